What follows belongs to an exercise in optimizing a design on an open flow for small area; a production flow would make more cautious choices. Function was checked by simulation only, so behaviour that the tests miss may differ from the original. Order is by start time. A run may have started before the one above it ended, and the first run may already hold edits. Some runs may be left out. An edit can pass the tests and still lose a function that they never use. No activity file was given, so power comes from the tool's default toggle rates.

<file path="flow/run.sh">
#!/bin/bash
# synth_recipe.tcl (not shown) runs the flow's synth.tcl, then flattens the netlist and writes it again
# the make line also repeats each setting of config.mk as NAME=value (left out here)
make -C /OpenROAD-flow-scripts/flow DESIGN_CONFIG=/design/flow/config.mk WORK_HOME=/design/flow/orfs CLKGATE_MAP_FILE= SYNTH_SCRIPT=/design/flow/synth_recipe.tcl finish
</file>
<file path="flow/config.mk">
export PLATFORM = sky130hd
export DESIGN_NAME = pulse_gen
export DESIGN_NICKNAME = pulse_gen
export VERILOG_FILES = /design/flow/design.v
export SDC_FILE = /design/flow/constraint.sdc
export NUM_CORES = 4
export LEC_CHECK = 0
export CAP_MARGIN = 20
export CORE_MARGIN = 2
export CORE_UTILIZATION = 30
export SLEW_MARGIN = 20
</file>
<file path="flow/constraint.sdc">
create_clock -name core_clock -period 10.0 [get_ports {clk}]
set_input_delay 2.0000 -clock core_clock [delete_from_list [all_inputs] [get_ports {clk}]]
set_output_delay 2.0000 -clock core_clock [all_outputs]
set_load 0.01 [all_outputs]
</file>
<file path="flow/design.v">
module pulse_gen
(
	input wire clk, rst, 
	input wire instr_fifo_empty,
	input wire [31:0] instr_fifo_data,
	output reg instr_fifo_read,
	input wire pulse_fifo_empty,
	input wire [31:0] pulse_fifo_data,
	output reg pulse_fifo_read,
    (* X_INTERFACE_PARAMETER = "FREQ_HZ 250000000"*) output wire [255:0] m_axis_tdata,
    (* X_INTERFACE_PARAMETER = "FREQ_HZ 250000000"*) output wire m_axis_tvalid,
    (* X_INTERFACE_PARAMETER = "FREQ_HZ 250000000"*) input wire m_axis_tready,
	(* X_INTERFACE_PARAMETER = "FREQ_HZ 250000000"*) output reg [255:0] m0_axis_tdata,
    (* X_INTERFACE_PARAMETER = "FREQ_HZ 250000000"*) output wire m0_axis_tvalid,
    (* X_INTERFACE_PARAMETER = "FREQ_HZ 250000000"*) input wire m0_axis_tready,
	output wire [7:0] state_out,
	output wire busy
);
assign m0_axis_tvalid = 1;
reg is_phase_meas_mode; 
reg [15:0] amplitude;
reg [15:0] coarse_delay;
reg [7:0] fine_delay;
reg rst_clock;
reg [45:0] main_clock; 
reg [23:0] clock_period;
reg [15:0] pulses_to_send; 
reg [7:0] dead_pulses, dead_pulses_reg; 
reg [15:0] pulse_len_reg; 
reg [255:0] m_axis_tdata_int;
reg [15:0] pulse_samples_left; 
assign m_axis_tvalid = 1;
wire [255:0] default_pulse = {amplitude,amplitude,amplitude,amplitude,amplitude,amplitude,amplitude,amplitude,amplitude,amplitude,amplitude,amplitude,amplitude,amplitude,amplitude,amplitude};
wire clock_tick = main_clock == 0;
wire clock_pre_tick = main_clock >= (clock_period - 1); 
wire [7:0] FIFO_COMMAND = instr_fifo_data[31:24];
wire [15:0] FIFO_COARSE = instr_fifo_data[23:8];
wire [7:0] FIFO_FINE = instr_fifo_data[7:0];
reg [7:0] pulse_end_return_vector; 
localparam [7:0] command_reset_clock = 0, 
				 command_send_pulse = 1,
				 command_set_period = 2,
				 command_set_phase_meas_mode = 3,
				 command_reset_phase_meas_mode = 4,
				 command_toggle_phase_meas_mode = 5,
				 command_sync_and_stream = 6,
				 command_clear_queue = 7, 
				 command_set_amplitude = 8,
				 command_set_pulse_len = 9;
reg [7:0] state;
assign state_out = state;
localparam [7:0] state_idle  = 0,
				 state_rst_read = 1,
				 state_read = 2,
				 state_wait_tick = 3, 
				 state_wait_pulse = 4,
				 state_toggle_end = 5,
				 state_ss_1 = 6,
				 state_ss_2 = 7,
				 state_ss_3 = 8,
				 state_ss_4 = 9,
				 state_ss_5 = 10,
				 state_ss_6 = 11,
				 state_ss_wait = 12,
				 state_wait_clear = 13,
				 state_ss_sync_send = 14,
				 state_toggle_send = 15;
assign m_axis_tdata = is_phase_meas_mode ? (clock_tick ? get_default_pulse(pulse_len_reg, amplitude) : 0) : m_axis_tdata_int;
assign busy = (state != state_idle) || is_phase_meas_mode;
function [255:0] get_default_pulse;
input [15:0] pulse_len;  
input [15:0] amp; 
integer i;
begin
	if(pulse_len < 16) begin 
		for(i = 0; i < 16; i = i + 1) begin
			if(i < pulse_len) begin
				get_default_pulse[((15-i)<<4)+:16] = amp;
			end
			else begin
				get_default_pulse[((15-i)<<4)+:16] = 16'h0;
			end
		end
	end
	else begin 
		get_default_pulse = {amp,amp,amp,amp,amp,amp,amp,amp,amp,amp,amp,amp,amp,amp,amp,amp};
	end
end
endfunction
task reset_regs();
begin
    coarse_delay <= 0;
    fine_delay <= 0;
    rst_clock <= 0;
    clock_period <= 10; 
    state <= state_idle;
    instr_fifo_read <= 0;
    m_axis_tdata_int <= 0;
	is_phase_meas_mode <= 0;
	pulses_to_send <= 0;
	dead_pulses <= 0;
	amplitude <= 16'h7FFF;
	pulse_len_reg <= 18; 
	pulse_end_return_vector <= state_idle;
	pulse_samples_left <= 0;
	pulse_fifo_read <= 0;
	m0_axis_tdata <= 0;
	dead_pulses_reg <= 0;
end
endtask
always @ (posedge clk or negedge rst) begin
	if(!rst) begin
        reset_regs();
	end
	else begin
		case(state)
			state_idle: begin
				instr_fifo_read <= 0;
				m_axis_tdata_int <= 0;
				rst_clock <= 0;
				if(!instr_fifo_empty) begin
					instr_fifo_read <= 1;
					state <= state_rst_read;
				end
			end
			state_rst_read: begin
				instr_fifo_read <= 0;
				state <= state_read;
			end
			state_read: begin
				case(FIFO_COMMAND)
					command_reset_clock: begin
						rst_clock <= 1;
						m_axis_tdata_int <= get_default_pulse(pulse_len_reg, amplitude);
						state <= state_idle;
					end
					command_send_pulse: begin
						  coarse_delay <= FIFO_COARSE;
						  fine_delay <= FIFO_FINE;
						  state <= state_wait_tick;
					end
					command_set_period: begin
						clock_period <= instr_fifo_data[23:0];
						state <= state_idle;
					end
					command_set_phase_meas_mode: begin
						is_phase_meas_mode <= 1;
						state <= state_idle;
					end
					command_reset_phase_meas_mode: begin
						is_phase_meas_mode <= 0;
						state <= state_idle;
					end
					command_toggle_phase_meas_mode: begin
						pulses_to_send <= instr_fifo_data[15:0];
						is_phase_meas_mode <= 0;
						state <= state_toggle_end;
					end
					command_sync_and_stream: begin
						pulses_to_send <= instr_fifo_data[15:0];
						dead_pulses <= instr_fifo_data[23:16];
						dead_pulses_reg <= instr_fifo_data[23:16];
						state <= state_ss_1;
					end
					command_clear_queue: begin
						if(pulse_fifo_empty) begin
							state <= state_idle;
						end
						else begin
							state <= state_wait_clear;
							pulse_fifo_read <= 1; 
						end
					end
					command_set_amplitude: begin
						amplitude = instr_fifo_data[15:0];
						state <= state_idle;
					end
					command_set_pulse_len: begin
						pulse_len_reg <= instr_fifo_data[15:0];
						state <= state_idle;
					end
					default begin
						  state <= state_idle;
					end
				endcase
			end
			state_wait_clear: begin
				if(pulse_fifo_empty) begin 
					state <= state_idle; 
					pulse_fifo_read <= 0; 
				end
			end
			state_toggle_end: begin
				m_axis_tdata_int <= 0; 
				if(pulses_to_send == 0) begin
					state <= state_idle; 
				end
				else if(clock_pre_tick) begin 
					pulses_to_send = pulses_to_send - 1; 
					pulse_samples_left <= pulse_len_reg < 16 ? 0 : pulse_len_reg - 16; 
					m_axis_tdata_int <= get_default_pulse(pulse_len_reg, amplitude);
					state <= state_toggle_send;
				end
			end
			state_toggle_send: begin
				if(pulse_samples_left < 16) begin
					m_axis_tdata_int <= get_default_pulse(pulse_samples_left, amplitude);
					state <= state_toggle_end;
				end
				else begin
					pulse_samples_left <= pulse_samples_left - 16;
					m_axis_tdata_int <= default_pulse;
				end
			end
			state_ss_1: begin 
				if(pulses_to_send == 0) begin
					m_axis_tdata_int <= 0; 
					if(!pulse_fifo_empty) begin 
						state <= state_ss_wait;
					end
					else begin
						state <= state_idle; 
					end
				end
				else if(clock_pre_tick) begin 
					pulses_to_send = pulses_to_send - 1; 
					pulse_samples_left <= pulse_len_reg < 16 ? 0 : pulse_len_reg - 16; 
					m_axis_tdata_int <= get_default_pulse(pulse_len_reg, amplitude);
					state <= state_ss_sync_send;
				end
			end
			state_ss_sync_send: begin
				if(pulse_samples_left < 16) begin
					m_axis_tdata_int <= get_default_pulse(pulse_samples_left, amplitude);
					state <= state_ss_1;
				end
				else begin
					pulse_samples_left <= pulse_samples_left - 16;
					m_axis_tdata_int <= default_pulse;
				end
			end
			state_ss_wait: begin 
				m0_axis_tdata <= 0;
				if(dead_pulses == 0) begin
					state <= state_ss_2;
					pulse_fifo_read <= 1;
				end
				else if(clock_tick) begin
					dead_pulses <= dead_pulses - 1;
					if(dead_pulses == (dead_pulses_reg >> 1)) begin
						m0_axis_tdata <= get_default_pulse(pulse_len_reg, amplitude);
					end
				end
			end
			state_ss_2: begin
				m_axis_tdata_int <= 0; 
				pulse_fifo_read <= 0;
				state <= state_ss_3;
			end
			state_ss_3: begin 
				coarse_delay <= pulse_fifo_data[23:8];
				fine_delay <= pulse_fifo_data[7:0] & 8'h0F; 
				state <= state_ss_4;
			end
			state_ss_4: begin 
				if(clock_pre_tick) begin
					if(coarse_delay == 0) begin
						start_encoded_pulse();
					end
					else begin
						state <= state_ss_5;
						coarse_delay <= coarse_delay - 1; 
					end
			     end
			end
			state_ss_5: begin
				if(coarse_delay == 0) begin
			        start_encoded_pulse();
			     end
	             else begin 
	                 coarse_delay <= coarse_delay - 1;
	             end
			end
			state_ss_6: begin
				if(pulse_samples_left < 16) begin
					m_axis_tdata_int <= get_default_pulse(pulse_samples_left, amplitude);
					if(!pulse_fifo_empty) begin
						pulse_fifo_read <= 1;
						state <= state_ss_2;
					end
					else begin
						state <= state_idle;
					end
				end
				else begin 
					pulse_samples_left <= pulse_samples_left - 16;
					m_axis_tdata_int <= default_pulse;
				end
			end
			state_wait_tick: begin
			     if(clock_pre_tick) begin
					if(coarse_delay == 0) begin
						m_axis_tdata_int <= (default_pulse >> (fine_delay << 4));
						state <= state_idle;
					end
					else begin
						state <= state_wait_pulse;
						coarse_delay <= coarse_delay - 1;
					end
			     end
			end 
			state_wait_pulse: begin
			     if(coarse_delay == 0) begin
			         m_axis_tdata_int <= (default_pulse >> (fine_delay << 4));
			         state <= state_idle;
			     end
	             else begin 
	                 coarse_delay <= coarse_delay - 1;
	             end
			end
			default begin
			     reset_regs();
			end
		endcase 
	end
end
always @ (posedge clk or negedge rst) begin
	if(!rst) begin
		main_clock <= 0;
	end
	else begin
		if(rst_clock) begin
			main_clock <= 0;
		end
		else begin
		    if(main_clock >= (clock_period - 1)) begin
			     main_clock <= 0; 
			end
			else begin
			     main_clock <= main_clock + 1;
			end
		end
	end
end
task start_encoded_pulse();
begin
m_axis_tdata_int <= (get_default_pulse(pulse_len_reg, amplitude) >> (fine_delay << 4));
if(pulse_len_reg > 15) begin 
	pulse_samples_left = pulse_len_reg - 16 + fine_delay;
end
else begin
	if(fine_delay + pulse_len_reg > 16) begin
		pulse_samples_left <= fine_delay + pulse_len_reg - 16;
	end
	else begin
		pulse_samples_left <= 0;
	end
end
state <= state_ss_6;
end
endtask
endmodule
</file>
==> qor.csv, run 1 <==
metric,value,unit
run_status,no timing/DRC/antenna violations,
leakage,18.5,nW
cts_sinks,693,
core_area,118000,sq um
grt-busiest-layer,met2,
grt_pass1_wl,221000,um
min_period,7.50,ns
grtUsageTotal,24.2,%
post_cts_buffers,0,
gp_congestion,0.955,
layout.nets,4171,
clockPowerShare,32.7,%
tightest_slew,1.30,ns
grt_pass1_vias,31288,
wirelength,152000,um
cp.arrival,5.50,ns
yosysMostFrequentCell,dfrtp_1,
synth.area.top_cells,"dfrtp_1 (47%), a22o_1 (5.3%), o22ai_1 (4.8%), a32o_1 (4.0%), inv_1 (3.3%)",
clk_latency,0.68,ns
relSlewSlack,13.5,%
async_flop_share,100,%
reg2reg_from,clock_period[2],
reg2regPathDepth,16,
netlist.area_leader.share,47.4,%
r2r_end,m_axis_tdata_int[104],
cp_top_family,simple AND/OR/NAND/NOR gates,
whs_path_depth,2,
syn_avg_cell_area,9.83,sq um
viasPerCell,5.84,
grtUsageMet1,33.0,%
slowest_stage,nand2b_1,
cp.required,8.00,ns
critPathMaxStageDelay,0.91,ns
final_cell_area,45500,sq um
ioPinCount,595,
cts_root_buf,clkbuf_16,
postSynthCellCount,3623,
yosys.area.top_type,dfrtp_1,
maxCapViolations,0,
dp_hpwl,102000,um
place_inst,5482,
antenna_found_initial,4,
cts-htree-levels,3,
postCtsResizedCells,0,
power.density,210,nW/um^2
fin_cells,5636,
die_area,121000,sq um
wire_per_inst,27.0,um
whs,0.482,ns
report.final.slew_viol_count,0,
finalCritPeriodShare,75.0,%
ant_nets,0,
largestRegisters,"m0_axis_tdata x256, m_axis_tdata_int x256, main_clock x46",
p_comb_share,34.7,%
grt.overflow.total,0,
remaining_drc_errors,0,
p_seq_share,32.6,%
drt-initial-drc-count,3518,
worst-path-buf-inv,2,
chipHeight,349,um
rsz0062_at_grt,no,
ys.flop_type,dfrtp_1,
cts_tree,yes,
ir_drop,0.000259,V
port_buffers,574,
fmax,133,MHz
yosysUniqueCellTypes,100,
fin_tns_setup,0,ns
die_w,349,um
start_kind,register,
cts_buffers,82,
p_int,5.60,mW
first_pass_iters,17,
hp-start,m0_axis_tdata[79],
crit_path_cell_trace,"inv_1, ha_1, or3b_2, nor3_2, nand2_1, o21ai_1, nand2b_1, o22ai_1, clkdlybuf4s50_1",
post-route-util,38.6,%
switching_power,3.97,mW
placed_area,42700,sq um
hold_end,m0_axis_tdata[79],
min_path_type,reg2reg,
syn-cell-area,35600,sq um
clk_pin_slew,0.06,ns
start_util,30.2,%
setup_viol,0,
synth-edff-count,0,
hold_buffers,0,
skew,0.0388,ns
ys_seq_area_share,48.8,%
ys_warn_count,1,
synth.top_cells.by_count,"dfrtp_1 (674), inv_1 (314), o22ai_1 (271), clkbuf_1 (252), nand2_1 (229)",
drive_gt1_share,8.54,%
fin_ws,2.50,ns
worst_setup_path_end_kind,output port,
critPathMaxFanout,15,
synth_seq_cells,693,
gr-usage-met3,5.19,%
crit_type,reg2out,
hold_viol,0,
rows,126,
cts_max_path_buffers,3,
place_ws,3.22,ns
vias,32901,
grt_max_degree,236,
p_total,9.57,mW
grt.met2_usage,36.2,%
r2r_slack,3.12,ns
area_growth,27.8,%
netSwitchingFraction,41.5,%
nFillCells,11683,
power groups by stage:
stage                     Clock (mW)  Sequential (mW)  Combinational (mW)
final                           3.13             3.12                3.32
after global routing            3.30             3.14                3.54
after detailed placement           0             3.16                3.22
after floorplan                    0             3.09                2.23
after CTS                       3.19             3.12                3.23
after global placement             0             3.16                3.20
layout make-up:
class | instances | area, sq um | share of cell area (%)
Tap cell | 1536 | 1920 | 4.22
Antenna cell | 2 | 5.00 | 0.0110
Clock inverter | 23 | 375 | 0.825
Sequential cell | 693 | 17400 | 38.2
Timing Repair Buffer | 650 | 6400 | 14.1
Inverter | 315 | 1180 | 2.60
Multi-Input combinational cell | 2289 | 15800 | 34.8
Clock buffer | 128 | 2430 | 5.33
cell usage in the layout, fill, tap and decap left out, drive strengths merged, types with 16 or more instances in the layout:
| cell | Yosys | layout |
|---|---|---|
| nor4 | 46 | 46 |
| a22oi | 54 | 54 |
| a22o | 216 | 216 |
| nor2 | 183 | 183 |
| o22ai | 271 | 271 |
| o21ai | 206 | 206 |
| a21oi | 127 | 127 |
| or3 | 19 | 19 |
| mux2 | 66 | 66 |
| buf | 78 | 77 |
| nand3 | 66 | 66 |
| nor3 | 67 | 67 |
| xor2 | 56 | 56 |
| ha | 69 | 69 |
| o2bb2ai | 81 | 81 |
| o31ai | 23 | 23 |
| nand2 | 230 | 230 |
| dfrtp | 674 | 674 |
| clkdlybuf4s50 | 0 | 573 |
| inv | 314 | 317 |
| a32o | 143 | 143 |
| nand4 | 49 | 49 |
| nand2b | 16 | 16 |
| clkbuf | 252 | 128 |
| xnor2 | 42 | 42 |
| dfstp | 19 | 19 |
worst reg2reg max path, delay by kind of cell, from the launching register on:
kind / cells / cell delay [ns]
and+or+nand+nor: 8 / 3.84
buffers and inverters: 3 / 1.20
AOI/OAI and AO/OA: 4 / 0.91
adders and majority gates: 1 / 0.49
DFF: 1 / 0.42
routing by layer:
| metal | routed length (um) | up-vias | share of wire, % |
|---|---|---|---|
| met3 | 12800 | 372 | 8.4 |
| met4 | 8430 | 2 | 5.5 |
| met2 | 66600 | 1675 | 44 |
| met1 | 64100 | 16594 | 42 |
| met5 | 15 | - | 0.0099 |
| li1 | - | 14258 | - |
cell families after synthesis:
family,share of synthesized area [%]
XOR/XNOR,2.41
buffers and inverters,7.10
adder cells (fa/ha/maj),2.48
multiplexers,2.23
AO/OA/AOI/OAI,26.6
other,0.0211
flip-flops,48.8
AND/OR/NAND/NOR,10.4
worst max path at each step:
stage | slack, ns | from | to | cells after the start
after global routing | 2.42 | pulse_len_reg[5] | m_axis_tdata[54] | 9
after floorplan | 5.17 | pulse_len_reg[4] | m_axis_tdata[182] | 10
final | 2.50 | pulse_len_reg[4] | m_axis_tdata[54] | 9
after CTS | 2.69 | pulse_len_reg[4] | m_axis_tdata[54] | 9
after detailed placement | 3.22 | clock_period[2] | m_axis_tdata_int[104] | 16
after global placement | 3.33 | clock_period[2] | m_axis_tdata_int[250] | 16
==> run 2, diff against run 1 <==
==> flow/design.v (replaced) <==
module pulse_gen
(
	input wire clk, rst,
	input wire instr_fifo_empty,
	input wire [31:0] instr_fifo_data,
	output wire instr_fifo_read,
	input wire pulse_fifo_empty,
	input wire [31:0] pulse_fifo_data,
	output wire pulse_fifo_read,
	output wire [255:0] m_axis_tdata,
	output wire m_axis_tvalid,
	input wire m_axis_tready,
	output wire [255:0] m0_axis_tdata,
	output wire m0_axis_tvalid,
	input wire m0_axis_tready,
	output wire [7:0] state_out,
	output wire busy
);
localparam [3:0] S_IDLE = 0, S_RST_READ = 1, S_READ = 2, S_WAIT_TICK = 3,
                 S_WAIT_PULSE = 4, S_TOGGLE_END = 5, S_SS_1 = 6, S_SS_2 = 7,
                 S_SS_3 = 8, S_SS_4 = 9, S_SS_5 = 10, S_SS_6 = 11,
                 S_SS_WAIT = 12, S_WAIT_CLEAR = 13, S_SS_SYNC_SEND = 14,
                 S_TOGGLE_SEND = 15;
reg [3:0] state;
reg is_phase_meas_mode;
reg [15:0] amplitude;
reg [15:0] pulse_len_reg;
reg [23:0] clock_period;
reg [45:0] main_clock;
reg rst_clock;
reg [15:0] cnt;           
reg [3:0] fine_delay;
reg [7:0] dead_pulses, dead_pulses_reg;
reg [16:0] samples;       
reg [15:0] mask;          
reg m0_on;
assign m_axis_tvalid = 1'b1;
assign m0_axis_tvalid = 1'b1;
assign state_out = {4'b0, state};
assign busy = (state != S_IDLE) || is_phase_meas_mode;
assign instr_fifo_read = (state == S_RST_READ);
assign pulse_fifo_read = (state == S_SS_2) || (state == S_WAIT_CLEAR);
wire clock_tick = main_clock == 0;
wire clock_pre_tick = main_clock >= ({22'b0, clock_period} - 46'd1);
function [15:0] len_mask;
input [15:0] n;
begin
	len_mask = (n[15:4] != 0) ? 16'hFFFF : ~(16'hFFFF >> n[3:0]);
end
endfunction
wire [15:0] pulse_mask = len_mask(pulse_len_reg);
wire [15:0] out_mask = is_phase_meas_mode ? (clock_tick ? pulse_mask : 16'h0) : mask;
wire [15:0] m0_mask = m0_on ? pulse_mask : 16'h0;
genvar g;
generate
	for (g = 0; g < 16; g = g + 1) begin : lanes
		assign m_axis_tdata[g*16 +: 16] = out_mask[g] ? amplitude : 16'h0;
		assign m0_axis_tdata[g*16 +: 16] = m0_mask[g] ? amplitude : 16'h0;
	end
endgenerate
wire [7:0] cmd = instr_fifo_data[31:24];
wire cnt_zero = (cnt == 0);
wire [15:0] cnt_dec = cnt - 16'd1;
wire samples_last = (samples[16:5] == 0);
wire [15:0] samples_tail = samples[4] ? ~(16'hFFFF >> samples[3:0]) : 16'h0;
always @(posedge clk or negedge rst) begin
	if (!rst) begin
		state <= S_IDLE;
		is_phase_meas_mode <= 0;
		amplitude <= 16'h7FFF;
		pulse_len_reg <= 18;
		clock_period <= 10;
		rst_clock <= 0;
		cnt <= 0;
		fine_delay <= 0;
		dead_pulses <= 0;
		dead_pulses_reg <= 0;
		samples <= 0;
		mask <= 0;
		m0_on <= 0;
	end
	else begin
		rst_clock <= 0;
		m0_on <= 0;
		case (state)
			S_IDLE: begin
				mask <= 0;
				if (!instr_fifo_empty) state <= S_RST_READ;
			end
			S_RST_READ: state <= S_READ;
			S_READ: begin
				state <= S_IDLE;
				case (cmd)
					8'd0: begin
						rst_clock <= 1;
						mask <= pulse_mask;
					end
					8'd1: begin
						cnt <= instr_fifo_data[23:8];
						fine_delay <= instr_fifo_data[3:0];
						state <= S_WAIT_TICK;
					end
					8'd2: clock_period <= instr_fifo_data[23:0];
					8'd3: is_phase_meas_mode <= 1;
					8'd4: is_phase_meas_mode <= 0;
					8'd5: begin
						cnt <= instr_fifo_data[15:0];
						is_phase_meas_mode <= 0;
						state <= S_TOGGLE_END;
					end
					8'd6: begin
						cnt <= instr_fifo_data[15:0];
						dead_pulses <= instr_fifo_data[23:16];
						dead_pulses_reg <= instr_fifo_data[23:16];
						state <= S_SS_1;
					end
					8'd7: if (!pulse_fifo_empty) state <= S_WAIT_CLEAR;
					8'd8: amplitude <= instr_fifo_data[15:0];
					8'd9: pulse_len_reg <= instr_fifo_data[15:0];
					default: ;
				endcase
			end
			S_WAIT_CLEAR: if (pulse_fifo_empty) state <= S_IDLE;
			S_TOGGLE_END, S_SS_1: begin
				if (cnt_zero) begin
					mask <= 0;
					if (state == S_TOGGLE_END || pulse_fifo_empty) state <= S_IDLE;
					else state <= S_SS_WAIT;
				end
				else if (clock_pre_tick) begin
					cnt <= cnt_dec;
					samples <= {1'b0, pulse_len_reg};
					mask <= pulse_mask;
					state <= (state == S_TOGGLE_END) ? S_TOGGLE_SEND : S_SS_SYNC_SEND;
				end
				else if (state == S_TOGGLE_END) mask <= 0;
			end
			S_TOGGLE_SEND, S_SS_SYNC_SEND, S_SS_6: begin
				if (samples_last) begin
					mask <= samples_tail;
					if (state == S_TOGGLE_SEND) state <= S_TOGGLE_END;
					else if (state == S_SS_SYNC_SEND) state <= S_SS_1;
					else if (!pulse_fifo_empty) state <= S_SS_2;
					else state <= S_IDLE;
				end
				else begin
					samples <= samples - 17'd16;
					mask <= 16'hFFFF;
				end
			end
			S_SS_WAIT: begin
				if (dead_pulses == 0) state <= S_SS_2;
				else if (clock_tick) begin
					dead_pulses <= dead_pulses - 1;
					if (dead_pulses == (dead_pulses_reg >> 1)) m0_on <= 1;
				end
			end
			S_SS_2: begin
				mask <= 0;
				state <= S_SS_3;
			end
			S_SS_3: begin
				cnt <= pulse_fifo_data[23:8];
				fine_delay <= pulse_fifo_data[3:0];
				state <= S_SS_4;
			end
			S_SS_4, S_SS_5, S_WAIT_TICK, S_WAIT_PULSE: begin
				if (clock_pre_tick || state == S_SS_5 || state == S_WAIT_PULSE) begin
					if (cnt_zero) begin
						if (state == S_SS_4 || state == S_SS_5) begin
							mask <= pulse_mask >> fine_delay;
							samples <= {1'b0, pulse_len_reg} + fine_delay;
							state <= S_SS_6;
						end
						else begin
							mask <= 16'hFFFF >> fine_delay;
							state <= S_IDLE;
						end
					end
					else begin
						cnt <= cnt_dec;
						if (state == S_SS_4) state <= S_SS_5;
						else if (state == S_WAIT_TICK) state <= S_WAIT_PULSE;
					end
				end
			end
		endcase
	end
end
always @(posedge clk or negedge rst) begin
	if (!rst) main_clock <= 0;
	else if (rst_clock || clock_pre_tick) main_clock <= 0;
	else main_clock <= main_clock + 1;
end
endmodule
==> run 2 against run 1 <==
Still clean; setup slack improved by 0.73 ns; combinational power decreased by 52%; sequential share of layout area decreased by 19 points; maximum frequency increased by 11%; final cell count decreased by 43%; register-to-register slack improved by 0.91 ns; critical path depth unchanged; utilization increased by 4.7 points; routed wire length decreased by 52%; clock-buffer cell count decreased by 109.
==> qor.csv, run 2 <==
metric,value,unit,change
hold_viol,0,,unchanged
vias,17223,,-48%
hold_end,mask[3],,
setup_viol,0,,unchanged
antenna_found_initial,2,,-2
worst_setup_path_end_kind,output port,,
fin_tns_setup,0,ns,unchanged
synth.area.top_cells,"dfrtp_1 (25%), and2_1 (7.9%), and3_1 (5.9%), nor2_1 (5.3%), nor2b_1 (5.0%)",,
final_cell_area,22700,sq um,-50%
cp.required,8.00,ns,about the same
cts-htree-levels,4,,+1
drt-initial-drc-count,1354,,-62%
largestRegisters,"main_clock x46, clock_period x24, samples x17",,
grt_pass1_wl,104000,um,-53%
wl_met3,5200,um,-59%
leakage,9.80,nW,-47%
ioPinCount,595,,unchanged
ant_nets,0,,unchanged
dp_hpwl,53500,um,-48%
syn-cell-area,15900,sq um,-55%
hp-start,mask[3],,
grt_pass1_vias,15378,,-51%
port_buffers,574,,unchanged
gp_congestion,0.961,,+0.65%
cp.arrival,4.77,ns,-0.73 ns
wl_met2,34800,um,-48%
wire_per_inst,22.9,um,-15%
finalCritPeriodShare,67.7,%,-7.3 points
relSlewSlack,24.2,%,+11 points
cts_sinks,177,,-74%
grtUsageTotal,25.4,%,+1.2 points
highest_layer,met4,,
tightest_slew,1.14,ns,-0.160 ns
place_ws,3.67,ns,+0.444 ns
report.final.slew_viol_count,0,,unchanged
die_w,234,um,-33%
placed_area,22100,sq um,-48%
run_status,no timing/DRC/antenna violations,,
grt_max_degree,101,,-57%
yosysMostFrequentCell,nor2_1,,
crit_type,reg2out,,
critPathMaxFanout,27,,+12
fin_ws,3.23,ns,+0.730 ns
rsz0062_at_grt,no,,
cts_tree,yes,,
yosys.area.top_type,dfrtp_1,,
whs_path_depth,2,,unchanged
clk_latency,0.45,ns,-0.23 ns
cts_buffers,17,,-79%
whs,0.494,ns,+0.0129 ns
yosysUniqueCellTypes,90,,-10%
syn_avg_cell_area,7.76,sq um,-21%
ys.flop_type,dfrtp_1,,
netlist.area_leader.share,24.9,%,-23 points
reg2reg_from,clock_period[0],,
wl_met1,30600,um,-52%
synth.top_cells.by_count,"nor2_1 (225), and2_1 (200), dfrtp_1 (158), and3_1 (149), clkbuf_1 (142)",,
cts_max_path_buffers,2,,-1
core_area,52400,sq um,-56%
min_path_type,reg2reg,,
ys_seq_area_share,28.0,%,-21 points
reg2regPathDepth,16,,unchanged
clk_pin_slew,0.07,ns,about the same
drive_gt1_share,8.04,%,-0.51 points
power.density,147,nW/um^2,-30%
ys_warn_count,1,,unchanged
postSynthCellCount,2050,,-43%
async_flop_share,100,%,unchanged
post_cts_buffers,0,,unchanged
r2r_end,mask[15],,
grt.overflow.total,0,,unchanged
layout.nets,2629,,-37%
maxCapViolations,0,,unchanged
hold_buffers,0,,unchanged
r2r_slack,4.03,ns,+0.91 ns
synth_seq_cells,177,,-74%
synth-edff-count,0,,unchanged
largest_register_ffs,46,,
final_cell_mix,"clkdlybuf4s50_1 (573), nor2_1 (225), and2_1 (200)",,
rows,84,,-33%
postCtsResizedCells,0,,unchanged
fmax,148,MHz,+11%
skew,0.0169,ns,-0.0219 ns
chipHeight,234,um,-33%
viasPerCell,5.37,,-7.9%
final_common_cell,clkdlybuf4s50_1,,
start_kind,register,,
start_util,30.3,%,+0.13 points
cts_root_buf,clkbuf_16,,
die_area,54900,sq um,-55%
first_pass_iters,5,,-12
min_period,6.77,ns,-0.730 ns
regMostFlops,main_clock,,
ir_drop,0.000131,V,-49%
remaining_drc_errors,0,,unchanged
wirelength,73500,um,-52%
area_growth,42.8,%,
-- run 2: cell types whose count changed in the layout (fill, tap and decap cells not counted), moves of 95 or more --
cell,previous run,this run
nor2b_1,9,126
o22ai_1,271,9
dfrtp_1,672,156
a32o_1,143,1
and3_1,9,149
nand2_1,229,134
and2_1,11,200
a22o_1,216,12
inv_1,314,44
-- run 2: worst max-delay path by stage --
stage | from | end | cells past startpoint
final | pulse_len_reg[10] | m_axis_tdata[74] | 9
after global routing | pulse_len_reg[10] | m_axis_tdata[65] | 9
after CTS | pulse_len_reg[10] | m_axis_tdata[74] | 9
after detailed placement | pulse_len_reg[10] | m_axis_tdata[74] | 9
after global placement | pulse_len_reg[10] | m_axis_tdata[67] | 9
after floorplan | pulse_len_reg[6] | m_axis_tdata[213] | 9
-- run 2: kinds of logic (layout without fill, tap and decap cells) --
logic type / count (synthesis) / in the layout / synth area share, %
flops: 177 / 177 / 28.0
other cells: 2 / 9 / 0.0472
compound gates: 357 / 357 / 14.5
buf+inv: 216 / 676 / 5.50
mux: 91 / 91 / 6.24
fa+ha+maj: 60 / 60 / 4.73
xor+xnor: 81 / 81 / 4.46
simple gates: 1066 / 1066 / 36.5
-- run 2: per-layer routing --
metal,vias to the layer above,track usage (%)
met5,-,0
met4,0,11.1
met3,101,3.42
met2,765,41.6
met1,8323,33.4
li1,8034,-
-- run 2: metrics by stage --
step                      util, %  instances  power [mW]
final                        43.3       3205        3.35
after global routing         43.3       3202        3.61
after CTS                    43.3       3202        3.34
after detailed placement     42.1       3170        2.63
after global placement       42.1       3170        2.59
after floorplan                 -       2054        2.15
-- run 2: worst max-delay path, cell delays in order (launching register included) --
cell and delay, ns:
dfrtp_1 0.45, or4_4 0.60, or3_1 0.36, buf_4 0.25
nor2_2 0.83, nor2_1 0.15, and3_1 0.25, a21oi_2 0.76
nor2b_1 0.11, clkdlybuf4s50_1 0.52
-- run 2: power by group --
group,switching (mW),internal [mW]
Combinational,0.968,0.617
Clock,0.319,0.376
Sequential,0.214,0.858
Total,1.50,1.85
-- run 2: cell type report --
type                    instances  area, sq um
diodes                          3         7.51
repair buffers                598         5930
clock inverters                13          118
flip-flops and latches        177         4460
fillers                      5110        29700
clock buffers                  19          475
inverters                      46          173
well taps                     688          861
multi-input cells            1661        10700
==> run 3, diff against run 2 <==
==> flow/design.v (replaced) <==
module pulse_gen
(
	input wire clk, rst,
	input wire instr_fifo_empty,
	input wire [31:0] instr_fifo_data,
	output wire instr_fifo_read,
	input wire pulse_fifo_empty,
	input wire [31:0] pulse_fifo_data,
	output wire pulse_fifo_read,
	output wire [255:0] m_axis_tdata,
	output wire m_axis_tvalid,
	input wire m_axis_tready,
	output wire [255:0] m0_axis_tdata,
	output wire m0_axis_tvalid,
	input wire m0_axis_tready,
	output wire [7:0] state_out,
	output wire busy
);
localparam [3:0] S_IDLE = 0, S_RST_READ = 1, S_READ = 2, S_WAIT_TICK = 3,
                 S_WAIT_PULSE = 4, S_TOGGLE_END = 5, S_SS_1 = 6, S_SS_2 = 7,
                 S_SS_3 = 8, S_SS_4 = 9, S_SS_5 = 10, S_SS_6 = 11,
                 S_SS_WAIT = 12, S_WAIT_CLEAR = 13, S_SS_SYNC_SEND = 14,
                 S_TOGGLE_SEND = 15;
reg [3:0] state;
reg is_phase_meas_mode;
reg [15:0] amplitude_n;    
reg [15:0] pulse_len_reg;
reg [23:0] clock_period;
reg [45:0] main_clock;
reg rst_clock;
reg [15:0] cnt;           
reg [3:0] fine_delay;     
reg [7:0] dead_pulses;
reg [6:0] dead_half;      
reg [11:0] words;         
reg [15:0] mask;          
reg m0_on;
assign m_axis_tvalid = 1'b1;
assign m0_axis_tvalid = 1'b1;
assign state_out = {4'b0, state};
assign busy = (state != S_IDLE) || is_phase_meas_mode;
assign instr_fifo_read = (state == S_RST_READ);
assign pulse_fifo_read = (state == S_SS_2) || (state == S_WAIT_CLEAR);
wire clock_tick = main_clock == 0;
wire clock_pre_tick = main_clock >= ({22'b0, clock_period} - 46'd1);
function [15:0] therm;
input [3:0] n;
begin
	therm = ~(16'hFFFF >> n);
end
endfunction
wire len_long = (pulse_len_reg[15:4] != 0);
wire [15:0] pulse_mask = len_long ? 16'hFFFF : therm(pulse_len_reg[3:0]);
wire [15:0] out_mask = is_phase_meas_mode ? (clock_tick ? pulse_mask : 16'h0) : mask;
wire [15:0] m0_mask = m0_on ? pulse_mask : 16'h0;
genvar g;
generate
	for (g = 0; g < 16; g = g + 1) begin : lanes
		assign m_axis_tdata[g*16 +: 16] = ~(amplitude_n | {16{~out_mask[g]}});
		assign m0_axis_tdata[g*16 +: 16] = ~(amplitude_n | {16{~m0_mask[g]}});
	end
endgenerate
wire [4:0] end_lane = pulse_len_reg[3:0] + fine_delay;
wire [15:0] end_mask = therm(end_lane[3:0]);
wire [15:0] late_mask = ~therm(fine_delay);
wire [15:0] start_mask = late_mask & ((len_long || end_lane[4]) ? 16'hFFFF : end_mask);
wire words_last = (words[11:1] == 0) && !(words[0] && end_lane[4]);
wire [15:0] tail_mask = (words[0] ^ end_lane[4]) ? end_mask : 16'h0;
wire [7:0] cmd = instr_fifo_data[31:24];
wire cnt_zero = (cnt == 0);
always @(posedge clk) begin
	case (state)
		S_RST_READ: fine_delay <= 0;
		S_READ: if (cmd == 8'd1) fine_delay <= instr_fifo_data[3:0];
		S_SS_3: fine_delay <= pulse_fifo_data[3:0];
		default: ;
	endcase
	case (state)
		S_READ: begin
			if (cmd == 8'd1) cnt <= instr_fifo_data[23:8];
			else if (cmd == 8'd5 || cmd == 8'd6) cnt <= instr_fifo_data[15:0];
		end
		S_SS_3: cnt <= pulse_fifo_data[23:8];
		S_TOGGLE_END, S_SS_1, S_WAIT_TICK, S_SS_4:
			if (!cnt_zero && clock_pre_tick) cnt <= cnt - 16'd1;
		S_WAIT_PULSE, S_SS_5:
			if (!cnt_zero) cnt <= cnt - 16'd1;
		default: ;
	endcase
	if (state == S_READ && cmd == 8'd6) begin
		dead_pulses <= instr_fifo_data[23:16];
		dead_half <= instr_fifo_data[23:17];
	end
	else if (state == S_SS_WAIT && dead_pulses != 0 && clock_tick)
		dead_pulses <= dead_pulses - 8'd1;
	case (state)
		S_TOGGLE_END, S_SS_1, S_SS_4, S_SS_5: words <= pulse_len_reg[15:4];
		S_TOGGLE_SEND, S_SS_SYNC_SEND, S_SS_6: if (!words_last) words <= words - 12'd1;
		default: ;
	endcase
end
always @(posedge clk or negedge rst) begin
	if (!rst) begin
		state <= S_IDLE;
		is_phase_meas_mode <= 0;
		amplitude_n <= 16'h8000;
		pulse_len_reg <= 18;
		clock_period <= 10;
		rst_clock <= 0;
		mask <= 0;
		m0_on <= 0;
	end
	else begin
		rst_clock <= (state == S_READ) && (cmd == 8'd0);
		m0_on <= (state == S_SS_WAIT) && (dead_pulses != 0) && clock_tick &&
		         (dead_pulses == {1'b0, dead_half});
		case (state)
			S_IDLE: begin
				mask <= 0;
				if (!instr_fifo_empty) state <= S_RST_READ;
			end
			S_RST_READ: state <= S_READ;
			S_READ: begin
				state <= S_IDLE;
				case (cmd)
					8'd0: mask <= start_mask;
					8'd1: state <= S_WAIT_TICK;
					8'd2: clock_period <= instr_fifo_data[23:0];
					8'd3: is_phase_meas_mode <= 1;
					8'd4: is_phase_meas_mode <= 0;
					8'd5: begin
						is_phase_meas_mode <= 0;
						state <= S_TOGGLE_END;
					end
					8'd6: state <= S_SS_1;
					8'd7: if (!pulse_fifo_empty) state <= S_WAIT_CLEAR;
					8'd8: amplitude_n <= ~instr_fifo_data[15:0];
					8'd9: pulse_len_reg <= instr_fifo_data[15:0];
					default: ;
				endcase
			end
			S_WAIT_CLEAR: if (pulse_fifo_empty) state <= S_IDLE;
			S_TOGGLE_END, S_SS_1: begin
				if (cnt_zero) begin
					mask <= 0;
					if (state == S_TOGGLE_END || pulse_fifo_empty) state <= S_IDLE;
					else state <= S_SS_WAIT;
				end
				else if (clock_pre_tick) begin
					mask <= start_mask;
					state <= (state == S_TOGGLE_END) ? S_TOGGLE_SEND : S_SS_SYNC_SEND;
				end
				else if (state == S_TOGGLE_END) mask <= 0;
			end
			S_TOGGLE_SEND, S_SS_SYNC_SEND, S_SS_6: begin
				if (words_last) begin
					mask <= tail_mask;
					if (state == S_TOGGLE_SEND) state <= S_TOGGLE_END;
					else if (state == S_SS_SYNC_SEND) state <= S_SS_1;
					else if (!pulse_fifo_empty) state <= S_SS_2;
					else state <= S_IDLE;
				end
				else mask <= 16'hFFFF;
			end
			S_SS_WAIT: if (dead_pulses == 0) state <= S_SS_2;
			S_SS_2: begin
				mask <= 0;
				state <= S_SS_3;
			end
			S_SS_3: state <= S_SS_4;
			S_SS_4, S_SS_5: begin
				if (clock_pre_tick || state == S_SS_5) begin
					if (cnt_zero) begin
						mask <= start_mask;
						state <= S_SS_6;
					end
					else state <= S_SS_5;
				end
			end
			S_WAIT_TICK, S_WAIT_PULSE: begin
				if (clock_pre_tick || state == S_WAIT_PULSE) begin
					if (cnt_zero) begin
						mask <= late_mask;
						state <= S_IDLE;
					end
					else state <= S_WAIT_PULSE;
				end
			end
		endcase
	end
end
always @(posedge clk or negedge rst) begin
	if (!rst) main_clock <= 0;
	else if (rst_clock || clock_pre_tick) main_clock <= 0;
	else main_clock <= main_clock + 46'd1;
end
endmodule
==> flow/flow/run.sh (new file) <==
#!/bin/bash
# Standard layout, with the smallest buffer on every port and no CTS dummy loads.
set -euo pipefail
export BUFFER_PORTS_ARGS="-buffer_cell sky130_fd_sc_hd__buf_1"
export CTS_ARGS="-sink_clustering_enable -repair_clock_nets -dont_use_dummy_load"
bash standard.sh > standard.log 2>&1
==> flow/standard.sh (new file) <==
#!/bin/bash
# synth_recipe.tcl (not shown) runs the flow's synth.tcl, then flattens the netlist and writes it again
# the make line also repeats each setting of config.mk as NAME=value (left out here)
make -C /OpenROAD-flow-scripts/flow DESIGN_CONFIG=/design/flow/config.mk WORK_HOME=/design/flow/orfs CLKGATE_MAP_FILE= SYNTH_SCRIPT=/design/flow/synth_recipe.tcl "${@:-finish}"
removed: flow/run.sh
==> run 3 against run 2 <==
Global-route usage decreased by 1.4 points; highest routed layer is now met5; still clean on timing, DRC and antenna; setup slack improved by 0.70 ns; clock-buffer cell count decreased by 2; sequential power increased by 4%.
==> qor.csv, run 3 <==
metric,value,unit,change
final_cell_mix,"nor2_1 (587), buf_1 (573), nand2_1 (131)",,
postSynthCellCount,1817,,-11%
skew,0.0191,ns,+0.00218 ns
drive_gt1_share,6.42,%,-1.6 points
min_path_type,reg2reg,,
whs_path_depth,2,,unchanged
synth.area.top_cells,"dfrtp_1 (22%), nor2_1 (16%), edfxtp_1 (11%), ha_1 (5.4%), xnor2_1 (3.8%)",,
final_common_cell,nor2_1,,
dp_hpwl,42900,um,-20%
switching_power,1.27,mW,-15%
remaining_drc_errors,0,,unchanged
clk_pin_slew,0.07,ns,about the same
drt-initial-drc-count,1689,,+25%
fin_ws,3.92,ns,+0.698 ns
clk_latency,0.44,ns,about the same
yosysMostFrequentCell,nor2_1,,
clockPowerShare,18.3,%,-2.4 points
cp.required,8.00,ns,about the same
p_comb_share,44.3,%,-3.0 points
p_int,1.69,mW,-8.6%
async_flop_share,72.7,%,-27 points
chipHeight,216,um,-8.0%
start_kind,register,,
ys.flop_type,dfrtp_1,,
die_w,216,um,-8.0%
rows,77,,-8.3%
port_buffers,574,,unchanged
r2r_slack,4.04,ns,about the same
critPathMaxFanout,19,,-30%
min_period,6.08,ns,-0.698 ns
rsz0062_at_grt,no,,
netlist.area_leader.share,22.4,%,-2.5 points
ioPinCount,595,,unchanged
hp-start,mask[6],,
largestRegisters,"main_clock x46, clock_period x24",,
place_ws,4.11,ns,+0.445 ns
yosysUniqueCellTypes,67,,-26%
cts_tree,yes,,
crit_type,reg2out,,
wire_per_inst,20.6,um,-10%
yosys.area.top_type,dfrtp_1,,
leakage,7.70,nW,-21%
run_status,no timing/DRC/antenna violations,,
place_inst,2865,,-9.6%
grt_pass1_wl,85400,um,-18%
antenna_found_initial,2,,unchanged
gp_congestion,0.915,,-4.9%
worst_setup_path_end_kind,output port,,
core_area,44200,sq um,-16%
grt_max_degree,73,,-28%
layout.nets,2422,,-7.9%
p_seq_share,37.4,%,+5.4 points
reg2reg_from,clock_period[7],,
largest_register_ffs,46,,unchanged
relSlewSlack,24.7,%,+0.51 points
syn-cell-area,13400,sq um,-16%
cts_buffers,17,,unchanged
grtUsageTotal,24.1,%,-1.4 points
grt.overflow.total,0,,unchanged
fin_cells,2884,,-10%
cp.arrival,4.08,ns,-0.69 ns
maxCapViolations,0,,unchanged
die_area,46400,sq um,-15%
ir_drop,0.000120,V,-8.7%
cts-htree-levels,4,,unchanged
finalCritPeriodShare,60.8,%,-7.0 points
synth-edff-count,47,,+47
cts_max_path_buffers,2,,unchanged
power.density,179,nW/um^2,+21%
grt_pass1_vias,13565,,-12%
r2r_end,mask[10],,
hold_viol,0,,unchanged
start_util,30.4,%,about the same
hold_buffers,0,,unchanged
first_pass_iters,6,,+1
setup_viol,0,,unchanged
vias,15510,,-9.9%
area_growth,23.6,%,
fin_tns_setup,0,ns,unchanged
wirelength,59400,um,-19%
cts_sinks,172,,-2.8%
regMostFlops,main_clock,,
viasPerCell,5.38,,about the same
postCtsResizedCells,0,,unchanged
synth.top_cells.by_count,"nor2_1 (588), nand2_1 (132), clkbuf_1 (128), dfrtp_1 (120), o21ai_0 (85)",,
synth_seq_cells,172,,-2.8%
ys_warn_count,1,,unchanged
hold_end,mask[6],,
ys_seq_area_share,33.9,%,+5.9 points
reg2regPathDepth,16,,unchanged
post_cts_buffers,0,,unchanged
cts_root_buf,clkbuf_16,,
netSwitchingFraction,42.9,%,-1.9 points
report.final.slew_viol_count,0,,unchanged
tightest_slew,1.13,ns,-0.0110 ns
fmax,165,MHz,+11%
ant_nets,0,,unchanged
syn_avg_cell_area,7.39,sq um,-4.8%
==> run 3: cell types whose count changed after synthesis, sizes merged, moves of 18 or more <==
cell / before / now
and3: 149 / 19
inv: 44 / 21
xnor2: 40 / 58
nor2b: 126 / 22
edfxtp: 0 / 47
a21oi: 97 / 73
nor2: 231 / 588
nor3: 45 / 77
mux2: 66 / 40
dfrtp: 158 / 120
o21ai: 129 / 88
and2: 200 / 3
==> run 3: metrics by stage <==
step	instance area [sq um]	total power, mW	hold slack [ns]	util (%)
after global placement	16100	2.37	0.457	36.4
after floorplan	13400	2.00	0.442	-
after global routing	16600	3.16	0.496	37.5
after CTS	16600	2.95	0.476	37.4
final	16600	2.96	0.472	37.5
after detailed placement	16100	2.41	0.463	36.5
==> run 3: cells by family after synthesis <==
family	after synthesis	synth area share, %
multiplexers	66	5.30
other	2	0.0560
XOR/XNOR	105	6.85
AND/OR/NAND/NOR	972	31.4
adder cells (fa/ha/maj)	59	5.56
AO/OA/AOI/OAI	260	11.7
flip-flops	172	33.9
buffers and inverters	181	5.29
==> run 3: cell type report <==
type	count	area (sq um)
sequential	172	4560
tap	592	741
timing repair buffer	611	2460
antenna	1	2.50
fill	4661	27600
multi-input combinational	1468	8310
inverter	23	86.3
clock buffer	17	425
==> run 3: per-layer routing <==
| metal | track usage (%) | part of all wire (%) | up-vias |
|---|---|---|---|
| li1 | - | - | 7093 |
| met1 | 31.4 | 42 | 7374 |
| met2 | 40.2 | 47 | 911 |
| met3 | 5.03 | 8.6 | 130 |
| met4 | 6.90 | 2.6 | 2 |
| met5 | 0.625 | 0.017 | - |
==> run 3: how the worst max path moves through the flow <==
stage	from	end	slack [ns]	cells past startpoint
floorplan	clock_period[7]	cnt[0]	4.52	14
CTS	pulse_len_reg[11]	m_axis_tdata[126]	4.02	9
global placement	clock_period[7]	mask[15]	4.30	16
finish	pulse_len_reg[11]	m_axis_tdata[184]	3.92	8
global route	pulse_len_reg[11]	m_axis_tdata[188]	3.57	8
detailed placement	clock_period[7]	mask[10]	4.11	16
==> run 3: critical path, stage by stage, from the launching register on <==
cell and delay (ns):
dfrtp_1 0.40, nor4_1 0.44, nand3_1 0.64, a21oi_1 0.31
buf_4 0.29, nand3_1 0.27, a31oi_2 0.99, nor2_1 0.11
buf_1 0.17
==> run 3: power groups by stage <==
| stage | Sequential, mW | Clock [mW] | Combinational [mW] |
|---|---|---|---|
| after detailed placement | 1.11 | 0 | 1.29 |
| after global routing | 1.13 | 0.580 | 1.46 |
| after global placement | 1.10 | 0 | 1.26 |
| after CTS | 1.10 | 0.554 | 1.30 |
| final | 1.11 | 0.543 | 1.31 |
| after floorplan | 1.02 | 0 | 0.986 |
==> run 4, diff against run 3 <==
==> flow/design.v (replaced) <==
module pulse_gen
(
	input wire clk, rst,
	input wire instr_fifo_empty,
	input wire [31:0] instr_fifo_data,
	output wire instr_fifo_read,
	input wire pulse_fifo_empty,
	input wire [31:0] pulse_fifo_data,
	output wire pulse_fifo_read,
	output wire [255:0] m_axis_tdata,
	output wire m_axis_tvalid,
	input wire m_axis_tready,
	output wire [255:0] m0_axis_tdata,
	output wire m0_axis_tvalid,
	input wire m0_axis_tready,
	output wire [7:0] state_out,
	output wire busy
);
localparam [3:0] S_IDLE = 0, S_RST_READ = 1, S_READ = 2, S_WAIT_TICK = 3,
                 S_WAIT_PULSE = 4, S_TOGGLE_END = 5, S_SS_1 = 6, S_SS_2 = 7,
                 S_SS_3 = 8, S_SS_4 = 9, S_SS_5 = 10, S_SS_6 = 11,
                 S_SS_WAIT = 12, S_WAIT_CLEAR = 13, S_SS_SYNC_SEND = 14,
                 S_TOGGLE_SEND = 15;
reg [3:0] state;
reg is_phase_meas_mode;
reg [15:0] amplitude_n;   
reg [15:0] pulse_len_reg;
reg [23:0] clock_period;
reg [45:0] main_clock;
reg clock_tick;           
reg rst_clock;
reg [15:0] cnt_n;         
reg [3:0] fine_delay;     
reg [7:0] dead_n;         
reg [6:0] dead_half;      
reg [11:0] words_n;       
reg word_on;              
reg word_late;            
reg word_end;             
reg m0_on;
assign m_axis_tvalid = 1'b1;
assign m0_axis_tvalid = 1'b1;
assign state_out = {4'b0, state};
assign busy = (state != S_IDLE) || is_phase_meas_mode;
assign instr_fifo_read = (state == S_RST_READ);
assign pulse_fifo_read = (state == S_SS_2) || (state == S_WAIT_CLEAR);
genvar i;
wire [46:0] mc_c;
assign mc_c[0] = 1'b1;
generate
	for (i = 0; i < 46; i = i + 1) begin : mc_chain
		assign mc_c[i+1] = mc_c[i] & main_clock[i];
	end
endgenerate
wire [45:0] mc_inc = main_clock ^ mc_c[45:0];
wire period_zero = (clock_period == 0);
wire clock_pre_tick = period_zero ? mc_c[46] :
	(mc_c[24] || (main_clock[45:24] != 0) || (mc_inc[23:0] >= clock_period));
wire clock_clear = rst_clock || clock_pre_tick;
function [15:0] therm;
input [3:0] n;
begin
	therm = ~(16'hFFFF >> n);
end
endfunction
wire len_long = (pulse_len_reg[15:4] != 0);
wire [15:0] pulse_mask = len_long ? 16'hFFFF : therm(pulse_len_reg[3:0]);
wire [4:0] end_lane = pulse_len_reg[3:0] + fine_delay;
wire [15:0] end_mask = therm(end_lane[3:0]);
wire [15:0] late_mask = ~therm(fine_delay);
wire words_last = (&words_n[11:1]) && !(!words_n[0] && end_lane[4]);
wire tail_on = !words_n[0] ^ end_lane[4];
wire [15:0] mask = {16{word_on}} & (word_late ? late_mask : 16'hFFFF) &
	(word_end ? (end_mask | {16{word_late && (len_long || end_lane[4])}}) : 16'hFFFF);
wire [15:0] out_mask = is_phase_meas_mode ? (clock_tick ? pulse_mask : 16'h0) : mask;
wire [15:0] m0_mask = m0_on ? pulse_mask : 16'h0;
generate
	for (i = 0; i < 16; i = i + 1) begin : lanes
		assign m_axis_tdata[i*16 +: 16] = ~(amplitude_n | {16{~out_mask[i]}});
		assign m0_axis_tdata[i*16 +: 16] = ~(amplitude_n | {16{~m0_mask[i]}});
	end
endgenerate
wire [16:0] cnt_c;
wire [12:0] words_c;
wire [8:0] dead_c;
assign cnt_c[0] = 1'b1;
assign words_c[0] = 1'b1;
assign dead_c[0] = 1'b1;
generate
	for (i = 0; i < 16; i = i + 1) begin : cnt_chain
		assign cnt_c[i+1] = cnt_c[i] & cnt_n[i];
	end
	for (i = 0; i < 12; i = i + 1) begin : words_chain
		assign words_c[i+1] = words_c[i] & words_n[i];
	end
	for (i = 0; i < 8; i = i + 1) begin : dead_chain
		assign dead_c[i+1] = dead_c[i] & dead_n[i];
	end
endgenerate
wire cnt_zero = cnt_c[16];
wire dead_zero = dead_c[8];
wire [7:0] cmd = instr_fifo_data[31:24];
task set_word(input on, input late, input ends);
begin
	word_on <= on;
	word_late <= late;
	word_end <= ends;
end
endtask
always @(posedge clk) begin
	case (state)
		S_RST_READ: fine_delay <= 0;
		S_READ: if (cmd == 8'd1) fine_delay <= instr_fifo_data[3:0];
		S_SS_3: fine_delay <= pulse_fifo_data[3:0];
		default: ;
	endcase
	case (state)
		S_READ: begin
			if (cmd == 8'd1) cnt_n <= ~instr_fifo_data[23:8];
			else if (cmd == 8'd5 || cmd == 8'd6) cnt_n <= ~instr_fifo_data[15:0];
		end
		S_SS_3: cnt_n <= ~pulse_fifo_data[23:8];
		S_TOGGLE_END, S_SS_1, S_WAIT_TICK, S_SS_4:
			if (!cnt_zero && clock_pre_tick) cnt_n <= cnt_n ^ cnt_c[15:0];
		S_WAIT_PULSE, S_SS_5:
			if (!cnt_zero) cnt_n <= cnt_n ^ cnt_c[15:0];
		default: ;
	endcase
	if (state == S_READ && cmd == 8'd6) begin
		dead_n <= ~instr_fifo_data[23:16];
		dead_half <= instr_fifo_data[23:17];
	end
	else if (state == S_SS_WAIT && !dead_zero && clock_tick)
		dead_n <= dead_n ^ dead_c[7:0];
	case (state)
		S_TOGGLE_END, S_SS_1: if (clock_pre_tick) words_n <= ~pulse_len_reg[15:4];
		S_SS_4, S_SS_5: words_n <= ~pulse_len_reg[15:4];
		S_TOGGLE_SEND, S_SS_SYNC_SEND, S_SS_6: if (!words_last) words_n <= words_n ^ words_c[11:0];
		default: ;
	endcase
end
always @(posedge clk or negedge rst) begin
	if (!rst) begin
		state <= S_IDLE;
		is_phase_meas_mode <= 0;
		amplitude_n <= 16'h8000;
		pulse_len_reg <= 18;
		clock_period <= 10;
		rst_clock <= 0;
		word_on <= 0;
		word_late <= 0;
		word_end <= 0;
		m0_on <= 0;
	end
	else begin
		rst_clock <= (state == S_READ) && (cmd == 8'd0);
		m0_on <= (state == S_SS_WAIT) && !dead_zero && clock_tick &&
		         (dead_n == ~{1'b0, dead_half});
		case (state)
			S_IDLE: begin
				set_word(0, 0, 0);
				if (!instr_fifo_empty) state <= S_RST_READ;
			end
			S_RST_READ: state <= S_READ;
			S_READ: begin
				state <= S_IDLE;
				case (cmd)
					8'd0: set_word(1, 1, 1);
					8'd1: state <= S_WAIT_TICK;
					8'd2: clock_period <= instr_fifo_data[23:0];
					8'd3: is_phase_meas_mode <= 1;
					8'd4: is_phase_meas_mode <= 0;
					8'd5: begin
						is_phase_meas_mode <= 0;
						state <= S_TOGGLE_END;
					end
					8'd6: state <= S_SS_1;
					8'd7: if (!pulse_fifo_empty) state <= S_WAIT_CLEAR;
					8'd8: amplitude_n <= ~instr_fifo_data[15:0];
					8'd9: pulse_len_reg <= instr_fifo_data[15:0];
					default: ;
				endcase
			end
			S_WAIT_CLEAR: if (pulse_fifo_empty) state <= S_IDLE;
			S_TOGGLE_END, S_SS_1: begin
				if (cnt_zero) begin
					set_word(0, 0, 0);
					if (state == S_TOGGLE_END || pulse_fifo_empty) state <= S_IDLE;
					else state <= S_SS_WAIT;
				end
				else if (clock_pre_tick) begin
					set_word(1, 1, 1);
					state <= (state == S_TOGGLE_END) ? S_TOGGLE_SEND : S_SS_SYNC_SEND;
				end
				else if (state == S_TOGGLE_END) set_word(0, 0, 0);
			end
			S_TOGGLE_SEND, S_SS_SYNC_SEND, S_SS_6: begin
				if (words_last) begin
					set_word(tail_on, 0, 1);
					if (state == S_TOGGLE_SEND) state <= S_TOGGLE_END;
					else if (state == S_SS_SYNC_SEND) state <= S_SS_1;
					else if (!pulse_fifo_empty) state <= S_SS_2;
					else state <= S_IDLE;
				end
				else set_word(1, 0, 0);
			end
			S_SS_WAIT: if (dead_zero) state <= S_SS_2;
			S_SS_2: begin
				set_word(0, 0, 0);
				state <= S_SS_3;
			end
			S_SS_3: state <= S_SS_4;
			S_SS_4, S_SS_5: begin
				if (clock_pre_tick || state == S_SS_5) begin
					if (cnt_zero) begin
						set_word(1, 1, 1);
						state <= S_SS_6;
					end
					else state <= S_SS_5;
				end
			end
			S_WAIT_TICK, S_WAIT_PULSE: begin
				if (clock_pre_tick || state == S_WAIT_PULSE) begin
					if (cnt_zero) begin
						set_word(1, 1, 0);
						state <= S_IDLE;
					end
					else state <= S_WAIT_PULSE;
				end
			end
		endcase
	end
end
always @(posedge clk or negedge rst) begin
	if (!rst) begin
		main_clock <= 0;
		clock_tick <= 1;
	end
	else begin
		main_clock <= clock_clear ? 46'd0 : mc_inc;
		clock_tick <= clock_clear;
	end
end
endmodule
==> run 4 against run 3 <==
Clock power shrank 3%; routed wire length shrank 13%; sequential share of layout area increased by 1.4 points; critical path depth grew 42; final cell count decreased by 12%; first-iteration DRC count is 13% lower; cell area decreased by 11%; setup slack worse by 3.5 ns; combinational power is 39% lower; critical path type is now reg2reg; highest routed layer unchanged.
==> qor.csv, run 4 <==
metric,value,unit,change
postSynthCellCount,1540,,-15%
synth.top_cells.by_count,"nor2_1 (518), dfrtp_1 (107), ha_1 (106), nand2_1 (106), clkbuf_1 (92)",,
core_area,38800,sq um,-12%
r2r_end,words_n[6],,
port_buffers,574,,unchanged
dp_hpwl,38300,um,-11%
cts-htree-levels,4,,unchanged
synth.area.top_cells,"dfrtp_1 (23%), nor2_1 (16%), edfxtp_1 (12%), ha_1 (11%), nand2_1 (3.4%)",,
worst_setup_path_end_kind,register,,
seqCellArea,4260,sq um,-6.6%
chipHeight,203,um,-5.9%
hold_buffers,0,,unchanged
yosysUniqueCellTypes,66,,-1.5%
start_util,30.5,%,+0.19 points
clk_latency,0.44,ns,about the same
ir_drop,0.000107,V,-11%
hp-start,clock_period[3],,
largestRegisters,"main_clock x46, clock_period x24",,
final_common_cell,buf_1,,
reg2reg_from,main_clock[0],,
rows,72,,-6.5%
grt_pass1_vias,11924,,-12%
min_period,9.53,ns,+3.45 ns
cts_max_path_buffers,2,,unchanged
final_cell_area,14700,sq um,-11%
ioPinCount,595,,unchanged
fin_cells,2528,,-12%
cp.arrival,9.69,ns,+5.61 ns
start_kind,register,,
slowest_stage,dfrtp_1,,
ys.flop_type,dfrtp_1,,
grt.overflow.total,0,,unchanged
critPathMaxStageDelay,0.39,ns,-0.60 ns
diodes,0,,-1
worst-path-buf-inv,1,,-1
clk_pin_slew,0.06,ns,about the same
ant_nets,0,,unchanged
finalCritPeriodShare,95.3,%,+35 points
netlist.area_leader.share,22.6,%,+0.21 points
relSlewSlack,25.8,%,+1.1 points
viasPerCell,5.18,,-3.6%
leakage,7.35,nW,-4.6%
remaining_drc_errors,0,,unchanged
switching_power,0.866,mW,-32%
whs_path_depth,2,,unchanged
placed_area,14200,sq um,-12%
power.density,154,nW/um^2,-14%
fmax,105,MHz,-36%
yosys.area.top_type,dfrtp_1,,
drive_gt1_share,5.92,%,-0.50 points
cts_tree,yes,,
grt_pass1_wl,72900,um,-15%
setup_viol,0,,unchanged
critPathMaxFanout,12,,-7
wire_per_inst,20.5,um,-0.59%
run_status,no timing/DRC/antenna violations,,
grtUsageTotal,23.6,%,-0.43 points
area_growth,24.4,%,
yosysMostFrequentCell,nor2_1,,
tightest_slew,1.11,ns,-0.0135 ns
report.final.slew_viol_count,0,,unchanged
min_path_type,reg2reg,,
cp_top_family,adder cells,,
startpoint,main_clock[0],,
grt_max_degree,75,,+2.7%
largest_register_ffs,46,,unchanged
vias,13103,,-16%
syn-cell-area,11900,sq um,-12%
ys_warn_count,1,,unchanged
r2r_slack,0.47,ns,-3.57 ns
cts_buffers,17,,unchanged
gp_congestion,0.930,,+1.7%
crit_type,reg2reg,,
first_pass_iters,5,,-1
ys_seq_area_share,35.8,%,+1.9 points
synth-edff-count,47,,unchanged
skew,0.0382,ns,+0.0191 ns
crit_cells,50,,+42
p_seq_share,41.4,%,+4.0 points
wirelength,51800,um,-13%
layout.nets,2189,,-9.6%
drt-initial-drc-count,1466,,-13%
reg2regPathDepth,50,,+34
crit_path_end,words_n[6],,
maxCapViolations,0,,unchanged
syn_avg_cell_area,7.70,sq um,+4.2%
path_common_cell,ha_1,,
regMostFlops,main_clock,,
cts_root_buf,clkbuf_16,,
final_cell_mix,"buf_1 (573), nor2_1 (517), nand2_1 (106)",,
antenna_found_initial,0,,-2
die_w,203,um,-5.9%
multi_input_area,6890,sq um,-17%
p_comb_share,35.3,%,-9.0 points
p_int,1.40,mW,-17%
cp.required,10.16,ns,+2.16 ns
async_flop_share,70.6,%,-2.0 points
clockPowerShare,23.3,%,+5.0 points
nFillCells,4064,,-13%
cts_sinks,160,,-7.0%
netSwitchingFraction,38.2,%,-4.7 points
synth_seq_cells,160,,-7.0%
die_area,41100,sq um,-11%
place_inst,2507,,-12%
hold_viol,0,,unchanged
[run 4: cell types whose count changed after synthesis, sizes merged, moves of 21 or more]
cell / delta
and2: +45
buf: +33
clkbuf: -36
ha: +48
mux2: -22
nand2: -27
nand3: -21
nor2: -68
nor4: -21
xnor2: -56
xor2: -35
[run 4: routing by layer]
layer | routed length [um] | share of wire (%) | track usage, %
met1 | 21100 | 41 | 29.1
met2 | 24600 | 48 | 40.0
met3 | 4300 | 8.3 | 5.76
met4 | 1660 | 3.2 | 8.63
met5 | 48 | 0.093 | 0.952
[run 4: worst register-to-register path: cells and delay by family (launching register included)]
family | cells | cell delay, ns
fa+ha+maj | 45 | 8.07
flops | 1 | 0.39
compound gates | 3 | 0.38
simple gates | 1 | 0.24
buf+inv | 1 | 0.23
[run 4: how the worst min path moves through the flow]
stage,endpoint,slack [ns]
3_3_place_gp,main_clock[0],0.46
6_report,clock_period[3],0.54
3_5_place_dp,main_clock[0],0.47
5_1_grt,clock_period[3],0.56
4_1_cts,main_clock[0],0.48
2_1_floorplan,main_clock[0],0.43
[run 4: cell families after synthesis]
family | synth area share, %
XOR/XNOR | 1.03
AND/OR/NAND/NOR | 30.0
other | 0.0633
adder cells (fa/ha/maj) | 11.4
flip-flops | 35.8
buffers and inverters | 6.88
multiplexers | 3.14
AO/OA/AOI/OAI | 11.7
[run 4: area by class of cell]
type	instances	share of cell area, %
tap	518	4.39
clock buffer	17	2.88
multi-input combinational	1193	46.7
timing repair buffer	604	16.3
inverter	36	0.916
sequential	160	28.9
[run 4: through the flow]
step | worst slack, ns | hold WS, ns | util (%) | total power [mW] | setup TNS (ns)
finish | 0.470 | 0.538 | 38.0 | 2.27 | 0
global route | -0.000929 | 0.561 | 38.0 | 2.41 | -0.000929
CTS | 0.218 | 0.477 | 37.8 | 2.25 | 0
detailed placement | 0.271 | 0.465 | 36.7 | 1.73 | 0
global placement | 0.354 | 0.461 | 36.6 | 1.71 | 0
floorplan | 0.733 | 0.433 | - | 1.49 | 0
[run 4: power by group through the flow]
stage          Combinational, mW  Sequential, mW  Clock (mW)
2_1_floorplan              0.630           0.863           0
3_3_place_gp               0.771           0.942           0
3_5_place_dp               0.783           0.946           0
4_1_cts                    0.784           0.934       0.534
5_1_grt                    0.896           0.949       0.562
6_report                   0.800           0.938       0.527
[run 4: what timing repair did]
action	in CTS	in global routing
resized for setup	0	10
endpoints found under the setup margin	0	80
setup buffers	0	1
==> run 5, diff against run 4 <==
==> flow/flow/run.sh (replaced) <==
#!/bin/bash
# Standard layout, with the smallest buffer on every port, a clock tree of
# mid-sized buffers and no CTS dummy loads.
set -euo pipefail
export BUFFER_PORTS_ARGS="-buffer_cell sky130_fd_sc_hd__buf_1"
export CTS_ARGS="-sink_clustering_enable -repair_clock_nets -dont_use_dummy_load -buf_list sky130_fd_sc_hd__clkbuf_8 -root_buf sky130_fd_sc_hd__clkbuf_8 -sink_clustering_size 24 -sink_clustering_max_diameter 60"
bash standard.sh > standard.log 2>&1
==> run 5 against run 4 <==
Setup slack improved by 0.0054 ns; die area unchanged; power decreased by 7.5%; register-to-register slack about the same.
==> qor.csv, run 5 <==
metric,value,unit,change
run_status,no timing/DRC/antenna violations,,
synth-edff-count,47,,unchanged
final_common_cell,buf_1,,
hp-start,clock_period[3],,
rsz0062_at_grt,no,,
placed_area,14200,sq um,unchanged
r2r_slack,0.48,ns,about the same
cts_tree,yes,,
cp.required,10.12,ns,-0.04 ns
yosysUniqueCellTypes,66,,unchanged
area_growth,22.7,%,
ioPinCount,595,,unchanged
synth.top_cells.by_count,"nor2_1 (518), dfrtp_1 (107), ha_1 (106), nand2_1 (106), clkbuf_1 (92)",,
maxCapViolations,0,,unchanged
port_buffers,574,,unchanged
leakage,7.26,nW,-1.2%
skew,0.0496,ns,+0.0113 ns
report.final.slew_viol_count,0,,unchanged
cts_root_buf,clkbuf_8,,
ys_warn_count,1,,unchanged
grt_pass1_vias,11925,,+0.0084%
grt.overflow.total,0,,unchanged
setup_viol,0,,unchanged
remaining_drc_errors,0,,unchanged
cts_max_path_buffers,2,,unchanged
ys_seq_area_share,35.8,%,unchanged
clk_latency,0.47,ns,+0.03 ns
synth_seq_cells,160,,unchanged
yosysMostFrequentCell,nor2_1,,
viasPerCell,5.21,,+0.44%
wirelength,51700,um,-0.22%
startpoint,main_clock[0],,
power.density,144,nW/um^2,-6.3%
synth.area.top_cells,"dfrtp_1 (23%), nor2_1 (16%), edfxtp_1 (12%), ha_1 (11%), nand2_1 (3.4%)",,
core_area,38800,sq um,unchanged
grt.met2_usage,40.1,%,+0.12 points
async_flop_share,70.6,%,unchanged
vias,13161,,+0.44%
diodes,0,,unchanged
whs,0.540,ns,+0.00204 ns
cp_top_family,adder cells,,
dp_hpwl,38300,um,unchanged
fin_tns_setup,0,ns,unchanged
die_area,41100,sq um,unchanged
fmax,105,MHz,about the same
ys.flop_type,dfrtp_1,,
first_pass_iters,6,,+1
drt-initial-drc-count,1402,,-4.4%
ir_drop,0.0000914,V,-14%
critPathMaxStageDelay,0.39,ns,about the same
fin_cells,2528,,unchanged
netlist.area_leader.share,22.6,%,unchanged
wire_per_inst,20.4,um,-0.22%
crit_type,reg2reg,,
cts_sinks,160,,unchanged
regMostFlops,main_clock,,
reg2reg_from,main_clock[0],,
clk_pin_slew,0.07,ns,about the same
slowest_stage,dfrtp_1,,
final_cell_mix,"buf_1 (573), nor2_1 (517), nand2_1 (106)",,
largest_register_ffs,46,,unchanged
drive_gt1_share,5.97,%,+0.050 points
start_kind,register,,
worst-path-buf-inv,0,,-1
die_w,203,um,unchanged
critPathMaxFanout,16,,+4
syn_avg_cell_area,7.70,sq um,unchanged
gr-usage-met3,5.31,%,-0.45 points
start_util,30.5,%,unchanged
rows,72,,unchanged
hold_viol,0,,unchanged
grt_pass1_wl,72900,um,-0.12%
tightest_slew,1.11,ns,-0.00388 ns
min_period,9.52,ns,-0.00538 ns
worst_setup_path_end_kind,register,,
largestRegisters,"main_clock x46, clock_period x24",,
grt-busiest-layer,met2,,
syn-cell-area,11900,sq um,unchanged
grtUsageMet1,29.1,%,about the same
final_cell_area,14600,sq um,-1.3%
min_path_type,reg2reg,,
path_common_cell,ha_1,,
grtUsageTotal,23.6,%,-0.043 points
place_inst,2507,,unchanged
antenna_found_initial,0,,unchanged
cts-htree-levels,4,,unchanged
gp_congestion,0.930,,unchanged
layout.nets,2189,,unchanged
cp.arrival,9.64,ns,-0.05 ns
finalCritPeriodShare,95.2,%,about the same
postSynthCellCount,1540,,unchanged
chipHeight,203,um,unchanged
grt_max_degree,75,,unchanged
ant_nets,0,,unchanged
relSlewSlack,26.1,%,+0.26 points
cts_buffers,17,,unchanged
yosys.area.top_type,dfrtp_1,,
==> run 5: kinds of logic (layout without fill, tap and decap cells) <==
kind of cell,count (synthesis),after routing,synth area share (%)
compound gates,205,205,11.7
xor+xnor,14,14,1.03
fa+ha+maj,107,107,11.4
buf+inv,191,657,6.88
flops,160,160,35.8
mux,35,35,3.14
other cells,2,6,0.0633
simple gates,826,826,30.0
==> run 5: final timing paths <==
check / to / cells after the start
setup / recovery: cnt_n[12] / 49
hold / removal: clock_period[3] / 2
setup reg to reg: cnt_n[12] / 49
hold reg to reg: clock_period[3] / 2
max in group asynchronous: amplitude_n[6] / 2
min in group asynchronous: amplitude_n[1] / 1
==> run 5: stage by stage <==
step | total power, mW | utilization, % | worst slack (ns)
floorplan | 1.49 | - | 0.733
global placement | 1.71 | 36.6 | 0.354
detailed placement | 1.73 | 36.7 | 0.271
CTS | 2.08 | 37.3 | 0.198
global route | 2.24 | 37.5 | 0.0175
finish | 2.10 | 37.5 | 0.476
==> run 5: area by class of cell <==
class / instances / area [sq um]
flip-flops and latches: 160 / 4260
clock buffers: 17 / 234
repair buffers: 604 / 2400
well taps: 518 / 648
inverters: 36 / 135
fillers: 4089 / 24300
multi-input cells: 1193 / 6880
==> run 5: repair_timing <==
| action | 4_1_cts | 5_1_grt |
|---|---|---|
| gates resized for setup | 0 | 10 |
| hold buffers | 0 | 0 |
| hold endpoints to repair | 0 | 0 |
| buffers inserted | 0 | 1 |
| endpoints found under the setup margin | 0 | 81 |
==> run 5: worst register-to-register path, delay by kind of cell (launching register included) <==
family                     cells  cell delay [ns]
and+or+nand+nor                2             0.45
AOI/OAI and AO/OA              2             0.32
DFF                            1             0.39
adders and majority gates     45             8.10
==> run 5: power breakdown <==
part           total [mW]  switching [mW]  internal (mW)
clock network       0.360           0.210          0.150
logic               0.796           0.504          0.292
registers           0.938           0.128          0.810
==> run 5: layer usage <==
metal / up-vias / share of wire (%)
met1: 6218 / 40
met2: 809 / 48
met5: - / 0.093
met3: 86 / 8.5
li1: 6046 / -
met4: 2 / 3.1
==> run 6, diff against run 5 <==
--- a/flow/design.v
+++ b/flow/design.v
@@ -26,9 +26,8 @@
 reg [15:0] amplitude_n;   
 reg [15:0] pulse_len_reg;
 reg [23:0] clock_period;
-reg [45:0] main_clock;
+reg [45:0] main_clock_p1;  
 reg clock_tick;           
-reg rst_clock;
 reg [15:0] cnt_n;         
 reg [3:0] fine_delay;     
 reg [7:0] dead_n;         
@@ -45,17 +44,24 @@
 assign instr_fifo_read = (state == S_RST_READ);
 assign pulse_fifo_read = (state == S_SS_2) || (state == S_WAIT_CLEAR);
 genvar i;
-wire [46:0] mc_c;
+wire [24:0] mc_c;
+wire [22:0] mc_hc;
 assign mc_c[0] = 1'b1;
+assign mc_hc[0] = &main_clock_p1[23:0];
 generate
-	for (i = 0; i < 46; i = i + 1) begin : mc_chain
-		assign mc_c[i+1] = mc_c[i] & main_clock[i];
+	for (i = 0; i < 24; i = i + 1) begin : mc_chain
+		assign mc_c[i+1] = mc_c[i] & main_clock_p1[i];
+	end
+	for (i = 0; i < 22; i = i + 1) begin : mc_hchain
+		assign mc_hc[i+1] = mc_hc[i] & main_clock_p1[24+i];
 	end
 endgenerate
-wire [45:0] mc_inc = main_clock ^ mc_c[45:0];
-wire period_zero = (clock_period == 0);
-wire clock_pre_tick = period_zero ? mc_c[46] :
-	(mc_c[24] || (main_clock[45:24] != 0) || (mc_inc[23:0] >= clock_period));
+wire [45:0] mc_inc = main_clock_p1 ^ {mc_hc[21:0], mc_c[23:0]};
+wire mc_high = (main_clock_p1[45:24] != 0);
+wire mc_ones = !mc_high && (main_clock_p1[23:0] == 0);
+wire clock_pre_tick = mc_ones ||
+	((clock_period != 0) && (mc_high || (main_clock_p1[23:0] >= clock_period)));
+wire rst_clock = (state == S_IDLE) && word_on && word_late && word_end;
 wire clock_clear = rst_clock || clock_pre_tick;
 function [15:0] therm;
 input [3:0] n;
@@ -80,12 +86,22 @@
 		assign m0_axis_tdata[i*16 +: 16] = ~(amplitude_n | {16{~m0_mask[i]}});
 	end
 endgenerate
+wire cnt_zero = &cnt_n;
+wire dead_zero = &dead_n;
+wire cnt_count = !cnt_zero && (((state == S_TOGGLE_END || state == S_SS_1 ||
+	state == S_WAIT_TICK || state == S_SS_4) && clock_pre_tick) ||
+	state == S_WAIT_PULSE || state == S_SS_5);
+wire dead_count = (state == S_SS_WAIT) && !dead_zero && clock_tick;
+wire words_count = (state == S_TOGGLE_SEND || state == S_SS_SYNC_SEND || state == S_SS_6) &&
+	!words_last;
+wire words_load = ((state == S_TOGGLE_END || state == S_SS_1) && clock_pre_tick) ||
+	state == S_SS_4 || state == S_SS_5;
 wire [16:0] cnt_c;
 wire [12:0] words_c;
 wire [8:0] dead_c;
-assign cnt_c[0] = 1'b1;
-assign words_c[0] = 1'b1;
-assign dead_c[0] = 1'b1;
+assign cnt_c[0] = cnt_count;
+assign words_c[0] = words_count;
+assign dead_c[0] = dead_count;
 generate
 	for (i = 0; i < 16; i = i + 1) begin : cnt_chain
 		assign cnt_c[i+1] = cnt_c[i] & cnt_n[i];
@@ -97,8 +113,6 @@
 		assign dead_c[i+1] = dead_c[i] & dead_n[i];
 	end
 endgenerate
-wire cnt_zero = cnt_c[16];
-wire dead_zero = dead_c[8];
 wire [7:0] cmd = instr_fifo_data[31:24];
 task set_word(input on, input late, input ends);
 begin
@@ -114,30 +128,17 @@
 		S_SS_3: fine_delay <= pulse_fifo_data[3:0];
 		default: ;
 	endcase
-	case (state)
-		S_READ: begin
-			if (cmd == 8'd1) cnt_n <= ~instr_fifo_data[23:8];
-			else if (cmd == 8'd5 || cmd == 8'd6) cnt_n <= ~instr_fifo_data[15:0];
-		end
-		S_SS_3: cnt_n <= ~pulse_fifo_data[23:8];
-		S_TOGGLE_END, S_SS_1, S_WAIT_TICK, S_SS_4:
-			if (!cnt_zero && clock_pre_tick) cnt_n <= cnt_n ^ cnt_c[15:0];
-		S_WAIT_PULSE, S_SS_5:
-			if (!cnt_zero) cnt_n <= cnt_n ^ cnt_c[15:0];
-		default: ;
-	endcase
+	if (state == S_READ && cmd == 8'd1) cnt_n <= ~instr_fifo_data[23:8];
+	else if (state == S_READ && (cmd == 8'd5 || cmd == 8'd6)) cnt_n <= ~instr_fifo_data[15:0];
+	else if (state == S_SS_3) cnt_n <= ~pulse_fifo_data[23:8];
+	else cnt_n <= cnt_n ^ cnt_c[15:0];
 	if (state == S_READ && cmd == 8'd6) begin
 		dead_n <= ~instr_fifo_data[23:16];
 		dead_half <= instr_fifo_data[23:17];
 	end
-	else if (state == S_SS_WAIT && !dead_zero && clock_tick)
-		dead_n <= dead_n ^ dead_c[7:0];
-	case (state)
-		S_TOGGLE_END, S_SS_1: if (clock_pre_tick) words_n <= ~pulse_len_reg[15:4];
-		S_SS_4, S_SS_5: words_n <= ~pulse_len_reg[15:4];
-		S_TOGGLE_SEND, S_SS_SYNC_SEND, S_SS_6: if (!words_last) words_n <= words_n ^ words_c[11:0];
-		default: ;
-	endcase
+	else dead_n <= dead_n ^ dead_c[7:0];
+	if (words_load) words_n <= ~pulse_len_reg[15:4];
+	else words_n <= words_n ^ words_c[11:0];
 end
 always @(posedge clk or negedge rst) begin
 	if (!rst) begin
@@ -146,14 +147,12 @@
 		amplitude_n <= 16'h8000;
 		pulse_len_reg <= 18;
 		clock_period <= 10;
-		rst_clock <= 0;
 		word_on <= 0;
 		word_late <= 0;
 		word_end <= 0;
 		m0_on <= 0;
 	end
 	else begin
-		rst_clock <= (state == S_READ) && (cmd == 8'd0);
 		m0_on <= (state == S_SS_WAIT) && !dead_zero && clock_tick &&
 		         (dead_n == ~{1'b0, dead_half});
 		case (state)
@@ -233,11 +232,11 @@
 end
 always @(posedge clk or negedge rst) begin
 	if (!rst) begin
-		main_clock <= 0;
+		main_clock_p1 <= 1;
 		clock_tick <= 1;
 	end
 	else begin
-		main_clock <= clock_clear ? 46'd0 : mc_inc;
+		main_clock_p1 <= clock_clear ? 46'd1 : mc_inc;
 		clock_tick <= clock_clear;
 	end
 end
==> flow/flow/run.sh (replaced) <==
#!/bin/bash
# The standard layout (standard.sh), with three changes that only size cells:
#  - synthesis maps logic with an area-oriented ABC script (flow/area_synth.tcl);
#  - every port still gets its own buffer, the smallest one (buf_1);
#  - CTS builds the clock tree from clkbuf_8 cells and adds no dummy loads.
set -euo pipefail
here=$(cd "$(dirname "$0")" && pwd)
export BUFFER_PORTS_ARGS="-buffer_cell sky130_fd_sc_hd__buf_1"
export CTS_ARGS="-sink_clustering_enable -repair_clock_nets -dont_use_dummy_load -buf_list sky130_fd_sc_hd__clkbuf_8 -root_buf sky130_fd_sc_hd__clkbuf_8 -sink_clustering_size 24 -sink_clustering_max_diameter 60"
bash standard.sh SYNTH_SCRIPT="$here/area_synth.tcl" finish > standard.log 2>&1
==> flow/flow/area.abc (new file) <==
strash; &get -n; &st; &dch; &nf -R 1000; &put; topo; dnsize -c
==> flow/flow/area_synth.tcl (new file) <==
# The standard synthesis, with ABC mapping the logic by an area-oriented
# script (flow/area.abc) in place of ORFS's speed script. Registers are
# untouched: ABC maps only the combinational logic between them.
set area_abc_script [file join [file dirname [file normalize [info script]]] area.abc]
proc abc {args} {
  set i [lsearch -exact $args -script]
  if {$i >= 0} {
    set args [lreplace $args $i [expr {$i + 1}] -script $::area_abc_script]
  }
  yosys abc {*}$args
}
source [file join [file dirname [file dirname [file normalize [info script]]]] synth_recipe.tcl]
==> run 6 against run 5 <==
Clock-buffer cell count unchanged; via count decreased by 3.2%; global-route usage rose by 0.41 points; maximum frequency up 44%; critical path depth decreased by 15; sequential power shrank 4.4%; area after synthesis is 11% lower; clock power fell by 2%; combinational power rose to 2.9 times the previous value; routed wire length decreased by 6.9%; largest power group is now combinational cells.
==> qor.csv, run 6 <==
metric,value,unit,change
vias,12736,,-3.2%
diodes,0,,unchanged
drive_gt1_share,3.62,%,-2.4 points
synth.area.top_cells,"dfrtp_1 (25%), nor2_1 (21%), ha_1 (13%), dfxtp_1 (6.8%), mux2_1 (4.4%)",,
fin_tns_setup,0,ns,unchanged
final_cell_area,13800,sq um,-5.2%
final_common_cell,nor2_1,,
core_area,34600,sq um,-11%
r2r_slack,3.38,ns,+2.90 ns
grt_pass1_wl,65500,um,-10%
report.final.slew_viol_count,0,,unchanged
area_growth,30.4,%,
tightest_slew,1.13,ns,+0.0171 ns
syn_avg_cell_area,7.68,sq um,-0.26%
fmax,151,MHz,+44%
startpoint,clock_period[1],,
start_util,30.6,%,about the same
die_w,192,um,-5.4%
syn-cell-area,10600,sq um,-11%
cts_sinks,159,,-0.63%
yosys.area.top_type,dfrtp_1,,
synth_seq_cells,159,,-0.63%
reg2reg_from,clock_period[1],,
grt_pass1_vias,10756,,-9.8%
wirelength,48100,um,-6.9%
cp_top_family,adder cells,,
crit_type,reg2reg,,
r2r_end,cnt_n[15],,
largestRegisters,"main_clock_p1 x46, clock_period x24",,
whs_path_depth,1,,-1
critPathMaxFanout,5,,-11
postSynthCellCount,1378,,-11%
netlist.area_leader.share,24.8,%,+2.2 points
cts_tree,yes,,
ys.flop_type,dfrtp_1,,
remaining_drc_errors,0,,unchanged
largest_register_ffs,46,,unchanged
ys_warn_count,1,,unchanged
synth.top_cells.by_count,"nor2_1 (592), ha_1 (106), dfrtp_1 (105), nand2_1 (78), a21oi_1 (65)",,
worst_setup_path_end_kind,register,,
relSlewSlack,24.9,%,-1.1 points
dp_hpwl,33700,um,-12%
ant_nets,0,,unchanged
power.density,257,nW/um^2,+78%
ir_drop,0.000245,V,+170%
hold_end,main_clock_p1[0],,
cts-htree-levels,4,,unchanged
cts_max_path_buffers,2,,unchanged
slowest_stage,dfstp_2,,
yosysUniqueCellTypes,52,,-21%
cp.required,10.35,ns,+0.23 ns
post_cts_buffers,0,,unchanged
first_pass_iters,6,,unchanged
hp-start,main_clock_p1[0],,
viasPerCell,5.21,,about the same
leakage,7.07,nW,-2.6%
antenna_found_initial,0,,unchanged
worst-path-buf-inv,1,,+1
reg2regPathDepth,34,,-31%
die_area,36800,sq um,-11%
skew,0.0295,ns,-0.0200 ns
cts_buffers,17,,unchanged
synth-edff-count,11,,-77%
rsz0062_at_grt,no,,
setup_viol,0,,unchanged
grtUsageTotal,24.0,%,+0.41 points
yosysMostFrequentCell,nor2_1,,
ys_seq_area_share,36.5,%,+0.68 points
gp_congestion,0.872,,-6.2%
maxCapViolations,0,,unchanged
wire_per_inst,19.7,um,-3.8%
ioPinCount,595,,unchanged
run_status,no timing/DRC/antenna violations,,
finalCritPeriodShare,66.2,%,-29 points
cts_root_buf,clkbuf_8,,
placed_area,13500,sq um,-5.2%
critPathMaxStageDelay,0.55,ns,+0.16 ns
async_flop_share,70.4,%,-0.18 points
regMostFlops,main_clock_p1,,
layout.nets,2169,,-0.91%
path_common_cell,ha_1,,
clk_pin_slew,0.09,ns,+0.02 ns
grt_max_degree,63,,-16%
postCtsResizedCells,0,,unchanged
rows,68,,-5.6%
cp.arrival,6.97,ns,-2.67 ns
min_period,6.62,ns,-2.90 ns
clk_latency,0.46,ns,about the same
chipHeight,192,um,-5.4%
final_cell_mix,"nor2_1 (591), buf_1 (573), ha_1 (106)",,
min_path_type,reg2reg,,
grt.overflow.total,0,,unchanged
hold_viol,0,,unchanged
port_buffers,574,,unchanged
start_kind,register,,
drt-initial-drc-count,1471,,+4.9%
hold_buffers,0,,unchanged
[run 6: cell count changes after synthesis, sizes merged, moves of 36 or more]
cell / previous run / this run
nor2: 520 / 592
buf: 63 / 6
edfxtp: 47 / 11
dfxtp: 0 / 36
nor3: 64 / 14
clkbuf: 92 / 0
inv: 36 / 0
[run 6: worst max path at each step]
| stage | to | slack (ns) | cells after the start |
|---|---|---|---|
| 5_1_grt | cnt_n[15] | 2.91 | 34 |
| 6_report | cnt_n[15] | 3.38 | 34 |
| 2_1_floorplan | cnt_n[15] | 4.20 | 34 |
| 4_1_cts | cnt_n[15] | 3.34 | 34 |
| 3_5_place_dp | cnt_n[15] | 3.41 | 34 |
| 3_3_place_gp | cnt_n[15] | 3.39 | 34 |
[run 6: logic make-up (layout without fill, tap and decap cells)]
| kind of cell | count (synthesis) | count (layout) | share of synthesized area, % |
|---|---|---|---|
| and+or+nand+nor | 830 | 830 | 33.0 |
| AOI/OAI and AO/OA | 187 | 187 | 10.8 |
| DFF | 159 | 159 | 36.5 |
| adders and majority gates | 107 | 107 | 12.7 |
| muxes | 42 | 42 | 4.46 |
| buffers and inverters | 41 | 649 | 1.67 |
| xor gates and xnor gates | 10 | 10 | 0.828 |
| other | 2 | 6 | 0.0710 |
[run 6: layout make-up]
| type | instances | area, sq um |
|---|---|---|
| clock buffer | 17 | 234 |
| fill | 3633 | 20800 |
| inverter | 35 | 131 |
| multi-input combinational | 1182 | 6620 |
| sequential | 159 | 3880 |
| tap | 455 | 569 |
| timing repair buffer | 597 | 2360 |
[run 6: stage by stage]
stage                     cells  power (mW)  worst slack, ns  hold slack [ns]  utilization, %
after floorplan            1382        2.20             4.20            0.433               -
after global placement     2424        3.13             3.39            0.440            38.9
after detailed placement   2426        3.15             3.41            0.449            39.0
after CTS                  2443        3.52             3.34            0.462            39.7
after global routing       2445        3.82             2.91            0.489            39.8
final                      2445        3.54             3.38            0.462            39.8
[run 6: routing by layer]
layer	vias to the layer above	part of all wire [%]	global-route usage, %
met4	0	2.6	7.25
met2	768	49	41.6
met1	5954	39	29.6
met3	92	9.6	5.34
li1	5922	-	-
met5	-	0	0
[run 6: power by group]
group	internal, mW	switching [mW]
clock network	0.150	0.204
registers	0.750	0.147
logic	0.753	1.54
==> run 7, diff against run 6 <==
--- a/flow/design.v
+++ b/flow/design.v
@@ -59,8 +59,25 @@
 wire [45:0] mc_inc = main_clock_p1 ^ {mc_hc[21:0], mc_c[23:0]};
 wire mc_high = (main_clock_p1[45:24] != 0);
 wire mc_ones = !mc_high && (main_clock_p1[23:0] == 0);
-wire clock_pre_tick = mc_ones ||
-	((clock_period != 0) && (mc_high || (main_clock_p1[23:0] >= clock_period)));
+wire [24:0] ge_lo;        
+wire [24:12] ge_hi0, ge_hi1;
+assign ge_lo[0] = 1'b1;
+assign ge_hi0[12] = 1'b0;
+assign ge_hi1[12] = 1'b1;
+generate
+	for (i = 0; i < 12; i = i + 1) begin : ge_chain
+		assign ge_lo[i+1] = (main_clock_p1[i] & ~clock_period[i]) |
+			((main_clock_p1[i] | ~clock_period[i]) & ge_lo[i]);
+	end
+	for (i = 12; i < 24; i = i + 1) begin : ge_sel
+		assign ge_hi0[i+1] = (main_clock_p1[i] & ~clock_period[i]) |
+			((main_clock_p1[i] | ~clock_period[i]) & ge_hi0[i]);
+		assign ge_hi1[i+1] = (main_clock_p1[i] & ~clock_period[i]) |
+			((main_clock_p1[i] | ~clock_period[i]) & ge_hi1[i]);
+	end
+endgenerate
+wire mc_ge = ge_lo[12] ? ge_hi1[24] : ge_hi0[24];
+wire clock_pre_tick = mc_ones || ((clock_period != 0) && (mc_high || mc_ge));
 wire rst_clock = (state == S_IDLE) && word_on && word_late && word_end;
 wire clock_clear = rst_clock || clock_pre_tick;
 function [15:0] therm;
==> flow/flow/area.abc (replaced) <==
strash; &get -n; &st; &dch; &nf -R 20; &put; topo; dnsize -c
==> run 7 against run 6 <==
First-iteration DRC count decreased by 18%; routed wire length down 0.78%; setup slack lost 0.89 ns; die area decreased by 2.0%; global-route usage grew 0.59 points; register-to-register slack got worse by 0.89 ns; maximum frequency fell by 12%; critical endpoint is now cnt_n[14]; highest routed layer unchanged.
==> qor.csv, run 7 <==
metric,value,unit,change
run_status,no timing/DRC/antenna violations,,
syn-cell-area,10400,sq um,-2.1%
startpoint,main_clock_p1[0],,
dp_hpwl,32700,um,-2.9%
synth.area.top_cells,"dfrtp_1 (25%), nor2_1 (21%), ha_1 (9.9%), dfxtp_1 (7.0%), mux2_1 (3.8%)",,
cts_sinks,159,,unchanged
diodes,0,,unchanged
die_w,190,um,-1.0%
hold_end,main_clock_p1[0],,
p_comb_share,60.0,%,-4.7 points
power.density,238,nW/um^2,-7.4%
vias,12668,,-0.53%
ir_drop,0.000122,V,-50%
grt_pass1_vias,10552,,-1.9%
clk_pin_slew,0.08,ns,about the same
wire_per_inst,19.6,um,-0.25%
r2r_end,cnt_n[14],,
whs_path_depth,1,,unchanged
postCtsResizedCells,0,,unchanged
leakage,6.88,nW,-2.6%
ys_warn_count,1,,unchanged
final_common_cell,nor2_1,,
synth-edff-count,11,,unchanged
netSwitchingFraction,51.8,%,-1.5 points
clockPowerShare,11.1,%,+1.1 points
cp.required,10.32,ns,-0.03 ns
grt_max_degree,63,,unchanged
rows,68,,unchanged
wirelength,47700,um,-0.78%
remaining_drc_errors,0,,unchanged
drt-initial-drc-count,1200,,-18%
critPathMaxStageDelay,0.55,ns,about the same
syn_avg_cell_area,7.59,sq um,-1.2%
min_path_type,reg2reg,,
crit_type,reg2reg,,
r2r_slack,2.49,ns,-0.89 ns
synth.top_cells.by_count,"nor2_1 (579), dfrtp_1 (105), nand2_1 (92), ha_1 (82), o21ai_0 (64)",,
yosysMostFrequentCell,nor2_1,,
drive_gt1_share,3.64,%,+0.024 points
largest_register_ffs,46,,unchanged
viasPerCell,5.21,,about the same
reg2reg_from,main_clock_p1[0],,
start_util,30.2,%,-0.34 points
cts_root_buf,clkbuf_8,,
cts-htree-levels,4,,unchanged
cp.arrival,7.83,ns,+0.86 ns
slowest_stage,dfstp_2,,
cts_buffers,17,,unchanged
async_flop_share,70.4,%,unchanged
skew,0.0473,ns,+0.0177 ns
ys.flop_type,dfrtp_1,,
post_cts_buffers,0,,unchanged
port_buffers,574,,unchanged
start_kind,register,,
fin_tns_setup,0,ns,unchanged
grtUsageTotal,24.6,%,+0.59 points
final_cell_area,13600,sq um,-1.7%
hold_viol,0,,unchanged
switching_power,1.67,mW,-12%
synth_seq_cells,159,,unchanged
gp_congestion,0.935,,+7.2%
cts_max_path_buffers,2,,unchanged
grt_pass1_wl,66500,um,+1.5%
first_pass_iters,6,,unchanged
relSlewSlack,26.5,%,+1.5 points
hp-start,main_clock_p1[0],,
netlist.area_leader.share,25.4,%,+0.52 points
place_inst,2415,,-0.45%
yosys.area.top_type,dfrtp_1,,
antenna_found_initial,0,,unchanged
worst_setup_path_end_kind,register,,
whs,0.462,ns,-0.000178 ns
rsz0062_at_grt,no,,
p_total,3.23,mW,-9.0%
chipHeight,190,um,-1.0%
cts_tree,yes,,
reg2regPathDepth,39,,+15%
postSynthCellCount,1366,,-0.87%
p_seq_share,28.9,%,+3.6 points
layout.nets,2132,,-1.7%
final_cell_mix,"nor2_1 (579), buf_1 (573), nand2_1 (92)",,
ant_nets,0,,unchanged
path_common_cell,ha_1,,
grt.overflow.total,0,,unchanged
placed_area,13300,sq um,-1.5%
report.final.slew_viol_count,0,,unchanged
maxCapViolations,0,,unchanged
tightest_slew,1.10,ns,-0.0267 ns
yosysUniqueCellTypes,54,,+3.8%
core_area,34300,sq um,-0.98%
fin_cells,2432,,-0.53%
nFillCells,3615,,-0.50%
setup_viol,0,,unchanged
die_area,36000,sq um,-2.0%
ioPinCount,595,,unchanged
hold_buffers,0,,unchanged
ys_seq_area_share,37.3,%,+0.77 points
fmax,133,MHz,-12%
critPathMaxFanout,5,,unchanged
largestRegisters,"main_clock_p1 x46, clock_period x24",,
clk_latency,0.47,ns,about the same
area_growth,30.9,%,
min_period,7.51,ns,+0.886 ns
finalCritPeriodShare,75.1,%,+8.9 points
p_int,1.55,mW,-6.0%
regMostFlops,main_clock_p1,,
run 7: cell types whose count changed in the layout (fill, tap and decap cells not counted), sizes merged, moves of 6 or more:
| cell | delta |
|---|---|
| nand2 | +14 |
| nor2 | -13 |
| ha | -24 |
| clkinv | -8 |
| o22ai | +7 |
| o21ai | +13 |
| a21oi | -7 |
| nand2b | +6 |
| mux2 | -6 |
run 7: how the worst max path moves through the flow:
stage / slack [ns] / endpoint
after CTS: 2.51 / cnt_n[14]
final: 2.49 / cnt_n[14]
after global placement: 2.59 / cnt_n[14]
after detailed placement: 2.57 / cnt_n[14]
after floorplan: 3.36 / cnt_n[14]
after global routing: 1.94 / cnt_n[15]
run 7: stage by stage:
step | util (%) | worst slack (ns)
global route | 39.6 | 1.94
CTS | 39.5 | 2.51
finish | 39.6 | 2.49
detailed placement | 38.8 | 2.57
floorplan | - | 3.36
global placement | 38.7 | 2.59
run 7: routing by layer:
layer	share of wire [%]	wire, um	global-route usage [%]
met1	42	20200	33.0
met2	48	22800	42.0
met3	8.7	4170	4.32
met4	1.2	564	4.03
met5	0	0	0
run 7: power by group through the flow:
stage                     Clock (mW)  Sequential, mW  Combinational, mW
after floorplan                    0           0.877               1.16
after global placement             0           0.939               1.89
after detailed placement           0           0.940               1.91
after CTS                      0.366           0.928               1.92
after global routing           0.393           0.949               2.13
final                          0.357           0.933               1.94
run 7: cells by family after synthesis:
group / synth area share (%)
flops: 37.3
xor+xnor: 0.676
compound gates: 12.2
fa+ha+maj: 10.4
simple gates: 34.1
mux: 3.90
other cells: 0.0725
buf+inv: 1.41
run 7: layout make-up:
class                      count  area [sq um]  area share (%)
clock buffer                  17           234            1.73
inverter                      27           101           0.747
multi-input combinational   1178          6430            47.4
sequential                   159          3880            28.6
tap                          455           569            4.20
timing repair buffer         596          2340            17.3
run 7: critical path: cells and delay by family, from the launching register on:
family | cells | cell delay [ns]
AO/OA/AOI/OAI | 19 | 3.22
adder cells (fa/ha/maj) | 18 | 3.43
buffers and inverters | 1 | 0.08
flip-flops | 1 | 0.55
AND/OR/NAND/NOR | 1 | 0.10
==> run 8, diff against run 7 <==
==> flow/config.mk (replaced) <==
export PLATFORM = sky130hd
export DESIGN_NAME = pulse_gen
export DESIGN_NICKNAME = pulse_gen
export VERILOG_FILES = /design/flow/design.v
export SDC_FILE = /design/flow/constraint.sdc
export NUM_CORES = 4
export LEC_CHECK = 0
export CAP_MARGIN = 0
export CORE_MARGIN = 2
export CORE_UTILIZATION = 45
export SLEW_MARGIN = 0
==> run 8 against run 7 <==
The run now fails in 3_2_place_iop; area after synthesis stayed put; synthesized cell count is the same.
==> qor.csv, run 8 <==
metric,value,unit,change
run_status,stopped before the end,,
flow.stopped_at,3_2_place_iop,,
firstError,[ERROR PPL-0024] Number of IO pins (595) exceeds maximum number of available positions (556). Increase the die perimeter from 623.02um to 809.20um.,,
synth.top_cells.by_count,"nor2_1 (579), dfrtp_1 (105), nand2_1 (92), ha_1 (82), o21ai_0 (64)",,
yosys.area.top_type,dfrtp_1,,
ys_warn_count,1,,unchanged
synth.area.top_cells,"dfrtp_1 (25%), nor2_1 (21%), ha_1 (9.9%), dfxtp_1 (7.0%), mux2_1 (3.8%)",,
yosysUniqueCellTypes,54,,unchanged
ys.flop_type,dfrtp_1,,
rows,55,,-19%
syn_avg_cell_area,7.59,sq um,unchanged
async_flop_share,70.4,%,unchanged
chipHeight,156,um,-18%
synth-edff-count,11,,unchanged
postSynthCellCount,1366,,unchanged
netlist.area_leader.share,25.4,%,unchanged
start_util,45.8,%,+16 points
ys_seq_area_share,37.3,%,unchanged
synth_seq_cells,159,,unchanged
die_w,156,um,-18%
syn-cell-area,10400,sq um,unchanged
yosysMostFrequentCell,nor2_1,,
## run 8: kinds of logic after synthesis
logic type               synth area share [%]
AO/OA/AOI/OAI                            12.2
XOR/XNOR                                0.676
adder cells (fa/ha/maj)                  10.4
buffers and inverters                    1.41
flip-flops                               37.3
multiplexers                             3.90
other                                  0.0725
AND/OR/NAND/NOR                          34.1
==> run 9, diff against run 8 <==
--- a/flow/config.mk
+++ b/flow/config.mk
@@ -7,5 +7,5 @@
 export LEC_CHECK = 0
 export CAP_MARGIN = 0
 export CORE_MARGIN = 2
-export CORE_UTILIZATION = 45
+export CORE_UTILIZATION = 30
 export SLEW_MARGIN = 0
==> run 9 against run 8 <==
Now clean on timing, DRC and antenna; area after synthesis is the same; synthesized cell count is the same.
==> qor.csv, run 9 <==
metric,value,unit,change
run_status,no timing/DRC/antenna violations,,
hold_buffers,0,,
syn-cell-area,10400,sq um,unchanged
core_area,34300,sq um,
cts_root_buf,clkbuf_8,,
synth.top_cells.by_count,"nor2_1 (579), dfrtp_1 (105), nand2_1 (92), ha_1 (82), o21ai_0 (64)",,
syn_avg_cell_area,7.59,sq um,unchanged
drt-initial-drc-count,1419,,
ys_warn_count,1,,unchanged
remaining_drc_errors,0,,
finalCritPeriodShare,75.6,%,
synth-edff-count,11,,unchanged
leakage,6.86,nW,
grt_pass1_wl,66500,um,
largest_register_ffs,46,,
grt_max_degree,63,,
clk_latency,0.47,ns,
rsz0062_at_grt,no,,
area_growth,30.4,%,
netlist.area_leader.share,25.4,%,unchanged
setup_viol,0,,
rows,68,,+24%
ant_nets,0,,
antenna_found_initial,1,,
tightest_slew,1.30,ns,
fmax,132,MHz,
ir_drop,0.000130,V,
vias,12684,,
worst_setup_path_end_kind,register,,
wire_per_inst,19.6,um,
hp-start,main_clock_p1[0],,
fin_tns_setup,0,ns,
yosys.area.top_type,dfrtp_1,,
crit_type,reg2reg,,
drive_gt1_share,3.34,%,
die_area,36000,sq um,
start_util,30.2,%,-16 points
path_common_cell,ha_1,,
synth.area.top_cells,"dfrtp_1 (25%), nor2_1 (21%), ha_1 (9.9%), dfxtp_1 (7.0%), mux2_1 (3.8%)",,
critPathMaxStageDelay,0.55,ns,
cts_buffers,17,,
cts_max_path_buffers,2,,
critPathMaxFanout,5,,
largestRegisters,"main_clock_p1 x46, clock_period x24",,
yosysUniqueCellTypes,54,,unchanged
wirelength,47800,um,
min_path_type,reg2reg,,
report.final.slew_viol_count,0,,
skew,0.0490,ns,
post_cts_buffers,0,,
cp.required,10.31,ns,
fin_cells,2433,,
gp_congestion,0.935,,
grt.overflow.total,0,,
postSynthCellCount,1366,,unchanged
cts-htree-levels,4,,
final_cell_mix,"nor2_1 (579), buf_1 (573), nand2_1 (92)",,
reg2reg_from,main_clock_p1[0],,
start_kind,register,,
clk_pin_slew,0.08,ns,
regMostFlops,main_clock_p1,,
ys.flop_type,dfrtp_1,,
first_pass_iters,6,,
cp.arrival,7.88,ns,
startpoint,main_clock_p1[0],,
postCtsResizedCells,0,,
place_inst,2413,,
die_w,190,um,+22%
relSlewSlack,12.8,%,
power.density,238,nW/um^2,
cts_sinks,159,,
port_buffers,574,,
maxCapViolations,0,,
grtUsageTotal,24.6,%,
slowest_stage,dfstp_2,,
grt_pass1_vias,10535,,
viasPerCell,5.21,,
ioPinCount,595,,
chipHeight,190,um,+22%
synth_seq_cells,159,,unchanged
layout.nets,2130,,
async_flop_share,70.4,%,unchanged
final_common_cell,nor2_1,,
dp_hpwl,32600,um,
hold_viol,0,,
ys_seq_area_share,37.3,%,unchanged
yosysMostFrequentCell,nor2_1,,
min_period,7.56,ns,
cts_tree,yes,,
[run 9: cell counts after synthesis]
Identical to the previous run, type by type.
[run 9: power by group]
| group | total, mW | switching [mW] | internal (mW) |
|---|---|---|---|
| clock network | 0.358 | 0.208 | 0.150 |
| registers | 0.935 | 0.173 | 0.762 |
| logic | 1.92 | 1.29 | 0.630 |
[run 9: final timing paths]
path                               endpoint  slack [ns]  cells after the start
setup reg to reg                  cnt_n[14]        2.44                     39
hold / removal             main_clock_p1[0]        0.47                      1
max in group asynchronous    amplitude_n[0]        7.01                      2
min in group asynchronous   amplitude_n[11]        1.60                      1
hold reg to reg            main_clock_p1[0]        0.47                      1
setup / recovery                  cnt_n[14]        2.44                     39
[run 9: critical path, delay by kind of cell, from the launching register on]
kind | cells | cell delay (ns)
flops | 1 | 0.55
buf+inv | 1 | 0.09
compound gates | 19 | 3.28
fa+ha+maj | 18 | 3.40
simple gates | 1 | 0.10
[run 9: logic make-up after synthesis]
family / count (synthesis) / share of synthesized area [%]
XOR/XNOR: 8 / 0.676
buffers and inverters: 33 / 1.41
multiplexers: 36 / 3.90
AND/OR/NAND/NOR: 836 / 34.1
other: 2 / 0.0725
flip-flops: 159 / 37.3
adder cells (fa/ha/maj): 86 / 10.4
AO/OA/AOI/OAI: 206 / 12.2
[run 9: metrics by stage]
step / hold WS [ns] / power (mW) / utilization [%] / instance area [sq um] / worst slack, ns
5_1_grt: 0.484 / 3.46 / 39.4 / 13500 / 2.00
3_5_place_dp: 0.454 / 2.84 / 38.7 / 13300 / 2.58
3_3_place_gp: 0.444 / 2.83 / 38.7 / 13300 / 2.59
6_report: 0.466 / 3.22 / 39.4 / 13500 / 2.44
4_1_cts: 0.473 / 3.21 / 39.4 / 13500 / 2.47
2_1_floorplan: 0.433 / 2.04 / - / 10400 / 3.36
[run 9: layout make-up]
class	instances	area [sq um]
antenna	3	7.51
clock buffer	17	234
fill	3578	20800
inverter	27	101
multi-input combinational	1178	6410
sequential	159	3880
tap	455	569
timing repair buffer	594	2310
[run 9: metal layers]
| metal | up-vias | track usage (%) | share of wire [%] | wire length (um) |
|---|---|---|---|---|
| li1 | 5895 | - | - | - |
| met5 | - | 0 | 0 | 0 |
| met1 | 5942 | 32.7 | 42 | 19900 |
| met4 | 0 | 4.35 | 1.2 | 550 |
| met2 | 794 | 41.6 | 48 | 22800 |
| met3 | 53 | 5.18 | 9.4 | 4490 |
==> run 10, diff against run 9 <==
--- a/flow/design.v
+++ b/flow/design.v
@@ -58,7 +58,6 @@
 endgenerate
 wire [45:0] mc_inc = main_clock_p1 ^ {mc_hc[21:0], mc_c[23:0]};
 wire mc_high = (main_clock_p1[45:24] != 0);
-wire mc_ones = !mc_high && (main_clock_p1[23:0] == 0);
 wire [24:0] ge_lo;        
 wire [24:12] ge_hi0, ge_hi1;
 assign ge_lo[0] = 1'b1;
@@ -77,6 +76,7 @@
 	end
 endgenerate
 wire mc_ge = ge_lo[12] ? ge_hi1[24] : ge_hi0[24];
+wire mc_ones = !mc_high && (main_clock_p1[23:0] == 0);
 wire clock_pre_tick = mc_ones || ((clock_period != 0) && (mc_high || mc_ge));
 wire rst_clock = (state == S_IDLE) && word_on && word_late && word_end;
 wire clock_clear = rst_clock || clock_pre_tick;
@@ -134,8 +134,6 @@
 task set_word(input on, input late, input ends);
 begin
 	word_on <= on;
-	word_late <= late;
-	word_end <= ends;
 end
 endtask
 always @(posedge clk) begin
@@ -154,6 +152,11 @@
 		dead_half <= instr_fifo_data[23:17];
 	end
 	else dead_n <= dead_n ^ dead_c[7:0];
+	if (!(state == S_SS_1 && !cnt_zero && !clock_pre_tick)) begin
+		word_late <= !(state == S_TOGGLE_SEND || state == S_SS_SYNC_SEND || state == S_SS_6);
+		word_end <= (state == S_TOGGLE_SEND || state == S_SS_SYNC_SEND || state == S_SS_6) ?
+			words_last : !(state == S_WAIT_TICK || state == S_WAIT_PULSE);
+	end
 	if (words_load) words_n <= ~pulse_len_reg[15:4];
 	else words_n <= words_n ^ words_c[11:0];
 end
@@ -165,8 +168,6 @@
 		pulse_len_reg <= 18;
 		clock_period <= 10;
 		word_on <= 0;
-		word_late <= 0;
-		word_end <= 0;
 		m0_on <= 0;
 	end
 	else begin
==> flow/flow/run.sh (replaced) <==
#!/bin/bash
# The standard layout (standard.sh), with four changes that only size cells:
#  - synthesis maps logic with an area-oriented ABC script (flow/area_synth.tcl);
#  - every port still gets its own buffer, the smallest one (buf_1);
#  - tie cells are not copied per port;
#  - CTS builds the clock tree from clkbuf_8 cells and adds no dummy loads.
set -euo pipefail
here=$(cd "$(dirname "$0")" && pwd)
export BUFFER_PORTS_ARGS="-buffer_cell sky130_fd_sc_hd__buf_1"
export SKIP_REPAIR_TIE_FANOUT=1
export CTS_ARGS="-sink_clustering_enable -repair_clock_nets -dont_use_dummy_load -buf_list sky130_fd_sc_hd__clkbuf_8 -root_buf sky130_fd_sc_hd__clkbuf_8 -sink_clustering_size 24 -sink_clustering_max_diameter 60"
bash standard.sh SYNTH_SCRIPT="$here/area_synth.tcl" finish > standard.log 2>&1
==> run 10 against run 9 <==
Sequential power is 4.4% lower; highest routed layer unchanged; still clean on timing, DRC and antenna; critical path type unchanged; worst hold slack better by 0.0059 ns; sequential share of layout area is 0.17 points higher; largest cell class unchanged; critical endpoint is now cnt_n[15].
==> qor.csv, run 10 <==
metric,value,unit,change
wirelength,48100,um,+0.70%
min_period,8.27,ns,+0.707 ns
cp.required,10.31,ns,about the same
nFillCells,3543,,-0.98%
whs_path_depth,1,,unchanged
core_area,33700,sq um,-1.7%
wire_per_inst,19.8,um,+0.87%
worst_setup_path_end_kind,register,,
cts_sinks,159,,unchanged
syn-cell-area,10300,sq um,-0.24%
final_common_cell,nor2_1,,
finalCritPeriodShare,82.7,%,+7.1 points
ioPinCount,595,,unchanged
grt.overflow.total,0,,unchanged
antenna_found_initial,0,,-1
startpoint,clock_period[1],,
seqCellArea,3890,sq um,+0.26%
die_w,190,um,-0.12%
ys_seq_area_share,37.5,%,+0.19 points
relSlewSlack,17.5,%,+4.7 points
remaining_drc_errors,0,,unchanged
run_status,no timing/DRC/antenna violations,,
ant_nets,0,,unchanged
final_cell_mix,"nor2_1 (590), buf_1 (573), nand2_1 (89)",,
netlist.area_leader.share,24.9,%,-0.42 points
min_path_type,reg2reg,,
yosys.area.top_type,dfrtp_1,,
grt_max_degree,68,,+7.9%
reg2regPathDepth,41,,+5.1%
reg2reg_from,clock_period[1],,
wl_met1,20700,um,+3.7%
yosysUniqueCellTypes,51,,-5.6%
async_flop_share,69.2,%,-1.3 points
p_total,3.04,mW,-5.4%
slowest_stage,a21boi_0,,
area_growth,30.3,%,about the same
grtUsageTotal,25.2,%,+0.61 points
start_kind,register,,
ys.flop_type,dfrtp_1,,
clk_latency,0.45,ns,-0.02 ns
maxCapViolations,0,,unchanged
crit_type,reg2reg,,
die_area,36000,sq um,-0.24%
cts_max_path_buffers,2,,unchanged
hold_end,words_n[8],,
cp.arrival,8.58,ns,+0.70 ns
vias,12582,,-0.80%
grt_pass1_vias,11110,,+5.5%
yosysMostFrequentCell,nor2_1,,
postSynthCellCount,1373,,+0.51%
leakage,6.73,nW,-2.0%
drive_gt1_share,3.43,%,+0.093 points
hp-start,pulse_len_reg[12],,
fmax,121,MHz,-8.6%
cts_buffers,17,,unchanged
cts_tree,yes,,
port_buffers,574,,unchanged
wl_met3,3590,um,-20%
drt-initial-drc-count,944,,-33%
synth-edff-count,13,,+2
rows,67,,-1.5%
multi_input_area,6360,sq um,-0.88%
critPathMaxFanout,5,,unchanged
post-route-util,40.0,%,+0.55 points
fin_ws,1.73,ns,-0.707 ns
largestRegisters,"main_clock_p1 x46, clock_period x24",,
cts_root_buf,clkbuf_8,,
synth_seq_cells,159,,unchanged
clk_pin_slew,0.08,ns,about the same
viasPerCell,5.18,,-0.64%
hold_buffers,0,,unchanged
whs,0.472,ns,+0.00589 ns
largest_register_ffs,46,,unchanged
critPathMaxStageDelay,0.66,ns,+0.11 ns
regMostFlops,main_clock_p1,,
gp_congestion,0.898,,-4.0%
post_cts_buffers,0,,unchanged
synth.area.top_cells,"dfrtp_1 (25%), nor2_1 (21%), ha_1 (9.9%), dfxtp_1 (7.0%), edfxtp_1 (3.8%)",,
tightest_slew,1.23,ns,-0.0653 ns
power.density,226,nW/um^2,-5.0%
r2r_end,cnt_n[15],,
place_ws,1.78,ns,-0.803 ns
ir_drop,0.000148,V,+13%
r2r_slack,1.73,ns,-0.71 ns
layout.nets,2135,,+0.23%
postCtsResizedCells,0,,unchanged
path_common_cell,ha_1,,
cts-htree-levels,4,,unchanged
highest_layer,met4,,
chipHeight,190,um,-0.12%
first_pass_iters,5,,-1
fin_tns_setup,0,ns,unchanged
rsz0062_at_grt,no,,
ys_warn_count,1,,unchanged
grt_pass1_wl,68300,um,+2.6%
setup_viol,0,,unchanged
syn_avg_cell_area,7.53,sq um,-0.75%
hold_viol,0,,unchanged
report.final.slew_viol_count,0,,unchanged
synth.top_cells.by_count,"nor2_1 (590), dfrtp_1 (103), nand2_1 (89), ha_1 (82), a21oi_1 (67)",,
start_util,30.7,%,+0.45 points
skew,0.0389,ns,-0.0102 ns
wl_met2,22500,um,-1.5%
dp_hpwl,32900,um,+0.94%
run 10: cell types whose count changed after synthesis, sizes merged, moves of 6 or more:
cell and change:
mux2 -7, and3 -6, nor2 +11, a21oi +9
run 10: critical path, delay by kind of cell (launching register included):
kind / cells / cell delay, ns
fa+ha+maj: 18 / 3.86
xor+xnor: 1 / 0.14
flops: 1 / 0.54
buf+inv: 2 / 0.39
simple gates: 2 / 0.20
compound gates: 18 / 3.03
run 10: per-layer routing:
layer	global-route usage, %	up-vias
li1	-	5895
met1	32.7	5915
met2	41.8	684
met3	4.81	88
met4	9.15	0
met5	0	-
run 10: cell families (layout without fill, tap and decap cells):
logic type / after synthesis / after routing / share of synthesized area (%)
AOI/OAI and AO/OA: 206 / 206 / 12.0
DFF: 159 / 159 / 37.5
buffers and inverters: 33 / 640 / 1.42
other: 2 / 3 / 0.0726
adders and majority gates: 86 / 86 / 10.4
xor gates and xnor gates: 10 / 10 / 0.847
and+or+nand+nor: 849 / 849 / 34.7
muxes: 28 / 28 / 3.05
run 10: final cells by class:
class / count / area share, %
Multi-Input combinational cell: 1181 / 47.2
Sequential cell: 159 / 28.9
Timing Repair Buffer: 596 / 17.2
Tap cell: 448 / 4.16
Clock buffer: 17 / 1.74
Inverter: 27 / 0.752
Antenna cell: 1 / 0.0186
run 10: where the power goes:
| group | switching (mW) | total, mW | leakage [nW] | internal [mW] |
|---|---|---|---|---|
| clock | 0.206 | 0.356 | 0.122 | 0.150 |
| combinational | 1.21 | 1.79 | 4.78 | 0.588 |
| sequential | 0.141 | 0.894 | 1.83 | 0.753 |
| total | 1.55 | 3.04 | 6.73 | 1.49 |
run 10: worst max-delay path by stage:
stage | cells past startpoint | endpoint
2_1_floorplan | 41 | cnt_n[15]
3_3_place_gp | 41 | cnt_n[15]
3_5_place_dp | 41 | cnt_n[15]
4_1_cts | 40 | cnt_n[14]
5_1_grt | 40 | cnt_n[14]
6_report | 41 | cnt_n[15]
run 10: stage by stage:
stage / instances / cell area [sq um]
2_1_floorplan: 1373 / 10300
3_3_place_gp: 2410 / 13200
3_5_place_dp: 2410 / 13200
4_1_cts: 2427 / 13500
5_1_grt: 2428 / 13500
6_report: 2429 / 13500
==> run 11, diff against run 10 <==
--- a/flow/config.mk
+++ b/flow/config.mk
@@ -8,4 +8,5 @@
 export CAP_MARGIN = 0
 export CORE_MARGIN = 2
 export CORE_UTILIZATION = 30
+export GPL_TIMING_DRIVEN = 0
 export SLEW_MARGIN = 0
==> run 11 against run 10 <==
Cell area increased by 1.8%; largest cell class unchanged; critical endpoint unchanged; setup slack got worse by 0.19 ns; clock-buffer cell count unchanged; sequential share of layout area decreased by 0.51 points; critical path depth unchanged; still clean on timing, DRC and antenna; largest power group unchanged; routed wire length increased by 1.3%.
==> qor.csv, run 11 <==
metric,value,unit,change
run_status,no timing/DRC/antenna violations,,
fmax,118,MHz,-2.3%
chipHeight,190,um,unchanged
power.density,224,nW/um^2,-0.92%
cts-htree-levels,4,,unchanged
maxCapViolations,0,,unchanged
min_path_type,reg2reg,,
rsz0062_at_grt,no,,
wirelength,48700,um,+1.3%
vias,12628,,+0.37%
largestRegisters,"main_clock_p1 x46, clock_period x24",,
whs_path_depth,1,,unchanged
clk_latency,0.46,ns,about the same
p_comb_share,59.4,%,+0.5 points
ir_drop,0.000153,V,+3.0%
drive_gt1_share,4.12,%,+0.69 points
cts_max_path_buffers,2,,unchanged
slowest_stage,a21boi_0,,
largest_register_ffs,46,,unchanged
yosys.area.top_type,dfrtp_1,,
cts_tree,yes,,
netlist.area_leader.share,24.9,%,unchanged
postSynthCellCount,1373,,unchanged
min_period,8.46,ns,+0.192 ns
syn_avg_cell_area,7.53,sq um,unchanged
layout.nets,2143,,+0.37%
ys_warn_count,1,,unchanged
ant_nets,0,,unchanged
p_total,3.07,mW,+0.85%
fin_cells,2436,,+0.29%
final_cell_mix,"nor2_1 (590), buf_1 (573), nand2_1 (89)",,
die_w,190,um,unchanged
synthSimpleGateAreaFrac,34.7,%,unchanged
grtUsageTotal,25.6,%,+0.34 points
postCtsResizedCells,0,,unchanged
ys.flop_type,dfrtp_1,,
ys_seq_area_share,37.5,%,unchanged
tightest_slew,1.43,ns,+0.198 ns
async_flop_share,69.2,%,unchanged
synthXorXnorAreaFrac,0.847,%,unchanged
critPathMaxFanout,5,,unchanged
syn-cell-area,10300,sq um,unchanged
cp.required,10.30,ns,about the same
p_seq_share,29.0,%,-0.4 points
clk_pin_slew,0.08,ns,about the same
first_pass_iters,6,,+1
grt_max_degree,40,,-41%
place_inst,2416,,+0.25%
dp_hpwl,35000,um,+6.4%
start_kind,register,,
reg2regPathDepth,41,,unchanged
area_growth,32.6,%,
grt_pass1_vias,11308,,+1.8%
cp.arrival,8.76,ns,+0.18 ns
cts_buffers,17,,unchanged
fin_ws,1.54,ns,-0.192 ns
cts_sinks,159,,unchanged
place_ws,1.58,ns,-0.196 ns
worst_setup_path_end_kind,register,,
setup_viol,0,,unchanged
switching_power,1.56,mW,+0.48%
nFillCells,3541,,-0.056%
grt.overflow.total,0,,unchanged
hold_buffers,0,,unchanged
viasPerCell,5.18,,about the same
core_area,33700,sq um,unchanged
fin_tns_setup,0,ns,unchanged
start_util,30.7,%,unchanged
yosysMostFrequentCell,nor2_1,,
synth_mux_area_share,3.05,%,unchanged
synth_top_family_by_area,simple AND/OR/NAND/NOR gates,,
netSwitchingFraction,50.8,%,-0.19 points
drt-initial-drc-count,1029,,+9.0%
path_common_cell,ha_1,,
synth.area.top_cells,"dfrtp_1 (25%), nor2_1 (21%), ha_1 (9.9%), dfxtp_1 (7.0%), edfxtp_1 (3.8%)",,
report.final.slew_viol_count,0,,unchanged
synth-edff-count,13,,unchanged
hold_viol,0,,unchanged
ioPinCount,595,,unchanged
diodes,0,,-1
gp_congestion,0.902,,+0.46%
synth_seq_cells,159,,unchanged
synth_compound_area_share,12.0,%,unchanged
remaining_drc_errors,0,,unchanged
crit_type,reg2reg,,
yosysUniqueCellTypes,51,,unchanged
antenna_found_initial,0,,unchanged
synthAdderAreaFrac,10.4,%,unchanged
leakage,6.83,nW,+1.5%
port_buffers,574,,unchanged
placed_area,13400,sq um,+1.6%
grt_pass1_wl,69000,um,+1.0%
synth.top_cells.by_count,"nor2_1 (590), dfrtp_1 (103), nand2_1 (89), ha_1 (82), a21oi_1 (67)",,
wire_per_inst,20.0,um,+1.0%
relSlewSlack,4.48,%,-13 points
post_cts_buffers,0,,unchanged
rows,67,,unchanged
critPathMaxStageDelay,0.76,ns,+0.10 ns
final_cell_area,13700,sq um,+1.8%
regMostFlops,main_clock_p1,,
p_int,1.51,mW,+1.2%
finalCritPeriodShare,84.6,%,+1.9 points
cts_root_buf,clkbuf_8,,
final_common_cell,nor2_1,,
die_area,36000,sq um,unchanged
clockPowerShare,11.6,%,about the same
skew,0.0419,ns,+0.00298 ns
## run 11: changes by cell type in the layout (fill, tap and decap cells not counted), sizes merged
cell and delta:
buf +9, diode -1, clkbuf -1
## run 11: logic make-up after synthesis
group,Yosys count
xor+xnor,10
compound gates,206
fa+ha+maj,86
mux,28
other cells,2
simple gates,849
flops,159
buf+inv,33
## run 11: per-stage QoR
stage / hold WS, ns / utilization (%)
finish: 0.466 / 40.7
global route: 0.493 / 40.7
CTS: 0.463 / 40.6
detailed placement: 0.455 / 39.9
global placement: 0.449 / 38.7
floorplan: 0.437 / -
## run 11: layout make-up
cell class / instances / area [sq um] / area share [%]
sequential: 159 / 3890 / 28.4
tap: 448 / 561 / 4.09
multi-input combinational: 1181 / 6390 / 46.6
timing repair buffer: 598 / 2490 / 18.1
buffer: 6 / 45.0 / 0.328
clock buffer: 17 / 234 / 1.71
inverter: 27 / 101 / 0.739
## run 11: per-layer routing
metal	wire length, um	vias to the layer above	GRT usage, %
met5	0	-	0
met1	20200	5895	32.1
li1	-	5899	-
met4	1660	0	9.00
met2	23000	735	43.3
met3	3950	99	5.57
## run 11: critical path, delay by kind of cell, from the launching register on
family | cells | cell delay, ns
adders and majority gates | 18 | 3.92
AOI/OAI and AO/OA | 18 | 3.03
DFF | 1 | 0.54
buffers and inverters | 2 | 0.44
and+or+nand+nor | 2 | 0.22
xor gates and xnor gates | 1 | 0.14
## run 11: worst paths after layout
| kind | slack [ns] | start | to |
|---|---|---|---|
| worst max-delay path | 1.54 | clock_period[1] | cnt_n[15] |
| worst min-delay path | 0.47 | pulse_len_reg[8] | words_n[4] |
| worst max register to register | 1.54 | clock_period[1] | cnt_n[15] |
| worst min register to register | 0.47 | pulse_len_reg[8] | words_n[4] |
| max in group asynchronous | 7.26 | rst | clock_tick |
| min in group asynchronous | 1.64 | rst | amplitude_n[7] |
## run 11: power groups by stage
stage	logic, mW	registers [mW]	clock network (mW)
final	1.82	0.889	0.356
after global routing	2.01	0.901	0.390
after CTS	1.82	0.884	0.363
after detailed placement	1.80	0.897	0
after global placement	1.76	0.898	0
after floorplan	1.09	0.853	0
==> run 12, diff against run 11 <==
==> flow/flow/area.abc (replaced) <==
strash; &get -n; &st; &dch; &nf -R 20 -p -F 8 -A 4 -C 32; &put; strash; &get -n; &st; &dch; &nf -R 20 -p -F 8 -A 4 -C 32; &put; topo; dnsize -c
--- a/flow/config.mk
+++ b/flow/config.mk
@@ -8,5 +8,4 @@
 export CAP_MARGIN = 0
 export CORE_MARGIN = 2
 export CORE_UTILIZATION = 30
-export GPL_TIMING_DRIVEN = 0
 export SLEW_MARGIN = 0
==> run 12 against run 11 <==
Still clean; critical path depth fell by 2; routed wire length is 3.3% lower; worst hold slack improved by 0.0051 ns; sequential share of layout area grew 0.65 points; setup slack gained 0.83 ns; clock skew fell by 0.010 ns; power is 0.14% lower; cell area shrank 2.2%; critical endpoint unchanged; largest cell class unchanged.
==> qor.csv, run 12 <==
metric,value,unit,change
run_status,no timing/DRC/antenna violations,,
post-route-util,40.0,%,-0.71 points
synth.area.top_cells,"dfrtp_1 (25%), nor2_1 (22%), ha_1 (10%), dfxtp_1 (7.0%), edfxtp_1 (3.8%)",,
setup_viol,0,,unchanged
grt_max_degree,77,,+93%
ant_nets,0,,unchanged
rows,67,,unchanged
vias,12630,,+0.016%
remaining_drc_errors,0,,unchanged
area_growth,31.0,%,
wire_per_inst,19.6,um,-1.9%
cp.arrival,7.96,ns,-0.80 ns
highest_layer,met5,,
final_cell_mix,"nor2_1 (594), buf_1 (573), dfrtp_1 (88)",,
yosysUniqueCellTypes,58,,+14%
drive_gt1_share,3.84,%,-0.28 points
maxCapViolations,0,,unchanged
wl_met3,4780,um,+21%
antenna_found_initial,1,,+1
final_common_cell,nor2_1,,
min_period,7.63,ns,-0.832 ns
wl_met1,19000,um,-5.9%
wirelength,47100,um,-3.3%
cts_sinks,159,,unchanged
clk_pin_slew,0.09,ns,about the same
largestRegisters,"main_clock_p1 x46, clock_period x24",,
post_cts_buffers,0,,unchanged
worst_setup_path_end_kind,register,,
slowest_stage,dfstp_2,,
leakage,6.90,nW,+1.0%
fmax,131,MHz,+11%
postSynthCellCount,1341,,-2.3%
dp_hpwl,32800,um,-6.2%
ioPinCount,595,,unchanged
syn_avg_cell_area,7.63,sq um,+1.3%
ys_seq_area_share,37.8,%,+0.38 points
synth_seq_cells,159,,unchanged
hold_buffers,0,,unchanged
relSlewSlack,24.9,%,+20 points
finalCritPeriodShare,76.3,%,-8.3 points
syn-cell-area,10200,sq um,-1.0%
yosysMostFrequentCell,nor2_1,,
first_pass_iters,6,,unchanged
min_path_type,reg2reg,,
ys_warn_count,1,,unchanged
regMostFlops,main_clock_p1,,
core_area,33500,sq um,-0.50%
cts_buffers,17,,unchanged
critPathMaxFanout,3,,-2
path_common_cell,ha_1,,
skew,0.0314,ns,-0.0105 ns
grt.overflow.total,0,,unchanged
crit_type,reg2reg,,
synth-edff-count,13,,unchanged
fin_tns_setup,0,ns,unchanged
port_buffers,574,,unchanged
viasPerCell,5.26,,+1.5%
postCtsResizedCells,0,,unchanged
largest_register_ffs,46,,unchanged
grt_pass1_wl,67400,um,-2.3%
grt_pass1_vias,11077,,-2.0%
chipHeight,189,um,-0.50%
cts_max_path_buffers,2,,unchanged
diodes,0,,unchanged
report.final.slew_viol_count,0,,unchanged
clk_latency,0.45,ns,about the same
start_util,30.5,%,-0.16 points
rsz0062_at_grt,no,,
drt-initial-drc-count,1489,,+45%
wl_met2,22300,um,-2.8%
die_w,189,um,-0.50%
ir_drop,0.000143,V,-6.0%
cts-htree-levels,4,,unchanged
yosys.area.top_type,dfrtp_1,,
grtUsageTotal,24.9,%,-0.68 points
cts_root_buf,clkbuf_8,,
power.density,229,nW/um^2,+2.1%
ys.flop_type,dfrtp_1,,
die_area,35600,sq um,-0.99%
start_kind,register,,
netlist.area_leader.share,25.2,%,+0.26 points
synth.top_cells.by_count,"nor2_1 (595), dfrtp_1 (103), ha_1 (82), nand2_1 (73), a21oi_1 (65)",,
hold_viol,0,,unchanged
async_flop_share,69.2,%,unchanged
tightest_slew,1.12,ns,-0.309 ns
cts_tree,yes,,
layout.nets,2108,,-1.6%
gp_congestion,0.905,,+0.41%
cp.required,10.33,ns,+0.03 ns
critPathMaxStageDelay,0.54,ns,-0.22 ns
-- run 12: cell count changes after synthesis, sizes merged, moves of 6 or more --
| cell | delta |
|---|---|
| and2 | -49 |
| and3 | +47 |
| nand2 | -16 |
| nor2b | -7 |
| nor4 | -6 |
| o21ai | -17 |
-- run 12: final timing paths --
path	start	end	slack [ns]	depth (start not counted)
setup / recovery	clock_period[1]	cnt_n[15]	2.37	39
hold / removal	pulse_len_reg[12]	words_n[8]	0.47	1
setup reg to reg	clock_period[1]	cnt_n[15]	2.37	39
hold reg to reg	pulse_len_reg[12]	words_n[8]	0.47	1
max in group asynchronous	rst	main_clock_p1[21]	7.07	2
min in group asynchronous	rst	amplitude_n[4]	1.55	1
-- run 12: per-layer routing --
metal  vias to the layer above  global-route usage [%]
met1                      5936                    31.8
li1                       5870                       -
met2                       751                    41.7
met4                         2                    5.77
met5                         -                    2.47
met3                        71                    6.54
-- run 12: stage by stage --
step	cell area, sq um	hold WS (ns)	instances	power (mW)	setup WS, ns
floorplan	10200	0.438	1341	1.95	2.37
global placement	13200	0.457	2383	2.68	2.38
detailed placement	13200	0.460	2383	2.69	2.39
CTS	13400	0.471	2400	3.05	2.39
global route	13400	0.480	2401	3.29	1.83
finish	13400	0.471	2401	3.07	2.37
-- run 12: worst max-delay path, delay by kind of cell, from the launching register on --
family | cells | cell delay [ns]
AO/OA/AOI/OAI | 18 | 3.42
adder cells (fa/ha/maj) | 18 | 3.28
flip-flops | 1 | 0.54
AND/OR/NAND/NOR | 2 | 0.18
XOR/XNOR | 1 | 0.14
-- run 12: cell type report --
class	instances	area, sq um
clock buffers	17	234
fillers	3556	20100
inverters	27	101
multi-input cells	1149	6250
flip-flops and latches	159	3890
well taps	448	561
repair buffers	601	2360
-- run 12: logic make-up (layout without fill, tap and decap cells) --
kind of cell,after synthesis,in the layout,synth area share [%]
mux,29,29,3.19
xor+xnor,9,9,0.770
flops,159,159,37.8
compound gates,205,205,12.7
simple gates,818,818,33.5
fa+ha+maj,86,86,10.5
other cells,2,2,0.0734
buf+inv,33,645,1.43
-- run 12: power breakdown --
group / internal, mW / switching (mW)
combinational: 0.595 / 1.21
clock: 0.150 / 0.205
sequential: 0.755 / 0.146
total: 1.50 / 1.56
==> run 13, diff against run 12 <==
--- a/flow/config.mk
+++ b/flow/config.mk
@@ -8,4 +8,5 @@
 export CAP_MARGIN = 0
 export CORE_MARGIN = 2
 export CORE_UTILIZATION = 30
+export PLACE_DENSITY = 0.8
 export SLEW_MARGIN = 0
==> run 13 against run 12 <==
Still clean on timing, DRC and antenna; sequential cell count unchanged; setup slack worse by 0.16 ns; combinational power about the same; maximum frequency down 2.1%; sequential power about the same; die area unchanged; synthesized cell count unchanged; cell area down 0.10%; non-clock buffer count down 1; largest cell class unchanged.
==> qor.csv, run 13 <==
metric,value,unit,change
cts_max_path_buffers,2,,unchanged
grt_max_degree,74,,-3.9%
hold_end,words_n[6],,
hold_viol,0,,unchanged
cts_tree,yes,,
fin_ws,2.21,ns,-0.161 ns
fin_cells,2400,,-0.042%
run_status,no timing/DRC/antenna violations,,
reg2regPathDepth,39,,unchanged
reg2reg_from,clock_period[1],,
fmax,128,MHz,-2.1%
hold_buffers,0,,unchanged
drive_gt1_share,3.69,%,-0.15 points
place_inst,2383,,unchanged
antenna_found_initial,0,,-1
final_cell_mix,"nor2_1 (594), buf_1 (573), dfrtp_1 (88)",,
whs,0.467,ns,-0.00458 ns
rsz0062_at_grt,no,,
start_kind,register,,
die_area,35600,sq um,unchanged
yosysMostFrequentCell,nor2_1,,
synth_seq_cells,159,,unchanged
worst_setup_path_end_kind,register,,
relSlewSlack,23.7,%,-1.2 points
leakage,6.89,nW,about the same
gp_congestion,0.921,,+1.7%
postSynthCellCount,1341,,unchanged
chipHeight,189,um,unchanged
largestRegisters,"main_clock_p1 x46, clock_period x24",,
final_cell_area,13400,sq um,-0.10%
whs_path_depth,1,,unchanged
setup_viol,0,,unchanged
placed_area,13200,sq um,about the same
diodes,0,,unchanged
skew,0.0240,ns,-0.00736 ns
async_flop_share,69.2,%,unchanged
die_w,189,um,unchanged
fin_tns_setup,0,ns,unchanged
synth.top_cells.by_count,"nor2_1 (595), dfrtp_1 (103), ha_1 (82), nand2_1 (73), a21oi_1 (65)",,
grt_pass1_vias,10968,,-0.98%
layout.nets,2107,,-0.047%
grtUsageTotal,24.0,%,-0.93 points
r2r_end,cnt_n[15],,
first_pass_iters,6,,unchanged
dp_hpwl,32100,um,-2.4%
finalCritPeriodShare,77.9,%,+1.6 points
wire_per_inst,19.2,um,-2.2%
yosys.area.top_type,dfrtp_1,,
critPathMaxFanout,3,,unchanged
grt_pass1_wl,65200,um,-3.3%
rows,67,,unchanged
power.density,228,nW/um^2,about the same
synth.area.top_cells,"dfrtp_1 (25%), nor2_1 (22%), ha_1 (10%), dfxtp_1 (7.0%), edfxtp_1 (3.8%)",,
ioPinCount,595,,unchanged
yosysUniqueCellTypes,58,,unchanged
tightest_slew,1.14,ns,+0.0178 ns
post-route-util,39.9,%,-0.041 points
r2r_slack,2.21,ns,-0.16 ns
ys_seq_area_share,37.8,%,unchanged
remaining_drc_errors,0,,unchanged
area_growth,30.9,%,
vias,12901,,+2.1%
cts_sinks,159,,unchanged
clk_latency,0.46,ns,about the same
core_area,33500,sq um,unchanged
maxCapViolations,0,,unchanged
cts-htree-levels,4,,unchanged
p_total,3.06,mW,-0.20%
ir_drop,0.000170,V,+19%
hp-start,pulse_len_reg[10],,
port_buffers,574,,unchanged
cts_root_buf,clkbuf_8,,
wirelength,46100,um,-2.2%
critPathMaxStageDelay,0.55,ns,about the same
cts_buffers,17,,unchanged
path_common_cell,ha_1,,
report.final.slew_viol_count,0,,unchanged
ys_warn_count,1,,unchanged
min_path_type,reg2reg,,
post_cts_buffers,0,,unchanged
synth-edff-count,13,,unchanged
postCtsResizedCells,0,,unchanged
min_period,7.79,ns,+0.161 ns
start_util,30.5,%,unchanged
syn-cell-area,10200,sq um,unchanged
regMostFlops,main_clock_p1,,
ys.flop_type,dfrtp_1,,
netlist.area_leader.share,25.2,%,unchanged
place_ws,2.30,ns,-0.0845 ns
clk_pin_slew,0.08,ns,about the same
crit_type,reg2reg,,
slowest_stage,dfstp_2,,
viasPerCell,5.38,,+2.2%
drt-initial-drc-count,1738,,+17%
final_common_cell,nor2_1,,
cp.arrival,8.13,ns,+0.17 ns
syn_avg_cell_area,7.63,sq um,unchanged
grt.overflow.total,0,,unchanged
cp.required,10.34,ns,about the same
largest_register_ffs,46,,unchanged
ant_nets,0,,unchanged
## run 13: final cells by class
type	count	area, sq um
Clock buffer	17	234
Inverter	27	101
Fill cell	3378	20100
Sequential cell	159	3890
Tap cell	448	561
Multi-Input combinational cell	1149	6250
Timing Repair Buffer	600	2350
## run 13: cells by family (layout without fill, tap and decap cells)
| family | Yosys count | in the layout | synth area share, % |
|---|---|---|---|
| AND/OR/NAND/NOR | 818 | 818 | 33.5 |
| XOR/XNOR | 9 | 9 | 0.770 |
| buffers and inverters | 33 | 644 | 1.43 |
| adder cells (fa/ha/maj) | 86 | 86 | 10.5 |
| other | 2 | 2 | 0.0734 |
| AO/OA/AOI/OAI | 205 | 205 | 12.7 |
| multiplexers | 29 | 29 | 3.19 |
| flip-flops | 159 | 159 | 37.8 |
## run 13: report_power, final
group          switching (mW)  internal, mW  total, mW  leakage [nW]
clock                   0.199         0.150      0.349         0.122
combinational            1.22         0.594       1.81          4.95
sequential              0.144         0.756      0.899          1.82
## run 13: metal layers
metal  GRT usage, %  part of all wire [%]
met5              0                     0
met4           12.2                   4.9
met3           7.19                    10
met2           37.2                    46
met1           30.1                    39
## run 13: worst max-delay path, delay by kind of cell, from the launching register on
| kind | cells | cell delay [ns] |
|---|---|---|
| AOI/OAI and AO/OA | 18 | 3.51 |
| adders and majority gates | 18 | 3.29 |
| DFF | 1 | 0.55 |
| and+or+nand+nor | 2 | 0.17 |
| xor gates and xnor gates | 1 | 0.14 |
## run 13: how the worst max path moves through the flow
stage | start | endpoint | cells after the start
after floorplan | clock_period[1] | cnt_n[15] | 39
after global placement | clock_period[1] | cnt_n[15] | 39
after detailed placement | clock_period[1] | cnt_n[15] | 39
after CTS | clock_period[1] | cnt_n[15] | 39
after global routing | clock_period[0] | cnt_n[15] | 40
final | clock_period[1] | cnt_n[15] | 39
==> run 14, diff against run 13 <==
==> flow/flow/area.abc (replaced) <==
strash; &get -n; &st; &dch -f; &nf -R 20 -p -F 8 -A 4 -C 32; &put; strash; &get -n; &st; &dch -f; &nf -R 20 -p -F 8 -A 4 -C 32; &put; topo; dnsize -c
==> run 14 against run 13 <==
Power shrank 3.3%; final cell count is essentially flat; register-to-register slack improved by 0.22 ns; first-iteration DRC count fell by 22%; sequential cell count did not move.
==> qor.csv, run 14 <==
metric,value,unit,change
critPathMaxFanout,3,,unchanged
ys.flop_type,dfrtp_1,,
remaining_drc_errors,0,,unchanged
post-route-util,39.8,%,-0.14 points
slowest_stage,dfrtp_1,,
min_path_type,reg2reg,,
synth_mux_area_share,3.17,%,-0.017 points
area_growth,30.7,%,
grt_pass1_vias,11445,,+4.3%
report.final.slew_viol_count,0,,unchanged
hold_viol,0,,unchanged
chipHeight,188,um,-0.12%
start_util,30.4,%,-0.075 points
rsz0062_at_grt,no,,
largest_register_ffs,46,,unchanged
synthXorXnorAreaFrac,0.772,%,+0.0019 points
viasPerCell,5.43,,+0.98%
hold_buffers,0,,unchanged
ir_drop,0.000158,V,-6.8%
grtUsageTotal,25.2,%,+1.2 points
clk_latency,0.47,ns,about the same
synth.area.top_cells,"dfrtp_1 (25%), nor2_1 (21%), ha_1 (10%), dfxtp_1 (7.1%), edfxtp_1 (3.8%)",,
syn-cell-area,10200,sq um,-0.24%
cts_buffers,17,,unchanged
first_pass_iters,6,,unchanged
synth-edff-count,13,,unchanged
final_cell_area,13300,sq um,-0.36%
grt.overflow.total,0,,unchanged
fin_tns_setup,0,ns,unchanged
drive_gt1_share,3.59,%,-0.099 points
run_status,no timing/DRC/antenna violations,,
largestRegisters,"main_clock_p1 x46, clock_period x24",,
vias,13022,,+0.94%
grt_max_degree,66,,-11%
fmax,132,MHz,+2.9%
nFillCells,3460,,+2.4%
skew,0.0377,ns,+0.0137 ns
worst_setup_path_end_kind,register,,
grt_pass1_wl,67800,um,+4.0%
rows,67,,unchanged
final_cell_mix,"nor2_1 (583), buf_1 (573), dfrtp_1 (88)",,
final_common_cell,nor2_1,,
dp_hpwl,33000,um,+2.9%
cts_root_buf,clkbuf_8,,
power.density,222,nW/um^2,-3.0%
ys_seq_area_share,37.9,%,+0.093 points
path_common_cell,ha_1,,
yosysMostFrequentCell,nor2_1,,
antenna_found_initial,3,,+3
syn_avg_cell_area,7.58,sq um,-0.62%
ant_nets,0,,unchanged
cts_tree,yes,,
async_flop_share,69.2,%,unchanged
relSlewSlack,11.6,%,-12 points
drt-initial-drc-count,1361,,-22%
core_area,33500,sq um,unchanged
cts-htree-levels,4,,unchanged
min_period,7.57,ns,-0.217 ns
whs,0.476,ns,+0.00954 ns
synthSimpleGateAreaFrac,33.4,%,-0.16 points
wirelength,48200,um,+4.5%
tightest_slew,1.32,ns,+0.180 ns
layout.nets,2105,,-0.095%
ioPinCount,595,,unchanged
cts_sinks,159,,unchanged
synth.top_cells.by_count,"nor2_1 (583), dfrtp_1 (103), nand2_1 (85), ha_1 (82), a21oi_1 (65)",,
netlist.area_leader.share,25.2,%,+0.062 points
synth_top_family_by_area,simple AND/OR/NAND/NOR gates,,
maxCapViolations,0,,unchanged
postCtsResizedCells,0,,unchanged
setup_viol,0,,unchanged
cp.required,10.32,ns,-0.02 ns
yosysUniqueCellTypes,52,,-10%
post_cts_buffers,0,,unchanged
synth_seq_cells,159,,unchanged
postSynthCellCount,1346,,+0.37%
wire_per_inst,20.1,um,+4.6%
regMostFlops,main_clock_p1,,
clk_pin_slew,0.08,ns,about the same
port_buffers,574,,unchanged
cp.arrival,7.89,ns,-0.24 ns
synth_compound_area_share,12.6,%,-0.055 points
finalCritPeriodShare,75.7,%,-2.2 points
crit_type,reg2reg,,
gp_congestion,0.910,,-1.2%
die_area,35500,sq um,-0.24%
start_kind,register,,
placed_area,13100,sq um,-0.38%
critPathMaxStageDelay,0.37,ns,-0.18 ns
yosys.area.top_type,dfrtp_1,,
ys_warn_count,1,,unchanged
cts_max_path_buffers,2,,unchanged
leakage,6.84,nW,-0.80%
die_w,188,um,-0.12%
synthAdderAreaFrac,10.5,%,+0.026 points
## run 14: cell count changes after synthesis, sizes merged, moves of 3 or more
cell	delta
o21ai	+14
a41oi	-3
nand2	+12
a211oi	-16
clkinv	+3
nor4	+4
o211ai	+15
a22oi	-3
nor3	+3
nor2	-12
## run 14: cells by family after synthesis
logic type / Yosys count
xor+xnor: 9
other cells: 2
simple gates: 816
compound gates: 209
mux: 29
flops: 159
fa+ha+maj: 86
buf+inv: 36
## run 14: layer usage
| metal | routed length [um] | track usage [%] | share of wire [%] | vias up |
|---|---|---|---|---|
| met4 | 2090 | 11.7 | 4.3 | 4 |
| met1 | 18400 | 30.6 | 38 | 6101 |
| met2 | 22100 | 41.0 | 46 | 912 |
| met3 | 5490 | 7.54 | 11 | 154 |
| met5 | 32 | 0 | 0.066 | - |
| li1 | - | - | - | 5851 |
## run 14: stage by stage
step	setup slack [ns]	instances	total power, mW
finish	2.43	2399	2.96
global route	1.81	2399	3.16
CTS	2.44	2398	2.94
detailed placement	2.51	2381	2.58
global placement	2.55	2381	2.56
floorplan	1.90	1346	1.87
## run 14: final timing paths
check	slack, ns	endpoint	cells after the start	start
worst max-delay path	2.43	cnt_n[14]	38	clock_period[0]
worst min-delay path	0.48	words_n[3]	1	pulse_len_reg[7]
worst max register to register	2.43	cnt_n[14]	38	clock_period[0]
worst min register to register	0.48	words_n[3]	1	pulse_len_reg[7]
max in group asynchronous	7.17	clock_period[1]	2	rst
min in group asynchronous	1.66	amplitude_n[10]	1	rst
## run 14: final cells by class
class,count,area (sq um),area share (%)
timing repair buffer,593,2300,17.2
antenna,1,2.50,0.0188
clock buffer,17,234,1.75
sequential,159,3890,29.2
multi-input combinational,1151,6240,46.8
tap,448,561,4.20
inverter,30,113,0.844
## run 14: report_power, final
part / switching, mW / internal, mW
Sequential: 0.133 / 0.752
Clock: 0.201 / 0.150
Combinational: 1.17 / 0.556
Total: 1.50 / 1.46
## run 14: worst max-delay path: cells and delay by family (launching register included)
kind                       cells  cell delay (ns)
adders and majority gates     18             3.38
AOI/OAI and AO/OA             15             3.09
and+or+nand+nor                4             0.52
DFF                            1             0.37
muxes                          1             0.09
==> run 15, diff against run 14 <==
==> flow/flow/run.sh (replaced) <==
#!/bin/bash
# The standard layout (standard.sh), with five changes that only size cells:
#  - synthesis maps logic with an area-oriented ABC script (flow/area_synth.tcl);
#  - every port still gets its own buffer, the smallest one (buf_1);
#  - tie cells are not copied per port;
#  - CTS builds the clock tree from clkbuf_8 cells and adds no dummy loads;
#  - before placement, gates driving 12 or more pins get the next drive
#    strength (flow/upsize.tcl), in place of buffers added by repair_design.
set -euo pipefail
here=$(cd "$(dirname "$0")" && pwd)
export BUFFER_PORTS_ARGS="-buffer_cell sky130_fd_sc_hd__buf_1"
export SKIP_REPAIR_TIE_FANOUT=1
export PRE_GLOBAL_PLACE_TCL="$here/upsize.tcl"
export CTS_ARGS="-sink_clustering_enable -repair_clock_nets -dont_use_dummy_load -buf_list sky130_fd_sc_hd__clkbuf_8 -root_buf sky130_fd_sc_hd__clkbuf_8 -sink_clustering_size 24 -sink_clustering_max_diameter 60"
bash standard.sh SYNTH_SCRIPT="$here/area_synth.tcl" finish > standard.log 2>&1
==> flow/flow/upsize.tcl (new file) <==
# Before placement: give each logic gate that drives many pins the next drive
# strength up, so that repair_design need not buffer its net.
proc upsize_high_fanout_drivers {min_fanout} {
  set db [ord::get_db]
  set block [ord::get_db_block]
  set n 0
  foreach net [$block getNets] {
    if {[$net getSigType] ne "SIGNAL"} continue
    set iterms [$net getITerms]
    if {[llength $iterms] - 1 < $min_fanout} continue
    foreach it $iterms {
      if {![$it isOutputSignal]} continue
      set inst [$it getInst]
      set m [[$inst getMaster] getName]
      if {[regexp {^sky130_fd_sc_hd__(df|edf|sdf|dl|buf|clk|conb|ha|fa)} $m]} continue
      if {![regexp {^(sky130_fd_sc_hd__\w+)_[01]$} $m -> base]} continue
      set new [$db findMaster ${base}_2]
      if {$new eq "NULL"} continue
      $inst swapMaster $new
      incr n
      puts "upsize: [$inst getName] $m -> ${base}_2 (fanout [expr {[llength $iterms] - 1}])"
    }
  }
  puts "upsized $n high-fanout drivers"
}
upsize_high_fanout_drivers [expr {[info exists ::env(UPSIZE_MIN_FANOUT)] ? $::env(UPSIZE_MIN_FANOUT) : 12}]
==> run 15 against run 14 <==
Critical path depth unchanged; area after synthesis unchanged; global-route usage increased by 0.32 points; clock-buffer cell count unchanged; combinational power about the same; sequential share of layout area decreased by 0.074 points; sequential power about the same.
==> qor.csv, run 15 <==
metric,value,unit,change
run_status,no timing/DRC/antenna violations,,
final_cell_mix,"nor2_1 (583), buf_1 (573), dfrtp_1 (88)",,
ys.flop_type,dfrtp_1,,
crit_type,reg2reg,,
netlist.area_leader.share,25.2,%,unchanged
critPathMaxStageDelay,0.54,ns,+0.17 ns
wire_per_inst,20.3,um,+1.1%
yosysUniqueCellTypes,52,,unchanged
tightest_slew,1.24,ns,-0.0859 ns
post_cts_buffers,0,,unchanged
grt_pass1_vias,11423,,-0.19%
start_kind,register,,
synth_mux_area_share,3.17,%,unchanged
cts_tree,yes,,
hp-start,pulse_len_reg[7],,
place_ws,2.33,ns,-0.179 ns
hold_buffers,0,,unchanged
layout.nets,2093,,-0.57%
synth_seq_cells,159,,unchanged
fin_ws,2.16,ns,-0.267 ns
nFillCells,3419,,-1.2%
syn_avg_cell_area,7.58,sq um,unchanged
antenna_found_initial,2,,-1
postSynthCellCount,1346,,unchanged
path_common_cell,ha_1,,
synthXorXnorAreaFrac,0.772,%,unchanged
synth_top_family_by_area,simple AND/OR/NAND/NOR gates,,
die_area,35500,sq um,unchanged
area_growth,31.0,%,
synth.top_cells.by_count,"nor2_1 (583), dfrtp_1 (103), nand2_1 (85), ha_1 (82), a21oi_1 (65)",,
finalCritPeriodShare,78.4,%,+2.7 points
slowest_stage,dfstp_2,,
synthAdderAreaFrac,10.5,%,unchanged
hold_viol,0,,unchanged
min_period,7.84,ns,+0.267 ns
cts_buffers,17,,unchanged
dp_hpwl,33100,um,+0.38%
drt-initial-drc-count,1266,,-7.0%
maxCapViolations,0,,unchanged
vias,12912,,-0.84%
critPathMaxFanout,3,,unchanged
first_pass_iters,9,,+3
synthSimpleGateAreaFrac,33.4,%,unchanged
gp_congestion,0.903,,-0.77%
rsz0062_at_grt,no,,
async_flop_share,69.2,%,unchanged
min_path_type,reg2reg,,
port_buffers,574,,unchanged
cts_sinks,159,,unchanged
grt_max_degree,67,,+1.5%
leakage,6.83,nW,-0.10%
drive_gt1_share,4.64,%,+1.1 points
relSlewSlack,17.4,%,+5.7 points
cts-htree-levels,4,,unchanged
clk_pin_slew,0.09,ns,about the same
cp.arrival,8.15,ns,+0.26 ns
die_w,188,um,unchanged
ir_drop,0.000164,V,+3.4%
cts_root_buf,clkbuf_8,,
ys_seq_area_share,37.9,%,unchanged
regMostFlops,main_clock_p1,,
rows,67,,unchanged
cp.required,10.31,ns,about the same
setup_viol,0,,unchanged
largest_register_ffs,46,,unchanged
grtUsageTotal,25.5,%,+0.32 points
largestRegisters,"main_clock_p1 x46, clock_period x24",,
core_area,33500,sq um,unchanged
reg2reg_from,clock_period[1],,
yosysMostFrequentCell,nor2_1,,
grt.overflow.total,0,,unchanged
cts_max_path_buffers,2,,unchanged
grt_pass1_wl,68500,um,+1.0%
syn-cell-area,10200,sq um,unchanged
power.density,222,nW/um^2,+0.21%
post-route-util,39.9,%,+0.10 points
viasPerCell,5.41,,-0.35%
chipHeight,188,um,unchanged
skew,0.0332,ns,-0.00452 ns
fin_tns_setup,0,ns,unchanged
start_util,30.4,%,unchanged
worst_setup_path_end_kind,register,,
final_common_cell,nor2_1,,
yosys.area.top_type,dfrtp_1,,
ant_nets,0,,unchanged
fmax,128,MHz,-3.4%
synth.area.top_cells,"dfrtp_1 (25%), nor2_1 (21%), ha_1 (10%), dfxtp_1 (7.1%), edfxtp_1 (3.8%)",,
ioPinCount,595,,unchanged
wirelength,48400,um,+0.56%
postCtsResizedCells,0,,unchanged
report.final.slew_viol_count,0,,unchanged
ys_warn_count,1,,unchanged
clk_latency,0.46,ns,about the same
synth-edff-count,13,,unchanged
remaining_drc_errors,0,,unchanged
synth_compound_area_share,12.6,%,unchanged
startpoint,clock_period[1],,
-- run 15: layout make-up --
type	count	area, sq um	area share (%)
inverters	30	113	0.842
clock buffers	17	234	1.75
well taps	448	561	4.19
repair buffers	581	2210	16.5
diodes	1	2.50	0.0187
flip-flops and latches	159	3890	29.1
multi-input cells	1151	6370	47.6
-- run 15: critical path: cells and delay by family (launching register included) --
family	cells	cell delay (ns)
AOI/OAI and AO/OA	16	3.40
adders and majority gates	18	3.29
DFF	1	0.54
and+or+nand+nor	3	0.34
xor gates and xnor gates	1	0.14
-- run 15: cell families after synthesis --
group                      after synthesis
buffers and inverters                   36
and+or+nand+nor                        816
adders and majority gates               86
other                                    2
DFF                                    159
AOI/OAI and AO/OA                      209
xor gates and xnor gates                 9
muxes                                   29
-- run 15: routing by layer --
layer,vias up,track usage (%),wire [um]
met3,141,7.79,5280
met4,2,10.3,1900
met2,893,42.6,22600
met1,6051,30.6,18700
li1,5825,-,-
met5,-,0,13
-- run 15: worst paths after layout --
path                                     endpoint  slack (ns)  cells past startpoint
worst max-delay path                    cnt_n[15]        2.16                     38
worst min-delay path                   words_n[3]        0.48                      1
worst max register to register          cnt_n[15]        2.16                     38
worst min register to register         words_n[3]        0.48                      1
max in group asynchronous          amplitude_n[2]        7.07                      2
min in group asynchronous       pulse_len_reg[13]        1.57                      1
-- run 15: where the power goes --
| group | leakage, nW | internal (mW) | total, mW | switching (mW) |
|---|---|---|---|---|
| clock | 0.122 | 0.150 | 0.354 | 0.204 |
| sequential | 1.81 | 0.752 | 0.886 | 0.134 |
| combinational | 4.90 | 0.553 | 1.73 | 1.18 |
-- run 15: metrics by stage --
step | hold slack (ns) | instances | total power [mW] | cell area, sq um
2_1_floorplan | 0.441 | 1346 | 1.87 | 10200
3_3_place_gp | 0.457 | 2369 | 2.56 | 13100
3_5_place_dp | 0.464 | 2369 | 2.59 | 13100
4_1_cts | 0.478 | 2386 | 2.95 | 13400
5_1_grt | 0.488 | 2387 | 3.18 | 13400
6_report | 0.479 | 2387 | 2.97 | 13400

afterwards: timing with drivers on the ports:
No port has a modelled driver above. Below, the same layouts with a new extraction and two added sets of constraints.
Step 1: set_driving_cell puts a clkbuf_16 on clk and a buf_2 on each other input, an assumption about the parent block.
Step 2, shift: input delay + t, output delay - t, t = (earliest + latest rising clock arrival at the registers) / 2. This alone moves slack from input paths to output paths.
Three values: ideal, step 1, step 2; two values: the first two.
run | t, ns | setup WS [ns] | worst setup path after step 2 | slew at the worst register clock pin (ns) | pins driven straight from the clock port
run 1 | 0.730 | 2.495 / 2.425 / 3.113 | input to register | 0.06 / 0.06 | 1
run 2 | 0.495 | 3.225 / 3.176 / 3.671 | register to output | 0.08 / 0.08 | 1
run 3 | 0.476 | 3.924 / 3.876 / 4.044 | register to register | 0.07 / 0.07 | 1
run 4 | 0.476 | 0.470 / 0.470 / 0.470 | register to register | 0.08 / 0.08 | 1
run 5 | 0.491 | 0.476 / 0.476 / 0.476 | register to register | 0.12 / 0.12 | 1
run 6 | 0.483 | 3.376 / 3.376 / 3.376 | register to register | 0.09 / 0.09 | 1
run 7 | 0.487 | 2.489 / 2.489 / 2.489 | register to register | 0.11 / 0.11 | 1
run 9 | 0.493 | 2.437 / 2.437 / 2.437 | register to register | 0.11 / 0.11 | 1
run 10 | 0.474 | 1.730 / 1.730 / 1.730 | register to register | 0.10 / 0.10 | 1
run 11 | 0.482 | 1.538 / 1.538 / 1.538 | register to register | 0.10 / 0.10 | 1
run 12 | 0.467 | 2.370 / 2.370 / 2.370 | register to register | 0.09 / 0.09 | 1
run 13 | 0.483 | 2.209 / 2.209 / 2.209 | register to register | 0.08 / 0.08 | 1
run 14 | 0.487 | 2.426 / 2.426 / 2.426 | register to register | 0.09 / 0.09 | 1
run 15 | 0.480 | 2.159 / 2.159 / 2.159 | register to register | 0.09 / 0.09 | 1
After both steps setup and hold are still met in every run listed.
